What follows belongs to an exercise in optimizing a design on an open flow for small area; a production flow would make more cautious choices. Where RTL was checked, it was by simulation tests only, not by an equivalence proof against the original. Runs are listed by start time; runs that overlapped did not see each other's results, and the first one shown may already differ from the original design. Some runs may be left out. An edit can pass the tests and still lose a function that they never use. For runs 2 to 6, 9, 10 and 18, only the layout was checked, not whether the RTL still works. In runs 15 to 24 the design's own scripts or RTL, not TritonCTS, make the clock network. No driver is modelled on the clock port, so clock power and skew are understated where the tree is cut down; a real chip needs a root buffer or a tree. No activity file was given, so power comes from the tool's default toggle rates.

File: flow/constraint.sdc
create_clock -name core_clock -period 5.0 [get_ports {sys_clk}]
set_input_delay 1.0000 -clock core_clock [delete_from_list [all_inputs] [get_ports {sys_clk}]]
set_output_delay 1.0000 -clock core_clock [all_outputs]
set_load 0.01 [all_outputs]
File: flow/config.mk
export PLATFORM = sky130hd
export DESIGN_NAME = top
export DESIGN_NICKNAME = top
export VERILOG_FILES = /design/flow/design.v
export SDC_FILE = /design/flow/constraint.sdc
export NUM_CORES = 4
export LEC_CHECK = 0
export CAP_MARGIN = 20
export CORE_MARGIN = 2
export CORE_UTILIZATION = 40
export SLEW_MARGIN = 20
File: flow/run.sh
#!/bin/bash
# synth_recipe.tcl (not shown) runs the flow's synth.tcl, then flattens the netlist and writes it again
# the make line also repeats each setting of config.mk as NAME=value (left out here)
make -C /OpenROAD-flow-scripts/flow DESIGN_CONFIG=/design/flow/config.mk WORK_HOME=/design/flow/orfs CLKGATE_MAP_FILE= SYNTH_SCRIPT=/design/flow/synth_recipe.tcl finish
File: flow/design.v
module apb_slave (
	input wire CLK,
	input wire RST_N,
	input wire PSEL,
	input wire PENABLE,
	input wire PWRITE,
	input wire PSLVERR,
	output wire PREADY,
	output wire WRITE_EN,
	output wire READ_EN
);
reg ready;
always @(posedge CLK or negedge RST_N) begin
	if(!RST_N) begin
		ready <= 1'b0;
	end
	else begin
		ready <= PSEL & PENABLE & !ready;
	end
end
assign PREADY   = ready;
assign WRITE_EN = ready & (PWRITE & ~PSLVERR);
assign READ_EN  = ready & !PWRITE;
endmodule
module counter(
	input wire CLK,
	input wire RST_N,
	input wire sel_wTDR0,
	input wire sel_wTDR1,
	input wire timer_en,
	input wire cnt_en,
	input wire [31:0]DATA_TDR0,
	input wire [31:0]DATA_TDR1,
	output reg [63:0]COUNTER_VALUE
);
reg pre_timer_en;
wire [1:0]timer_ctrl;
reg [63:0]cnt;
assign timer_ctrl = {pre_timer_en, timer_en};
always @* begin
	case (timer_ctrl)
		2'b00  : cnt = COUNTER_VALUE;
		2'b01  : cnt = cnt_en ? (COUNTER_VALUE + 1) : COUNTER_VALUE;
		2'b10  : cnt = 64'h0;
		default: cnt = cnt_en ? (COUNTER_VALUE + 1) : COUNTER_VALUE;	
	endcase
end
always @(posedge CLK or negedge RST_N) begin
	if(!RST_N) begin
		pre_timer_en <= 1'b0;
	end
	else begin
		pre_timer_en <= timer_en;
	end
end
always @(posedge CLK or negedge RST_N) begin
	if(!RST_N) begin
		COUNTER_VALUE <= 64'h0;
	end
	else begin
		if(sel_wTDR0) begin
			COUNTER_VALUE[31:0] <= DATA_TDR0; 
		end
		else begin
			COUNTER_VALUE[31:0] <= cnt[31:0];
		end
		if(sel_wTDR1) begin
			COUNTER_VALUE[63:32] <= DATA_TDR1; 
		end
		else begin
			COUNTER_VALUE[63:32] <= cnt[63:32];
		end
	end
end
endmodule
module counter_control(
	input wire CLK,
	input wire RST_N,
	input wire [3:0]div_val,
	input wire div_en,
	input wire timer_en,
	input wire halt_ack,
	output reg cnt_en
);
reg  [7:0]int_cnt;
always @(posedge CLK or negedge RST_N) begin
	if(!RST_N) begin
		int_cnt <= 8'b0;
	end
	else begin
		if(halt_ack) begin
			int_cnt <= int_cnt;
		end
		else begin
			if((int_cnt == 2**(div_val)-1) || !div_en || !timer_en) begin
				int_cnt <= 8'b0;
			end
			else begin
				int_cnt <= int_cnt + 1;
			end
		end
	end
end
always @* begin
	if(!timer_en) begin
		cnt_en = 1'b0;
	end
	else begin
		if(!div_en) begin
			cnt_en = ~halt_ack;
		end
		else begin
			cnt_en = (int_cnt == 2**(div_val)-1) & ~halt_ack;
		end
	end
end
endmodule
module register (
	input wire CLK,
	input wire RST_N,
	input wire WRITE_EN,
	input wire READ_EN,
	input wire PWRITE,
	input wire [11:0] PADDR,
	input wire [31:0] PWDATA,
	input wire [3:0]  PSTRB,
	input wire [63:0] COUNTER_VALUE,
	input wire dbg_mode,
	input wire PREADY,
	output wire halt_ack,
	output wire div_en,
	output wire [3:0] div_val,
	output wire timer_en,
	output wire sel_wTDR0,
	output wire sel_wTDR1,
	output reg [31:0] PRDATA, 
	output wire PSLVERR, 
	output wire tim_int,
	output wire err_div_val_timer,
        output wire err_div_en,
	output wire [31:0] DATA_TDR0,
	output wire [31:0] DATA_TDR1
);
wire sel_wTCR;
wire ewrite_div_val;
wire ewrite_div_timer_en;
reg  [3:0] div_val_t;
reg  div_en_t;
reg  timer_en_t;
assign sel_wTCR            = (PADDR == 12'h000) & WRITE_EN;
assign ewrite_div_val      = (PWDATA[11:8] < 4'b1001) & PSTRB[1] & sel_wTCR;
assign ewrite_div_timer_en = PSTRB[0] & sel_wTCR;
assign div_val             = div_val_t;
assign div_en              = div_en_t;
assign timer_en            = timer_en_t;
always @(posedge CLK or negedge RST_N) begin
	if(!RST_N) begin
		div_val_t <= 4'b0001;
		div_en_t <= 1'b0;
		timer_en_t <= 1'b0;
	end 
	else begin
		if(ewrite_div_val) begin
			div_val_t <= PWDATA[11:8];
		end
		else begin
			div_val_t <= div_val_t;
		end
		if(ewrite_div_timer_en) begin
			div_en_t <= PWDATA[1];
			timer_en_t <= PWDATA[0];
		end
		else begin
			div_en_t <= div_en_t;
			timer_en_t <= timer_en_t;
		end
	end
end
wire [31:0] TDR0;
assign sel_wTDR0   = WRITE_EN & (PADDR == 12'h004);
assign TDR0[31:24] = (PSTRB[3] & sel_wTDR0) ? PWDATA[31:24] : COUNTER_VALUE[31:24];
assign TDR0[23:16] = (PSTRB[2] & sel_wTDR0) ? PWDATA[23:16] : COUNTER_VALUE[23:16];
assign TDR0[15:8]  = (PSTRB[1] & sel_wTDR0) ? PWDATA[15:8]  : COUNTER_VALUE[15:8] ;
assign TDR0[7:0]   = (PSTRB[0] & sel_wTDR0) ? PWDATA[7:0]   : COUNTER_VALUE[7:0]  ;
assign DATA_TDR0   = TDR0;
wire [31:0] TDR1;
assign sel_wTDR1   = WRITE_EN & (PADDR == 12'h008);
assign TDR1[31:24] = (PSTRB[3] & sel_wTDR1) ? PWDATA[31:24] : COUNTER_VALUE[63:56];
assign TDR1[23:16] = (PSTRB[2] & sel_wTDR1) ? PWDATA[23:16] : COUNTER_VALUE[55:48];
assign TDR1[15:8]  = (PSTRB[1] & sel_wTDR1) ? PWDATA[15:8]  : COUNTER_VALUE[47:40];
assign TDR1[7:0]   = (PSTRB[0] & sel_wTDR1) ? PWDATA[7:0]   : COUNTER_VALUE[39:32];
assign DATA_TDR1   = TDR1;
reg [31:0] TCMP0;
wire sel_wTCMP0;
assign sel_wTCMP0 = WRITE_EN & (PADDR == 12'h00C);
always @(posedge CLK or negedge RST_N) begin
	if(!RST_N) begin
		TCMP0 <= 32'hffff_ffff;
	end
	else begin
		if(sel_wTCMP0 && PSTRB[3]) begin
			TCMP0[31:24] <= PWDATA[31:24];
		end
		else begin
			TCMP0[31:24] <= TCMP0[31:24];
		end
		if(sel_wTCMP0 && PSTRB[2]) begin
			TCMP0[23:16] <= PWDATA[23:16];
		end
		else begin
			TCMP0[23:16] <= TCMP0[23:16];
		end
		if(sel_wTCMP0 && PSTRB[1]) begin
			TCMP0[15:8] <= PWDATA[15:8];
		end
		else begin
			TCMP0[15:8] <= TCMP0[15:8];
		end
		if(sel_wTCMP0 && PSTRB[0]) begin
			TCMP0[7:0] <= PWDATA[7:0];
		end
		else begin
			TCMP0[7:0] <= TCMP0[7:0];
		end
	end
end
reg [31:0] TCMP1;
wire sel_wTCMP1;
assign sel_wTCMP1 = WRITE_EN & (PADDR == 12'h010);
always @(posedge CLK or negedge RST_N) begin
	if(!RST_N) begin
		TCMP1 <= 32'hffff_ffff;
	end
	else begin
		if(sel_wTCMP1 && PSTRB[3]) begin
			TCMP1[31:24] <= PWDATA[31:24];
		end
		else begin
			TCMP1[31:24] <= TCMP1[31:24];
		end
		if(sel_wTCMP1 && PSTRB[2]) begin
			TCMP1[23:16] <= PWDATA[23:16];
		end
		else begin
			TCMP1[23:16] <= TCMP1[23:16];
		end
		if(sel_wTCMP1 && PSTRB[1]) begin
			TCMP1[15:8] <= PWDATA[15:8];
		end
		else begin
			TCMP1[15:8] <= TCMP1[15:8];
		end
		if(sel_wTCMP1 && PSTRB[0]) begin
			TCMP1[7:0] <= PWDATA[7:0];
		end
		else begin
			TCMP1[7:0] <= TCMP1[7:0];
		end
	end
end
wire sel_wTIER;
reg INT_EN;
assign sel_wTIER = WRITE_EN & (PADDR == 12'h014);
always @(posedge CLK or negedge RST_N) begin
	if(!RST_N) begin
		INT_EN = 1'b0;
	end
	else begin
		if(sel_wTIER && PSTRB[0]) begin
			INT_EN <= PWDATA[0];
		end
		else begin
			INT_EN <= INT_EN;
		end
	end
end
wire [63:0] TCMP;
wire sel_wTISR;
reg INT_ST;
wire clr_int;
assign TCMP      = {TCMP1, TCMP0};
assign sel_wTISR = WRITE_EN & (PADDR == 12'h018);
assign clr_int   = (sel_wTISR & PSTRB[0]) & PWDATA[0];
always @(posedge CLK or negedge RST_N) begin
	if(!RST_N) begin
		INT_ST <= 1'b0;
	end
	else begin
		if(clr_int) begin
			INT_ST <= 1'b0;
		end
		else begin
			if(COUNTER_VALUE == TCMP) begin
				INT_ST <= 1'b1;
			end
			else begin
				INT_ST <= INT_ST;
			end
		end 
	end
end
assign tim_int = INT_EN & INT_ST;
wire sel_wTHCSR;
reg halt_req;
assign sel_wTHCSR = WRITE_EN & (PADDR == 12'h01C);
always @(posedge CLK or negedge RST_N) begin
	if(!RST_N) begin
		halt_req <= 1'b0;
	end
	else begin	
		if(sel_wTHCSR && PSTRB[0]) begin
			halt_req <= PWDATA[0];	
		end
		else begin
			halt_req <= halt_req;
		end
	end
end
assign halt_ack = halt_req & dbg_mode;
always @* begin
	if(!READ_EN) begin
		PRDATA = 32'h0;
	end
	else begin
		case(PADDR)
			12'h000: PRDATA = {20'h0, div_val_t, 6'h0, div_en_t, timer_en_t};
			12'h004: PRDATA = COUNTER_VALUE[31:0];
			12'h008: PRDATA = COUNTER_VALUE[63:32];
			12'h00C: PRDATA = TCMP0;
			12'h010: PRDATA = TCMP1;
			12'h014: PRDATA = {31'h0, INT_EN};
			12'h018: PRDATA = {31'h0, INT_ST};
			12'h01C: PRDATA = {30'h0, halt_ack, halt_req};
			default: PRDATA = 32'h0;
		endcase
	end
end
wire err_div_val_mode;
assign err_div_val_mode  = !(PWDATA[11:8] < 4'b1001) & PSTRB[1];
assign err_div_val_timer = (PWDATA[11:8] != div_val) & timer_en & PSTRB[1];
assign err_div_en        = (PWDATA[1] != div_en) & timer_en & PSTRB[0];
assign PSLVERR           = (err_div_val_mode | err_div_val_timer | err_div_en) & PREADY & (PADDR == 12'h000) & PWRITE;
endmodule
module top(
	input wire sys_clk,
	input wire sys_rst_n,
	input wire tim_psel,
	input wire tim_pwrite,
	input wire tim_penable,
	input wire [11:0]tim_paddr,
	input wire [31:0]tim_pwdata,
	input wire dbg_mode,
	input wire [3:0] tim_pstrb,
	output wire [31:0]tim_prdata,
	output wire tim_pready,
	output wire tim_pslverr,
	output wire tim_int
);
wire WRITE_EN;
wire READ_EN;
wire div_en;
wire [3:0]div_val;
wire timer_en;
wire halt_ack;
wire err_div_val;
wire err_div_en;
wire cnt_en;
wire sel_wTDR0;
wire sel_wTDR1;
wire [31:0]DATA_TDR0;
wire [31:0]DATA_TDR1;
wire [63:0]COUNTER_VALUE;
register re(.CLK(sys_clk),
            .RST_N(sys_rst_n),
            .WRITE_EN(WRITE_EN),
            .READ_EN(READ_EN),
            .PADDR(tim_paddr),
            .PWDATA(tim_pwdata),
            .PSTRB(tim_pstrb),
            .COUNTER_VALUE(COUNTER_VALUE),
            .dbg_mode(dbg_mode),
            .halt_ack(halt_ack),
            .div_en(div_en),
            .div_val(div_val),
            .timer_en(timer_en),
            .sel_wTDR0(sel_wTDR0),
            .sel_wTDR1(sel_wTDR1),
            .PRDATA(tim_prdata),
            .PSLVERR(tim_pslverr),
            .tim_int(tim_int),
            .err_div_val_timer(err_div_val),
            .err_div_en(err_div_en),
            .DATA_TDR0(DATA_TDR0),	    
            .DATA_TDR1(DATA_TDR1),
	    .PREADY(tim_pready),
	    .PWRITE(tim_pwrite)	    
);
apb_slave as(.CLK(sys_clk),
	     .RST_N(sys_rst_n),
	     .PSEL(tim_psel),
	     .PENABLE(tim_penable),
	     .PWRITE(tim_pwrite),
	     .PREADY(tim_pready),
	     .WRITE_EN(WRITE_EN),
	     .READ_EN(READ_EN),
	     .PSLVERR(tim_pslverr)
);
counter_control cc(.CLK(sys_clk),
	           .RST_N(sys_rst_n),
		   .div_en(div_en),
		   .div_val(div_val),
		   .timer_en(timer_en),
		   .halt_ack(halt_ack),
		   .cnt_en(cnt_en)
);
counter co(.CLK(sys_clk),
	   .RST_N(sys_rst_n),
	   .sel_wTDR0(sel_wTDR0),
	   .sel_wTDR1(sel_wTDR1),
	   .timer_en(timer_en),
	   .cnt_en(cnt_en),
	   .DATA_TDR0(DATA_TDR0),
	   .DATA_TDR1(DATA_TDR1),
	   .COUNTER_VALUE(COUNTER_VALUE)
);
endmodule
==> metrics.cfg, run 1 <==
[detailed_routing]
vias = 9578
drc = 0
avgRoutedWirePerCell_um = 23.18
avgViaCountPerCell = 6.281
routed_wl_um = 35350
drt_iter0_markers = 818
postRouteAntennaNets = 0
dr.pass1.iters = 5

[floorplan]
boundaryPins = 89
dieArea_sq_um = 26640
start_util_pct = 40.50
die_y_um = 163.2
chipWidth_um = 163.2
fp-row-count = 58
core_region_area_sq_um = 25040

[cts]
clkSinkCount = 147
cts_buffer_depth = 2
ctsHtreeMaxLevel = 4
post_cts_buffers = 0
clk_pin_slew_worst_paths_ns = 0.06
clock_latency_ns = 0.44
post_cts_resized = 0
cts_buffers = 17
cts_tree = done
clockRootBuffer = clkbuf_16
cts_hold_buf = 0

[timing]
fin_worst_skew_ns = 0.008789
timing.final.crit_period_ns = 4.573
relSlewSlack_pct = 37.46
fin_ws_ns = 0.4267
tns_ns = 0
rsz0062_at_grt = no
hold_ws_ns = 0.5313
setup_violations = 0
finalHoldViolCount = 0
max_freq_mhz = 218.7
timing.final.crit_share_pct = 91.47
tightest_slew_ns = 0.9381
maxSlewViolCount = 0

[logic_synthesis]
synth_largest_area_cell = dfrtp_1
synth-xor-area-share_pct = 6.219
synth-seq-cells = 147
synth.distinct_cells = 73
synthFlopType = dfrtp_1
synth_edf_count = 0
synth_top_family_by_area = compound AO/OA/AOI/OAI gates
synthTopCellsByArea = dfrtp_1 20%, dfstp_2 17%, mux2_2 8.4%, xor2_1 6.1%, a22oi_1 5.4%
synth-simple-area-share_pct = 19.51
synth_compound_area_share_pct = 22.98
yosysWarnings = 4
yosys.area.top_type_share_pct = 20.24
syn_nets = 1191
ys_async_sr_fraction_pct = 100.0
synth-seq-area-share_pct = 37.08
syn_inst = 1133
netlist_area_sq_um = 10140
synth_fa_ha_area_share_pct = 0.4936
avgSynthCellArea_sq_um = 8.949
muxShareOfSynthArea_pct = 8.835

[flow_run]
max-cap-violations = 0

[global_route]
grt_antenna_before_repair = 0
overflow = 0
grt_pass1_wl_um = 55120
grt_usage_pct = 26.92
grt_pass1_vias = 9172
grt_max_degree = 66

[min_path]
hold_class = reg2reg

[cells_and_area]
syn_to_final_growth_pct = 17.00
drive_above_1_share_pct = 20.00
num_antenna_cells = 0
stdcell_count = 1525
nets = 1240
post-route-util_pct = 47.39
final_area_sq_um = 11860

[placed_design]
gp_congestion = 0.9321
pre_cts_ws_ns = 0.3992
place_inst = 1493
dp_hpwl_um = 25310
io_buffers = 88
place_area_sq_um = 11320

[power]
irDropWorstVdd_mv = 0.1410
p_total_mw = 2.573
p_leak_nw = 4.334
power.density_nw_per_um2 = 216.8

[setup_path]
cp-start-kind = primary input
arrival_ns = 3.57
cp_max_fo = 32
worstSetupPathType = in2out
cp-end-kind = output port
cp_data_required_time_ns = 4.00

[run_status]
outcome = no timing/DRC/antenna violations

power by group:
group / internal (mW) / switching [mW] / leakage (nW)
clock: 0.680 / 0.561 / 0.265
sequential: 1.19 / 0.00442 / 1.67
combinational: 0.0533 / 0.0801 / 2.40
total: 1.93 / 0.645 / 4.33
cells by family (layout without fill, tap and decap cells):
kind of cell	after synthesis	after routing
compound gates	361	361
simple gates	356	356
flops	147	147
buf+inv	113	175
mux	80	80
xor+xnor	72	72
fa+ha+maj	4	4
synthesized netlist by cell type (all sizes together), types with 4 or more instances:
master   instances
buf             33
a22oi           73
nor3            48
nor2b           11
nand3           36
nor4            42
clkbuf          58
o21ai           84
nor2            69
nor3b            8
a222oi           5
o2111ai          4
and3            14
mux2i            4
and2            11
a31oi           20
nand2b           7
xor2            71
nand2           68
nand4           22
a221oi           5
o2bb2ai          4
inv             22
dfrtp           82
a32oi           12
ha               4
a21oi           98
dfstp           65
mux2            76
o211ai          15
o22ai           14
and4             5
metal layers:
metal	up-vias	part of all wire [%]	GRT usage [%]
met5	-	0	0
met4	0	3.3	9.936
met3	66	7.7	5.079
met2	443	46	42.54
met1	4708	43	36.66
li1	4361	-	-
cells in the final DEF, fill, tap and decap left out, types with 40 or more instances in the layout:
cell type,n
a21oi_1,96
clkdlybuf4s50_1,87
dfrtp_1,82
mux2_2,76
a22oi_1,73
xor2_1,71
nand2_1,68
nor2_1,66
dfstp_2,65
o21ai_0,44
nor3_1,42
o21ai_1,40
state kept, by name, summed over array words and instances, names as in the netlist:
signal,cells
as.ready,1
cc.int_cnt,8
co.COUNTER_VALUE,64
co.pre_timer_en,1
re.INT_EN,1
re.INT_ST,1
re.TCMP0,32
re.TCMP1,32
re.div_en_t,1
re.div_val_t,4
re.halt_req,1
re.timer_en_t,1
path summary, 6_finish.rpt:
check | start | depth (start not counted) | end | slack (ns)
max in group asynchronous | sys_rst_n | 2 | co.COUNTER_VALUE[49]$_DFFE_PN0P_ | 3.35
worst min-delay path | re.INT_ST$_DFFE_PN0P_ | 1 | re.INT_ST$_DFFE_PN0P_ | 0.53
worst max register to register | re.div_val_t[2]$_DFFE_PN0P_ | 10 | co.COUNTER_VALUE[59]$_DFFE_PN0P_ | 1.18
min in group asynchronous | sys_rst_n | 1 | co.COUNTER_VALUE[58]$_DFFE_PN0P_ | 0.56
worst min register to register | re.INT_ST$_DFFE_PN0P_ | 1 | re.INT_ST$_DFFE_PN0P_ | 0.53
worst max-delay path | tim_paddr[9] | 8 | tim_prdata[1] | 0.43
worst max-delay path, cell delays in order:
cell,delay (ns)
clkdlybuf4s50_1,0.44
nor4_4,0.39
nand3_4,0.22
nor3_2,0.28
buf_12,0.25
a32oi_1,0.09
a31oi_1,0.31
clkdlybuf4s50_1,0.59
layout make-up:
class,instances,area (sq um)
clock inverter,14,113.9
multi-input combinational,873,5911
tap,330,412.9
clock buffer,18,429.2
sequential,147,3760
timing repair buffer,121,1155
inverter,22,82.58
fill,2456,13170
==> run 2: changes to the inputs <==
==> flow/design.v (replaced) <==
module top(
	input wire sys_clk,
	input wire sys_rst_n,
	input wire tim_psel,
	input wire tim_pwrite,
	input wire tim_penable,
	input wire [11:0]tim_paddr,
	input wire [31:0]tim_pwdata,
	input wire dbg_mode,
	input wire [3:0] tim_pstrb,
	output reg [31:0]tim_prdata,
	output wire tim_pready,
	output wire tim_pslverr,
	output wire tim_int
);
reg        ready;
reg        timer_en;
reg        div_en;
reg  [3:0] div_val;
reg        pre_en;
reg  [63:0] cnt;
reg  [63:0] ncmp;       
reg        int_en;
reg        int_st;
reg        halt_req;
reg  [7:0] pcnt;
wire base = (tim_paddr[11:5] == 7'd0) & (tim_paddr[1:0] == 2'd0);
wire [2:0] a = tim_paddr[4:2];
wire s_tcr   = base & (a == 3'd0);
wire s_tdr0  = base & (a == 3'd1);
wire s_tdr1  = base & (a == 3'd2);
wire s_tcmp0 = base & (a == 3'd3);
wire s_tcmp1 = base & (a == 3'd4);
wire s_tier  = base & (a == 3'd5);
wire s_tisr  = base & (a == 3'd6);
wire s_thcsr = base & (a == 3'd7);
wire [3:0] dv = tim_pwdata[11:8];
wire err = (tim_pstrb[1] & ((dv > 4'd8) | (timer_en & (dv != div_val)))) |
           (tim_pstrb[0] & timer_en & (tim_pwdata[1] != div_en));
assign tim_pslverr = tim_pwrite & s_tcr & err;
assign tim_pready  = ready;
wire wr = ready & tim_pwrite;
wire halt_ack = halt_req & dbg_mode;
always @(posedge sys_clk or negedge sys_rst_n)
	if (!sys_rst_n) ready <= 1'b0;
	else ready <= tim_psel & tim_penable & ~ready;
always @(posedge sys_clk or negedge sys_rst_n)
	if (!sys_rst_n) begin
		timer_en <= 1'b0;
		div_en   <= 1'b0;
		div_val  <= 4'd1;
	end else if (wr & s_tcr & ~err) begin
		if (tim_pstrb[0]) begin
			timer_en <= tim_pwdata[0];
			div_en   <= tim_pwdata[1];
		end
		if (tim_pstrb[1]) div_val <= dv;
	end
wire [7:0] limit = {div_val > 4'd7, div_val > 4'd6, div_val > 4'd5, div_val > 4'd4,
                    div_val > 4'd3, div_val > 4'd2, div_val > 4'd1, div_val > 4'd0};
wire match = (pcnt == limit);
wire cnt_en = timer_en & ~halt_ack & (~div_en | match);
always @(posedge sys_clk or negedge sys_rst_n)
	if (!sys_rst_n) pcnt <= 8'd0;
	else if (!halt_ack) begin
		if (match | ~div_en | ~timer_en) pcnt <= 8'd0;
		else pcnt <= pcnt + 8'd1;
	end
wire clr = pre_en & ~timer_en;
wire w0 = wr & s_tdr0;
wire w1 = wr & s_tdr1;
always @(posedge sys_clk or negedge sys_rst_n)
	if (!sys_rst_n) pre_en <= 1'b0;
	else pre_en <= timer_en;
wire [7:0] ball;
genvar g;
generate for (g = 0; g < 8; g = g + 1) begin : gb
	assign ball[g] = &cnt[8*g+7:8*g];
end endgenerate
wire [7:0] bcin;
assign bcin[0] = cnt_en & ~w0;
assign bcin[1] = bcin[0] & ball[0];
assign bcin[2] = bcin[1] & ball[1];
assign bcin[3] = bcin[2] & ball[2];
assign bcin[4] = cnt_en & ~w1 & ball[0] & ball[1] & ball[2] & ball[3];
assign bcin[5] = bcin[4] & ball[4];
assign bcin[6] = bcin[5] & ball[5];
assign bcin[7] = bcin[6] & ball[6];
wire [63:0] tg;
generate for (g = 0; g < 8; g = g + 1) begin : gt
	wire [8:0] c;
	assign c[0] = bcin[g];
	genvar i;
	for (i = 0; i < 8; i = i + 1) begin : gi
		assign c[i+1] = c[i] & cnt[8*g+i];
		assign tg[8*g+i] = c[i];
	end
end endgenerate
wire [63:0] inc = (cnt ^ tg) & {64{~clr}};
wire [7:0] bsel = {{4{w1}} & tim_pstrb, {4{w0}} & tim_pstrb};
wire [63:0] nxt;
generate for (g = 0; g < 8; g = g + 1) begin : gn
	assign nxt[8*g+7:8*g] = bsel[g] ? tim_pwdata[8*(g%4)+7:8*(g%4)] : inc[8*g+7:8*g];
end endgenerate
always @(posedge sys_clk or negedge sys_rst_n)
	if (!sys_rst_n) cnt <= 64'd0;
	else cnt <= nxt;
wire [7:0] csel = {{4{wr & s_tcmp1}} & tim_pstrb, {4{wr & s_tcmp0}} & tim_pstrb};
generate for (g = 0; g < 8; g = g + 1) begin : gc
	always @(posedge sys_clk or negedge sys_rst_n)
		if (!sys_rst_n) ncmp[8*g+7:8*g] <= 8'd0;
		else if (csel[g]) ncmp[8*g+7:8*g] <= ~tim_pwdata[8*(g%4)+7:8*(g%4)];
end endgenerate
wire eq = &(cnt ^ ncmp);
wire clr_int = wr & s_tisr & tim_pstrb[0] & tim_pwdata[0];
always @(posedge sys_clk or negedge sys_rst_n)
	if (!sys_rst_n) begin
		int_en   <= 1'b0;
		int_st   <= 1'b0;
		halt_req <= 1'b0;
	end else begin
		if (wr & s_tier & tim_pstrb[0]) int_en <= tim_pwdata[0];
		if (clr_int) int_st <= 1'b0;
		else if (eq) int_st <= 1'b1;
		if (wr & s_thcsr & tim_pstrb[0]) halt_req <= tim_pwdata[0];
	end
assign tim_int = int_en & int_st;
always @* begin
	tim_prdata = 32'h0;
	if (base) case (a)
		3'd0: tim_prdata = {20'h0, div_val, 6'h0, div_en, timer_en};
		3'd1: tim_prdata = cnt[31:0];
		3'd2: tim_prdata = cnt[63:32];
		3'd3: tim_prdata = ~ncmp[31:0];
		3'd4: tim_prdata = ~ncmp[63:32];
		3'd5: tim_prdata = {31'h0, int_en};
		3'd6: tim_prdata = {31'h0, int_st};
		3'd7: tim_prdata = {30'h0, halt_ack, halt_req};
	endcase
end
endmodule
--- a/flow/config.mk
+++ b/flow/config.mk
@@ -7,5 +7,6 @@
 export LEC_CHECK = 0
 export CAP_MARGIN = 20
 export CORE_MARGIN = 2
-export CORE_UTILIZATION = 40
+export CORE_UTILIZATION = 60
+export CTS_BUF_LIST = sky130_fd_sc_hd__clkbuf_4 sky130_fd_sc_hd__clkbuf_8
 export SLEW_MARGIN = 20
==> run 2 against run 1 <==
  * Critical path type unchanged
  * Die area down 42%
  * Largest cell class unchanged
  * Count of clock-buffer cells in the layout up 1
  * Worst hold slack worse by 0.073 ns
  * Synthesized cell count down 12%
  * Cell count down 17%
  * Highest routed layer unchanged
  * Sequential share of layout area up 4.7 points
  * Utilization up 23 points
==> metrics.cfg, run 2 <==
[cts]
clkSinkCount = 147
cts_tree = done
cts_hold_buf = 0
clockRootBuffer = clkbuf_8
post_cts_buffers = 0
ctsHtreeMaxLevel = 4
clk_pin_slew_worst_paths_ns = 0.08
cts_buffers = 17
post_cts_resized = 0
clock_latency_ns = 0.45
cts_buffer_depth = 2

[cells_and_area]
largest_registers = cnt (64), ncmp (64), pcnt (8)
layout_common_cells = 211 x nand2_1, 146 x dfrtp_1, 123 x o21ai_0
syn_to_final_growth_pct = 16.22
drive_above_1_share_pct = 6.979
final_common_cell = nand2_1
num_antenna_cells = 0
nets = 1187
nFillCells = 1202

[logic_synthesis]
syn_nets = 1113
synth_compound_area_share_pct = 15.42
synth-seq-cells = 147
synth_edf_count = 0
ys_async_sr_fraction_pct = 100.0
synthTopCellsByArea = dfrtp_1 42%, nand2_1 9.1%, ha_1 8.2%, o21ai_0 7.1%, xnor2_1 6.8%
synth_largest_area_cell = dfrtp_1
synth-xor-area-share_pct = 8.448
synth.distinct_cells = 62
muxShareOfSynthArea_pct = 2.098
avgSynthCellArea_sq_um = 8.691
yosysWarnings = 1
yosys.area.top_type_share_pct = 41.95
netlist_area_sq_um = 8708
yosys.cell_count.top_type = nand2_1
synth_fa_ha_area_share_pct = 8.190
synth-simple-area-share_pct = 20.29
synthFlopType = dfrtp_1
yosys-top-cells-count = 211 x nand2_1, 146 x dfrtp_1, 123 x o21ai_0
synth_top_family_by_area = simple AND/OR/NAND/NOR gates
syn_inst = 1002
synth-seq-area-share_pct = 42.26

[detailed_routing]
drt_iter0_markers = 739
avgViaCountPerCell = 5.990
routed_wl_um = 24650
vias = 7625
postRouteAntennaNets = 0
avgRoutedWirePerCell_um = 19.36
drc = 0
dr.pass1.iters = 5

[power]
irDropWorstVdd_mv = 0.2296
p_seq_share_pct = 51.7
comb_power_share_pct = 6.8
power.density_nw_per_um2 = 227.4
switching_share_pct = 25.28
p_int_mw = 1.720
p_leak_nw = 4.401
p_sw_mw = 0.5818
pwr-share-clk_pct = 41.5

[floorplan]
core_region_area_sq_um = 14370
boundaryPins = 89
start_util_pct = 60.61
dieArea_sq_um = 15490
fp-row-count = 44
chipWidth_um = 124.5
die_y_um = 124.5

[setup_path]
worstSetupPathType = in2out
cp_max_fo = 18
cp_data_required_time_ns = 4.00
cp-start-kind = primary input
arrival_ns = 3.50
cp-end-kind = output port

[placed_design]
pre_cts_ws_ns = 0.3371
dp_hpwl_um = 17840
gp_congestion = 0.9139
io_buffers = 88

[timing]
maxSlewViolCount = 0
relSlewSlack_pct = 36.09
timing.final.crit_period_ns = 4.495
tightest_slew_ns = 0.9534
fin_worst_skew_ns = 0.01178
max_freq_mhz = 222.5
timing.final.crit_share_pct = 89.91
finalHoldViolCount = 0
rsz0062_at_grt = no
setup_violations = 0
fin_ws_ns = 0.5046
tns_ns = 0

[flow_run]
max-cap-violations = 0

[global_route]
grt_pass1_wl_um = 39930
grt_pass1_vias = 7393
grt_usage_pct = 32.92
overflow = 0
grt_max_degree = 87
grt_antenna_before_repair = 0

[min_path]
hold_class = reg2reg

[run_status]
outcome = no timing/DRC/antenna violations

[run 2: changes by cell type after synthesis, sizes merged, moves of 18 or more]
cell,previous run,this run
a22oi,73,2
a31oi,20,2
clkbuf,58,32
dfrtp,82,146
dfstp,65,1
ha,4,57
mux2,76,8
nand2,68,211
nand3,36,14
nor3,48,20
nor4,42,20
o21ai,84,131
xnor2,1,68
xor2,71,16
[run 2: kinds of logic after synthesis]
kind of cell / count (synthesis)
multiplexers: 16
buffers and inverters: 62
XOR/XNOR: 84
AND/OR/NAND/NOR: 390
flip-flops: 147
AO/OA/AOI/OAI: 246
adder cells (fa/ha/maj): 57
[run 2: critical path: stages]
cell             delay, ns
clkdlybuf4s50_1       0.65
buf_4                 0.29
nor2_1                0.25
nand2_1               0.12
buf_4                 0.24
nor2_1                0.11
a21oi_1               0.07
a21oi_1               0.19
clkdlybuf4s50_1       0.56
[run 2: power by group through the flow]
stage | Combinational, mW | Sequential (mW) | Clock (mW)
after global placement | 0.155 | 1.21 | 0
after global routing | 0.170 | 1.19 | 1.02
after floorplan | 0.0488 | 1.21 | 0
final | 0.155 | 1.19 | 0.956
after detailed placement | 0.154 | 1.21 | 0
after CTS | 0.155 | 1.19 | 0.969
[run 2: worst paths after layout]
path / startpoint / slack [ns] / endpoint / depth (start not counted)
worst max-delay path: tim_paddr[2] / 0.50 / tim_prdata[24] / 9
worst max register to register: cnt[9]$_DFF_PN0_ / 0.89 / cnt[63]$_DFF_PN0_ / 15
min in group asynchronous: sys_rst_n / 0.58 / ncmp[61]$_DFFE_PN0P_ / 1
max in group asynchronous: sys_rst_n / 3.43 / ncmp[48]$_DFFE_PN0P_ / 2
worst min register to register: ready$_DFF_PN0_ / 0.46 / ready$_DFF_PN0_ / 1
worst min-delay path: ready$_DFF_PN0_ / 0.46 / ready$_DFF_PN0_ / 1
[run 2: per-layer routing]
layer / global-route usage, % / up-vias / routed length, um
met5: 0 / - / 0
met4: 12.49 / 0 / 803
met3: 8.076 / 60 / 1871
met2: 48.47 / 304 / 10940
met1: 47.27 / 3619 / 11040
li1: - / 3642 / -
[run 2: final cells by class]
class | instances | area, sq um | share of cell area, %
Inverter | 11 | 41.29 | 0.4080
Multi-Input combinational cell | 793 | 4748 | 46.92
Timing Repair Buffer | 106 | 1017 | 10.05
Sequential cell | 147 | 3680 | 36.36
Clock buffer | 19 | 255.2 | 2.522
Tap cell | 184 | 230.2 | 2.275
Clock inverter | 13 | 148.9 | 1.471
[run 2: stage by stage]
stage               instances  util, %  instance area, sq um  hold WS, ns  total power, mW
floorplan                1002        -                  8708       0.4723            1.263
global placement         1241    67.62                  9717       0.4337            1.369
detailed placement       1241    67.62                  9717       0.4397            1.368
CTS                      1273    70.44                 10120       0.4505            2.314
global route             1273    70.44                 10120       0.4871            2.381
finish                   1273    70.44                 10120       0.4581            2.302
==> run 3: changes to the inputs <==
--- a/flow/config.mk
+++ b/flow/config.mk
@@ -7,6 +7,5 @@
 export LEC_CHECK = 0
 export CAP_MARGIN = 20
 export CORE_MARGIN = 2
-export CORE_UTILIZATION = 60
-export CTS_BUF_LIST = sky130_fd_sc_hd__clkbuf_4 sky130_fd_sc_hd__clkbuf_8
+export CORE_UTILIZATION = 40
 export SLEW_MARGIN = 20
==> run 3 against run 2 <==
  * Still clean
  * Utilization is 21 points lower
  * Setup slack worse by 0.067 ns
  * Combinational power hardly changed
==> metrics.cfg, run 3 <==
[run_status]
outcome = no timing/DRC/antenna violations

[cells_and_area]
regArea_sq_um = 3680
layout_common_cells = 211 x nand2_1, 146 x dfrtp_1, 123 x o21ai_0
drive_above_1_share_pct = 6.716
post-route-util_pct = 48.95
syn_to_final_growth_pct = 19.28
nFillCells = 2070
final_common_cell = nand2_1
nets = 1185
num_antenna_cells = 0
multi_input_area_sq_um = 4748
largest_registers = cnt (64), ncmp (64), pcnt (8)

[detailed_routing]
avgRoutedWirePerCell_um = 19.67
dr.pass1.iters = 5
postRouteAntennaNets = 0
drc = 0
wl_met1_um = 12130
avgViaCountPerCell = 5.538
drt_iter0_markers = 605
vias = 7543
dr_wl_met3_um = 1806
top_layer_used = met4
wl_met2_um = 12280
routed_wl_um = 26790

[logic_synthesis]
synth.distinct_cells = 62
yosysWarnings = 1
synth-seq-area-share_pct = 42.26
netlist_area_sq_um = 8708
syn_nets = 1113
avgSynthCellArea_sq_um = 8.691
synth-seq-cells = 147
yosys-top-cells-count = 211 x nand2_1, 146 x dfrtp_1, 123 x o21ai_0
synthTopCellsByArea = dfrtp_1 42%, nand2_1 9.1%, ha_1 8.2%, o21ai_0 7.1%, xnor2_1 6.8%
synthFlopType = dfrtp_1
ys_async_sr_fraction_pct = 100.0
synth_edf_count = 0
yosys.cell_count.top_type = nand2_1
yosys.area.top_type_share_pct = 41.95
syn_inst = 1002
synth_largest_area_cell = dfrtp_1

[floorplan]
dieArea_sq_um = 22970
die_y_um = 151.6
chipWidth_um = 151.6
fp-row-count = 53
core_region_area_sq_um = 21220
start_util_pct = 41.04
boundaryPins = 89

[setup_path]
cp_max_fo = 26
cp_data_required_time_ns = 4.00
cp_num_buf_inv = 3
worstSetupPathType = in2out
cp-end-kind = output port
slowest_delay_ns = 0.86
slowest_stage = clkdlybuf4s50_1
cp-start-kind = primary input
arrival_ns = 3.56
crit_chain = clkdlybuf4s50_1 -> nor2_1 -> nand2_1 -> nand2_1 -> buf_4 -> a21oi_1 -> clkdlybuf4s50_1
crit_family = buffers and inverters

[global_route]
overflow = 0
grt_usage_pct = 24.23
grt_pass1_vias = 7386
grt_max_degree = 83
grt_pass1_wl_um = 42020
grt_antenna_before_repair = 0

[timing]
finalHoldViolCount = 0
fin_worst_skew_ns = 0.01214
timing.final.crit_period_ns = 4.562
rsz0062_at_grt = no
relSlewSlack_pct = 29.99
hold_ws_ns = 0.4628
tightest_slew_ns = 1.045
setup_violations = 0
maxSlewViolCount = 0
tns_ns = 0
timing.final.crit_share_pct = 91.25
max_freq_mhz = 219.2

[min_path]
hold_class = reg2reg

[cts]
post_cts_resized = 0
cts_buffer_depth = 2
clockRootBuffer = clkbuf_16
ctsHtreeMaxLevel = 4
clk_pin_slew_worst_paths_ns = 0.06
clock_latency_ns = 0.44
clkSinkCount = 147
cts_hold_buf = 0
post_cts_buffers = 0
cts_buffers = 17
cts_tree = done

[power]
comb_power_share_pct = 6.1
p_leak_nw = 4.450
p_int_mw = 1.941
switching_share_pct = 24.23
pwr-share-clk_pct = 47.4
p_sw_mw = 0.6209
p_seq_share_pct = 46.5
power.density_nw_per_um2 = 246.7
irDropWorstVdd_mv = 0.1735

[flow_run]
max-cap-violations = 0

[placed_design]
gp_congestion = 0.9305
dp_hpwl_um = 19100
io_buffers = 88

## run 3: cell families (layout without fill, tap and decap cells)
logic type,Yosys count,after routing,synth area share (%)
adder cells (fa/ha/maj),57,57,8.190
XOR/XNOR,84,84,8.448
buffers and inverters,62,147,3.305
AO/OA/AOI/OAI,246,246,15.42
AND/OR/NAND/NOR,390,390,20.29
flip-flops,147,147,42.26
multiplexers,16,16,2.098
## run 3: final cells by class
type	instances	area share [%]
multi-input combinational	793	45.71
sequential	147	35.43
timing repair buffer	104	9.769
clock buffer	22	4.662
tap	275	3.312
clock inverter	10	0.7227
inverter	11	0.3975
## run 3: worst reg2reg max path: cells and delay by family, from the launching register on
kind,cells,cell delay (ns)
AOI/OAI and AO/OA,2,0.45
xor gates and xnor gates,1,0.16
adders and majority gates,7,1.13
DFF,1,0.44
and+or+nand+nor,5,1.81
## run 3: final timing paths
check,start,endpoint,slack (ns),cells after the start
setup / recovery,tim_paddr[3],tim_prdata[15],0.44,7
hold / removal,ready$_DFF_PN0_,ready$_DFF_PN0_,0.46,1
setup reg to reg,cnt[8]$_DFF_PN0_,cnt[55]$_DFF_PN0_,0.92,15
hold reg to reg,ready$_DFF_PN0_,ready$_DFF_PN0_,0.46,1
max in group asynchronous,sys_rst_n,div_val[0]$_DFFE_PN1P_,3.33,2
min in group asynchronous,sys_rst_n,ncmp[51]$_DFFE_PN0P_,0.61,1
## run 3: power groups by stage
stage / Sequential [mW] / Combinational [mW] / Clock, mW
3_3_place_gp: 1.21 / 0.155 / 0
5_1_grt: 1.19 / 0.171 / 1.29
4_1_cts: 1.19 / 0.157 / 1.23
6_report: 1.19 / 0.156 / 1.21
3_5_place_dp: 1.21 / 0.156 / 0
2_1_floorplan: 1.21 / 0.0488 / 0
## run 3: layer usage
| metal | track usage [%] | up-vias |
|---|---|---|
| li1 | - | 3639 |
| met1 | 33.95 | 3608 |
| met2 | 37.22 | 254 |
| met3 | 5.419 | 42 |
| met4 | 8.009 | 0 |
| met5 | 0 | - |
## run 3: metrics by stage
stage                     cells  instance area (sq um)  worst slack (ns)  power, mW
after detailed placement   1330                   9828            0.2887      1.370
after global placement     1330                   9828            0.3789      1.369
after global routing       1362                  10390            0.2881      2.647
after CTS                  1362                  10390            0.4734      2.580
after floorplan            1002                   8708             1.256      1.263
final                      1362                  10390            0.4377      2.562
==> run 4: changes to the inputs <==
==> flow/flow/run.sh (new file) <==
#!/bin/bash
# Own layout flow: the standard flow (standard.sh), with three changes:
#  - synthesis maps logic with an area-oriented ABC script (flow/area.abc);
#    every other synthesis step is the standard synthesis, unchanged;
#  - input/output ports are buffered with sky130_fd_sc_hd__buf_1;
#  - CTS does not insert dummy loads and uses the buffer list below.
set -euo pipefail
W=$(pwd)
# standard synthesis script with only the abc script swapped
sed "s#log_cmd abc {\*}\$abc_args#log_cmd abc -script $W/flow/area.abc {*}[lrange \$abc_args 2 end]#" \
  "$FLOW_HOME/scripts/synth.tcl" > "$W/synth_core.tcl"
grep -q "flow/area.abc" "$W/synth_core.tcl"
sed "s#\$::env(SCRIPTS_DIR)/synth.tcl#$W/synth_core.tcl#" "$W/synth_recipe.tcl" > "$W/own_synth.tcl"
grep -q "synth_core.tcl" "$W/own_synth.tcl"
CTS="-sink_clustering_enable -repair_clock_nets -dont_use_dummy_load"
CTS="$CTS ${OWN_CTS_EXTRA:-}"
bash standard.sh "SYNTH_SCRIPT=$W/own_synth.tcl" \
  "BUFFER_PORTS_ARGS=-buffer_cell sky130_fd_sc_hd__buf_1" \
  "CTS_ARGS=$CTS" finish > "$W/standard_sh.log" 2>&1
==> flow/flow/area.abc (new file) <==
&get -n
&st
&dch -f
&nf -R 1000
&put
==> flow/standard.sh (new file) <==
#!/bin/bash
# synth_recipe.tcl (not shown) runs the flow's synth.tcl, then flattens the netlist and writes it again
# the make line also repeats each setting of config.mk as NAME=value (left out here)
make -C /OpenROAD-flow-scripts/flow DESIGN_CONFIG=/design/flow/config.mk WORK_HOME=/design/flow/orfs CLKGATE_MAP_FILE= SYNTH_SCRIPT=/design/flow/synth_recipe.tcl "${@:-finish}"
removed: flow/run.sh
==> run 4 against run 3 <==
  * Still clean
  * Flip-flop and latch count did not move
  * Global-route usage rose by 0.15 points
  * Non-clock buffer count fell by 4
  * Maximum frequency rose by 2.1%
  * Area after synthesis fell by 6.6%
  * Power fell by 3.6%
  * Critical path depth rose by 12
  * Cell area fell by 9.8%
  * Sequential power rose by 5%
  * Clock power fell by 15%
  * Critical path type is now reg2reg
  * Largest cell class unchanged
==> metrics.cfg, run 4 <==
[run_status]
outcome = no timing/DRC/antenna violations

[logic_synthesis]
synth_top_family_by_area = compound AO/OA/AOI/OAI gates
synth-xor-area-share_pct = 6.351
avgSynthCellArea_sq_um = 9.246
synth_compound_area_share_pct = 20.02
netlist_area_sq_um = 8137
synth_largest_area_cell = dfrtp_1
synthTopCellsByArea = dfrtp_1 45%, ha_1 8.8%, nand2_1 8.6%, o21ai_0 7.8%, xor2_1 4.8%
synthFlopType = dfrtp_1
yosys.cell_count.top_type = nand2_1
synth-seq-cells = 147
synth.distinct_cells = 37
yosys.area.top_type_share_pct = 44.90
synth_fa_ha_area_share_pct = 8.765
syn_nets = 991
synth-simple-area-share_pct = 17.38
synth_edf_count = 0
yosys-top-cells-count = 187 x nand2_1, 146 x dfrtp_1, 126 x o21ai_0
synth-seq-area-share_pct = 45.23
yosysWarnings = 1
syn_inst = 880
ys_async_sr_fraction_pct = 100.0
muxShareOfSynthArea_pct = 2.076

[cells_and_area]
largest_registers = cnt (64), ncmp (64), pcnt (8)
final_common_cell = nand2_1
nFillCells = 1972
regArea_sq_um = 3680
multi_input_area_sq_um = 4479
layout_common_cells = 186 x nand2_1, 146 x dfrtp_1, 126 x o21ai_0
drive_above_1_share_pct = 3.611
syn_to_final_growth_pct = 15.21
nets = 1110
num_antenna_cells = 0
post-route-util_pct = 46.63

[setup_path]
cp_common_cell = ha_1
crit_family = simple AND/OR/NAND/NOR gates
r2r_cells = 19
arrival_ns = 4.78
cp_max_fo = 8
cp_data_required_time_ns = 5.31
slowest_delay_ns = 0.46
r2r-start = div_val[1]$_DFFE_PN0P_
worstSetupPathType = reg2reg
r2r_slack_ns = 0.53
cp-start-kind = register
cp-end-kind = register
crit_chain = or2_0 -> nor3_1 -> xor2_1 -> nand4_1 -> o21ai_0 -> nand3_1 -> or3_1 -> or3_1 -> nor3_1 -> and2_0 -> ha_1 -> ha_1 -> ha_1 -> ha_1 -> ha_1 -> ha_1 -> ha_1 -> a21oi_1 -> mux2_1
slowest_stage = dfrtp_1
rr_endpoint = cnt[63]$_DFF_PN0_
cp_num_buf_inv = 0

[power]
p_total_mw = 2.469
power.density_nw_per_um2 = 263.4
irDropWorstVdd_mv = 0.2273
p_leak_nw = 4.257

[detailed_routing]
postRouteAntennaNets = 0
drc = 0
routed_wl_um = 25620
drt_iter0_markers = 563
avgViaCountPerCell = 5.701
avgRoutedWirePerCell_um = 20.22
dr.pass1.iters = 5
vias = 7223

[floorplan]
start_util_pct = 40.47
fp-row-count = 52
core_region_area_sq_um = 20100
dieArea_sq_um = 21500
boundaryPins = 89
chipWidth_um = 146.6
die_y_um = 146.6

[cts]
cts_hold_buf = 0
cts_buffers = 17
clk_pin_slew_worst_paths_ns = 0.06
cts_buffer_depth = 2
clock_latency_ns = 0.43
cts_tree = done
post_cts_resized = 0
clockRootBuffer = clkbuf_16
clkSinkCount = 147
ctsHtreeMaxLevel = 4
post_cts_buffers = 0

[timing]
relSlewSlack_pct = 32.71
setup_violations = 0
maxSlewViolCount = 0
max_freq_mhz = 223.8
timing.final.crit_share_pct = 89.37
finalHoldViolCount = 0
hold_ws_ns = 0.4464
rsz0062_at_grt = no
fin_worst_skew_ns = 0.01127
tightest_slew_ns = 1.006
timing.final.crit_period_ns = 4.469
tns_ns = 0

[min_path]
min_path_cells = 1
min_from = ready$_DFF_PN0_
whs_endpoint = ready$_DFF_PN0_
hold_class = reg2reg

[placed_design]
gp_congestion = 0.9026
io_buffers = 88
dp_hpwl_um = 18050

[global_route]
grt_pass1_wl_um = 40390
grt_pass1_vias = 7025
grt_max_degree = 68
grt_antenna_before_repair = 0
grt_usage_pct = 24.38
overflow = 0

[flow_run]
max-cap-violations = 0

[run 4: cell count changes in the layout (fill, tap and decap cells not counted), moves of 19 or more]
cell / delta
xor2_1: +29
clkdlybuf4s50_1: -87
a21oi_1: -24
xnor2_1: -54
o22a_1: +26
buf_1: +87
nor2_1: -19
nand2_1: -25
a22oi_1: +25
[run 4: cells by family (layout without fill, tap and decap cells)]
kind of cell               count (synthesis)  count (layout)
buffers and inverters                      4             121
AOI/OAI and AO/OA                        275             275
and+or+nand+nor                          323             323
xor gates and xnor gates                  59              59
muxes                                     15              15
DFF                                      147             147
adders and majority gates                 57              57
[run 4: layer usage]
| metal | part of all wire (%) | track usage, % |
|---|---|---|
| met1 | 46 | 34.04 |
| met2 | 46 | 38.19 |
| met3 | 5.6 | 4.281 |
| met4 | 2.1 | 8.738 |
| met5 | 0 | 0 |
[run 4: layout make-up]
| cell class | instances | area share [%] |
|---|---|---|
| Multi-Input combinational cell | 729 | 47.78 |
| Sequential cell | 147 | 39.26 |
| Timing Repair Buffer | 100 | 4.658 |
| Clock buffer | 17 | 4.538 |
| Inverter | 4 | 0.1602 |
| Tap cell | 270 | 3.604 |
[run 4: report_power, final]
group | total [mW] | switching (mW) | internal [mW]
Sequential | 1.25 | 0.0357 | 1.22
Clock | 1.03 | 0.440 | 0.588
Combinational | 0.189 | 0.123 | 0.0655
Total | 2.47 | 0.599 | 1.87
[run 4: worst max path at each step]
stage                            from  depth (start not counted)           endpoint
2_1_floorplan            tim_paddr[2]                         16  cnt[63]$_DFF_PN0_
3_3_place_gp             tim_paddr[7]                         18  cnt[63]$_DFF_PN0_
3_5_place_dp            tim_paddr[11]                         19  cnt[31]$_DFF_PN0_
4_1_cts        div_val[1]$_DFFE_PN0P_                         19  cnt[63]$_DFF_PN0_
5_1_grt        div_val[1]$_DFFE_PN0P_                         20  cnt[63]$_DFF_PN0_
6_report       div_val[1]$_DFFE_PN0P_                         19  cnt[63]$_DFF_PN0_
[run 4: worst register-to-register path, cell delays in order (launching register included)]
cell	delay (ns)
dfrtp_1	0.46
or2_0	0.26
nor3_1	0.20
xor2_1	0.18
nand4_1	0.10
o21ai_0	0.23
nand3_1	0.17
or3_1	0.39
or3_1	0.43
nor3_1	0.41
and2_0	0.20
ha_1	0.16
ha_1	0.14
ha_1	0.14
ha_1	0.14
ha_1	0.14
ha_1	0.14
ha_1	0.15
a21oi_1	0.06
mux2_1	0.28
[run 4: per-stage QoR]
stage	std cells	area, sq um	worst slack (ns)
after global routing	1267	9374	0.1202
after global placement	1250	8949	0.5237
after detailed placement	1250	8949	0.4109
final	1267	9374	0.5313
after floorplan	880	8147	0.4393
after CTS	1267	9374	0.5083
==> run 5: changes to the inputs <==
--- a/flow/flow/run.sh
+++ b/flow/flow/run.sh
@@ -13,7 +13,7 @@
 sed "s#\$::env(SCRIPTS_DIR)/synth.tcl#$W/synth_core.tcl#" "$W/synth_recipe.tcl" > "$W/own_synth.tcl"
 grep -q "synth_core.tcl" "$W/own_synth.tcl"
 CTS="-sink_clustering_enable -repair_clock_nets -dont_use_dummy_load"
-CTS="$CTS ${OWN_CTS_EXTRA:-}"
+CTS="$CTS -buf_list sky130_fd_sc_hd__clkbuf_8 -root_buf sky130_fd_sc_hd__clkbuf_8 -sink_clustering_size 30 -sink_clustering_max_diameter 80"
 bash standard.sh "SYNTH_SCRIPT=$W/own_synth.tcl" \
   "BUFFER_PORTS_ARGS=-buffer_cell sky130_fd_sc_hd__buf_1" \
   "CTS_ARGS=$CTS" finish > "$W/standard_sh.log" 2>&1
==> run 5 against run 4 <==
  * Still clean on timing, DRC and antenna
  * Clock skew rose by 0.0057 ns
  * Maximum frequency fell by 1.0%
  * Power fell by 14%
  * Flip-flop and latch count did not move
  * Sequential power barely moved
  * Register-to-register slack got worse by 0.05 ns
==> metrics.cfg, run 5 <==
[power]
p_total_mw = 2.132
switching_share_pct = 25.91
p_seq_share_pct = 58.6
p_leak_nw = 4.170
pwr-share-clk_pct = 32.6
power.density_nw_per_um2 = 232.1
irDropWorstVdd_mv = 0.1608
p_int_mw = 1.579
comb_power_share_pct = 8.8
p_sw_mw = 0.5522

[setup_path]
cp_data_required_time_ns = 5.34
arrival_ns = 4.85
cp_max_fo = 8
slowest_delay_ns = 0.47
worstSetupPathType = reg2reg
cp-end-kind = register
crit_chain = or2_0 -> nor3_1 -> xor2_1 -> nand4_1 -> o21ai_0 -> nand3_1 -> or3_1 -> or3_1 -> nor3_1 -> and2_0 -> ha_1 -> ha_1 -> ha_1 -> ha_1 -> ha_1 -> ha_1 -> ha_1 -> a21oi_1 -> mux2_1
slowest_stage = dfrtp_1
r2r_slack_ns = 0.48
r2r_cells = 19
cp-start-kind = register
cp_common_cell = ha_1

[timing]
fin_worst_skew_ns = 0.01699
hold_ws_ns = 0.4476
setup_violations = 0
max_freq_mhz = 221.5
timing.final.crit_share_pct = 90.31
finalHoldViolCount = 0
maxSlewViolCount = 0
tightest_slew_ns = 0.9875
relSlewSlack_pct = 33.93
tns_ns = 0
timing.final.crit_period_ns = 4.516
rsz0062_at_grt = no

[logic_synthesis]
avgSynthCellArea_sq_um = 9.246
synthFlopType = dfrtp_1
synth-seq-cells = 147
syn_inst = 880
netlist_area_sq_um = 8137
syn_nets = 991
synthTopCellsByArea = dfrtp_1 45%, ha_1 8.8%, nand2_1 8.6%, o21ai_0 7.8%, xor2_1 4.8%
synth_largest_area_cell = dfrtp_1
ys_async_sr_fraction_pct = 100.0
synth-seq-area-share_pct = 45.23
yosys.area.top_type_share_pct = 44.90
synth_edf_count = 0
yosysWarnings = 1
yosys.cell_count.top_type = nand2_1
yosys-top-cells-count = 187 x nand2_1, 146 x dfrtp_1, 126 x o21ai_0
synth.distinct_cells = 37

[floorplan]
core_region_area_sq_um = 20100
boundaryPins = 89
fp-row-count = 52
start_util_pct = 40.47
dieArea_sq_um = 21500
chipWidth_um = 146.6
die_y_um = 146.6

[cts]
clkSinkCount = 147
post_cts_buffers = 0
cts_buffer_depth = 2
post_cts_resized = 0
clockRootBuffer = clkbuf_8
clk_pin_slew_worst_paths_ns = 0.07
cts_tree = done
ctsHtreeMaxLevel = 4
cts_buffers = 17
clock_latency_ns = 0.45
cts_hold_buf = 0

[detailed_routing]
dr.pass1.iters = 5
drt_iter0_markers = 484
vias = 7205
routed_wl_um = 25200
postRouteAntennaNets = 0
avgViaCountPerCell = 5.687
avgRoutedWirePerCell_um = 19.89
drc = 0

[global_route]
grt_usage_pct = 24.10
grt_pass1_vias = 6972
grt_max_degree = 68
overflow = 0
grt_antenna_before_repair = 0
grt_pass1_wl_um = 40030

[placed_design]
gp_congestion = 0.9026
place_inst = 1250
place_area_sq_um = 8949
io_buffers = 88
dp_hpwl_um = 18050

[cells_and_area]
largest_registers = cnt (64), ncmp (64), pcnt (8)
drive_above_1_share_pct = 3.611
num_antenna_cells = 0
layout_common_cells = 186 x nand2_1, 146 x dfrtp_1, 126 x o21ai_0
regArea_sq_um = 3680
nFillCells = 2004
final_area_sq_um = 9183
final_common_cell = nand2_1
syn_to_final_growth_pct = 12.86
multi_input_area_sq_um = 4479
nets = 1110
stdcell_count = 1267

[min_path]
min_path_cells = 1
hold_class = reg2reg

[flow_run]
max-cap-violations = 0

[run_status]
outcome = no timing/DRC/antenna violations

run 5: final timing paths:
check | startpoint | endpoint
worst min register to register | ready$_DFF_PN0_ | ready$_DFF_PN0_
worst max register to register | div_val[1]$_DFFE_PN0P_ | cnt[63]$_DFF_PN0_
min in group asynchronous | sys_rst_n | ncmp[21]$_DFFE_PN0P_
worst min-delay path | ready$_DFF_PN0_ | ready$_DFF_PN0_
max in group asynchronous | sys_rst_n | cnt[5]$_DFF_PN0_
worst max-delay path | div_val[1]$_DFFE_PN0P_ | cnt[63]$_DFF_PN0_
run 5: cell type report:
cell class                 count  share of cell area [%]
clock buffer                  17                   2.548
inverter                       4                  0.1635
multi-input combinational    729                   48.78
sequential                   147                   40.07
tap                          270                   3.679
timing repair buffer         100                   4.755
run 5: stage by stage:
step	setup slack (ns)	util (%)
floorplan	0.4393	-
global placement	0.5237	44.51
detailed placement	0.4109	44.51
CTS	0.5151	45.67
global route	0.1252	45.67
finish	0.4843	45.67
run 5: logic make-up after synthesis:
group,synth area share (%)
simple gates,17.38
xor+xnor,6.351
mux,2.076
flops,45.23
compound gates,20.02
fa+ha+maj,8.765
buf+inv,0.1845
run 5: critical path: cells and delay by family, from the launching register on:
family          cells  cell delay (ns)
fa+ha+maj           7             1.01
compound gates      2             0.29
xor+xnor            1             0.18
mux                 1             0.28
simple gates        8             2.21
flops               1             0.47
run 5: metal layers:
metal | share of wire (%) | GRT usage (%)
met1 | 46 | 34.01
met2 | 46 | 37.84
met3 | 5.9 | 3.938
met4 | 2.2 | 8.107
met5 | 0 | 0
run 5: power by group through the flow:
stage / logic [mW] / registers, mW / clock network, mW
final: 0.188 / 1.25 / 0.694
after global routing: 0.213 / 1.25 / 0.757
after CTS: 0.190 / 1.25 / 0.706
after detailed placement: 0.189 / 1.27 / 0
after global placement: 0.186 / 1.27 / 0
after floorplan: 0.0870 / 1.26 / 0
==> run 6: changes to the inputs <==
--- a/flow/flow/run.sh
+++ b/flow/flow/run.sh
@@ -13,7 +13,7 @@
 sed "s#\$::env(SCRIPTS_DIR)/synth.tcl#$W/synth_core.tcl#" "$W/synth_recipe.tcl" > "$W/own_synth.tcl"
 grep -q "synth_core.tcl" "$W/own_synth.tcl"
 CTS="-sink_clustering_enable -repair_clock_nets -dont_use_dummy_load"
-CTS="$CTS -buf_list sky130_fd_sc_hd__clkbuf_8 -root_buf sky130_fd_sc_hd__clkbuf_8 -sink_clustering_size 30 -sink_clustering_max_diameter 80"
+CTS="$CTS -buf_list sky130_fd_sc_hd__clkbuf_4 -root_buf sky130_fd_sc_hd__clkbuf_8 -sink_clustering_size 20"
 bash standard.sh "SYNTH_SCRIPT=$W/own_synth.tcl" \
   "BUFFER_PORTS_ARGS=-buffer_cell sky130_fd_sc_hd__buf_1" \
   "CTS_ARGS=$CTS" finish > "$W/standard_sh.log" 2>&1
==> run 6 against run 5 <==
  * Largest cell class unchanged
  * Cell count stayed put
  * Setup slack improved by 0.031 ns
  * Non-clock buffer count is the same
  * Synthesized cell count unchanged
  * Flip-flop and latch count is the same
  * Cell area is 1.1% lower
  * Area after synthesis is the same
  * First-iteration DRC count up 16%
  * Sequential power is essentially flat
  * Worst hold slack better by 0.0042 ns
==> metrics.cfg, run 6 <==
[timing]
rsz0062_at_grt = no
timing.final.crit_period_ns = 4.484
setup_violations = 0
max_freq_mhz = 223.0
relSlewSlack_pct = 33.46
finalHoldViolCount = 0
fin_worst_skew_ns = 0.02663
timing.final.crit_share_pct = 89.68
maxSlewViolCount = 0
tightest_slew_ns = 0.9946
tns_ns = 0

[cells_and_area]
multi_input_area_sq_um = 4479
largest_registers = cnt (64), ncmp (64), pcnt (8)
final_area_sq_um = 9082
nFillCells = 2020
regArea_sq_um = 3680
drive_above_1_share_pct = 3.611
nets = 1110
num_antenna_cells = 0
stdcell_count = 1267
syn_to_final_growth_pct = 11.63
layout_common_cells = 186 x nand2_1, 146 x dfrtp_1, 126 x o21ai_0
final_common_cell = nand2_1

[logic_synthesis]
netlist_area_sq_um = 8137
ys_async_sr_fraction_pct = 100.0
synthFlopType = dfrtp_1
synth_fa_ha_area_share_pct = 8.765
synth_edf_count = 0
synth-xor-area-share_pct = 6.351
syn_nets = 991
synth_compound_area_share_pct = 20.02
yosys-top-cells-count = 187 x nand2_1, 146 x dfrtp_1, 126 x o21ai_0
synthTopCellsByArea = dfrtp_1 45%, ha_1 8.8%, nand2_1 8.6%, o21ai_0 7.8%, xor2_1 4.8%
syn_inst = 880
yosys.area.top_type_share_pct = 44.90
synth_largest_area_cell = dfrtp_1
synth-seq-area-share_pct = 45.23
synth-seq-cells = 147
muxShareOfSynthArea_pct = 2.076
synth-simple-area-share_pct = 17.38
yosysWarnings = 1
synth.distinct_cells = 37
avgSynthCellArea_sq_um = 9.246
yosys.cell_count.top_type = nand2_1
synth_top_family_by_area = compound AO/OA/AOI/OAI gates

[setup_path]
r2r_slack_ns = 0.52
cp-start-kind = register
slowest_delay_ns = 0.47
cp_common_cell = ha_1
slowest_stage = dfrtp_1
cp_data_required_time_ns = 5.34
arrival_ns = 4.83
crit_chain = or2_0 -> nor3_1 -> xor2_1 -> nand4_1 -> o21ai_0 -> nand3_1 -> or3_1 -> or3_1 -> nor3_1 -> and2_0 -> ha_1 -> ha_1 -> ha_1 -> ha_1 -> ha_1 -> ha_1 -> ha_1 -> a21oi_1 -> mux2_1
worstSetupPathType = reg2reg
cp-end-kind = register
cp_max_fo = 8

[global_route]
grt_usage_pct = 24.18
grt_pass1_wl_um = 40060
grt_pass1_vias = 6952
overflow = 0
grt_antenna_before_repair = 0
grt_max_degree = 68

[detailed_routing]
dr.pass1.iters = 5
drc = 0
avgViaCountPerCell = 5.687
avgRoutedWirePerCell_um = 19.95
postRouteAntennaNets = 0
routed_wl_um = 25270
drt_iter0_markers = 562
vias = 7206

[floorplan]
chipWidth_um = 146.6
boundaryPins = 89
dieArea_sq_um = 21500
start_util_pct = 40.47
fp-row-count = 52
core_region_area_sq_um = 20100
die_y_um = 146.6

[cts]
cts_tree = done
cts_hold_buf = 0
post_cts_buffers = 0
clock_latency_ns = 0.45
clkSinkCount = 147
clk_pin_slew_worst_paths_ns = 0.11
post_cts_resized = 0
clockRootBuffer = clkbuf_8
cts_buffer_depth = 2
cts_buffers = 17
ctsHtreeMaxLevel = 4

[run_status]
outcome = no timing/DRC/antenna violations

[power]
p_total_mw = 1.982
irDropWorstVdd_mv = 0.1398
p_leak_nw = 4.129
power.density_nw_per_um2 = 218.2

[placed_design]
io_buffers = 88
gp_congestion = 0.9026
place_inst = 1250
dp_hpwl_um = 18050
place_area_sq_um = 8949

[min_path]
hold_class = reg2reg

[flow_run]
max-cap-violations = 0

## run 6: cell counts after synthesis
No cell type changed its count.
## run 6: path summary, 6_finish.rpt
kind	endpoint	startpoint	cells after the start
min	ready$_DFF_PN0_	ready$_DFF_PN0_	1
min in group asynchronous	ncmp[21]$_DFFE_PN0P_	sys_rst_n	1
max in group asynchronous	cnt[5]$_DFF_PN0_	sys_rst_n	2
max reg2reg	cnt[63]$_DFF_PN0_	div_val[1]$_DFFE_PN0P_	19
max	cnt[63]$_DFF_PN0_	div_val[1]$_DFFE_PN0P_	19
min reg2reg	ready$_DFF_PN0_	ready$_DFF_PN0_	1
## run 6: final cells by class
type,instances,share of cell area [%]
tap,270,3.720
sequential,147,40.52
multi-input combinational,729,49.32
clock buffer,17,1.474
timing repair buffer,100,4.808
inverter,4,0.1653
## run 6: per-stage QoR
step | hold slack (ns) | setup WS (ns) | utilization, %
global placement | 0.4425 | 0.5237 | 44.51
CTS | 0.4569 | 0.5248 | 45.18
floorplan | 0.3960 | 0.4393 | -
global route | 0.4753 | 0.1261 | 45.18
finish | 0.4519 | 0.5158 | 45.18
detailed placement | 0.4450 | 0.4109 | 44.51
## run 6: logic make-up (layout without fill, tap and decap cells)
logic type | Yosys count | after routing
simple gates | 323 | 323
fa+ha+maj | 57 | 57
xor+xnor | 59 | 59
buf+inv | 4 | 121
flops | 147 | 147
mux | 15 | 15
compound gates | 275 | 275
## run 6: critical path: cells and delay by family (launching register included)
| kind | cells | cell delay (ns) |
|---|---|---|
| compound gates | 2 | 0.29 |
| xor+xnor | 1 | 0.18 |
| fa+ha+maj | 7 | 1.01 |
| flops | 1 | 0.47 |
| mux | 1 | 0.28 |
| simple gates | 8 | 2.18 |
## run 6: metal layers
metal | routed length [um] | up-vias | GRT usage [%] | part of all wire [%]
met2 | 11610 | 216 | 37.65 | 46
met1 | 11720 | 3490 | 34.35 | 46
li1 | - | 3465 | - | -
met3 | 1416 | 35 | 4.313 | 5.6
met5 | 0 | - | 0 | 0
met4 | 524 | 0 | 7.621 | 2.1
## run 6: where the power goes
part | internal (mW) | switching [mW]
combinational | 0.0654 | 0.123
clock | 0.167 | 0.379
sequential | 1.21 | 0.0347
==> run 7: changes to the inputs <==
--- a/flow/design.v
+++ b/flow/design.v
@@ -16,7 +16,7 @@
 reg        ready;
 reg        timer_en;
 reg        div_en;
-reg  [3:0] div_val;
+reg  [3:1] div_val_h;
 reg        pre_en;
 reg  [63:0] cnt;
 reg  [63:0] ncmp;       
@@ -44,20 +44,28 @@
 always @(posedge sys_clk or negedge sys_rst_n)
 	if (!sys_rst_n) ready <= 1'b0;
 	else ready <= tim_psel & tim_penable & ~ready;
+reg  div_val0_n;
+wire [3:0] div_val = {div_val_h, ~div_val0_n};
+wire tcr_ok = wr & s_tcr & ~err;
 always @(posedge sys_clk or negedge sys_rst_n)
 	if (!sys_rst_n) begin
-		timer_en <= 1'b0;
-		div_en   <= 1'b0;
-		div_val  <= 4'd1;
-	end else if (wr & s_tcr & ~err) begin
+		timer_en   <= 1'b0;
+		div_en     <= 1'b0;
+		div_val_h  <= 3'd0;
+		div_val0_n <= 1'b0;
+	end else if (tcr_ok) begin
 		if (tim_pstrb[0]) begin
 			timer_en <= tim_pwdata[0];
 			div_en   <= tim_pwdata[1];
 		end
-		if (tim_pstrb[1]) div_val <= dv;
+		if (tim_pstrb[1]) begin
+			div_val_h  <= dv[3:1];
+			div_val0_n <= ~dv[0];
+		end
 	end
-wire [7:0] limit = {div_val > 4'd7, div_val > 4'd6, div_val > 4'd5, div_val > 4'd4,
-                    div_val > 4'd3, div_val > 4'd2, div_val > 4'd1, div_val > 4'd0};
+wire [2:0] dvl = div_val[2:0];
+wire [7:0] limit = {8{div_val[3]}} | {1'b0, dvl > 3'd6, dvl > 3'd5, dvl > 3'd4,
+                    dvl > 3'd3, dvl > 3'd2, dvl > 3'd1, dvl > 3'd0};
 wire match = (pcnt == limit);
 wire cnt_en = timer_en & ~halt_ack & (~div_en | match);
 always @(posedge sys_clk or negedge sys_rst_n)
@@ -72,28 +80,27 @@
 always @(posedge sys_clk or negedge sys_rst_n)
 	if (!sys_rst_n) pre_en <= 1'b0;
 	else pre_en <= timer_en;
-wire [7:0] ball;
+localparam CB = 16;
+localparam NB = 64 / CB;
+wire [NB-1:0] ball;
 genvar g;
-generate for (g = 0; g < 8; g = g + 1) begin : gb
-	assign ball[g] = &cnt[8*g+7:8*g];
+generate for (g = 0; g < NB; g = g + 1) begin : gb
+	assign ball[g] = &cnt[CB*g+CB-1:CB*g];
 end endgenerate
-wire [7:0] bcin;
-assign bcin[0] = cnt_en & ~w0;
-assign bcin[1] = bcin[0] & ball[0];
-assign bcin[2] = bcin[1] & ball[1];
-assign bcin[3] = bcin[2] & ball[2];
-assign bcin[4] = cnt_en & ~w1 & ball[0] & ball[1] & ball[2] & ball[3];
-assign bcin[5] = bcin[4] & ball[4];
-assign bcin[6] = bcin[5] & ball[5];
-assign bcin[7] = bcin[6] & ball[6];
+wire [NB-1:0] bcin;
+generate for (g = 0; g < NB; g = g + 1) begin : gcin
+	if (g == 0) assign bcin[g] = cnt_en & ~w0;
+	else if (g == NB/2) assign bcin[g] = cnt_en & ~w1 & (&ball[NB/2-1:0]);
+	else assign bcin[g] = bcin[g-1] & ball[g-1];
+end endgenerate
 wire [63:0] tg;
-generate for (g = 0; g < 8; g = g + 1) begin : gt
-	wire [8:0] c;
+generate for (g = 0; g < NB; g = g + 1) begin : gt
+	wire [CB:0] c;
 	assign c[0] = bcin[g];
 	genvar i;
-	for (i = 0; i < 8; i = i + 1) begin : gi
-		assign c[i+1] = c[i] & cnt[8*g+i];
-		assign tg[8*g+i] = c[i];
+	for (i = 0; i < CB; i = i + 1) begin : gi
+		assign c[i+1] = c[i] & cnt[CB*g+i];
+		assign tg[CB*g+i] = c[i];
 	end
 end endgenerate
 wire [63:0] inc = (cnt ^ tg) & {64{~clr}};
@@ -125,17 +132,19 @@
 		if (wr & s_thcsr & tim_pstrb[0]) halt_req <= tim_pwdata[0];
 	end
 assign tim_int = int_en & int_st;
+wire r0 = base & (a == 3'd0);
+wire r1 = base & (a == 3'd1);
+wire r2 = base & (a == 3'd2);
+wire r3 = base & (a == 3'd3);
+wire r4 = base & (a == 3'd4);
+wire r5 = base & (a == 3'd5);
+wire r6 = base & (a == 3'd6);
+wire r7 = base & (a == 3'd7);
 always @* begin
-	tim_prdata = 32'h0;
-	if (base) case (a)
-		3'd0: tim_prdata = {20'h0, div_val, 6'h0, div_en, timer_en};
-		3'd1: tim_prdata = cnt[31:0];
-		3'd2: tim_prdata = cnt[63:32];
-		3'd3: tim_prdata = ~ncmp[31:0];
-		3'd4: tim_prdata = ~ncmp[63:32];
-		3'd5: tim_prdata = {31'h0, int_en};
-		3'd6: tim_prdata = {31'h0, int_st};
-		3'd7: tim_prdata = {30'h0, halt_ack, halt_req};
-	endcase
+	tim_prdata = ({32{r1}} & cnt[31:0]) | ({32{r2}} & cnt[63:32]) |
+	             ({32{r3}} & ~ncmp[31:0]) | ({32{r4}} & ~ncmp[63:32]);
+	tim_prdata[11:8] = tim_prdata[11:8] | ({4{r0}} & div_val);
+	tim_prdata[1] = tim_prdata[1] | (r0 & div_en) | (r7 & halt_ack);
+	tim_prdata[0] = tim_prdata[0] | (r0 & timer_en) | (r5 & int_en) | (r6 & int_st) | (r7 & halt_req);
 end
 endmodule
--- a/flow/flow/run.sh
+++ b/flow/flow/run.sh
@@ -13,7 +13,7 @@
 sed "s#\$::env(SCRIPTS_DIR)/synth.tcl#$W/synth_core.tcl#" "$W/synth_recipe.tcl" > "$W/own_synth.tcl"
 grep -q "synth_core.tcl" "$W/own_synth.tcl"
 CTS="-sink_clustering_enable -repair_clock_nets -dont_use_dummy_load"
-CTS="$CTS -buf_list sky130_fd_sc_hd__clkbuf_4 -root_buf sky130_fd_sc_hd__clkbuf_8 -sink_clustering_size 20"
+CTS="$CTS -buf_list sky130_fd_sc_hd__clkbuf_8 -root_buf sky130_fd_sc_hd__clkbuf_8 -sink_clustering_size 30 -sink_clustering_max_diameter 80"
 bash standard.sh "SYNTH_SCRIPT=$W/own_synth.tcl" \
   "BUFFER_PORTS_ARGS=-buffer_cell sky130_fd_sc_hd__buf_1" \
   "CTS_ARGS=$CTS" finish > "$W/standard_sh.log" 2>&1
==> flow/flow/area.abc (replaced) <==
&get -n
&st
&dch -f
&nf -R 1000
&put
strash
&get -n
&dch -f
&nf -R 1000
&put
==> run 7 against run 6 <==
  * Still clean
  * Cell area increased by 7.5%
  * Flip-flop and latch count is the same
  * Maximum frequency down 5.6%
  * Non-clock buffer count up 4
  * Clock power increased by about 30%
  * Combinational power fell by 58%
  * First-iteration DRC count increased by 21%
  * Utilization grew 4.8 points
  * Cell count fell by 0.24%
  * Critical path type unchanged
  * Largest cell class unchanged
  * Highest routed layer unchanged
==> metrics.cfg, run 7 <==
[run_status]
outcome = no timing/DRC/antenna violations

[timing]
fin_worst_skew_ns = 0.01926
maxSlewViolCount = 0
tns_ns = 0
relSlewSlack_pct = 27.24
max_freq_mhz = 210.5
finalHoldViolCount = 0
setup_violations = 0
fin_ws_ns = 0.2493
timing.final.crit_period_ns = 4.751
hold_ws_ns = 0.4713
timing.final.crit_share_pct = 95.01
rsz0062_at_grt = no
tightest_slew_ns = 1.064

[cts]
post_cts_buffers = 0
cts_buffer_depth = 2
cts_buffers = 17
post_cts_resized = 0
clk_pin_slew_worst_paths_ns = 0.08
ctsHtreeMaxLevel = 4
cts_hold_buf = 0
cts_tree = done
clockRootBuffer = clkbuf_8
clkSinkCount = 147
clock_latency_ns = 0.45

[global_route]
grt_pass1_vias = 7064
grt_pass1_wl_um = 41320
grt_max_degree = 58
overflow = 0
grt_antenna_before_repair = 0
grt_usage_pct = 25.41

[power]
irDropWorstVdd_mv = 0.1405
p_total_mw = 1.976
power.density_nw_per_um2 = 202.4
p_leak_nw = 3.978

[detailed_routing]
vias = 7313
routed_wl_um = 26240
dr.pass1.iters = 7
avgViaCountPerCell = 5.786
drt_iter0_markers = 679
avgRoutedWirePerCell_um = 20.76
postRouteAntennaNets = 0
drc = 0

[setup_path]
cp-end-kind = register
cp_max_fo = 6
cp_data_required_time_ns = 5.33
cp-start-kind = register
worstSetupPathType = reg2reg
arrival_ns = 5.09
r2r_slack_ns = 0.25

[cells_and_area]
syn_to_final_growth_pct = 22.65
num_antenna_cells = 0
nets = 1116
stdcell_count = 1264
largest_registers = cnt (64), ncmp (64), pcnt (8)
final_common_cell = nand2_1
drive_above_1_share_pct = 10.21
layout_common_cells = 176 x nand2_1, 147 x dfrtp_1, 98 x nor2_1
post-route-util_pct = 50.01
final_area_sq_um = 9764

[logic_synthesis]
synth.distinct_cells = 37
yosysWarnings = 1
synth-seq-cells = 147
synth_largest_area_cell = dfrtp_1
avgSynthCellArea_sq_um = 9.068
synth-seq-area-share_pct = 46.20
synth_edf_count = 0
netlist_area_sq_um = 7961
syn_inst = 878
syn_nets = 993
ys_async_sr_fraction_pct = 100.0
synthTopCellsByArea = dfrtp_1 46%, ha_1 9.6%, nand2_1 8.3%, o21ai_0 6.4%, a21oi_1 4.8%
yosys.cell_count.top_type = nand2_1
yosys-top-cells-count = 176 x nand2_1, 147 x dfrtp_1, 102 x o21ai_0
yosys.area.top_type_share_pct = 46.20
synthFlopType = dfrtp_1

[floorplan]
boundaryPins = 89
dieArea_sq_um = 21050
fp-row-count = 51
die_y_um = 145.1
start_util_pct = 40.77
core_region_area_sq_um = 19530
chipWidth_um = 145.1

[min_path]
hold_class = reg2reg

[placed_design]
io_buffers = 88
gp_congestion = 0.9186
pre_cts_ws_ns = -0.1092
dp_hpwl_um = 19040
place_inst = 1246
place_area_sq_um = 9520

[flow_run]
max-cap-violations = 0

==> run 7: changes by cell type after synthesis, moves of 11 or more <==
| cell | change |
|---|---|
| o211ai_1 | +12 |
| nor2_1 | +46 |
| a21oi_1 | +12 |
| a22oi_1 | -13 |
| xor2_1 | -19 |
| nand2_1 | -11 |
| mux2_1 | -11 |
| a221oi_1 | +13 |
| o22a_1 | -25 |
| o21ai_0 | -24 |
==> run 7: cells by family after synthesis <==
logic type,count (synthesis),synth area share (%)
buf+inv,8,0.3772
xor+xnor,39,4.290
simple gates,348,18.54
fa+ha+maj,61,9.587
mux,4,0.5657
compound gates,271,20.43
flops,147,46.20
==> run 7: final timing paths <==
| kind | from | endpoint | depth (start not counted) |
|---|---|---|---|
| max | div_val_h[1]$_DFFE_PN0P_ | cnt[63]$_DFF_PN0_ | 26 |
| max reg2reg | div_val_h[1]$_DFFE_PN0P_ | cnt[63]$_DFF_PN0_ | 26 |
| min | ready$_DFF_PN0_ | ready$_DFF_PN0_ | 1 |
| max in group asynchronous | sys_rst_n | ncmp[51]$_DFFE_PN0P_ | 2 |
| min reg2reg | ready$_DFF_PN0_ | ready$_DFF_PN0_ | 1 |
| min in group asynchronous | sys_rst_n | ncmp[29]$_DFFE_PN0P_ | 1 |
==> run 7: final cells by class <==
| cell class | instances | area [sq um] |
|---|---|---|
| Clock buffer | 17 | 234.0 |
| Inverter | 8 | 30.03 |
| Timing Repair Buffer | 104 | 466.7 |
| Fill cell | 1886 | 9762 |
| Sequential cell | 147 | 3679 |
| Multi-Input combinational cell | 723 | 5024 |
| Tap cell | 265 | 331.6 |
==> run 7: metal layers <==
metal / share of wire, % / up-vias / global-route usage (%)
li1: - / 3475 / -
met1: 47 / 3539 / 37.90
met4: 1.9 / 0 / 7.059
met5: 0 / - / 0
met3: 6.5 / 22 / 4.528
met2: 44 / 277 / 37.90
==> run 7: critical path, cell delays in order, from the launching register on <==
cell      delay [ns]
dfrtp_1         0.45
nor3_1          0.41
a221oi_1        0.14
o221ai_1        0.11
nor3_1          0.09
a31oi_1         0.23
nand3b_1        0.21
a211oi_2        0.07
and2_0          0.19
ha_2            0.20
ha_4            0.16
ha_4            0.15
ha_4            0.15
ha_4            0.16
ha_4            0.15
ha_4            0.16
ha_4            0.15
ha_4            0.16
ha_4            0.16
ha_4            0.15
ha_4            0.15
ha_4            0.15
ha_4            0.15
ha_4            0.15
o21ai_0         0.14
a211oi_1        0.07
a21o_1          0.16
==> run 7: where the power goes <==
| group | switching, mW | internal (mW) | total, mW | leakage (nW) |
|---|---|---|---|---|
| logic | 0.0588 | 0.0194 | 0.0782 | 1.82 |
| clock network | 0.407 | 0.300 | 0.707 | 0.122 |
| registers | 0.00177 | 1.19 | 1.19 | 2.03 |
| total | 0.467 | 1.51 | 1.98 | 3.98 |
==> run 8: changes to the inputs <==
--- a/flow/flow/run.sh
+++ b/flow/flow/run.sh
@@ -13,7 +13,7 @@
 sed "s#\$::env(SCRIPTS_DIR)/synth.tcl#$W/synth_core.tcl#" "$W/synth_recipe.tcl" > "$W/own_synth.tcl"
 grep -q "synth_core.tcl" "$W/own_synth.tcl"
 CTS="-sink_clustering_enable -repair_clock_nets -dont_use_dummy_load"
-CTS="$CTS -buf_list sky130_fd_sc_hd__clkbuf_8 -root_buf sky130_fd_sc_hd__clkbuf_8 -sink_clustering_size 30 -sink_clustering_max_diameter 80"
+CTS="$CTS -buf_list sky130_fd_sc_hd__clkbuf_4 -root_buf sky130_fd_sc_hd__clkbuf_8"
 bash standard.sh "SYNTH_SCRIPT=$W/own_synth.tcl" \
   "BUFFER_PORTS_ARGS=-buffer_cell sky130_fd_sc_hd__buf_1" \
   "CTS_ARGS=$CTS" finish > "$W/standard_sh.log" 2>&1
--- a/flow/config.mk
+++ b/flow/config.mk
@@ -7,5 +7,5 @@
 export LEC_CHECK = 0
 export CAP_MARGIN = 20
 export CORE_MARGIN = 2
-export CORE_UTILIZATION = 40
+export CORE_UTILIZATION = 65
 export SLEW_MARGIN = 20
==> run 8 against run 7 <==
  * Count of clock-buffer cells in the layout did not move
  * Register-to-register slack improved by 0.04 ns
  * Sequential power barely moved
  * Die area fell by 38%
  * Non-clock buffer count fell by 2
  * Flip-flop and latch count did not move
  * Area after synthesis did not move
  * First-iteration DRC count rose by 68%
  * Setup slack improved by 0.041 ns
  * Maximum frequency rose by 0.87%
  * Critical path type unchanged
  * Largest power group unchanged
  * Highest routed layer unchanged
==> metrics.cfg, run 8 <==
[cells_and_area]
final_area_sq_um = 9492
largest_registers = cnt (64), ncmp (64), pcnt (8)
nets = 1114
syn_to_final_growth_pct = 19.22
layout_common_cells = 176 x nand2_1, 147 x dfrtp_1, 99 x nor2_1
post-route-util_pct = 79.35
nFillCells = 823
num_antenna_cells = 0
final_common_cell = nand2_1
drive_above_1_share_pct = 10.03

[setup_path]
crit_family = adder cells
cp_num_buf_inv = 0
startpoint = div_val_h[3]$_DFFE_PN0P_
cp_max_fo = 9
crit_path_end = cnt[63]$_DFF_PN0_
worstSetupPathType = reg2reg
cp-end-kind = register
r2r-start = div_val_h[3]$_DFFE_PN0P_
cp_common_cell = ha_4
rr_endpoint = cnt[63]$_DFF_PN0_
cp_data_required_time_ns = 5.32
r2r_slack_ns = 0.29
cp-start-kind = register
arrival_ns = 5.03
slowest_stage = dfrtp_1
r2r_cells = 26
crit_cells = 26
slowest_delay_ns = 0.57

[global_route]
grt_max_degree = 55
grt_antenna_before_repair = 0
grt_pass1_vias = 7439
grt_pass1_wl_um = 39780
grt_usage_pct = 39.89
overflow = 0

[detailed_routing]
drt_iter0_markers = 1141
routed_wl_um = 24870
vias = 7829
dr.pass1.iters = 6
avgRoutedWirePerCell_um = 21.74
avgViaCountPerCell = 6.844
postRouteAntennaNets = 0
drc = 0

[placed_design]
dp_hpwl_um = 18170
pre_cts_ws_ns = -0.1314
gp_congestion = 1.098
io_buffers = 88
place_area_sq_um = 9353

[logic_synthesis]
syn_inst = 878
synth_edf_count = 0
synthFlopType = dfrtp_1
synthTopCellsByArea = dfrtp_1 46%, ha_1 9.6%, nand2_1 8.3%, o21ai_0 6.4%, a21oi_1 4.8%
avgSynthCellArea_sq_um = 9.068
yosysWarnings = 1
syn_nets = 993
synth-seq-area-share_pct = 46.20
yosys-top-cells-count = 176 x nand2_1, 147 x dfrtp_1, 102 x o21ai_0
yosys.cell_count.top_type = nand2_1
ys_async_sr_fraction_pct = 100.0
synth_largest_area_cell = dfrtp_1
netlist_area_sq_um = 7961
synth-seq-cells = 147
yosys.area.top_type_share_pct = 46.20
synth.distinct_cells = 37

[timing]
finalHoldViolCount = 0
timing.final.crit_period_ns = 4.710
maxSlewViolCount = 0
max_freq_mhz = 212.3
fin_worst_skew_ns = 0.03323
rsz0062_at_grt = no
setup_violations = 0
hold_ws_ns = 0.5006
tns_ns = 0
fin_ws_ns = 0.2901
timing.final.crit_share_pct = 94.20
tightest_slew_ns = 1.078
relSlewSlack_pct = 27.88

[cts]
clock_latency_ns = 0.44
cts_buffer_depth = 2
clkSinkCount = 147
ctsHtreeMaxLevel = 4
clk_pin_slew_worst_paths_ns = 0.10
cts_tree = done
cts_buffers = 17
clockRootBuffer = clkbuf_8

[floorplan]
start_util_pct = 66.56
fp-row-count = 40
core_region_area_sq_um = 11960
die_y_um = 114.7
chipWidth_um = 114.7
boundaryPins = 89
dieArea_sq_um = 13150

[power]
power.density_nw_per_um2 = 189.0
p_leak_nw = 3.920
irDropWorstVdd_mv = 0.2006

[run_status]
outcome = no timing/DRC/antenna violations

[flow_run]
max-cap-violations = 0

[min_path]
hold_class = reg2reg

run 8: metrics by stage:
stage,cells,total power [mW]
global route,1144,1.858
floorplan,878,1.224
global placement,1127,1.287
detailed placement,1127,1.289
finish,1144,1.794
CTS,1144,1.804
run 8: cell type report:
type	count	area [sq um]	share of cell area [%]
Multi-Input combinational cell	723	5026	52.95
Sequential cell	147	3679	38.76
Timing Repair Buffer	102	439.2	4.627
Tap cell	147	183.9	1.938
Clock buffer	17	133.9	1.410
Inverter	8	30.03	0.3164
run 8: worst min-delay path by stage:
stage / to / cells past startpoint / slack (ns) / start
finish: ready$_DFF_PN0_ / 1 / 0.50 / ready$_DFF_PN0_
global route: ready$_DFF_PN0_ / 1 / 0.52 / ready$_DFF_PN0_
CTS: ready$_DFF_PN0_ / 1 / 0.49 / ready$_DFF_PN0_
detailed placement: ready$_DFF_PN0_ / 1 / 0.47 / ready$_DFF_PN0_
global placement: ready$_DFF_PN0_ / 1 / 0.44 / ready$_DFF_PN0_
floorplan: pre_en$_DFF_PN0_ / 0 / 0.46 / timer_en$_DFFE_PN0P_
run 8: repair_timing:
item / in CTS / in global routing
endpoints found under the setup margin: 0 / 2
setup buffers: 0 / 0
gates resized for setup: 0 / 1
hold buffers: 0 / 0
run 8: kinds of logic after synthesis:
group,share of synthesized area [%]
buffers and inverters,0.3772
and+or+nand+nor,18.54
adders and majority gates,9.587
DFF,46.20
muxes,0.5657
xor gates and xnor gates,4.290
AOI/OAI and AO/OA,20.43
run 8: layer usage:
| layer | GRT usage [%] | vias up | share of wire, % |
|---|---|---|---|
| li1 | - | 3458 | - |
| met1 | 56.52 | 3725 | 39 |
| met2 | 61.26 | 548 | 46 |
| met3 | 7.305 | 98 | 11 |
| met4 | 15.69 | 0 | 3.8 |
| met5 | 0 | - | 0 |
run 8: where the power goes:
part	internal [mW]	leakage (nW)	switching, mW	total (mW)
Clock	0.167	0.0808	0.361	0.527
Combinational	0.0183	1.81	0.0572	0.0755
Sequential	1.19	2.03	0.00190	1.19
==> run 9: changes to the inputs <==
--- a/flow/design.v
+++ b/flow/design.v
@@ -63,24 +63,29 @@
 			div_val0_n <= ~dv[0];
 		end
 	end
-wire [2:0] dvl = div_val[2:0];
-wire [7:0] limit = {8{div_val[3]}} | {1'b0, dvl > 3'd6, dvl > 3'd5, dvl > 3'd4,
-                    dvl > 3'd3, dvl > 3'd2, dvl > 3'd1, dvl > 3'd0};
-wire match = (pcnt == limit);
+wire [8:0] lo1, hi0;
+assign lo1[0] = 1'b1;
+assign hi0[8] = 1'b1;
+genvar k;
+generate for (k = 0; k < 8; k = k + 1) begin : gm
+	assign lo1[k+1] = lo1[k] & pcnt[k];
+	assign hi0[k] = hi0[k+1] & ~pcnt[k];
+end endgenerate
+wire [8:0] mk = lo1 & hi0;
+wire match = div_val[3] ? mk[8] : mk[div_val[2:0]];
 wire cnt_en = timer_en & ~halt_ack & (~div_en | match);
+wire pzero = ~halt_ack & (match | ~div_en | ~timer_en);
 always @(posedge sys_clk or negedge sys_rst_n)
 	if (!sys_rst_n) pcnt <= 8'd0;
-	else if (!halt_ack) begin
-		if (match | ~div_en | ~timer_en) pcnt <= 8'd0;
-		else pcnt <= pcnt + 8'd1;
-	end
+	else if (pzero) pcnt <= 8'd0;
+	else pcnt <= pcnt + {7'd0, ~halt_ack};
 wire clr = pre_en & ~timer_en;
 wire w0 = wr & s_tdr0;
 wire w1 = wr & s_tdr1;
 always @(posedge sys_clk or negedge sys_rst_n)
 	if (!sys_rst_n) pre_en <= 1'b0;
 	else pre_en <= timer_en;
-localparam CB = 16;
+localparam CB = 8;
 localparam NB = 64 / CB;
 wire [NB-1:0] ball;
 genvar g;
--- a/flow/flow/run.sh
+++ b/flow/flow/run.sh
@@ -13,7 +13,7 @@
 sed "s#\$::env(SCRIPTS_DIR)/synth.tcl#$W/synth_core.tcl#" "$W/synth_recipe.tcl" > "$W/own_synth.tcl"
 grep -q "synth_core.tcl" "$W/own_synth.tcl"
 CTS="-sink_clustering_enable -repair_clock_nets -dont_use_dummy_load"
-CTS="$CTS -buf_list sky130_fd_sc_hd__clkbuf_4 -root_buf sky130_fd_sc_hd__clkbuf_8"
+CTS="$CTS -buf_list sky130_fd_sc_hd__clkbuf_8 -root_buf sky130_fd_sc_hd__clkbuf_8 -sink_clustering_size 30 -sink_clustering_max_diameter 80"
 bash standard.sh "SYNTH_SCRIPT=$W/own_synth.tcl" \
   "BUFFER_PORTS_ARGS=-buffer_cell sky130_fd_sc_hd__buf_1" \
   "CTS_ARGS=$CTS" finish > "$W/standard_sh.log" 2>&1
--- a/flow/config.mk
+++ b/flow/config.mk
@@ -7,5 +7,5 @@
 export LEC_CHECK = 0
 export CAP_MARGIN = 20
 export CORE_MARGIN = 2
-export CORE_UTILIZATION = 65
+export CORE_UTILIZATION = 40
 export SLEW_MARGIN = 20
==> run 9 against run 8 <==
  * Cell area decreased by 5.1%
  * Global-route usage fell by 16 points
  * Setup slack improved by 0.38 ns
  * Cell count up 9.5%
  * Maximum frequency grew 8.8%
  * Largest power group unchanged
==> metrics.cfg, run 9 <==
[setup_path]
cp-start-kind = register
cp-end-kind = register
cp_max_fo = 8
cp_data_required_time_ns = 5.33
startpoint = pcnt[2]$_DFF_PN0_
r2r-start = pcnt[2]$_DFF_PN0_
arrival_ns = 4.66
worstSetupPathType = reg2reg

[floorplan]
dieArea_sq_um = 21060
die_y_um = 145.1
chipWidth_um = 145.1
core_region_area_sq_um = 19530
fp-row-count = 51
boundaryPins = 89
start_util_pct = 40.80

[detailed_routing]
drc = 0
routed_wl_um = 24980
postRouteAntennaNets = 0
avgRoutedWirePerCell_um = 19.94
dr.pass1.iters = 7
avgViaCountPerCell = 5.687
vias = 7126
drt_iter0_markers = 616

[logic_synthesis]
synth_largest_area_cell = dfrtp_1
synth-seq-cells = 147
yosys-top-cells-count = 170 x nor2_1, 151 x a21oi_1, 147 x dfrtp_1
synth_edf_count = 0
ys_async_sr_fraction_pct = 100.0
synth_compound_area_share_pct = 18.97
netlist_area_sq_um = 7966
synth-seq-area-share_pct = 46.18
yosysWarnings = 1
avgSynthCellArea_sq_um = 9.157
yosys.cell_count.top_type = nor2_1
muxShareOfSynthArea_pct = 1.963
synth-xor-area-share_pct = 4.837
synthTopCellsByArea = dfrtp_1 46%, a21oi_1 9.5%, ha_1 9.1%, nor2_1 8.0%, nand2_1 4.9%
synth_top_family_by_area = compound AO/OA/AOI/OAI gates
syn_inst = 870
yosys.area.top_type_share_pct = 46.18
synth_fa_ha_area_share_pct = 9.109
synthFlopType = dfrtp_1
synth-simple-area-share_pct = 18.71
synth.distinct_cells = 40
syn_nets = 982

[cts]
post_cts_resized = 0
cts_tree = done
clk_pin_slew_worst_paths_ns = 0.07
clock_latency_ns = 0.47
clockRootBuffer = clkbuf_8
post_cts_buffers = 0
cts_hold_buf = 0
clkSinkCount = 147
ctsHtreeMaxLevel = 4
cts_buffer_depth = 2
cts_buffers = 17

[power]
p_leak_nw = 4.149
irDropWorstVdd_mv = 0.1420
p_total_mw = 1.971
power.density_nw_per_um2 = 219.0

[placed_design]
io_buffers = 88
gp_congestion = 0.9410
dp_hpwl_um = 17810
place_inst = 1236

[cells_and_area]
largest_registers = cnt (64), ncmp (64), pcnt (8)
post-route-util_pct = 46.11
nets = 1102
nFillCells = 2013
drive_above_1_share_pct = 3.644
syn_to_final_growth_pct = 13.02
num_antenna_cells = 0
final_common_cell = nor2_1
stdcell_count = 1253
layout_common_cells = 168 x nor2_1, 151 x a21oi_1, 147 x dfrtp_1

[global_route]
grt_max_degree = 148
grt_antenna_before_repair = 0
grt_pass1_wl_um = 39920
grt_pass1_vias = 7010
grt_usage_pct = 24.37
overflow = 0

[timing]
timing.final.crit_period_ns = 4.330
fin_worst_skew_ns = 0.02330
tightest_slew_ns = 1.065
setup_violations = 0
max_freq_mhz = 231.0
rsz0062_at_grt = no
hold_ws_ns = 0.4733
relSlewSlack_pct = 28.76
tns_ns = 0
finalHoldViolCount = 0
timing.final.crit_share_pct = 86.60
maxSlewViolCount = 0

[flow_run]
max-cap-violations = 0

[min_path]
min_from = ready$_DFF_PN0_
hold_class = reg2reg

[run_status]
outcome = no timing/DRC/antenna violations

[run 9: cell count changes after synthesis, moves of 15 or more]
cell,change
nand2_1,-73
a21oi_1,+75
nor2_1,+71
xnor2_1,+15
o21ai_0,-79
[run 9: logic make-up after synthesis]
kind of cell             after synthesis
AND/OR/NAND/NOR                      348
AO/OA/AOI/OAI                        254
flip-flops                           147
adder cells (fa/ha/maj)               58
XOR/XNOR                              44
multiplexers                          14
buffers and inverters                  5
[run 9: final cells by class]
| type | instances | area, sq um | area share [%] |
|---|---|---|---|
| sequential | 147 | 3679 | 40.86 |
| tap | 265 | 331.6 | 3.683 |
| inverter | 5 | 18.77 | 0.2084 |
| multi-input combinational | 718 | 4297 | 47.72 |
| clock buffer | 17 | 234.0 | 2.599 |
| timing repair buffer | 101 | 444.2 | 4.933 |
[run 9: through the flow]
step | instance area [sq um] | setup slack (ns)
after detailed placement | 8765 | 0.3257
after CTS | 8999 | 0.6803
after floorplan | 7973 | 0.3543
after global placement | 8765 | 0.4416
after global routing | 9004 | 0.2446
final | 9004 | 0.6701
[run 9: power by group]
group          total [mW]  leakage [nW]  internal (mW)  switching, mW
sequential           1.19          2.04           1.19        0.00203
clock               0.705         0.122          0.299          0.405
combinational      0.0747          1.98         0.0165         0.0582
total                1.97          4.15           1.51          0.465
[run 9: worst max-delay path, stage by stage (launching register included)]
cell and delay, ns:
dfrtp_1 0.49, nand4_1 0.19, nor4_1 0.28, o21ai_0 0.12, a21oi_1 0.20, o211ai_1 0.15
or3_1 0.42, or3_1 0.43, nor3_1 0.30, and2_0 0.23, ha_1 0.17, ha_1 0.14
ha_1 0.14, ha_1 0.14, ha_1 0.14, ha_1 0.15, ha_1 0.17, a21oi_1 0.07
mux2_1 0.29
[run 9: metal layers]
metal / track usage, % / vias to the layer above / wire length [um]
met4: 6.471 / 0 / 389
li1: - / 3412 / -
met5: 0 / - / 0
met2: 39.05 / 249 / 11790
met3: 5.440 / 29 / 1844
met1: 33.48 / 3436 / 10950
[run 9: final timing paths]
path,end,slack (ns),cells after the start
hold / removal,ready$_DFF_PN0_,0.47,1
setup / recovery,cnt[63]$_DFF_PN0_,0.67,18
setup reg to reg,cnt[63]$_DFF_PN0_,0.67,18
hold reg to reg,ready$_DFF_PN0_,0.47,1
min in group asynchronous,cnt[26]$_DFF_PN0_,0.72,2
max in group asynchronous,ncmp[44]$_DFFE_PN0P_,3.68,2
==> run 10: changes to the inputs <==
--- a/flow/design.v
+++ b/flow/design.v
@@ -85,18 +85,24 @@
 always @(posedge sys_clk or negedge sys_rst_n)
 	if (!sys_rst_n) pre_en <= 1'b0;
 	else pre_en <= timer_en;
-localparam CB = 8;
+localparam CB = 16;
 localparam NB = 64 / CB;
 wire [NB-1:0] ball;
 genvar g;
 generate for (g = 0; g < NB; g = g + 1) begin : gb
 	assign ball[g] = &cnt[CB*g+CB-1:CB*g];
 end endgenerate
+wire [NB:0] bpre;
+assign bpre[0] = 1'b1;
+generate for (g = 0; g < NB; g = g + 1) begin : gp
+	assign bpre[g+1] = bpre[g] & ball[g];
+end endgenerate
+wire en_lo = cnt_en & ~w0;
+wire en_hi = cnt_en & ~w1;
 wire [NB-1:0] bcin;
 generate for (g = 0; g < NB; g = g + 1) begin : gcin
-	if (g == 0) assign bcin[g] = cnt_en & ~w0;
-	else if (g == NB/2) assign bcin[g] = cnt_en & ~w1 & (&ball[NB/2-1:0]);
-	else assign bcin[g] = bcin[g-1] & ball[g-1];
+	if (g < NB/2) assign bcin[g] = en_lo & bpre[g];
+	else assign bcin[g] = en_hi & bpre[g];
 end endgenerate
 wire [63:0] tg;
 generate for (g = 0; g < NB; g = g + 1) begin : gt
==> run 10 against run 9 <==
  * Still clean
  * First-iteration DRC count up 4.1%
  * Register-to-register slack worse by 0.53 ns
  * Clock power is 0.9% higher
  * Synthesized cell count decreased by 0.46%
  * Area after synthesis fell by 0.22%
  * Setup slack lost 0.53 ns
  * Combinational power up 11%
  * Power grew 0.76%
==> metrics.cfg, run 10 <==
[run_status]
outcome = no timing/DRC/antenna violations

[logic_synthesis]
synth_edf_count = 0
synthTopCellsByArea = dfrtp_1 46%, ha_1 9.8%, a21oi_1 9.5%, nor2_1 8.1%, nand2_1 5.2%
synth-seq-cells = 147
synth-seq-area-share_pct = 46.28
yosys.cell_count.top_type = nor2_1
synthFlopType = dfrtp_1
yosys.area.top_type_share_pct = 46.28
syn_nets = 982
synth.distinct_cells = 40
netlist_area_sq_um = 7949
yosysWarnings = 1
ys_async_sr_fraction_pct = 100.0
syn_inst = 866
yosys-top-cells-count = 171 x nor2_1, 151 x a21oi_1, 147 x dfrtp_1
synth_largest_area_cell = dfrtp_1
avgSynthCellArea_sq_um = 9.179

[cts]
clk_pin_slew_worst_paths_ns = 0.08
cts_hold_buf = 0
cts_buffer_depth = 2
cts_tree = done
clkSinkCount = 147
ctsHtreeMaxLevel = 4
clockRootBuffer = clkbuf_8
cts_buffers = 17
clock_latency_ns = 0.47

[global_route]
grt_max_degree = 78
grt_usage_pct = 25.27
grt_pass1_vias = 7093
overflow = 0
grt_antenna_before_repair = 0
grt_pass1_wl_um = 41070

[cells_and_area]
final_common_cell = nor2_1
drive_above_1_share_pct = 14.17
nFillCells = 1839
post-route-util_pct = 50.34
layout_common_cells = 165 x nor2_1, 149 x a21oi_1, 145 x dfrtp_1
num_antenna_cells = 0
syn_to_final_growth_pct = 23.26
nets = 1127
largest_registers = cnt (64), ncmp (64), pcnt (8)

[floorplan]
core_region_area_sq_um = 19460
start_util_pct = 40.84
chipWidth_um = 145.0
fp-row-count = 51
boundaryPins = 89
die_y_um = 145.0
dieArea_sq_um = 21020

[power]
p_leak_nw = 4.150
comb_power_share_pct = 4.2
p_seq_share_pct = 60.0
switching_share_pct = 23.91
pwr-share-clk_pct = 35.8
p_int_mw = 1.511
irDropWorstVdd_mv = 0.1593
p_sw_mw = 0.4748
power.density_nw_per_um2 = 202.7

[detailed_routing]
dr.pass1.iters = 5
drt_iter0_markers = 641
routed_wl_um = 26410
wl_met1_um = 11940
wl_met2_um = 11920
avgViaCountPerCell = 5.829
postRouteAntennaNets = 0
avgRoutedWirePerCell_um = 20.73
drc = 0
top_layer_used = met4
vias = 7426
dr_wl_met3_um = 1802

[timing]
fin_worst_skew_ns = 0.02585
fin_ws_ns = 0.1410
timing.final.crit_period_ns = 4.859
relSlewSlack_pct = 28.88
max_freq_mhz = 205.8
maxSlewViolCount = 0
finalHoldViolCount = 0
tightest_slew_ns = 1.063
setup_violations = 0
timing.final.crit_share_pct = 97.18
tns_ns = 0

[setup_path]
cp-start-kind = register
cp_data_required_time_ns = 5.35
slowest_delay_ns = 0.46
slowest_stage = dfrtp_2
crit_family = adder cells
cp_max_fo = 4
cp-end-kind = register
arrival_ns = 5.21
cp_common_cell = ha_4
worstSetupPathType = reg2reg
cp_num_buf_inv = 0
r2r_slack_ns = 0.14

[placed_design]
dp_hpwl_um = 19010
io_buffers = 88
pre_cts_ws_ns = -0.3631
gp_congestion = 0.9216

[flow_run]
max-cap-violations = 0

[min_path]
hold_class = reg2reg

-- run 10: cell count changes in the layout (fill, tap and decap cells not counted), moves of 5 or more --
cell | previous run | this run
mux2_1 | 13 | 7
a22oi_1 | 18 | 7
o22ai_1 | 4 | 16
nand2_1 | 103 | 110
ha_2 | 0 | 21
clkinv_1 | 5 | 0
buf_4 | 12 | 37
ha_4 | 0 | 36
xor2_1 | 16 | 11
o221ai_1 | 20 | 9
o21ai_0 | 23 | 9
a221o_1 | 2 | 13
ha_1 | 58 | 5
-- run 10: kinds of logic (layout without fill, tap and decap cells) --
logic type | Yosys count | after routing | share of synthesized area (%)
XOR/XNOR | 39 | 39 | 4.297
AO/OA/AOI/OAI | 250 | 250 | 19.00
buffers and inverters | 0 | 143 | 0
multiplexers | 11 | 11 | 1.558
adder cells (fa/ha/maj) | 62 | 62 | 9.759
AND/OR/NAND/NOR | 357 | 357 | 19.11
flip-flops | 147 | 147 | 46.28
-- run 10: final cells by class --
type | count | area (sq um) | share of cell area [%]
timing repair buffer | 126 | 631.9 | 6.449
tap | 265 | 331.6 | 3.384
multi-input combinational | 719 | 4920 | 50.21
clock buffer | 17 | 234.0 | 2.388
sequential | 147 | 3681 | 37.57
-- run 10: power groups by stage --
stage	Clock [mW]	Sequential [mW]	Combinational, mW
5_1_grt	0.779	1.19	0.0934
2_1_floorplan	0	1.21	0.0112
3_3_place_gp	0	1.22	0.0846
3_5_place_dp	0	1.22	0.0840
4_1_cts	0.720	1.19	0.0844
6_report	0.711	1.19	0.0830
-- run 10: worst register-to-register path, delay by kind of cell, from the launching register on --
| kind | cells | cell delay, ns |
|---|---|---|
| fa+ha+maj | 15 | 2.34 |
| compound gates | 6 | 0.83 |
| simple gates | 5 | 0.62 |
| flops | 1 | 0.46 |
| mux | 1 | 0.26 |
| xor+xnor | 1 | 0.23 |
-- run 10: final timing paths --
| kind | from | endpoint | cells past startpoint |
|---|---|---|---|
| max reg2reg | div_val0_n$_DFFE_PN0P_ | cnt[63]$_DFF_PN0_ | 28 |
| max | div_val0_n$_DFFE_PN0P_ | cnt[63]$_DFF_PN0_ | 28 |
| min in group asynchronous | sys_rst_n | ncmp[38]$_DFFE_PN0P_ | 1 |
| min | ready$_DFF_PN0_ | ready$_DFF_PN0_ | 1 |
| min reg2reg | ready$_DFF_PN0_ | ready$_DFF_PN0_ | 1 |
| max in group asynchronous | sys_rst_n | cnt[25]$_DFF_PN0_ | 2 |
-- run 10: per-stage QoR --
stage / power (mW) / cell area, sq um / hold WS (ns) / std cells
2_1_floorplan: 1.226 / 8049 / 0.4534 / 866
3_3_place_gp: 1.300 / 8997 / 0.4775 / 1254
3_5_place_dp: 1.299 / 8997 / 0.4785 / 1254
4_1_cts: 1.997 / 9249 / 0.4986 / 1271
5_1_grt: 2.065 / 9798 / 0.5224 / 1274
6_report: 1.986 / 9798 / 0.4968 / 1274
-- run 10: what timing repair did --
item / in CTS / in global routing
buffers inserted: 0 / 3
endpoints found under the setup margin: 4 / 10
pin swaps: 3 / 11
resized for setup: 12 / 88
-- run 10: metal layers --
layer  up-vias  GRT usage [%]
met5         -              0
met3        55          5.597
met1      3618          35.80
met4         0          9.208
met2       277          38.02
li1       3476              -
==> run 11: changes to the inputs <==
--- a/flow/design.v
+++ b/flow/design.v
@@ -85,7 +85,7 @@
 always @(posedge sys_clk or negedge sys_rst_n)
 	if (!sys_rst_n) pre_en <= 1'b0;
 	else pre_en <= timer_en;
-localparam CB = 16;
+localparam CB = 8;
 localparam NB = 64 / CB;
 wire [NB-1:0] ball;
 genvar g;
==> run 11 against run 10 <==
  * Cell area shrank 7.8%
  * Highest routed layer unchanged
  * Cell count shrank 2.0%
  * Global-route usage shrank 1.4 points
  * Flip-flop and latch count is the same
  * Critical path depth shrank 7
  * Still clean
  * Largest power group unchanged
  * Power shrank 0.95%
  * Die area grew 0.33%
==> metrics.cfg, run 11 <==
[run_status]
outcome = no timing/DRC/antenna violations

[logic_synthesis]
avgSynthCellArea_sq_um = 9.211
yosys-top-cells-count = 164 x nor2_1, 147 x dfrtp_1, 144 x a21oi_1
synth_largest_area_cell = dfrtp_1
yosys.cell_count.top_type = nor2_1
synth-seq-cells = 147
syn_inst = 866
ys_async_sr_fraction_pct = 100.0
yosysWarnings = 1
yosys.area.top_type_share_pct = 46.12
netlist_area_sq_um = 7976
synthFlopType = dfrtp_1
syn_nets = 978
synth_edf_count = 0
synthTopCellsByArea = dfrtp_1 46%, ha_1 9.1%, a21oi_1 9.0%, nor2_1 7.7%, nand2_1 5.1%
synth-seq-area-share_pct = 46.12
synth.distinct_cells = 41

[cells_and_area]
layout_common_cells = 162 x nor2_1, 147 x dfrtp_1, 144 x a21oi_1
drive_above_1_share_pct = 3.963
num_antenna_cells = 0
final_common_cell = nor2_1
multi_input_area_sq_um = 4338
nets = 1098
largest_registers = cnt (64), ncmp (64), pcnt (8)
post-route-util_pct = 46.26
regArea_sq_um = 3679
syn_to_final_growth_pct = 13.25
nFillCells = 1995

[setup_path]
slowest_stage = or4_1
r2r-start = pcnt[2]$_DFF_PN0_
worstSetupPathType = reg2reg
slowest_delay_ns = 0.59
crit_family = simple AND/OR/NAND/NOR gates
r2r_slack_ns = 0.47
cp_max_fo = 8
crit_chain = nand4_1 -> nor2_1 -> nand4b_1 -> a21boi_0 -> a31oi_1 -> o21ai_0 -> a41oi_1 -> nand3b_1 -> or2_0 -> or4_1 -> nor3_1 -> and2_0 -> ha_1 -> ha_1 -> ha_1 -> ha_1 -> ha_1 -> ha_1 -> ha_1 -> a21oi_1 -> mux2_1
cp_data_required_time_ns = 5.33
r2r_cells = 21
cp_common_cell = ha_1
rr_endpoint = cnt[63]$_DFF_PN0_
arrival_ns = 4.86
cp_num_buf_inv = 0
cp-start-kind = register
cp-end-kind = register
crit_cells = 21

[cts]
ctsHtreeMaxLevel = 4
post_cts_buffers = 0
cts_hold_buf = 0
clkSinkCount = 147
post_cts_resized = 0
clock_latency_ns = 0.46
cts_buffers = 17
cts_buffer_depth = 2
clockRootBuffer = clkbuf_8
clk_pin_slew_worst_paths_ns = 0.07
cts_tree = done

[flow_run]
max-cap-violations = 0

[power]
pwr-share-clk_pct = 35.5
irDropWorstVdd_mv = 0.1546
p_sw_mw = 0.4602
p_leak_nw = 4.190
comb_power_share_pct = 3.9
switching_share_pct = 23.39
power.density_nw_per_um2 = 217.8
p_seq_share_pct = 60.6
p_int_mw = 1.507

[timing]
tightest_slew_ns = 1.011
finalHoldViolCount = 0
fin_ws_ns = 0.4675
hold_ws_ns = 0.4845
maxSlewViolCount = 0
fin_worst_skew_ns = 0.02565
setup_violations = 0
rsz0062_at_grt = no
timing.final.crit_share_pct = 90.65
timing.final.crit_period_ns = 4.533
max_freq_mhz = 220.6
relSlewSlack_pct = 32.35

[global_route]
grt_max_degree = 59
overflow = 0
grt_usage_pct = 23.88
grt_antenna_before_repair = 0
grt_pass1_wl_um = 39160
grt_pass1_vias = 6881

[floorplan]
core_region_area_sq_um = 19530
boundaryPins = 89
start_util_pct = 40.85
dieArea_sq_um = 21090
chipWidth_um = 145.2
fp-row-count = 51
die_y_um = 145.2

[detailed_routing]
vias = 7085
dr.pass1.iters = 6
routed_wl_um = 24910
avgRoutedWirePerCell_um = 19.94
drt_iter0_markers = 540
drc = 0
avgViaCountPerCell = 5.673
postRouteAntennaNets = 0

[min_path]
min_from = ready$_DFF_PN0_
hold_class = reg2reg
whs_endpoint = ready$_DFF_PN0_
min_path_cells = 1

[placed_design]
pre_cts_ws_ns = 0.2775
io_buffers = 88
gp_congestion = 0.8620
dp_hpwl_um = 17850

## run 11: changes by cell type after synthesis, moves of 4 or more
| cell | change |
|---|---|
| a21oi_1 | -7 |
| a221o_1 | -11 |
| a22oi_1 | +10 |
| ha_1 | -4 |
| mux2_1 | +4 |
| nor2_1 | -7 |
| o21ai_0 | +5 |
| o221ai_1 | +8 |
| o22ai_1 | -11 |
| xor2_1 | +10 |
## run 11: cell families after synthesis
logic type	count (synthesis)	synth area share (%)
AND/OR/NAND/NOR	351	18.85
AO/OA/AOI/OAI	245	18.43
flip-flops	147	46.12
adder cells (fa/ha/maj)	58	9.098
XOR/XNOR	47	5.161
multiplexers	16	2.243
buffers and inverters	2	0.09415
## run 11: cell type report
type,count,share of cell area (%)
Sequential cell,147,40.72
Timing Repair Buffer,101,4.917
Tap cell,265,3.670
Multi-Input combinational cell,717,48.02
Inverter,2,0.08310
Clock buffer,17,2.590
## run 11: worst max-delay path by stage
stage | startpoint | endpoint | slack [ns]
floorplan | tim_paddr[8] | cnt[63]$_DFF_PN0_ | -0.1
global placement | tim_paddr[8] | cnt[63]$_DFF_PN0_ | 0.37
detailed placement | tim_paddr[8] | cnt[63]$_DFF_PN0_ | 0.28
CTS | pcnt[2]$_DFF_PN0_ | cnt[63]$_DFF_PN0_ | 0.49
global route | pcnt[2]$_DFF_PN0_ | cnt[63]$_DFF_PN0_ | 0.10
finish | pcnt[2]$_DFF_PN0_ | cnt[63]$_DFF_PN0_ | 0.47
## run 11: power groups by stage
stage	sequential [mW]	clock [mW]	combinational, mW
finish	1.19	0.698	0.0773
global route	1.19	0.764	0.0867
CTS	1.19	0.719	0.0789
detailed placement	1.21	0	0.0785
global placement	1.21	0	0.0784
floorplan	1.21	0	0.00947
## run 11: routing by layer
| metal | global-route usage (%) | vias to the layer above | wire [um] |
|---|---|---|---|
| li1 | - | 3411 | - |
| met1 | 33.06 | 3434 | 11450 |
| met2 | 37.23 | 215 | 11550 |
| met3 | 5.723 | 25 | 1417 |
| met4 | 7.206 | 0 | 487 |
| met5 | 0 | - | 0 |
## run 11: stage by stage
step / setup TNS, ns / instance area [sq um] / cells / total power [mW]
floorplan: -0.09897 / 8016 / 866 / 1.224
global placement: 0 / 8795 / 1232 / 1.293
detailed placement: 0 / 8795 / 1232 / 1.293
CTS: 0 / 9029 / 1249 / 1.990
global route: 0 / 9034 / 1249 / 2.042
finish: 0 / 9034 / 1249 / 1.967
==> run 12: changes to the inputs <==
==> flow/flow/area.abc (replaced) <==
&get -n
&st
&dc2
&dch -f
&nf -R 1000
&put
strash
&get -n
&dch -f
&nf -R 1000
&put
--- a/flow/config.mk
+++ b/flow/config.mk
@@ -5,7 +5,7 @@
 export SDC_FILE = /design/flow/constraint.sdc
 export NUM_CORES = 4
 export LEC_CHECK = 0
-export CAP_MARGIN = 20
+export CAP_MARGIN = 0
 export CORE_MARGIN = 2
 export CORE_UTILIZATION = 40
-export SLEW_MARGIN = 20
+export SLEW_MARGIN = 0
==> run 12 against run 11 <==
  * First-iteration DRC count grew 38%
  * Maximum frequency is 5.0% higher
  * Count of clock-buffer cells in the layout did not move
  * Area after synthesis down 0.60%
  * Critical path type unchanged
  * Register-to-register slack gained 0.22 ns
  * Clock power barely moved
  * Critical path depth decreased by 1
  * Routed wire length rose by 4.4%
==> metrics.cfg, run 12 <==
[run_status]
outcome = no timing/DRC/antenna violations

[logic_synthesis]
synthTopCellsByArea = dfrtp_1 46%, ha_1 9.2%, a21oi_1 7.7%, nand2_1 6.6%, nor2_1 6.4%
synth-seq-cells = 147
synthFlopType = dfrtp_1
ys_async_sr_fraction_pct = 100.0
synth-simple-area-share_pct = 19.17
muxShareOfSynthArea_pct = 0.5681
synth_edf_count = 0
syn_nets = 989
yosys.area.top_type_share_pct = 46.39
synth-seq-area-share_pct = 46.39
synth_fa_ha_area_share_pct = 9.153
avgSynthCellArea_sq_um = 9.041
yosys-top-cells-count = 147 x dfrtp_1, 139 x nand2_1, 135 x nor2_1
synth.distinct_cells = 36
synth_top_family_by_area = compound AO/OA/AOI/OAI gates
yosysWarnings = 1
yosys.cell_count.top_type = dfrtp_1
synth-xor-area-share_pct = 3.756
netlist_area_sq_um = 7929
synth_compound_area_share_pct = 20.62
synth_largest_area_cell = dfrtp_1
syn_inst = 877

[min_path]
min_path_cells = 1
hold_class = reg2reg
whs_endpoint = ready$_DFF_PN0_
min_from = ready$_DFF_PN0_

[detailed_routing]
drt_iter0_markers = 747
postRouteAntennaNets = 0
avgViaCountPerCell = 5.845
vias = 7359
routed_wl_um = 26000
dr.pass1.iters = 5
avgRoutedWirePerCell_um = 20.65
drc = 0

[cts]
clock_latency_ns = 0.47
cts_tree = done
ctsHtreeMaxLevel = 4
clkSinkCount = 147
cts_buffer_depth = 2
post_cts_resized = 0
post_cts_buffers = 0
clk_pin_slew_worst_paths_ns = 0.08
cts_hold_buf = 0
clockRootBuffer = clkbuf_8
cts_buffers = 17

[cells_and_area]
layout_common_cells = 147 x dfrtp_1, 138 x nand2_1, 133 x nor2_1
post-route-util_pct = 45.90
syn_to_final_growth_pct = 12.66
num_antenna_cells = 0
nets = 1108
drive_above_1_share_pct = 3.421
largest_registers = cnt (64), ncmp (64), pcnt (8)
final_common_cell = dfrtp_1

[timing]
tns_ns = 0
relSlewSlack_pct = 22.37
rsz0062_at_grt = no
finalHoldViolCount = 0
timing.final.crit_share_pct = 86.31
setup_violations = 0
fin_worst_skew_ns = 0.02406
timing.final.crit_period_ns = 4.315
hold_ws_ns = 0.4671
maxSlewViolCount = 0
fin_ws_ns = 0.6847
tightest_slew_ns = 1.160
max_freq_mhz = 231.7

[power]
p_seq_share_pct = 59.7
p_leak_nw = 4.101
irDropWorstVdd_mv = 0.1661
p_sw_mw = 0.5377
pwr-share-clk_pct = 33.3
power.density_nw_per_um2 = 235.6
p_total_mw = 2.104
comb_power_share_pct = 7.1
switching_share_pct = 25.55
p_int_mw = 1.567

[placed_design]
pre_cts_ws_ns = 0.5416
gp_congestion = 0.9246
dp_hpwl_um = 18510
io_buffers = 88

[setup_path]
r2r-start = div_val0_n$_DFFE_PN0P_
cp-start-kind = register
worstSetupPathType = reg2reg
r2r_slack_ns = 0.68
cp-end-kind = register
rr_endpoint = cnt[63]$_DFF_PN0_
r2r_cells = 20
cp_max_fo = 9
arrival_ns = 4.67
cp_data_required_time_ns = 5.36

[floorplan]
boundaryPins = 89
core_region_area_sq_um = 19460
chipWidth_um = 144.8
start_util_pct = 40.74
die_y_um = 144.8
dieArea_sq_um = 20960
fp-row-count = 51

[global_route]
overflow = 0
grt_pass1_wl_um = 39780
grt_pass1_vias = 6917
grt_max_degree = 77
grt_antenna_before_repair = 0
grt_usage_pct = 25.49

[flow_run]
max-cap-violations = 0

## run 12: cell types whose count changed after synthesis, moves of 3 or more
cell and change:
o21ai_0 +35, nand2_1 +30, nor2_1 -29, a21oi_1 -22
xnor2_1 -13, mux2_1 -11, clkinv_1 +5, o22ai_1 +5
a221oi_1 +4, and3_1 +4, nor3_1 +4, a22oi_1 +3
o221ai_1 +3
## run 12: worst max-delay path by stage
stage	from	to	slack, ns	cells after the start
floorplan	tim_paddr[8]	cnt[62]$_DFF_PN0_	0.82	17
global placement	tim_paddr[7]	cnt[63]$_DFF_PN0_	0.69	19
detailed placement	tim_paddr[10]	cnt[63]$_DFF_PN0_	0.54	19
CTS	pcnt[2]$_DFF_PN0_	cnt[63]$_DFF_PN0_	0.73	21
global route	pcnt[2]$_DFF_PN0_	cnt[63]$_DFF_PN0_	0.42	21
finish	div_val0_n$_DFFE_PN0P_	cnt[63]$_DFF_PN0_	0.68	20
## run 12: final cells by class
type | count | area (sq um)
flip-flops and latches | 147 | 3679
clock buffers | 17 | 234.0
inverters | 7 | 26.28
fillers | 1967 | 10530
well taps | 265 | 331.6
multi-input cells | 723 | 4238
repair buffers | 100 | 424.2
## run 12: power by group through the flow
stage                     combinational [mW]  clock, mW  sequential, mW
after global routing                   0.172      0.765            1.26
after global placement                 0.149          0            1.28
after detailed placement               0.148          0            1.28
after CTS                              0.148      0.712            1.25
final                                  0.149      0.700            1.26
after floorplan                       0.0663          0            1.26
## run 12: routing by layer
layer / routed length, um / vias up / share of wire [%] / track usage [%]
li1: - / 3461 / - / -
met1: 11850 / 3592 / 46 / 36.03
met2: 11960 / 280 / 46 / 40.24
met3: 1696 / 26 / 6.5 / 4.344
met4: 485 / 0 / 1.9 / 7.563
met5: 0 / - / 0 / 0
## run 12: critical path, stage by stage (launching register included)
cell and delay (ns):
dfrtp_1 0.49, xnor2_1 0.18, o41ai_1 0.32, nand3_1 0.12
a21o_1 0.18, o211ai_1 0.14, nand3_1 0.16, or3_1 0.42
or3_1 0.44, nor3_1 0.29, and2_0 0.17, ha_1 0.15
ha_1 0.14, ha_1 0.15, ha_1 0.14, ha_1 0.14
ha_1 0.16, ha_1 0.16, a21oi_1 0.06, o211ai_1 0.13
nand2_1 0.07
## run 12: metrics by stage
step / area, sq um / instances
finish: 8932 / 1259
global route: 8932 / 1259
CTS: 8932 / 1259
detailed placement: 8698 / 1242
global placement: 8698 / 1242
floorplan: 7929 / 877
## run 12: cells by family (layout without fill, tap and decap cells)
family | Yosys count | after routing
AND/OR/NAND/NOR | 356 | 356
AO/OA/AOI/OAI | 271 | 271
flip-flops | 147 | 147
adder cells (fa/ha/maj) | 58 | 58
XOR/XNOR | 34 | 34
buffers and inverters | 7 | 124
multiplexers | 4 | 4
==> run 13: changes to the inputs <==
--- a/flow/config.mk
+++ b/flow/config.mk
@@ -7,5 +7,5 @@
 export LEC_CHECK = 0
 export CAP_MARGIN = 0
 export CORE_MARGIN = 2
-export CORE_UTILIZATION = 40
+export CORE_UTILIZATION = 60
 export SLEW_MARGIN = 0
==> run 13 against run 12 <==
  * Still clean
  * Maximum frequency decreased by 3.2%
  * Clock skew decreased by 0.0042 ns
  * Critical path depth increased by 1
  * Area after synthesis unchanged
  * Die area decreased by 33%
  * Highest routed layer unchanged
==> metrics.cfg, run 13 <==
[run_status]
outcome = no timing/DRC/antenna violations

[setup_path]
cp_common_cell = ha_1
cp-start-kind = register
cp-end-kind = register
arrival_ns = 4.79
slowest_stage = dfrtp_1
worstSetupPathType = reg2reg
cp_data_required_time_ns = 5.33
crit_chain = and4_1 -> nand3_1 -> nor3_1 -> o21ai_0 -> a21o_1 -> o211ai_1 -> nand3_1 -> or3_1 -> or3_1 -> nor3_1 -> and2_0 -> ha_1 -> ha_1 -> ha_1 -> ha_1 -> ha_1 -> ha_1 -> ha_1 -> a21oi_1 -> o211ai_1 -> nand2_1
cp_max_fo = 8
slowest_delay_ns = 0.48

[logic_synthesis]
synth_top_family_by_area = compound AO/OA/AOI/OAI gates
synth-seq-area-share_pct = 46.39
syn_nets = 989
syn_inst = 877
synth_edf_count = 0
synth-simple-area-share_pct = 19.17
synthTopCellsByArea = dfrtp_1 46%, ha_1 9.2%, a21oi_1 7.7%, nand2_1 6.6%, nor2_1 6.4%
muxShareOfSynthArea_pct = 0.5681
synth-seq-cells = 147
ys_async_sr_fraction_pct = 100.0
avgSynthCellArea_sq_um = 9.041
synth.distinct_cells = 36
synth_largest_area_cell = dfrtp_1
yosys.cell_count.top_type = dfrtp_1
yosys-top-cells-count = 147 x dfrtp_1, 139 x nand2_1, 135 x nor2_1
synthFlopType = dfrtp_1
yosys.area.top_type_share_pct = 46.39
yosysWarnings = 1
synth_fa_ha_area_share_pct = 9.153
synth-xor-area-share_pct = 3.756
netlist_area_sq_um = 7929
synth_compound_area_share_pct = 20.62

[cells_and_area]
final_common_cell = dfrtp_1
multi_input_area_sq_um = 4238
layout_common_cells = 147 x dfrtp_1, 138 x nand2_1, 133 x nor2_1
syn_to_final_growth_pct = 11.35
regArea_sq_um = 3679
drive_above_1_share_pct = 3.421
nFillCells = 1090
num_antenna_cells = 0
nets = 1108
largest_registers = cnt (64), ncmp (64), pcnt (8)

[detailed_routing]
postRouteAntennaNets = 0
avgViaCountPerCell = 6.538
vias = 7623
drc = 0
drt_iter0_markers = 1033
avgRoutedWirePerCell_um = 21.33
routed_wl_um = 24870
dr.pass1.iters = 6

[cts]
cts_tree = done
clkSinkCount = 147
cts_buffers = 17
cts_buffer_depth = 2
clock_latency_ns = 0.45
clockRootBuffer = clkbuf_8
ctsHtreeMaxLevel = 4
post_cts_buffers = 0
cts_hold_buf = 0
post_cts_resized = 0
clk_pin_slew_worst_paths_ns = 0.08

[power]
irDropWorstVdd_mv = 0.2123
p_total_mw = 2.092
p_leak_nw = 4.105
comb_power_share_pct = 7.0
pwr-share-clk_pct = 33.0
power.density_nw_per_um2 = 237.0
p_sw_mw = 0.5237
p_int_mw = 1.568
switching_share_pct = 25.03
p_seq_share_pct = 60.0

[timing]
timing.final.crit_share_pct = 89.13
finalHoldViolCount = 0
relSlewSlack_pct = 13.94
maxSlewViolCount = 0
max_freq_mhz = 224.4
rsz0062_at_grt = no
hold_ws_ns = 0.4735
timing.final.crit_period_ns = 4.456
fin_worst_skew_ns = 0.01989
setup_violations = 0
tns_ns = 0
tightest_slew_ns = 1.288

[flow_run]
max-cap-violations = 0

[global_route]
overflow = 0
grt_antenna_before_repair = 0
grt_usage_pct = 36.33
grt_pass1_vias = 7422
grt_pass1_wl_um = 39680
grt_max_degree = 82

[floorplan]
chipWidth_um = 119.0
fp-row-count = 41
core_region_area_sq_um = 12770
start_util_pct = 62.07
dieArea_sq_um = 14150
boundaryPins = 89
die_y_um = 119.0

[min_path]
hold_class = reg2reg

[placed_design]
dp_hpwl_um = 17880
io_buffers = 88
gp_congestion = 0.9523

[run 13: cell counts after synthesis]
No cell type changed its count.
[run 13: worst max-delay path, delay by kind of cell, from the launching register on]
kind            cells  cell delay, ns
flops               1            0.48
fa+ha+maj           7            1.02
simple gates        9            2.14
compound gates      5            0.66
[run 13: layout make-up]
cell class	count	area share, %
clock buffer	17	2.650
inverter	7	0.2976
multi-input combinational	723	48.00
sequential	147	41.67
tap	172	2.438
timing repair buffer	100	4.946
[run 13: cell families after synthesis]
logic type	Yosys count
buffers and inverters	7
flip-flops	147
XOR/XNOR	34
multiplexers	4
adder cells (fa/ha/maj)	58
AND/OR/NAND/NOR	356
AO/OA/AOI/OAI	271
[run 13: routing by layer]
layer | share of wire [%] | global-route usage, %
met3 | 9.5 | 8.238
met1 | 41 | 49.76
met5 | 0 | 0
met2 | 47 | 57.29
met4 | 3.0 | 12.35
[run 13: final timing paths]
path | start | endpoint | slack (ns) | cells after the start
worst max-delay path | pcnt[2]$_DFF_PN0_ | cnt[63]$_DFF_PN0_ | 0.54 | 21
max in group asynchronous | sys_rst_n | cnt[35]$_DFF_PN0_ | 3.32 | 2
worst max register to register | pcnt[2]$_DFF_PN0_ | cnt[63]$_DFF_PN0_ | 0.54 | 21
worst min-delay path | ready$_DFF_PN0_ | ready$_DFF_PN0_ | 0.47 | 1
min in group asynchronous | sys_rst_n | cnt[30]$_DFF_PN0_ | 0.71 | 1
worst min register to register | ready$_DFF_PN0_ | ready$_DFF_PN0_ | 0.47 | 1
[run 13: power by group through the flow]
stage	Clock [mW]	Combinational [mW]	Sequential (mW)
CTS	0.695	0.148	1.25
global placement	0	0.143	1.27
floorplan	0	0.0663	1.26
finish	0.689	0.147	1.26
global route	0.745	0.168	1.26
detailed placement	0	0.147	1.28
[run 13: per-stage QoR]
stage               area (sq um)  worst slack (ns)  cells  util (%)
floorplan                   7929            0.8164    877         -
global placement            8587            0.6923   1148     67.23
global route                8828            0.2380   1166     69.12
finish                      8828            0.5437   1166     69.12
CTS                         8821            0.5804   1165     69.06
detailed placement          8587            0.5729   1148     67.23
==> run 14: changes to the inputs <==
--- a/flow/flow/run.sh
+++ b/flow/flow/run.sh
@@ -13,7 +13,7 @@
 sed "s#\$::env(SCRIPTS_DIR)/synth.tcl#$W/synth_core.tcl#" "$W/synth_recipe.tcl" > "$W/own_synth.tcl"
 grep -q "synth_core.tcl" "$W/own_synth.tcl"
 CTS="-sink_clustering_enable -repair_clock_nets -dont_use_dummy_load"
-CTS="$CTS -buf_list sky130_fd_sc_hd__clkbuf_8 -root_buf sky130_fd_sc_hd__clkbuf_8 -sink_clustering_size 30 -sink_clustering_max_diameter 80"
+CTS="$CTS -buf_list sky130_fd_sc_hd__clkbuf_4 -root_buf sky130_fd_sc_hd__clkbuf_16"
 bash standard.sh "SYNTH_SCRIPT=$W/own_synth.tcl" \
   "BUFFER_PORTS_ARGS=-buffer_cell sky130_fd_sc_hd__buf_1" \
   "CTS_ARGS=$CTS" finish > "$W/standard_sh.log" 2>&1
==> run 14 against run 13 <==
  * Still clean
  * Via count up 0.62%
  * Synthesized cell count unchanged
  * Count of clock-buffer cells in the layout unchanged
  * Clock power down 19%
  * Cell count about the same
  * Routed wire length about the same
  * Sequential power about the same
==> metrics.cfg, run 14 <==
[timing]
relSlewSlack_pct = 16.35
hold_ws_ns = 0.4777
max_freq_mhz = 222.4
setup_violations = 0
maxSlewViolCount = 0
tightest_slew_ns = 1.252
timing.final.crit_share_pct = 89.93
tns_ns = 0
rsz0062_at_grt = no
timing.final.crit_period_ns = 4.496
finalHoldViolCount = 0
fin_worst_skew_ns = 0.03574

[cts]
cts_tree = done
clk_pin_slew_worst_paths_ns = 0.12
post_cts_resized = 0
clkSinkCount = 147
ctsHtreeMaxLevel = 4
cts_hold_buf = 0
clockRootBuffer = clkbuf_16
cts_buffers = 17
clock_latency_ns = 0.39
post_cts_buffers = 0
cts_buffer_depth = 2

[floorplan]
start_util_pct = 62.07
boundaryPins = 89
core_region_area_sq_um = 12770
chipWidth_um = 119.0
fp-row-count = 41
die_y_um = 119.0
dieArea_sq_um = 14150

[global_route]
grt_usage_pct = 36.33
grt_antenna_before_repair = 1
grt_pass1_wl_um = 39690
grt_pass1_vias = 7372
grt_max_degree = 82
overflow = 0

[logic_synthesis]
synth_largest_area_cell = dfrtp_1
netlist_area_sq_um = 7929
avgSynthCellArea_sq_um = 9.041
syn_inst = 877
synthTopCellsByArea = dfrtp_1 46%, ha_1 9.2%, a21oi_1 7.7%, nand2_1 6.6%, nor2_1 6.4%
yosys.cell_count.top_type = dfrtp_1
ys_async_sr_fraction_pct = 100.0
synth_edf_count = 0
synth-seq-cells = 147
yosysWarnings = 1
syn_nets = 989
yosys.area.top_type_share_pct = 46.39
synthFlopType = dfrtp_1
yosys-top-cells-count = 147 x dfrtp_1, 139 x nand2_1, 135 x nor2_1
synth.distinct_cells = 36
synth-seq-area-share_pct = 46.39

[setup_path]
cp-end-kind = register
cp_data_required_time_ns = 5.25
cp_max_fo = 8
worstSetupPathType = reg2reg
crit_path_end = cnt[63]$_DFF_PN0_
r2r_cells = 21
rr_endpoint = cnt[63]$_DFF_PN0_
arrival_ns = 4.75
startpoint = pcnt[2]$_DFF_PN0_
r2r-start = pcnt[2]$_DFF_PN0_
cp-start-kind = register
r2r_slack_ns = 0.50

[detailed_routing]
avgViaCountPerCell = 6.572
routed_wl_um = 24870
dr.pass1.iters = 8
vias = 7670
postRouteAntennaNets = 0
drt_iter0_markers = 1102
avgRoutedWirePerCell_um = 21.31
drc = 0

[cells_and_area]
drive_above_1_share_pct = 3.421
largest_registers = cnt (64), ncmp (64), pcnt (8)
layout_common_cells = 147 x dfrtp_1, 138 x nand2_1, 133 x nor2_1
nets = 1108
final_area_sq_um = 8742
post-route-util_pct = 68.44
syn_to_final_growth_pct = 10.26
final_common_cell = dfrtp_1

[min_path]
hold_class = reg2reg

[run_status]
outcome = no timing/DRC/antenna violations

[power]
pwr-share-clk_pct = 28.4
power.density_nw_per_um2 = 224.1
p_total_mw = 1.959
irDropWorstVdd_mv = 0.2287
p_seq_share_pct = 64.0
p_sw_mw = 0.5047
comb_power_share_pct = 7.5
p_int_mw = 1.455
switching_share_pct = 25.76
p_leak_nw = 4.069

[flow_run]
max-cap-violations = 0

[placed_design]
gp_congestion = 0.9523
place_area_sq_um = 8587
dp_hpwl_um = 17880
io_buffers = 88

run 14: cell counts after synthesis:
No cell type changed its count.
run 14: worst min path at each step:
| stage | slack (ns) | from | endpoint | cells after the start |
|---|---|---|---|---|
| 3_3_place_gp | 0.46 | ready$_DFF_PN0_ | ready$_DFF_PN0_ | 1 |
| 4_1_cts | 0.48 | ready$_DFF_PN0_ | ready$_DFF_PN0_ | 1 |
| 5_1_grt | 0.52 | ready$_DFF_PN0_ | ready$_DFF_PN0_ | 1 |
| 3_5_place_dp | 0.46 | ready$_DFF_PN0_ | ready$_DFF_PN0_ | 1 |
| 6_report | 0.48 | ready$_DFF_PN0_ | ready$_DFF_PN0_ | 1 |
| 2_1_floorplan | 0.44 | timer_en$_DFFE_PN0P_ | pre_en$_DFF_PN0_ | 0 |
run 14: area by class of cell:
type	instances	area (sq um)
inverter	7	26.28
timing repair buffer	100	436.7
sequential	147	3679
antenna	1	2.502
fill	1113	4031
tap	172	215.2
multi-input combinational	723	4238
clock buffer	17	145.1
run 14: cell families (layout without fill, tap and decap cells):
logic type,after synthesis,count (layout),share of synthesized area [%]
AOI/OAI and AO/OA,271,271,20.63
xor gates and xnor gates,34,34,3.756
adders and majority gates,58,58,9.153
buffers and inverters,7,124,0.3314
DFF,147,147,46.39
muxes,4,4,0.5681
other,0,1,0
and+or+nand+nor,356,356,19.17
run 14: per-layer routing:
| metal | global-route usage (%) | wire length [um] | share of wire [%] | vias up |
|---|---|---|---|---|
| li1 | - | - | - | 3481 |
| met1 | 49.98 | 10170 | 41 | 3642 |
| met2 | 57.15 | 11540 | 46 | 473 |
| met3 | 7.950 | 2365 | 9.5 | 74 |
| met4 | 12.57 | 797 | 3.2 | 0 |
| met5 | 0 | 0 | 0 | - |
run 14: per-stage QoR:
step	setup WS, ns	std cells
after floorplan	0.8164	877
after global placement	0.6923	1148
after detailed placement	0.5729	1148
after CTS	0.5569	1165
after global routing	0.2120	1167
final	0.5035	1167
run 14: power groups by stage:
stage / combinational (mW) / clock, mW / sequential (mW)
final: 0.148 / 0.557 / 1.25
after global routing: 0.168 / 0.616 / 1.26
after CTS: 0.148 / 0.562 / 1.25
after detailed placement: 0.147 / 0 / 1.28
after global placement: 0.143 / 0 / 1.27
after floorplan: 0.0663 / 0 / 1.26
run 14: critical path, stage by stage (launching register included):
cell and delay (ns):
dfrtp_1 0.50, and4_1 0.24, nand3_1 0.11, nor3_1 0.22, o21ai_0 0.12, a21o_1 0.17, o211ai_1 0.14, nand3_1 0.18
or3_1 0.41, or3_1 0.44, nor3_1 0.31, and2_0 0.18, ha_1 0.14, ha_1 0.15, ha_1 0.16, ha_1 0.15
ha_1 0.14, ha_1 0.15, ha_1 0.16, a21oi_1 0.07, o211ai_1 0.15, nand2_1 0.06
==> run 15: changes to the inputs <==
==> flow/flow/run.sh (replaced) <==
#!/bin/bash
# Own layout flow: the standard flow (standard.sh), with three changes:
#  - synthesis maps logic with an area-oriented ABC script (flow/area.abc);
#    every other synthesis step is the standard synthesis, unchanged;
#  - input/output ports are buffered with sky130_fd_sc_hd__buf_1;
#  - the clock tree is built by flow/pre_cts.tcl (a root buffer and a grid of
#    leaf buffers over the flip-flops) in place of TritonCTS.
set -euo pipefail
W=$(pwd)
# standard synthesis script with only the abc script swapped
sed "s#log_cmd abc {\*}\$abc_args#log_cmd abc -script $W/flow/area.abc {*}[lrange \$abc_args 2 end]#" \
  "$FLOW_HOME/scripts/synth.tcl" > "$W/synth_core.tcl"
grep -q "flow/area.abc" "$W/synth_core.tcl"
sed "s#\$::env(SCRIPTS_DIR)/synth.tcl#$W/synth_core.tcl#" "$W/synth_recipe.tcl" > "$W/own_synth.tcl"
grep -q "synth_core.tcl" "$W/own_synth.tcl"
CTS="-sink_clustering_enable -repair_clock_nets -dont_use_dummy_load"
CTS="$CTS -buf_list sky130_fd_sc_hd__clkbuf_8 -root_buf sky130_fd_sc_hd__clkbuf_8 -sink_clustering_size 30 -sink_clustering_max_diameter 80"
bash standard.sh "SYNTH_SCRIPT=$W/own_synth.tcl" \
  "BUFFER_PORTS_ARGS=-buffer_cell sky130_fd_sc_hd__buf_1" \
  "CTS_ARGS=$CTS" "PRE_CTS_TCL=$W/flow/pre_cts.tcl" finish > "$W/standard_sh.log" 2>&1
==> flow/flow/pre_cts.tcl (new file) <==
# Manual clock tree, sourced by ORFS's CTS step before clock_tree_synthesis.
# The clock port drives one root clock buffer at the centre of the flip-flops;
# the root drives MCTS_NX x MCTS_NY leaf clock buffers, each at the centre of a
# group of flip-flops made by splitting the flip-flops into MCTS_NX equal
# columns by x, then each column into MCTS_NY equal groups by y.
# TritonCTS is then skipped; the rest of the CTS step (placement legalisation,
# timing repair) runs as usual.
set mcts_buf [expr {[info exists ::env(MCTS_BUF)] ? $::env(MCTS_BUF) : "sky130_fd_sc_hd__clkbuf_8"}]
set mcts_nx  [expr {[info exists ::env(MCTS_NX)] ? $::env(MCTS_NX) : 3}]
set mcts_ny  [expr {[info exists ::env(MCTS_NY)] ? $::env(MCTS_NY) : 3}]
set mcts_root [expr {[info exists ::env(MCTS_ROOT)] ? $::env(MCTS_ROOT) : "sky130_fd_sc_hd__clkbuf_16"}]
set db [ord::get_db]
set block [ord::get_db_block]
set clk_net [$block findNet sys_clk]
set master [$db findMaster $mcts_buf]
set sinks {}
foreach it [$clk_net getITerms] {
  set inst [$it getInst]
  set box [$inst getBBox]
  set x [expr {([$box xMin] + [$box xMax]) / 2}]
  set y [expr {([$box yMin] + [$box yMax]) / 2}]
  lappend sinks [list $it $x $y]
}
puts "manual CTS: [llength $sinks] sinks, $mcts_nx x $mcts_ny leaf buffers $mcts_buf"
proc mcts_split {items idx n} {
  set items [lsort -integer -index $idx $items]
  set len [llength $items]
  set parts {}
  for {set i 0} {$i < $n} {incr i} {
    set a [expr {$i * $len / $n}]
    set b [expr {($i + 1) * $len / $n - 1}]
    lappend parts [lrange $items $a $b]
  }
  return $parts
}
set groups {}
foreach col [mcts_split $sinks 1 $mcts_nx] {
  foreach g [mcts_split $col 2 $mcts_ny] { lappend groups $g }
}
set drv_net $clk_net
if {$mcts_root ne ""} {
  set rmaster [$db findMaster $mcts_root]
  set rinst [odb::dbInst_create $block $rmaster "clkbuf_root"]
  set drv_net [odb::dbNet_create $block "clknet_root"]
  $drv_net setSigType CLOCK
  [$rinst findITerm A] connect $clk_net
  [$rinst findITerm X] connect $drv_net
  set sx 0; set sy 0
  foreach s $sinks { set sx [expr {$sx + [lindex $s 1]}]; set sy [expr {$sy + [lindex $s 2]}] }
  set rx [expr {$sx / [llength $sinks]}]
  set ry [expr {$sy / [llength $sinks]}]
  $rinst setLocation [expr {$rx - [$rmaster getWidth] / 2}] [expr {$ry - [$rmaster getHeight] / 2}]
  $rinst setPlacementStatus PLACED
}
set k 0
foreach g $groups {
  set sx 0; set sy 0
  foreach s $g { set sx [expr {$sx + [lindex $s 1]}]; set sy [expr {$sy + [lindex $s 2]}] }
  set cx [expr {$sx / [llength $g]}]
  set cy [expr {$sy / [llength $g]}]
  set inst [odb::dbInst_create $block $master "clkbuf_leaf_$k"]
  set net [odb::dbNet_create $block "clknet_leaf_$k"]
  $net setSigType CLOCK
  [$inst findITerm A] connect $drv_net
  [$inst findITerm X] connect $net
  foreach s $g {
    set it [lindex $s 0]
    $it disconnect
    $it connect $net
  }
  $inst setLocation [expr {$cx - [$master getWidth] / 2}] [expr {$cy - [$master getHeight] / 2}]
  $inst setPlacementStatus PLACED
  puts "manual CTS: clkbuf_leaf_$k drives [llength $g] sinks at ($cx, $cy)"
  incr k
}
set_propagated_clock [all_clocks]
proc clock_tree_synthesis {args} { puts "manual CTS: TritonCTS skipped" }
==> run 15 against run 14 <==
  * Still clean on timing, DRC and antenna
  * Utilization barely moved
  * Register-to-register slack better by 0.09 ns
  * Combinational power about the same
  * Clock power rose by 3%
  * Power increased by 0.90%
  * Critical path depth unchanged
  * Routed wire length fell by 0.36%
  * Sequential power barely moved
  * Largest cell class unchanged
==> metrics.cfg, run 15 <==
[timing]
fin_worst_skew_ns = 0.01326
timing.final.crit_period_ns = 4.409
max_freq_mhz = 226.8
timing.final.crit_share_pct = 88.18
fin_ws_ns = 0.5908
maxSlewViolCount = 0
relSlewSlack_pct = 21.86
tightest_slew_ns = 1.170
tns_ns = 0
setup_violations = 0
rsz0062_at_grt = no
finalHoldViolCount = 0

[logic_synthesis]
synthTopCellsByArea = dfrtp_1 46%, ha_1 9.2%, a21oi_1 7.7%, nand2_1 6.6%, nor2_1 6.4%
syn_nets = 989
syn_inst = 877
yosys.cell_count.top_type = dfrtp_1
synth_edf_count = 0
yosys-top-cells-count = 147 x dfrtp_1, 139 x nand2_1, 135 x nor2_1
synth_largest_area_cell = dfrtp_1
ys_async_sr_fraction_pct = 100.0
synth.distinct_cells = 36
netlist_area_sq_um = 7929
avgSynthCellArea_sq_um = 9.041
synthFlopType = dfrtp_1
synth-seq-area-share_pct = 46.39
yosysWarnings = 1
synth-seq-cells = 147
yosys.area.top_type_share_pct = 46.39

[flow_run]
max-cap-violations = 0

[detailed_routing]
drc = 0
dr.pass1.iters = 6
vias = 7546
avgViaCountPerCell = 6.516
drt_iter0_markers = 1067
routed_wl_um = 24780
postRouteAntennaNets = 0
avgRoutedWirePerCell_um = 21.40

[cells_and_area]
nets = 1100
layout_common_cells = 147 x dfrtp_1, 138 x nand2_1, 133 x nor2_1
largest_registers = cnt (64), ncmp (64), pcnt (8)
syn_to_final_growth_pct = 10.29
drive_above_1_share_pct = 2.637
final_common_cell = dfrtp_1
num_antenna_cells = 0

[floorplan]
core_region_area_sq_um = 12770
die_y_um = 119.0
chipWidth_um = 119.0
fp-row-count = 41
dieArea_sq_um = 14150
start_util_pct = 62.07
boundaryPins = 89

[cts]
cts_hold_buf = 0
post_cts_resized = 0
clk_pin_slew_worst_paths_ns = 0.11
post_cts_buffers = 0
clock_latency_ns = 0.37

[setup_path]
startpoint = pcnt[2]$_DFF_PN0_
r2r-start = pcnt[2]$_DFF_PN0_
slowest_delay_ns = 0.49
crit_family = simple AND/OR/NAND/NOR gates
cp-end-kind = register
arrival_ns = 4.67
cp_common_cell = ha_1
cp_max_fo = 8
cp_data_required_time_ns = 5.26
cp_num_buf_inv = 0
cp-start-kind = register
crit_chain = and4_1 -> nand3_1 -> nor3_1 -> o21ai_0 -> a21o_1 -> o211ai_1 -> nand3_1 -> or3_1 -> or3_1 -> nor3_1 -> and2_0 -> ha_1 -> ha_1 -> ha_1 -> ha_1 -> ha_1 -> ha_1 -> ha_1 -> a21oi_1 -> o211ai_1 -> nand2_1
slowest_stage = dfrtp_1
worstSetupPathType = reg2reg

[placed_design]
io_buffers = 88
gp_congestion = 0.9523
pre_cts_ws_ns = 0.5729
dp_hpwl_um = 17880

[min_path]
min_from = ready$_DFF_PN0_
hold_class = reg2reg

[power]
power.density_nw_per_um2 = 226.1
p_leak_nw = 4.060
irDropWorstVdd_mv = 0.2158

[global_route]
grt_antenna_before_repair = 0
overflow = 0
grt_pass1_wl_um = 39830
grt_usage_pct = 35.19
grt_pass1_vias = 7381
grt_max_degree = 82

[run_status]
outcome = no timing/DRC/antenna violations

run 15: cell count changes in the layout (fill, tap and decap cells not counted):
cell	previous run	this run
buf_4	11	10
clkbuf_4	17	1
clkbuf_8	0	9
diode_2	1	0
nor4_2	1	0
nor4_4	0	1
run 15: logic make-up (layout without fill, tap and decap cells):
group                      after synthesis  after routing  share of synthesized area (%)
AOI/OAI and AO/OA                      271            271                          20.63
xor gates and xnor gates                34             34                          3.756
adders and majority gates               58             58                          9.153
buffers and inverters                    7            116                         0.3314
DFF                                    147            147                          46.39
muxes                                    4              4                         0.5681
and+or+nand+nor                        356            356                          19.17
run 15: power by group:
| group | leakage [nW] | internal [mW] | switching, mW | total, mW |
|---|---|---|---|---|
| clock network | 0.0770 | 0.201 | 0.374 | 0.575 |
| registers | 2.02 | 1.21 | 0.0389 | 1.25 |
| logic | 1.96 | 0.0535 | 0.0949 | 0.148 |
| total | 4.06 | 1.47 | 0.508 | 1.98 |
run 15: final cells by class:
type                       count  area, sq um
inverter                       7        26.28
buffer                        10        148.9
multi-input combinational    723         4247
timing repair buffer          99        429.2
fill                        1114         4029
sequential                   147         3679
tap                          172        215.2
run 15: layer usage:
layer	vias up	track usage, %	wire (um)
met2	413	57.44	11570
met4	0	9.301	684
li1	3453	-	-
met5	-	0	0
met3	60	3.975	2181
met1	3620	50.27	10350
run 15: final timing paths:
kind | to | slack [ns] | cells after the start
min | ready$_DFF_PN0_ | 0.48 | 1
min in group asynchronous | ncmp[62]$_DFFE_PN0P_ | 0.79 | 1
min reg2reg | ready$_DFF_PN0_ | 0.48 | 1
max reg2reg | cnt[63]$_DFF_PN0_ | 0.59 | 21
max in group asynchronous | ncmp[51]$_DFFE_PN0P_ | 3.24 | 2
max | cnt[63]$_DFF_PN0_ | 0.59 | 21
run 15: metrics by stage:
stage	hold slack (ns)	power, mW	area (sq um)	util (%)	cells
final	0.4830	1.977	8745	68.46	1158
after global routing	0.5228	2.045	8745	68.46	1158
after CTS	0.4806	1.976	8736	68.39	1158
after detailed placement	0.4646	1.424	8587	67.23	1148
after global placement	0.4554	1.417	8587	67.23	1148
after floorplan	0.4392	1.331	7929	-	877
==> run 16: changes to the inputs <==
--- a/flow/flow/pre_cts.tcl
+++ b/flow/flow/pre_cts.tcl
@@ -5,9 +5,9 @@
 # columns by x, then each column into MCTS_NY equal groups by y.
 # TritonCTS is then skipped; the rest of the CTS step (placement legalisation,
 # timing repair) runs as usual.
-set mcts_buf [expr {[info exists ::env(MCTS_BUF)] ? $::env(MCTS_BUF) : "sky130_fd_sc_hd__clkbuf_8"}]
+set mcts_buf [expr {[info exists ::env(MCTS_BUF)] ? $::env(MCTS_BUF) : "sky130_fd_sc_hd__clkbuf_16"}]
 set mcts_nx  [expr {[info exists ::env(MCTS_NX)] ? $::env(MCTS_NX) : 3}]
-set mcts_ny  [expr {[info exists ::env(MCTS_NY)] ? $::env(MCTS_NY) : 3}]
+set mcts_ny  [expr {[info exists ::env(MCTS_NY)] ? $::env(MCTS_NY) : 2}]
 set mcts_root [expr {[info exists ::env(MCTS_ROOT)] ? $::env(MCTS_ROOT) : "sky130_fd_sc_hd__clkbuf_16"}]
 set db [ord::get_db]
 set block [ord::get_db_block]
==> run 16 against run 15 <==
  * Still clean on timing, DRC and antenna
  * Cell count is 0.17% lower
  * Power rose by 2.2%
  * Utilization increased by 0.20 points
  * Worst hold slack lost 0.0022 ns
  * Register-to-register slack hardly changed
  * First-iteration DRC count down 9.1%
  * Synthesized cell count is the same
  * Combinational power about the same
  * Via count up 0.21%
  * Critical endpoint unchanged
==> metrics.cfg, run 16 <==
[detailed_routing]
drc = 0
dr.pass1.iters = 5
avgViaCountPerCell = 6.542
avgRoutedWirePerCell_um = 21.39
postRouteAntennaNets = 0
vias = 7562
drt_iter0_markers = 970
routed_wl_um = 24720

[timing]
rsz0062_at_grt = no
timing.final.crit_share_pct = 88.25
relSlewSlack_pct = 18.48
tns_ns = 0
timing.final.crit_period_ns = 4.412
maxSlewViolCount = 0
setup_violations = 0
finalHoldViolCount = 0
tightest_slew_ns = 1.220
max_freq_mhz = 226.6
fin_worst_skew_ns = 0.01039

[logic_synthesis]
yosys.area.top_type_share_pct = 46.39
syn_nets = 989
synth.distinct_cells = 36
synth_edf_count = 0
syn_inst = 877
yosysWarnings = 1
yosys-top-cells-count = 147 x dfrtp_1, 139 x nand2_1, 135 x nor2_1
yosys.cell_count.top_type = dfrtp_1
avgSynthCellArea_sq_um = 9.041
ys_async_sr_fraction_pct = 100.0
synth_largest_area_cell = dfrtp_1
synth-seq-cells = 147
synth-seq-area-share_pct = 46.39
synthFlopType = dfrtp_1
netlist_area_sq_um = 7929
synthTopCellsByArea = dfrtp_1 46%, ha_1 9.2%, a21oi_1 7.7%, nand2_1 6.6%, nor2_1 6.4%

[placed_design]
io_buffers = 88
gp_congestion = 0.9523
dp_hpwl_um = 17880
place_area_sq_um = 8587

[setup_path]
arrival_ns = 4.66
cp_max_fo = 8
cp_data_required_time_ns = 5.25
cp-start-kind = register
worstSetupPathType = reg2reg
cp-end-kind = register

[cells_and_area]
num_antenna_cells = 0
largest_registers = cnt (64), ncmp (64), pcnt (8)
nFillCells = 1107
final_area_sq_um = 8770
nets = 1098
layout_common_cells = 147 x dfrtp_1, 138 x nand2_1, 133 x nor2_1
final_common_cell = dfrtp_1
syn_to_final_growth_pct = 10.60
drive_above_1_share_pct = 2.439

[global_route]
grt_antenna_before_repair = 0
grt_usage_pct = 35.03
overflow = 0
grt_pass1_wl_um = 39660
grt_max_degree = 82
grt_pass1_vias = 7344

[power]
irDropWorstVdd_mv = 0.2818
p_leak_nw = 4.069
power.density_nw_per_um2 = 230.5

[cts]
post_cts_buffers = 0
clock_latency_ns = 0.37
clk_pin_slew_worst_paths_ns = 0.10
post_cts_resized = 0
cts_hold_buf = 0

[floorplan]
start_util_pct = 62.07
die_y_um = 119.0
chipWidth_um = 119.0
boundaryPins = 89
fp-row-count = 41
core_region_area_sq_um = 12770
dieArea_sq_um = 14150

[min_path]
hold_class = reg2reg

[flow_run]
max-cap-violations = 0

[run_status]
outcome = no timing/DRC/antenna violations

## run 16: kinds of logic after synthesis
| kind of cell | synth area share [%] |
|---|---|
| adders and majority gates | 9.153 |
| and+or+nand+nor | 19.17 |
| AOI/OAI and AO/OA | 20.63 |
| muxes | 0.5681 |
| xor gates and xnor gates | 3.756 |
| buffers and inverters | 0.3314 |
| DFF | 46.39 |
## run 16: through the flow
| step | std cells | setup slack, ns | hold WS (ns) | util (%) | total power, mW |
|---|---|---|---|---|---|
| detailed placement | 1148 | 0.5729 | 0.4646 | 67.23 | 1.424 |
| global placement | 1148 | 0.6923 | 0.4554 | 67.23 | 1.417 |
| floorplan | 877 | 0.8164 | 0.4392 | - | 1.331 |
| finish | 1156 | 0.5875 | 0.4808 | 68.66 | 2.021 |
| CTS | 1155 | 0.6468 | 0.4788 | 68.60 | 2.030 |
| global route | 1156 | 0.2955 | 0.5211 | 68.66 | 2.092 |
## run 16: metal layers
layer	global-route usage, %	vias to the layer above	part of all wire [%]
li1	-	3439	-
met1	49.78	3633	41
met2	57.51	437	47
met3	3.975	53	8.6
met4	9.152	0	2.8
met5	0	-	0
## run 16: worst paths after layout
kind,start,endpoint,slack (ns),cells after the start
min,ready$_DFF_PN0_,ready$_DFF_PN0_,0.48,1
min in group asynchronous,sys_rst_n,ncmp[62]$_DFFE_PN0P_,0.80,1
max in group asynchronous,sys_rst_n,cnt[34]$_DFF_PN0_,3.25,2
min reg2reg,ready$_DFF_PN0_,ready$_DFF_PN0_,0.48,1
max reg2reg,pcnt[2]$_DFF_PN0_,cnt[63]$_DFF_PN0_,0.59,21
max,pcnt[2]$_DFF_PN0_,cnt[63]$_DFF_PN0_,0.59,21
## run 16: cell type report
cell class              instances  area [sq um]  share of cell area, %
plain buffers                   7         175.2                  1.997
inverters                       7         26.28                 0.2996
multi-input cells             723          4238                  48.32
flip-flops and latches        147          3679                  41.95
well taps                     172         215.2                  2.454
repair buffers                100         436.7                  4.979
## run 16: power breakdown
part / internal, mW / switching (mW) / total, mW / leakage, nW
Clock: 0.254 / 0.365 / 0.619 / 0.0863
Sequential: 1.21 / 0.0390 / 1.25 / 2.02
Combinational: 0.0533 / 0.0951 / 0.148 / 1.96
## run 16: worst max-delay path, stage by stage (launching register included)
cell and delay, ns:
dfrtp_1 0.49, and4_1 0.24, nand3_1 0.10, nor3_1 0.20, o21ai_0 0.11, a21o_1 0.16, o211ai_1 0.14, nand3_1 0.17
or3_1 0.41, or3_1 0.44, nor3_1 0.32, and2_0 0.18, ha_1 0.15, ha_1 0.15, ha_1 0.16, ha_1 0.14
ha_1 0.13, ha_1 0.15, ha_1 0.16, a21oi_1 0.07, o211ai_1 0.14, nand2_1 0.07
==> run 17: changes to the inputs <==
--- a/flow/config.mk
+++ b/flow/config.mk
@@ -8,4 +8,5 @@
 export CAP_MARGIN = 0
 export CORE_MARGIN = 2
 export CORE_UTILIZATION = 60
+export GPL_TIMING_DRIVEN = 0
 export SLEW_MARGIN = 0
==> run 17 against run 16 <==
  * Die area unchanged
  * Largest cell class unchanged
  * Routed wire length decreased by 0.36%
  * Highest routed layer unchanged
  * Area after synthesis unchanged
==> metrics.cfg, run 17 <==
[logic_synthesis]
yosysWarnings = 1
synth-seq-cells = 147
netlist_area_sq_um = 7929
synthTopCellsByArea = dfrtp_1 46%, ha_1 9.2%, a21oi_1 7.7%, nand2_1 6.6%, nor2_1 6.4%
yosys-top-cells-count = 147 x dfrtp_1, 139 x nand2_1, 135 x nor2_1
syn_nets = 989
syn_inst = 877
avgSynthCellArea_sq_um = 9.041
yosys.cell_count.top_type = dfrtp_1
synth-seq-area-share_pct = 46.39
ys_async_sr_fraction_pct = 100.0
synthFlopType = dfrtp_1
yosys.area.top_type_share_pct = 46.39
synth_edf_count = 0
synth.distinct_cells = 36
synth_largest_area_cell = dfrtp_1

[setup_path]
cp_max_fo = 6
cp-end-kind = register
crit_chain = buf_1 -> nor4_1 -> nand3_1 -> or2_0 -> nor3_1 -> nor2_1 -> and3_1 -> and2_0 -> ha_1 -> ha_1 -> ha_1 -> ha_1 -> ha_1 -> ha_1 -> ha_1 -> a21oi_1 -> o21ai_0 -> a21oi_1
slowest_delay_ns = 0.75
worstSetupPathType = in2reg
crit_family = simple AND/OR/NAND/NOR gates
startpoint = tim_paddr[8]
arrival_ns = 5.04
cp_data_required_time_ns = 5.29
r2r-start = pcnt[2]$_DFF_PN0_
cp_common_cell = ha_1
cp_num_buf_inv = 1
cp-start-kind = primary input
slowest_stage = nor3_1

[timing]
max_freq_mhz = 210.5
setup_violations = 0
tightest_slew_ns = 1.189
timing.final.crit_share_pct = 95.02
finalHoldViolCount = 0
rsz0062_at_grt = yes
maxSlewViolCount = 0
relSlewSlack_pct = 20.41
fin_worst_skew_ns = 0.01435
timing.final.crit_period_ns = 4.751

[flow_run]
max-cap-violations = 0

[placed_design]
place_inst = 1145
gp_congestion = 0.9229
dp_hpwl_um = 17790
io_buffers = 88
place_area_sq_um = 8657

[cts]
clk_pin_slew_worst_paths_ns = 0.10
clock_latency_ns = 0.37
cts_hold_buf = 0
post_cts_resized = 1
post_cts_buffers = 0

[global_route]
grt_pass1_wl_um = 39560
grt_usage_pct = 34.94
grt_busiest_layer = met2
grt_pass1_vias = 7562
grt_max_degree = 39
grtUsageMet1_pct = 47.57
use_met3_pct = 4.646
overflow = 0
grt_antenna_before_repair = 0
global_route.usage.met2_pct = 56.65

[cells_and_area]
largest_registers = cnt (64), ncmp (64), pcnt (8)
final_common_cell = dfrtp_1
nets = 1094
stdcell_count = 1152
layout_common_cells = 147 x dfrtp_1, 138 x nand2_1, 133 x nor2_1
syn_to_final_growth_pct = 11.60
final_area_sq_um = 8848
nFillCells = 1060
num_antenna_cells = 0
post-route-util_pct = 69.27
drive_above_1_share_pct = 2.551

[power]
irDropWorstVdd_mv = 0.2724
p_leak_nw = 4.095
p_total_mw = 2.039
power.density_nw_per_um2 = 230.4

[min_path]
min_from = ready$_DFF_PN0_
hold_class = reg2reg

[detailed_routing]
routed_wl_um = 24630
drc = 0
postRouteAntennaNets = 0
avgRoutedWirePerCell_um = 21.38
dr.pass1.iters = 5
drt_iter0_markers = 745
avgViaCountPerCell = 6.607
vias = 7611

[floorplan]
boundaryPins = 89
fp-row-count = 41
chipWidth_um = 119.0
start_util_pct = 62.07
core_region_area_sq_um = 12770
die_y_um = 119.0
dieArea_sq_um = 14150

[run_status]
outcome = no timing/DRC/antenna violations

-- run 17: cell types whose count changed in the layout (fill, tap and decap cells not counted), sizes merged --
cell	delta
buf	-3
clkbuf	-1
-- run 17: kinds of logic (layout without fill, tap and decap cells) --
| family | after synthesis | count (layout) | share of synthesized area, % |
|---|---|---|---|
| AND/OR/NAND/NOR | 356 | 356 | 19.17 |
| flip-flops | 147 | 147 | 46.39 |
| XOR/XNOR | 34 | 34 | 3.756 |
| multiplexers | 4 | 4 | 0.5681 |
| buffers and inverters | 7 | 110 | 0.3314 |
| AO/OA/AOI/OAI | 271 | 271 | 20.63 |
| adder cells (fa/ha/maj) | 58 | 58 | 9.153 |
-- run 17: report_power, final --
group / switching [mW] / internal (mW) / total (mW)
Sequential: 0.0411 / 1.21 / 1.26
Combinational: 0.102 / 0.0591 / 0.161
Clock: 0.368 / 0.254 / 0.622
Total: 0.511 / 1.53 / 2.04
-- run 17: cell type report --
type                            count  area [sq um]  share of cell area (%)
Tap cell                          172         215.2                   2.432
Multi-Input combinational cell    723          4275                   48.32
Inverter                            7         26.28                  0.2969
Timing Repair Buffer               96         478.0                   5.402
Sequential cell                   147          3679                   41.57
Buffer                              7         175.2                   1.980
-- run 17: path summary, 6_finish.rpt --
kind / cells after the start / slack [ns] / endpoint
worst min-delay path: 1 / 0.47 / ready$_DFF_PN0_
min in group asynchronous: 1 / 0.60 / ncmp[63]$_DFFE_PN0P_
worst max-delay path: 18 / 0.25 / cnt[31]$_DFF_PN0_
worst max register to register: 21 / 0.40 / cnt[63]$_DFF_PN0_
worst min register to register: 1 / 0.47 / ready$_DFF_PN0_
max in group asynchronous: 3 / 3.61 / cnt[32]$_DFF_PN0_
-- run 17: layer usage --
| metal | wire length (um) | part of all wire [%] |
|---|---|---|
| met5 | 0 | 0 |
| met4 | 1122 | 4.6 |
| met3 | 2187 | 8.9 |
| met2 | 11520 | 47 |
| met1 | 9800 | 40 |
-- run 17: through the flow --
stage               worst slack [ns]  hold WS, ns    TNS [ns]
floorplan                     0.8164       0.4392           0
global placement              -3.630       0.4540     -551.92
detailed placement           -0.4653       0.4628      -2.055
CTS                          0.09855       0.4715           0
global route              -0.0002585       0.5120  -0.0002585
finish                        0.2492       0.4723           0
-- run 17: worst reg2reg max path, delay by kind of cell, from the launching register on --
family | cells | cell delay [ns]
fa+ha+maj | 7 | 1.12
compound gates | 5 | 0.61
flops | 1 | 0.49
simple gates | 9 | 2.27
==> run 18: changes to the inputs <==
--- a/flow/design.v
+++ b/flow/design.v
@@ -114,21 +114,24 @@
 		assign tg[CB*g+i] = c[i];
 	end
 end endgenerate
-wire [63:0] inc = (cnt ^ tg) & {64{~clr}};
 wire [7:0] bsel = {{4{w1}} & tim_pstrb, {4{w0}} & tim_pstrb};
+wire [7:0] bkeep = ~bsel & {8{~clr}};
 wire [63:0] nxt;
-generate for (g = 0; g < 8; g = g + 1) begin : gn
-	assign nxt[8*g+7:8*g] = bsel[g] ? tim_pwdata[8*(g%4)+7:8*(g%4)] : inc[8*g+7:8*g];
+generate for (g = 0; g < 64; g = g + 1) begin : gn
+	cnt_bit u (.q(cnt[g]), .t(tg[g]), .sel(bsel[g/8]), .keep(bkeep[g/8]),
+	           .d(tim_pwdata[g%32]), .nx(nxt[g]));
 end endgenerate
 always @(posedge sys_clk or negedge sys_rst_n)
 	if (!sys_rst_n) cnt <= 64'd0;
 	else cnt <= nxt;
 wire [7:0] csel = {{4{wr & s_tcmp1}} & tim_pstrb, {4{wr & s_tcmp0}} & tim_pstrb};
-generate for (g = 0; g < 8; g = g + 1) begin : gc
-	always @(posedge sys_clk or negedge sys_rst_n)
-		if (!sys_rst_n) ncmp[8*g+7:8*g] <= 8'd0;
-		else if (csel[g]) ncmp[8*g+7:8*g] <= ~tim_pwdata[8*(g%4)+7:8*(g%4)];
+wire [63:0] ncmp_nx;
+generate for (g = 0; g < 64; g = g + 1) begin : gc
+	cmp_bit u (.n(ncmp[g]), .we(csel[g/8]), .d(tim_pwdata[g%32]), .nx(ncmp_nx[g]));
 end endgenerate
+always @(posedge sys_clk or negedge sys_rst_n)
+	if (!sys_rst_n) ncmp <= 64'd0;
+	else ncmp <= ncmp_nx;
 wire eq = &(cnt ^ ncmp);
 wire clr_int = wr & s_tisr & tim_pstrb[0] & tim_pwdata[0];
 always @(posedge sys_clk or negedge sys_rst_n)
@@ -159,3 +162,9 @@
 	tim_prdata[0] = tim_prdata[0] | (r0 & timer_en) | (r5 & int_en) | (r6 & int_st) | (r7 & halt_req);
 end
 endmodule
+module cnt_bit(input wire q, t, sel, keep, d, output wire nx);
+assign nx = (sel & d) | (keep & (q ^ t));
+endmodule
+module cmp_bit(input wire n, we, d, output wire nx);
+assign nx = we ? ~d : n;
+endmodule
--- a/flow/config.mk
+++ b/flow/config.mk
@@ -8,5 +8,4 @@
 export CAP_MARGIN = 0
 export CORE_MARGIN = 2
 export CORE_UTILIZATION = 60
-export GPL_TIMING_DRIVEN = 0
 export SLEW_MARGIN = 0
==> run 18 against run 17 <==
  * Utilization down 1.4 points
  * Via count down 7.6%
  * Flip-flop and latch count unchanged
  * Register-to-register slack better by 0.06 ns
  * Routed wire length down 3.1%
  * Clock power about the same
  * Power down 0.34%
  * Maximum frequency up 4.7%
  * Sequential power about the same
  * Cell area down 3.2%
  * Cell count down 9.7%
  * Clock skew down 0.0043 ns
  * Critical endpoint is now cnt[62]$_DFF_PN0_
==> metrics.cfg, run 18 <==
[global_route]
grt_max_degree = 70
grt_pass1_vias = 6993
grt_antenna_before_repair = 0
overflow = 0
grt_pass1_wl_um = 38100
grt_usage_pct = 34.22

[power]
power.density_nw_per_um2 = 237.2
switching_share_pct = 24.73
p_int_mw = 1.529
pwr-share-clk_pct = 30.6
p_seq_share_pct = 62.0
p_leak_nw = 3.956
p_sw_mw = 0.5024
comb_power_share_pct = 7.4
irDropWorstVdd_mv = 0.2645

[logic_synthesis]
netlist_area_sq_um = 7761
avgSynthCellArea_sq_um = 10.17
ys_async_sr_fraction_pct = 100.0
synth-seq-cells = 147
synthFlopType = dfrtp_1
synth-seq-area-share_pct = 47.40
yosys.cell_count.top_type = dfrtp_1
synth.distinct_cells = 35
synthTopCellsByArea = dfrtp_1 47%, ha_1 9.4%, a22o_1 7.3%, nor2_1 4.7%, a21oi_1 4.4%
yosysWarnings = 1
synth_largest_area_cell = dfrtp_1
synth_edf_count = 0
syn_nets = 875
yosys.area.top_type_share_pct = 47.40
yosys-top-cells-count = 147 x dfrtp_1, 98 x nor2_1, 72 x nand2_1
syn_inst = 763

[setup_path]
cp-start-kind = register
r2r_cells = 18
cp_common_cell = ha_1
slowest_delay_ns = 0.48
slowest_stage = nor3_1
cp_max_fo = 6
crit_cells = 18
cp-end-kind = register
crit_family = simple AND/OR/NAND/NOR gates
worstSetupPathType = reg2reg
arrival_ns = 4.79
crit_chain = and3_1 -> nand4_1 -> a2111oi_0 -> o21ai_0 -> o211ai_1 -> nand3_1 -> a211o_1 -> or3_1 -> nor3_1 -> and2_0 -> ha_1 -> ha_1 -> ha_1 -> ha_1 -> ha_1 -> ha_1 -> ha_1 -> a22o_1
cp_num_buf_inv = 0
cp_data_required_time_ns = 5.26

[timing]
fin_worst_skew_ns = 0.01001
max_freq_mhz = 220.4
setup_violations = 0
tns_ns = 0
rsz0062_at_grt = no
timing.final.crit_period_ns = 4.538
timing.final.crit_share_pct = 90.75
maxSlewViolCount = 0
finalHoldViolCount = 0
tightest_slew_ns = 0.9796
relSlewSlack_pct = 34.69

[cts]
clk_pin_slew_worst_paths_ns = 0.10
clock_latency_ns = 0.36
post_cts_buffers = 0
post_cts_resized = 0
cts_hold_buf = 0

[cells_and_area]
syn_to_final_growth_pct = 10.37
final_common_cell = dfrtp_1
layout_common_cells = 147 x dfrtp_1, 96 x nor2_1, 87 x buf_1
nets = 982
drive_above_1_share_pct = 2.304
num_antenna_cells = 0
stdcell_count = 1040
largest_registers = cnt (64), ncmp (64), pcnt (8)

[floorplan]
die_y_um = 117.7
start_util_pct = 61.50
fp-row-count = 41
core_region_area_sq_um = 12620
dieArea_sq_um = 13860
chipWidth_um = 117.7
boundaryPins = 89

[flow_run]
max-cap-violations = 0

[run_status]
outcome = no timing/DRC/antenna violations

[detailed_routing]
postRouteAntennaNets = 0
dr.pass1.iters = 5
drt_iter0_markers = 766
avgRoutedWirePerCell_um = 22.96
drc = 0
routed_wl_um = 23880
avgViaCountPerCell = 6.760
vias = 7030

[placed_design]
io_buffers = 88
gp_congestion = 0.9408
dp_hpwl_um = 17280
place_inst = 1033

[min_path]
hold_class = reg2reg
min_path_cells = 1

[run 18: cells by family after synthesis]
logic type / Yosys count / share of synthesized area, %
xor gates and xnor gates: 48 / 5.417
AOI/OAI and AO/OA: 252 / 22.62
and+or+nand+nor: 248 / 14.25
buffers and inverters: 5 / 0.2418
DFF: 147 / 47.40
muxes: 5 / 0.7254
adders and majority gates: 58 / 9.350
[run 18: final cells by class]
cell class                 instances  area [sq um]
sequential                       147          3679
tap                              172         215.2
multi-input combinational        611          4069
inverter                           5         18.77
fill                            1082          4054
buffer                             7         175.2
timing repair buffer              98         409.1
[run 18: worst reg2reg max path, delay by kind of cell (launching register included)]
kind                     cells  cell delay [ns]
AND/OR/NAND/NOR              6             1.63
AO/OA/AOI/OAI                5             1.19
flip-flops                   1             0.47
adder cells (fa/ha/maj)      7             1.15
[run 18: metrics by stage]
step / total power, mW / utilization [%] / hold WS (ns) / setup WS (ns) / instance area (sq um)
after global routing: 2.101 / 67.88 / 0.5177 / 0.1796 / 8566
after floorplan: 1.334 / - / 0.4382 / -0.04892 / 7761
after CTS: 2.037 / 67.88 / 0.4765 / 0.5468 / 8566
after detailed placement: 1.431 / 66.49 / 0.4612 / 0.5787 / 8391
after global placement: 1.428 / 66.49 / 0.4507 / 0.7254 / 8391
final: 2.032 / 67.88 / 0.4739 / 0.4624 / 8566
[run 18: worst paths after layout]
kind	slack [ns]	endpoint	start
min reg2reg	0.47	ready$_DFF_PN0_	ready$_DFF_PN0_
max	0.46	cnt[62]$_DFF_PN0_	pcnt[2]$_DFF_PN0_
min in group asynchronous	0.79	cnt[20]$_DFF_PN0_	sys_rst_n
max in group asynchronous	3.05	pcnt[0]$_DFF_PN0_	sys_rst_n
max reg2reg	0.46	cnt[62]$_DFF_PN0_	pcnt[2]$_DFF_PN0_
min	0.47	ready$_DFF_PN0_	ready$_DFF_PN0_
[run 18: layer usage]
metal	track usage [%]	wire (um)	vias up	share of wire, %
li1	-	-	3112	-
met1	48.14	9670	3464	40
met2	55.05	11190	390	47
met3	4.990	2138	64	9.0
met4	10.99	876	0	3.7
met5	0	0	-	0
[run 18: power groups by stage]
stage | clock, mW | combinational, mW | sequential, mW
floorplan | 0 | 0.0688 | 1.26
global placement | 0 | 0.149 | 1.28
detailed placement | 0 | 0.150 | 1.28
CTS | 0.629 | 0.151 | 1.26
global route | 0.669 | 0.169 | 1.26
finish | 0.622 | 0.150 | 1.26
==> run 19: changes to the inputs <==
--- a/flow/design.v
+++ b/flow/design.v
@@ -92,17 +92,11 @@
 generate for (g = 0; g < NB; g = g + 1) begin : gb
 	assign ball[g] = &cnt[CB*g+CB-1:CB*g];
 end endgenerate
-wire [NB:0] bpre;
-assign bpre[0] = 1'b1;
-generate for (g = 0; g < NB; g = g + 1) begin : gp
-	assign bpre[g+1] = bpre[g] & ball[g];
-end endgenerate
-wire en_lo = cnt_en & ~w0;
-wire en_hi = cnt_en & ~w1;
 wire [NB-1:0] bcin;
 generate for (g = 0; g < NB; g = g + 1) begin : gcin
-	if (g < NB/2) assign bcin[g] = en_lo & bpre[g];
-	else assign bcin[g] = en_hi & bpre[g];
+	if (g == 0) assign bcin[g] = cnt_en & ~w0;
+	else if (g == NB/2) assign bcin[g] = cnt_en & ~w1 & (&ball[NB/2-1:0]);
+	else assign bcin[g] = bcin[g-1] & ball[g-1];
 end endgenerate
 wire [63:0] tg;
 generate for (g = 0; g < NB; g = g + 1) begin : gt
==> run 19 against run 18 <==
  * Critical path depth rose by 1
  * Combinational power down 53%
  * Power shrank 7.4%
  * Via count grew 1.6%
  * Clock skew is 0.0036 ns higher
  * First-iteration DRC count rose by 20%
  * Cell count is 0.48% lower
  * Setup slack gained 0.069 ns
  * Synthesized cell count fell by 0.52%
  * Routed wire length is 3.1% higher
  * Die area is 0.52% lower
==> metrics.cfg, run 19 <==
[timing]
rsz0062_at_grt = no
tightest_slew_ns = 1.106
fin_worst_skew_ns = 0.01361
relSlewSlack_pct = 25.67
max_freq_mhz = 223.8
setup_violations = 0
timing.final.crit_share_pct = 89.36
fin_ws_ns = 0.5318
hold_ws_ns = 0.5021
finalHoldViolCount = 0
timing.final.crit_period_ns = 4.468
maxSlewViolCount = 0

[logic_synthesis]
netlist_area_sq_um = 7720
avgSynthCellArea_sq_um = 10.17
synthTopCellsByArea = dfrtp_1 48%, ha_1 9.4%, a22o_1 7.4%, nor2_1 4.9%, a21oi_1 4.3%
synth_edf_count = 0
yosysWarnings = 1
synth.distinct_cells = 36
yosys.cell_count.top_type = dfrtp_1
yosys.area.top_type_share_pct = 47.65
synthFlopType = dfrtp_1
synth-seq-cells = 147
ys_async_sr_fraction_pct = 100.0
syn_inst = 759
yosys-top-cells-count = 147 x dfrtp_1, 100 x nor2_1, 69 x nand2_1
synth-seq-area-share_pct = 47.65
syn_nets = 871
synth_largest_area_cell = dfrtp_1

[setup_path]
r2r_slack_ns = 0.53
rr_endpoint = cnt[62]$_DFF_PN0_
worstSetupPathType = reg2reg
arrival_ns = 4.72
startpoint = pcnt[2]$_DFF_PN0_
crit_cells = 19
cp_num_buf_inv = 0
cp_common_cell = ha_1
crit_family = simple AND/OR/NAND/NOR gates
crit_chain = nand4_1 -> nor4_1 -> a21oi_1 -> a21oi_1 -> o21ai_0 -> o311ai_0 -> nand3_1 -> a211o_1 -> or3_1 -> nor3_1 -> and2_0 -> ha_1 -> ha_1 -> ha_1 -> ha_1 -> ha_1 -> ha_1 -> ha_1 -> a22o_1
crit_path_end = cnt[62]$_DFF_PN0_
slowest_stage = dfrtp_1
cp_data_required_time_ns = 5.25
r2r_cells = 19
cp-end-kind = register
cp-start-kind = register
cp_max_fo = 7
slowest_delay_ns = 0.48
r2r-start = pcnt[2]$_DFF_PN0_

[detailed_routing]
avgViaCountPerCell = 6.899
drt_iter0_markers = 917
vias = 7140
dr.pass1.iters = 5
avgRoutedWirePerCell_um = 23.79
routed_wl_um = 24630
drc = 0
postRouteAntennaNets = 0

[floorplan]
fp-row-count = 41
boundaryPins = 89
die_y_um = 117.4
dieArea_sq_um = 13790
start_util_pct = 61.42
core_region_area_sq_um = 12570
chipWidth_um = 117.4

[cts]
clock_latency_ns = 0.37
clk_pin_slew_worst_paths_ns = 0.10
cts_hold_buf = 0
post_cts_buffers = 0
post_cts_resized = 0

[power]
power.density_nw_per_um2 = 220.9
irDropWorstVdd_mv = 0.2983
p_leak_nw = 3.943

[cells_and_area]
nFillCells = 1057
syn_to_final_growth_pct = 10.32
largest_registers = cnt (64), ncmp (64), pcnt (8)
drive_above_1_share_pct = 2.202
num_antenna_cells = 0
stdcell_count = 1035
layout_common_cells = 147 x dfrtp_1, 98 x nor2_1, 87 x buf_1
nets = 977
final_common_cell = dfrtp_1

[global_route]
grt_max_degree = 67
grt_pass1_wl_um = 38430
overflow = 0
grt_antenna_before_repair = 0
grt_usage_pct = 35.08
grt_pass1_vias = 6870

[placed_design]
gp_congestion = 0.9514
dp_hpwl_um = 18080
pre_cts_ws_ns = 0.6202
place_inst = 1028
io_buffers = 88

[flow_run]
max-cap-violations = 0

[min_path]
hold_class = reg2reg

[run_status]
outcome = no timing/DRC/antenna violations

==> run 19: cell types whose count changed after synthesis, sizes merged, moves of 3 or more <==
cell	delta
nand2	-3
a22oi	+9
o221ai	+9
o211ai	-7
xnor2	-19
o21ai	+5
==> run 19: worst min path at each step <==
stage,slack [ns],cells past startpoint,startpoint,to
floorplan,0.45,0,timer_en$_DFFE_PN0P_,pre_en$_DFF_PN0_
global placement,0.47,1,ready$_DFF_PN0_,ready$_DFF_PN0_
detailed placement,0.48,1,ready$_DFF_PN0_,ready$_DFF_PN0_
CTS,0.50,1,ready$_DFF_PN0_,ready$_DFF_PN0_
global route,0.52,1,ready$_DFF_PN0_,ready$_DFF_PN0_
finish,0.50,1,ready$_DFF_PN0_,ready$_DFF_PN0_
==> run 19: final cells by class <==
cell class,count,area (sq um),share of cell area (%)
repair buffers,97,401.6,4.716
inverters,5,18.77,0.2204
multi-input cells,607,4028,47.29
plain buffers,7,175.2,2.057
flip-flops and latches,147,3679,43.19
well taps,172,215.2,2.527
==> run 19: per-layer routing <==
metal	routed length (um)	part of all wire, %	vias up	global-route usage, %
met3	2170	8.8	60	4.183
met2	11600	47	379	57.75
met1	10200	41	3534	49.81
met4	654	2.7	0	9.187
li1	-	-	3167	-
met5	0	0	-	0
==> run 19: worst reg2reg max path, stage by stage (launching register included) <==
cell and delay, ns:
dfrtp_1 0.48, nand4_1 0.18, nor4_1 0.32, a21oi_1 0.10
a21oi_1 0.19, o21ai_0 0.12, o311ai_0 0.14, nand3_1 0.23
a211o_1 0.29, or3_1 0.45, nor3_1 0.33, and2_0 0.19
ha_1 0.14, ha_1 0.16, ha_1 0.16, ha_1 0.14
ha_1 0.14, ha_1 0.15, ha_1 0.23, a22o_1 0.20
==> run 19: through the flow <==
step	TNS [ns]	power (mW)	instance area [sq um]	utilization [%]
floorplan	-0.1023	1.223	7720	-
global placement	0	1.283	8342	66.37
detailed placement	0	1.286	8342	66.37
CTS	0	1.882	8517	67.77
global route	0	1.936	8517	67.77
finish	0	1.882	8517	67.77
==> run 19: cells by family after synthesis <==
group,synth area share [%]
simple gates,14.25
buf+inv,0.2431
flops,47.65
mux,0.8751
compound gates,24.52
xor+xnor,3.063
fa+ha+maj,9.400
==> run 19: power by group <==
group | internal, mW | switching (mW) | leakage, nW | total [mW]
registers | 1.19 | 0.00195 | 2.05 | 1.19
logic | 0.0157 | 0.0555 | 1.81 | 0.0712
clock network | 0.254 | 0.365 | 0.0863 | 0.619
total | 1.46 | 0.423 | 3.94 | 1.88
==> run 20: changes to the inputs <==
--- a/flow/flow/pre_cts.tcl
+++ b/flow/flow/pre_cts.tcl
@@ -5,9 +5,9 @@
 # columns by x, then each column into MCTS_NY equal groups by y.
 # TritonCTS is then skipped; the rest of the CTS step (placement legalisation,
 # timing repair) runs as usual.
-set mcts_buf [expr {[info exists ::env(MCTS_BUF)] ? $::env(MCTS_BUF) : "sky130_fd_sc_hd__clkbuf_16"}]
+set mcts_buf [expr {[info exists ::env(MCTS_BUF)] ? $::env(MCTS_BUF) : "sky130_fd_sc_hd__clkbuf_8"}]
 set mcts_nx  [expr {[info exists ::env(MCTS_NX)] ? $::env(MCTS_NX) : 3}]
-set mcts_ny  [expr {[info exists ::env(MCTS_NY)] ? $::env(MCTS_NY) : 2}]
+set mcts_ny  [expr {[info exists ::env(MCTS_NY)] ? $::env(MCTS_NY) : 3}]
 set mcts_root [expr {[info exists ::env(MCTS_ROOT)] ? $::env(MCTS_ROOT) : "sky130_fd_sc_hd__clkbuf_16"}]
 set db [ord::get_db]
 set block [ord::get_db_block]
==> run 20 against run 19 <==
  * Power is 2.9% lower
  * Combinational power is 1% lower
  * Maximum frequency is 1.9% lower
  * Clock power is 8.7% lower
  * Setup slack worse by 0.085 ns
  * Cell area is 0.31% lower
  * Sequential share of layout area is 0.13 points higher
  * Global-route usage is 0.24 points higher
  * Cell count is 0.29% higher
  * Critical endpoint unchanged
==> metrics.cfg, run 20 <==
[cts]
clock_latency_ns = 0.38
post_cts_resized = 0
post_cts_buffers = 0
cts_hold_buf = 0
clk_pin_slew_worst_paths_ns = 0.10

[timing]
timing.final.crit_period_ns = 4.554
tightest_slew_ns = 1.077
timing.final.crit_share_pct = 91.07
relSlewSlack_pct = 27.62
rsz0062_at_grt = no
setup_violations = 0
fin_ws_ns = 0.4463
maxSlewViolCount = 0
finalHoldViolCount = 0
max_freq_mhz = 219.6
fin_worst_skew_ns = 0.02157

[power]
comb_power_share_pct = 3.9
pwr-share-clk_pct = 30.9
p_int_mw = 1.406
power.density_nw_per_um2 = 215.2
p_seq_share_pct = 65.2
irDropWorstVdd_mv = 0.2151
p_sw_mw = 0.4214
switching_share_pct = 23.06
p_leak_nw = 3.934

[setup_path]
worstSetupPathType = reg2reg
r2r-start = pcnt[2]$_DFF_PN0_
cp_common_cell = ha_1
cp_max_fo = 7
r2r_slack_ns = 0.45
r2r_cells = 19
slowest_stage = dfrtp_1
cp_data_required_time_ns = 5.26
slowest_delay_ns = 0.49
cp-start-kind = register
startpoint = pcnt[2]$_DFF_PN0_
cp-end-kind = register
crit_family = simple AND/OR/NAND/NOR gates
arrival_ns = 4.81
crit_chain = nand4_1 -> nor4_1 -> a21oi_1 -> a21oi_1 -> o21ai_0 -> o311ai_0 -> nand3_1 -> a211o_1 -> or3_1 -> nor3_1 -> and2_0 -> ha_1 -> ha_1 -> ha_1 -> ha_1 -> ha_1 -> ha_1 -> ha_1 -> a22o_1
crit_cells = 19
rr_endpoint = cnt[62]$_DFF_PN0_
cp_num_buf_inv = 0
crit_path_end = cnt[62]$_DFF_PN0_

[flow_run]
max-cap-violations = 0

[logic_synthesis]
avgSynthCellArea_sq_um = 10.17
synth.distinct_cells = 36
synth-seq-cells = 147
yosysWarnings = 1
synthFlopType = dfrtp_1
netlist_area_sq_um = 7720
synth_largest_area_cell = dfrtp_1
syn_inst = 759
ys_async_sr_fraction_pct = 100.0
synth_edf_count = 0
synthTopCellsByArea = dfrtp_1 48%, ha_1 9.4%, a22o_1 7.4%, nor2_1 4.9%, a21oi_1 4.3%
yosys-top-cells-count = 147 x dfrtp_1, 100 x nor2_1, 69 x nand2_1
syn_nets = 871
yosys.area.top_type_share_pct = 47.65
synth-seq-area-share_pct = 47.65
yosys.cell_count.top_type = dfrtp_1

[cells_and_area]
final_common_cell = dfrtp_1
num_antenna_cells = 0
drive_above_1_share_pct = 2.540
syn_to_final_growth_pct = 9.984
largest_registers = cnt (64), ncmp (64), pcnt (8)
post-route-util_pct = 67.56
layout_common_cells = 147 x dfrtp_1, 98 x nor2_1, 87 x buf_1
nFillCells = 1065
nets = 980
stdcell_count = 1038

[detailed_routing]
vias = 7025
drc = 0
drt_iter0_markers = 882
dr.pass1.iters = 5
avgViaCountPerCell = 6.768
routed_wl_um = 24540
postRouteAntennaNets = 0
avgRoutedWirePerCell_um = 23.64

[placed_design]
gp_congestion = 0.9514
dp_hpwl_um = 18080
pre_cts_ws_ns = 0.6202
io_buffers = 88
place_inst = 1028

[floorplan]
core_region_area_sq_um = 12570
dieArea_sq_um = 13790
start_util_pct = 61.42
fp-row-count = 41
die_y_um = 117.4
boundaryPins = 89
chipWidth_um = 117.4

[global_route]
grt_pass1_wl_um = 38740
grt_antenna_before_repair = 0
grt_pass1_vias = 6933
grt_max_degree = 67
grt_usage_pct = 35.32
overflow = 0

[min_path]
min_from = ready$_DFF_PN0_
hold_class = reg2reg

[run_status]
outcome = no timing/DRC/antenna violations

run 20: final cells by class:
cell class	count	area, sq um	area share (%)
inverter	5	18.77	0.2210
sequential	147	3679	43.32
buffer	10	148.9	1.754
timing repair buffer	97	401.6	4.730
multi-input combinational	607	4028	47.44
tap	172	215.2	2.535
run 20: power by group through the flow:
stage | Combinational, mW | Sequential (mW) | Clock [mW]
floorplan | 0.00840 | 1.21 | 0
global placement | 0.0690 | 1.21 | 0
detailed placement | 0.0711 | 1.21 | 0
CTS | 0.0712 | 1.19 | 0.572
global route | 0.0805 | 1.19 | 0.612
finish | 0.0705 | 1.19 | 0.565
run 20: stage by stage:
step	TNS [ns]	instance area (sq um)	total power [mW]	hold slack [ns]
floorplan	-0.1023	7720	1.223	0.4538
global placement	0	8342	1.283	0.4717
detailed placement	0	8342	1.286	0.4809
CTS	0	8491	1.834	0.4977
global route	0	8491	1.884	0.5263
finish	0	8491	1.827	0.4963
run 20: worst min-delay path by stage:
stage	slack (ns)	depth (start not counted)	to
6_report	0.50	1	ready$_DFF_PN0_
2_1_floorplan	0.45	0	pre_en$_DFF_PN0_
5_1_grt	0.53	1	ready$_DFF_PN0_
4_1_cts	0.50	1	ready$_DFF_PN0_
3_3_place_gp	0.47	1	ready$_DFF_PN0_
3_5_place_dp	0.48	1	ready$_DFF_PN0_
run 20: cell families after synthesis:
kind of cell / after synthesis / synth area share [%]
compound gates: 270 / 24.52
xor+xnor: 27 / 3.063
fa+ha+maj: 58 / 9.400
buf+inv: 5 / 0.2431
flops: 147 / 47.65
mux: 6 / 0.8751
simple gates: 246 / 14.25
run 20: per-layer routing:
layer  part of all wire (%)  track usage (%)  wire length (um)
met5                      0                0                 0
met4                    3.4            10.92               846
met3                    7.6            4.134              1863
met2                     47            57.20             11600
met1                     42            50.29             10230
==> run 21: changes to the inputs <==
--- a/flow/config.mk
+++ b/flow/config.mk
@@ -7,5 +7,5 @@
 export LEC_CHECK = 0
 export CAP_MARGIN = 0
 export CORE_MARGIN = 2
-export CORE_UTILIZATION = 60
+export CORE_UTILIZATION = 70
 export SLEW_MARGIN = 0
==> run 21 against run 20 <==
  * Clock skew fell by 0.0038 ns
  * Still clean
  * Register-to-register slack better by 0.18 ns
  * Worst hold slack got worse by 0.0035 ns
==> metrics.cfg, run 21 <==
[logic_synthesis]
synth_edf_count = 0
synth-seq-area-share_pct = 47.65
yosys.area.top_type_share_pct = 47.65
synth.distinct_cells = 36
syn_nets = 871
netlist_area_sq_um = 7720
synth-seq-cells = 147
yosysWarnings = 1
yosys.cell_count.top_type = dfrtp_1
synthTopCellsByArea = dfrtp_1 48%, ha_1 9.4%, a22o_1 7.4%, nor2_1 4.9%, a21oi_1 4.3%
syn_inst = 759
synthFlopType = dfrtp_1
ys_async_sr_fraction_pct = 100.0
avgSynthCellArea_sq_um = 10.17
synth_largest_area_cell = dfrtp_1
yosys-top-cells-count = 147 x dfrtp_1, 100 x nor2_1, 69 x nand2_1

[cells_and_area]
nets = 981
final_common_cell = dfrtp_1
final_area_sq_um = 8461
nFillCells = 717
largest_registers = cnt (64), ncmp (64), pcnt (8)
drive_above_1_share_pct = 2.653
syn_to_final_growth_pct = 9.595
layout_common_cells = 147 x dfrtp_1, 98 x nor2_1, 87 x buf_1
regArea_sq_um = 3679
multi_input_area_sq_um = 4028

[setup_path]
slowest_stage = dfrtp_1
worstSetupPathType = reg2reg
cp_data_required_time_ns = 5.27
crit_family = simple AND/OR/NAND/NOR gates
cp_max_fo = 5
cp_common_cell = ha_1
cp-end-kind = register
r2r_cells = 20
crit_chain = or3_1 -> nor4_1 -> a21oi_1 -> a21oi_1 -> o21ai_0 -> o311ai_0 -> nand3_1 -> a211o_1 -> or3_1 -> nor3_1 -> and2_0 -> ha_1 -> ha_1 -> ha_1 -> ha_1 -> ha_1 -> ha_1 -> ha_1 -> xor2_1 -> a22o_1
slowest_delay_ns = 0.45
cp_num_buf_inv = 0
cp-start-kind = register
arrival_ns = 4.65
crit_cells = 20

[global_route]
grt_pass1_wl_um = 38580
grt_antenna_before_repair = 1
grt_max_degree = 64
grt_pass1_vias = 7141
grt_usage_pct = 42.36
overflow = 0

[timing]
timing.final.crit_period_ns = 4.377
relSlewSlack_pct = 28.86
rsz0062_at_grt = no
fin_worst_skew_ns = 0.01781
timing.final.crit_share_pct = 87.54
max_freq_mhz = 228.5
finalHoldViolCount = 0
tightest_slew_ns = 1.059
setup_violations = 0
maxSlewViolCount = 0

[power]
comb_power_share_pct = 3.9
p_sw_mw = 0.4324
pwr-share-clk_pct = 31.3
p_int_mw = 1.406
p_total_mw = 1.838
p_leak_nw = 3.940
p_seq_share_pct = 64.8
power.density_nw_per_um2 = 217.3
irDropWorstVdd_mv = 0.2487
switching_share_pct = 23.52

[detailed_routing]
drt_iter0_markers = 975
dr.pass1.iters = 7
routed_wl_um = 24860
avgViaCountPerCell = 7.361
postRouteAntennaNets = 0
drc = 0
avgRoutedWirePerCell_um = 24.66
vias = 7420

[run_status]
outcome = no timing/DRC/antenna violations

[cts]
clk_pin_slew_worst_paths_ns = 0.10
post_cts_buffers = 0
post_cts_resized = 0
cts_hold_buf = 0
clock_latency_ns = 0.39

[min_path]
hold_class = reg2reg
min_path_cells = 1

[floorplan]
die_y_um = 109.0
dieArea_sq_um = 11880
fp-row-count = 38
start_util_pct = 71.53
core_region_area_sq_um = 10790
boundaryPins = 89
chipWidth_um = 109.0

[placed_design]
io_buffers = 88
gp_congestion = 0.9679
place_area_sq_um = 8309
dp_hpwl_um = 18110

[flow_run]
max-cap-violations = 0

[run 21: changes by cell type in the layout (fill, tap and decap cells not counted), sizes merged]
cell   before  now
buf        96   97
diode       0    1
[run 21: per-layer routing]
layer	part of all wire, %	vias to the layer above	global-route usage [%]
met1	38	3560	57.33
met5	0	-	0
met3	12	120	8.010
li1	-	3165	-
met2	45	575	66.99
met4	5.3	0	18.50
[run 21: worst register-to-register path, cell delays in order, from the launching register on]
cell and delay (ns):
dfrtp_1 0.45, or3_1 0.40, nor4_1 0.22, a21oi_1 0.08
a21oi_1 0.14, o21ai_0 0.08, o311ai_0 0.15, nand3_1 0.23
a211o_1 0.29, or3_1 0.44, nor3_1 0.30, and2_0 0.19
ha_1 0.16, ha_1 0.16, ha_1 0.14, ha_1 0.14
ha_1 0.14, ha_1 0.14, ha_1 0.16, xor2_1 0.07
a22o_1 0.20
[run 21: final timing paths]
check / slack, ns / to / from
setup / recovery: 0.62 / cnt[63]$_DFF_PN0_ / pcnt[6]$_DFF_PN0_
hold / removal: 0.49 / ready$_DFF_PN0_ / ready$_DFF_PN0_
setup reg to reg: 0.62 / cnt[63]$_DFF_PN0_ / pcnt[6]$_DFF_PN0_
hold reg to reg: 0.49 / ready$_DFF_PN0_ / ready$_DFF_PN0_
max in group asynchronous: 3.15 / ncmp[14]$_DFFE_PN0P_ / sys_rst_n
min in group asynchronous: 0.75 / ncmp[31]$_DFFE_PN0P_ / sys_rst_n
[run 21: power groups by stage]
stage	Clock (mW)	Sequential, mW	Combinational, mW
finish	0.575	1.19	0.0722
global route	0.615	1.19	0.0795
CTS	0.567	1.19	0.0711
detailed placement	0	1.21	0.0710
global placement	0	1.21	0.0686
floorplan	0	1.21	0.00840
[run 21: layout make-up]
type / count / area share [%]
diodes: 1 / 0.02958
plain buffers: 10 / 1.760
inverters: 5 / 0.2218
multi-input cells: 607 / 47.60
flip-flops and latches: 147 / 43.48
well taps: 140 / 2.070
repair buffers: 98 / 4.836
[run 21: kinds of logic after synthesis]
logic type,Yosys count,share of synthesized area [%]
AOI/OAI and AO/OA,270,24.52
xor gates and xnor gates,27,3.063
and+or+nand+nor,246,14.25
muxes,6,0.8751
adders and majority gates,58,9.400
DFF,147,47.65
buffers and inverters,5,0.2431
[run 21: per-stage QoR]
step | util (%) | TNS, ns | setup slack, ns | cells | hold slack, ns
floorplan | - | -0.1023 | -0.05211 | 759 | 0.4538
global placement | 76.99 | 0 | 0.7521 | 997 | 0.4502
detailed placement | 76.99 | 0 | 0.5800 | 997 | 0.4736
CTS | 78.37 | 0 | 0.6370 | 1007 | 0.4882
global route | 78.37 | 0 | 0.3312 | 1007 | 0.5099
finish | 78.39 | 0 | 0.6231 | 1008 | 0.4928
==> run 22: changes to the inputs <==
--- a/flow/design.v
+++ b/flow/design.v
@@ -17,6 +17,7 @@
 reg        timer_en;
 reg        div_en;
 reg  [3:1] div_val_h;
+reg        div_val0_n;   
 reg        pre_en;
 reg  [63:0] cnt;
 reg  [63:0] ncmp;       
@@ -24,6 +25,7 @@
 reg        int_st;
 reg        halt_req;
 reg  [7:0] pcnt;
+wire [3:0] div_val = {div_val_h, ~div_val0_n};
 wire base = (tim_paddr[11:5] == 7'd0) & (tim_paddr[1:0] == 2'd0);
 wire [2:0] a = tim_paddr[4:2];
 wire s_tcr   = base & (a == 3'd0);
@@ -44,8 +46,6 @@
 always @(posedge sys_clk or negedge sys_rst_n)
 	if (!sys_rst_n) ready <= 1'b0;
 	else ready <= tim_psel & tim_penable & ~ready;
-reg  div_val0_n;
-wire [3:0] div_val = {div_val_h, ~div_val0_n};
 wire tcr_ok = wr & s_tcr & ~err;
 always @(posedge sys_clk or negedge sys_rst_n)
 	if (!sys_rst_n) begin
@@ -140,20 +140,13 @@
 		if (wr & s_thcsr & tim_pstrb[0]) halt_req <= tim_pwdata[0];
 	end
 assign tim_int = int_en & int_st;
-wire r0 = base & (a == 3'd0);
-wire r1 = base & (a == 3'd1);
-wire r2 = base & (a == 3'd2);
-wire r3 = base & (a == 3'd3);
-wire r4 = base & (a == 3'd4);
-wire r5 = base & (a == 3'd5);
-wire r6 = base & (a == 3'd6);
-wire r7 = base & (a == 3'd7);
 always @* begin
-	tim_prdata = ({32{r1}} & cnt[31:0]) | ({32{r2}} & cnt[63:32]) |
-	             ({32{r3}} & ~ncmp[31:0]) | ({32{r4}} & ~ncmp[63:32]);
-	tim_prdata[11:8] = tim_prdata[11:8] | ({4{r0}} & div_val);
-	tim_prdata[1] = tim_prdata[1] | (r0 & div_en) | (r7 & halt_ack);
-	tim_prdata[0] = tim_prdata[0] | (r0 & timer_en) | (r5 & int_en) | (r6 & int_st) | (r7 & halt_req);
+	tim_prdata = ({32{s_tdr0}} & cnt[31:0]) | ({32{s_tdr1}} & cnt[63:32]) |
+	             ({32{s_tcmp0}} & ~ncmp[31:0]) | ({32{s_tcmp1}} & ~ncmp[63:32]);
+	tim_prdata[11:8] = tim_prdata[11:8] | ({4{s_tcr}} & div_val);
+	tim_prdata[1] = tim_prdata[1] | (s_tcr & div_en) | (s_thcsr & halt_ack);
+	tim_prdata[0] = tim_prdata[0] | (s_tcr & timer_en) | (s_tier & int_en) |
+	                (s_tisr & int_st) | (s_thcsr & halt_req);
 end
 endmodule
 module cnt_bit(input wire q, t, sel, keep, d, output wire nx);
--- a/flow/flow/pre_cts.tcl
+++ b/flow/flow/pre_cts.tcl
@@ -5,10 +5,10 @@
 # columns by x, then each column into MCTS_NY equal groups by y.
 # TritonCTS is then skipped; the rest of the CTS step (placement legalisation,
 # timing repair) runs as usual.
-set mcts_buf [expr {[info exists ::env(MCTS_BUF)] ? $::env(MCTS_BUF) : "sky130_fd_sc_hd__clkbuf_8"}]
+set mcts_buf [expr {[info exists ::env(MCTS_BUF)] ? $::env(MCTS_BUF) : "sky130_fd_sc_hd__clkbuf_16"}]
 set mcts_nx  [expr {[info exists ::env(MCTS_NX)] ? $::env(MCTS_NX) : 3}]
-set mcts_ny  [expr {[info exists ::env(MCTS_NY)] ? $::env(MCTS_NY) : 3}]
-set mcts_root [expr {[info exists ::env(MCTS_ROOT)] ? $::env(MCTS_ROOT) : "sky130_fd_sc_hd__clkbuf_16"}]
+set mcts_ny  [expr {[info exists ::env(MCTS_NY)] ? $::env(MCTS_NY) : 2}]
+set mcts_root [expr {[info exists ::env(MCTS_ROOT)] ? $::env(MCTS_ROOT) : "sky130_fd_sc_hd__clkbuf_8"}]
 set db [ord::get_db]
 set block [ord::get_db_block]
 set clk_net [$block findNet sys_clk]
--- a/flow/config.mk
+++ b/flow/config.mk
@@ -7,5 +7,5 @@
 export LEC_CHECK = 0
 export CAP_MARGIN = 0
 export CORE_MARGIN = 2
-export CORE_UTILIZATION = 70
+export CORE_UTILIZATION = 60
 export SLEW_MARGIN = 0
==> run 22 against run 21 <==
  * Power rose by 1.0%
  * Cell area up 0.68%
  * Synthesized cell count unchanged
  * Sequential share of layout area down 0.29 points
  * Utilization decreased by 11 points
  * Clock power up 3.5%
  * Critical path type unchanged
==> metrics.cfg, run 22 <==
[run_status]
outcome = no timing/DRC/antenna violations

[min_path]
min_from = ready$_DFF_PN0_
whs_endpoint = ready$_DFF_PN0_
hold_class = reg2reg
min_path_cells = 1

[setup_path]
cp_max_fo = 5
cp_data_required_time_ns = 5.31
rr_endpoint = cnt[62]$_DFF_PN0_
arrival_ns = 4.67
crit_family = simple AND/OR/NAND/NOR gates
crit_chain = or3_1 -> nor4_1 -> a21oi_1 -> a21oi_1 -> o21ai_0 -> o311ai_0 -> nand3_1 -> a211o_1 -> or3_1 -> nor3_1 -> and2_0 -> ha_1 -> ha_1 -> ha_1 -> ha_1 -> ha_1 -> ha_1 -> ha_1 -> a22o_1
worstSetupPathType = reg2reg
r2r-start = pcnt[6]$_DFF_PN0_
slowest_delay_ns = 0.45
cp_num_buf_inv = 0
cp-end-kind = register
r2r_cells = 19
r2r_slack_ns = 0.64
cp-start-kind = register
cp_common_cell = ha_1
slowest_stage = dfrtp_1

[timing]
rsz0062_at_grt = no
maxSlewViolCount = 0
setup_violations = 0
fin_ws_ns = 0.6376
fin_worst_skew_ns = 0.01269
tightest_slew_ns = 0.9959
relSlewSlack_pct = 33.10
finalHoldViolCount = 0
max_freq_mhz = 229.2
hold_ws_ns = 0.4811
timing.final.crit_share_pct = 87.25
timing.final.crit_period_ns = 4.362

[logic_synthesis]
avgSynthCellArea_sq_um = 10.17
synth_edf_count = 0
netlist_area_sq_um = 7720
synthTopCellsByArea = dfrtp_1 48%, ha_1 9.4%, a22o_1 7.4%, nor2_1 4.9%, a21oi_1 4.3%
yosys.cell_count.top_type = dfrtp_1
syn_inst = 759
synth-seq-area-share_pct = 47.65
ys_async_sr_fraction_pct = 100.0
syn_nets = 871
yosys-top-cells-count = 147 x dfrtp_1, 100 x nor2_1, 69 x nand2_1
synth.distinct_cells = 36
yosysWarnings = 1
synthFlopType = dfrtp_1
synth_largest_area_cell = dfrtp_1
yosys.area.top_type_share_pct = 47.65
synth-seq-cells = 147

[global_route]
overflow = 0
grt_usage_pct = 34.50
grt_pass1_wl_um = 38440
grt_pass1_vias = 6783
grt_max_degree = 148
grt_antenna_before_repair = 0

[power]
power.density_nw_per_um2 = 218.0
p_int_mw = 1.440
p_sw_mw = 0.4176
irDropWorstVdd_mv = 0.2636
p_seq_share_pct = 64.1
p_leak_nw = 3.944
comb_power_share_pct = 3.9
pwr-share-clk_pct = 32.0
switching_share_pct = 22.49

[placed_design]
io_buffers = 88
dp_hpwl_um = 17480
place_inst = 1028
gp_congestion = 1.000
pre_cts_ws_ns = 0.6131

[detailed_routing]
postRouteAntennaNets = 0
drc = 0
routed_wl_um = 23970
avgViaCountPerCell = 6.871
avgRoutedWirePerCell_um = 23.16
vias = 7112
drt_iter0_markers = 1065
dr.pass1.iters = 6

[floorplan]
chipWidth_um = 117.4
die_y_um = 117.4
fp-row-count = 41
dieArea_sq_um = 13790
boundaryPins = 89
start_util_pct = 61.42
core_region_area_sq_um = 12570

[cells_and_area]
stdcell_count = 1035
layout_common_cells = 147 x dfrtp_1, 98 x nor2_1, 87 x buf_1
num_antenna_cells = 0
syn_to_final_growth_pct = 10.34
nets = 977
nFillCells = 1040
drive_above_1_share_pct = 2.202
largest_registers = cnt (64), ncmp (64), pcnt (8)
final_common_cell = dfrtp_1

[cts]
post_cts_buffers = 0
post_cts_resized = 0
clk_pin_slew_worst_paths_ns = 0.10
clock_latency_ns = 0.42
cts_hold_buf = 0

[flow_run]
max-cap-violations = 0

## run 22: cell counts after synthesis
Identical to the previous run, type by type.
## run 22: how the worst max path moves through the flow
stage	from	endpoint	slack [ns]	cells after the start
2_1_floorplan	tim_paddr[8]	cnt[63]$_DFF_PN0_	-0.05	17
4_1_cts	pcnt[6]$_DFF_PN0_	cnt[62]$_DFF_PN0_	0.67	19
5_1_grt	pcnt[6]$_DFF_PN0_	cnt[62]$_DFF_PN0_	0.42	19
3_5_place_dp	tim_paddr[8]	cnt[63]$_DFF_PN0_	0.61	18
3_3_place_gp	tim_paddr[8]	cnt[63]$_DFF_PN0_	0.76	18
6_report	pcnt[6]$_DFF_PN0_	cnt[62]$_DFF_PN0_	0.64	19
## run 22: kinds of logic (layout without fill, tap and decap cells)
family                     Yosys count  after routing  synth area share (%)
adders and majority gates           58             58                 9.400
AOI/OAI and AO/OA                  270            270                 24.52
DFF                                147            147                 47.65
xor gates and xnor gates            27             27                 3.063
muxes                                6              6                0.8751
and+or+nand+nor                    246            246                 14.25
buffers and inverters                5            109                0.2431
## run 22: per-layer routing
metal	GRT usage [%]	routed length [um]
met5	0	0
met4	8.133	714
met3	4.523	2263
met2	55.56	11250
met1	50.13	9740
## run 22: worst reg2reg max path, stage by stage, from the launching register on
cell and delay [ns]:
dfrtp_1 0.45, or3_1 0.39, nor4_1 0.19, a21oi_1 0.07, a21oi_1 0.14, o21ai_0 0.09, o311ai_0 0.14, nand3_1 0.21
a211o_1 0.29, or3_1 0.44, nor3_1 0.32, and2_0 0.19, ha_1 0.15, ha_1 0.14, ha_1 0.15, ha_1 0.16
ha_1 0.15, ha_1 0.15, ha_1 0.23, a22o_1 0.19
## run 22: power groups by stage
stage | Combinational (mW) | Sequential, mW | Clock, mW
after global placement | 0.0703 | 1.21 | 0
after global routing | 0.0799 | 1.19 | 0.647
after CTS | 0.0719 | 1.19 | 0.600
final | 0.0716 | 1.19 | 0.595
after detailed placement | 0.0716 | 1.21 | 0
after floorplan | 0.00840 | 1.21 | 0
## run 22: stage by stage
step	TNS, ns	cell area, sq um	util, %	power (mW)
after floorplan	-0.1023	7720	-	1.223
after global placement	0	8354	66.47	1.285
after detailed placement	0	8354	66.47	1.286
after CTS	0	8518	67.77	1.863
after global routing	0	8518	67.77	1.918
final	0	8518	67.77	1.857
## run 22: cell type report
type | instances | area (sq um) | share of cell area (%)
repair buffers | 97 | 414.1 | 4.862
inverters | 5 | 18.77 | 0.2203
well taps | 172 | 215.2 | 2.526
flip-flops and latches | 147 | 3679 | 43.18
plain buffers | 7 | 163.9 | 1.924
multi-input cells | 607 | 4028 | 47.28
==> run 23: changes to the inputs <==
==> flow/flow/area.abc (replaced) <==
&get -n
&st
&dc2
&dch -f
&nf -R 1000
&put
strash
&get -n
&dch -f
&nf -R 1000
&put
strash
&get -n
&dch -f
&nf -R 1000
&put
strash
&get -n
&dch -f
&nf -R 1000
&put
==> run 23 against run 22 <==
  * Still clean on timing, DRC and antenna
  * Utilization shrank 0.15 points
  * First-iteration DRC count decreased by 18%
  * Critical path depth shrank 10
  * Cell count fell by 1.4%
  * Power increased by 0.46%
  * Synthesized cell count is 1.8% lower
  * Flip-flop and latch count is the same
  * Worst hold slack worse by 0.0015 ns
  * Critical endpoint is now tim_prdata[28]
==> metrics.cfg, run 23 <==
[detailed_routing]
postRouteAntennaNets = 0
drc = 0
vias = 7172
dr.pass1.iters = 7
top_layer_used = met4
dr_wl_met3_um = 2434
drt_iter0_markers = 876
wl_met2_um = 11110
avgRoutedWirePerCell_um = 24.03
routed_wl_um = 24540
wl_met1_um = 10000
avgViaCountPerCell = 7.024

[cells_and_area]
drive_above_1_share_pct = 2.238
layout_common_cells = 147 x dfrtp_1, 127 x nor2_1, 87 x buf_1
syn_to_final_growth_pct = 10.37
final_common_cell = dfrtp_1
stdcell_count = 1021
largest_registers = cnt (64), ncmp (64), pcnt (8)
nets = 963
num_antenna_cells = 0

[cts]
cts_hold_buf = 0
post_cts_buffers = 0
clk_pin_slew_worst_paths_ns = 0.10
clock_latency_ns = 0.42
post_cts_resized = 0

[timing]
tns_ns = 0
rsz0062_at_grt = no
relSlewSlack_pct = 24.44
finalHoldViolCount = 0
tightest_slew_ns = 1.129
maxSlewViolCount = 0
hold_ws_ns = 0.4796
timing.final.crit_share_pct = 87.96
setup_violations = 0
max_freq_mhz = 227.4
timing.final.crit_period_ns = 4.398
fin_ws_ns = 0.6018
fin_worst_skew_ns = 0.01672

[global_route]
grt_antenna_before_repair = 0
grt_max_degree = 93
grt_pass1_wl_um = 38090
overflow = 0
grt_pass1_vias = 6737
grt_usage_pct = 36.11

[placed_design]
pre_cts_ws_ns = 0.6426
io_buffers = 88
dp_hpwl_um = 18250
place_inst = 1014
gp_congestion = 1.007

[logic_synthesis]
netlist_area_sq_um = 7701
yosysWarnings = 1
synthFlopType = dfrtp_1
ys_async_sr_fraction_pct = 100.0
synth_largest_area_cell = dfrtp_1
yosys-top-cells-count = 147 x dfrtp_1, 129 x nor2_1, 83 x a21oi_1
synth.distinct_cells = 40
syn_nets = 857
synthTopCellsByArea = dfrtp_1 48%, ha_1 9.4%, a22o_1 7.3%, nor2_1 6.3%, a21oi_1 5.4%
synth-seq-area-share_pct = 47.77
synth-seq-cells = 147
yosys.area.top_type_share_pct = 47.77
syn_inst = 745
yosys.cell_count.top_type = dfrtp_1
avgSynthCellArea_sq_um = 10.34
synth_edf_count = 0

[floorplan]
fp-row-count = 41
dieArea_sq_um = 13760
start_util_pct = 61.27
core_region_area_sq_um = 12570
chipWidth_um = 117.3
boundaryPins = 89
die_y_um = 117.3

[power]
irDropWorstVdd_mv = 0.2438
p_leak_nw = 3.961
power.density_nw_per_um2 = 219.5

[min_path]
min_from = ready$_DFF_PN0_
hold_class = reg2reg

[setup_path]
cp_max_fo = 23
arrival_ns = 3.40
startpoint = tim_paddr[8]
cp-end-kind = output port
r2r-start = div_val0_n$_DFFE_PN0P_
cp-start-kind = primary input
cp_data_required_time_ns = 4.00
worstSetupPathType = in2out

[flow_run]
max-cap-violations = 0

[run_status]
outcome = no timing/DRC/antenna violations

==> run 23: cell count changes in the layout (fill, tap and decap cells not counted), sizes merged, moves of 4 or more <==
cell	before	now
nand2	69	37
nor2	100	129
o21ai	38	10
a21oi	67	83
and3	12	3
o221ai	21	26
xor2	15	20
a2111oi	5	1
nor4	11	7
==> run 23: power by group <==
part | internal [mW] | switching, mW | leakage (nW)
registers | 1.19 | 0.00195 | 2.05
clock network | 0.235 | 0.368 | 0.0811
logic | 0.0162 | 0.0555 | 1.83
==> run 23: layer usage <==
layer / up-vias / global-route usage, %
met1: 3506 / 52.34
met4: 0 / 11.53
met3: 72 / 4.840
li1: 3118 / -
met2: 476 / 56.67
met5: - / 0
==> run 23: path summary, 6_finish.rpt <==
kind	to	slack [ns]	depth (start not counted)
max reg2reg	cnt[62]$_DFF_PN0_	0.85	20
max in group asynchronous	cnt[21]$_DFF_PN0_	3.36	2
min reg2reg	ready$_DFF_PN0_	0.48	1
min	ready$_DFF_PN0_	0.48	1
max	tim_prdata[28]	0.60	9
min in group asynchronous	ncmp[22]$_DFFE_PN0P_	0.67	1
==> run 23: area by class of cell <==
cell class / count / area (sq um)
fill: 1053 / 4069
multi-input combinational: 595 / 4016
sequential: 147 / 3679
timing repair buffer: 97 / 414.1
tap: 172 / 215.2
buffer: 7 / 163.9
inverter: 3 / 11.26
==> run 23: critical path, cell delays in order <==
cell	delay, ns
buf_1	0.07
nor4_1	0.43
nand3_1	0.23
or3_1	0.83
buf_4	0.40
nor2_1	0.10
a21oi_1	0.05
o211ai_1	0.12
buf_1	0.17
==> run 23: cell families after synthesis <==
group	share of synthesized area, %
xor+xnor	3.526
flops	47.77
fa+ha+maj	9.423
compound gates	24.86
buf+inv	0.1462
mux	1.024
simple gates	13.26
==> run 23: through the flow <==
stage | utilization (%) | power (mW) | cell area (sq um)
after floorplan | - | 1.224 | 7706
after global placement | 66.32 | 1.284 | 8335
after detailed placement | 66.32 | 1.286 | 8335
after CTS | 67.63 | 1.876 | 8499
after global routing | 67.63 | 1.917 | 8499
final | 67.63 | 1.866 | 8499
==> run 24: changes to the inputs <==
==> flow/flow/run.sh (replaced) <==
#!/bin/bash
# Own layout flow: the standard flow (standard.sh), with three changes:
#  - synthesis maps logic with an area-oriented ABC script (flow/area.abc);
#    every other synthesis step is the standard synthesis, unchanged;
#  - input/output ports are buffered with sky130_fd_sc_hd__buf_1;
#  - the clock tree is built by flow/pre_cts.tcl (a root buffer and a grid of
#    leaf buffers over the flip-flops) in place of TritonCTS.
# Every tool's output stays in ORFS's per-step logs (orfs/logs/...); make's
# own output goes to standard_sh.log.
set -euo pipefail
W=$(pwd)
# standard synthesis script with only the abc script swapped
sed "s#log_cmd abc {\*}\$abc_args#log_cmd abc -script $W/flow/area.abc {*}[lrange \$abc_args 2 end]#" \
  "$FLOW_HOME/scripts/synth.tcl" > "$W/synth_core.tcl"
grep -q "flow/area.abc" "$W/synth_core.tcl"
sed "s#\$::env(SCRIPTS_DIR)/synth.tcl#$W/synth_core.tcl#" "$W/synth_recipe.tcl" > "$W/own_synth.tcl"
grep -q "synth_core.tcl" "$W/own_synth.tcl"
bash standard.sh "SYNTH_SCRIPT=$W/own_synth.tcl" \
  "BUFFER_PORTS_ARGS=-buffer_cell sky130_fd_sc_hd__buf_1" \
  "PRE_CTS_TCL=$W/flow/pre_cts.tcl" finish > "$W/standard_sh.log" 2>&1
==> run 24 against run 23 <==
  * Still clean on timing, DRC and antenna
  * First-iteration DRC count unchanged
  * Power unchanged
  * Register-to-register slack about the same
  * Via count unchanged
  * Critical path depth unchanged
  * Setup slack unchanged
  * Highest routed layer unchanged
==> metrics.cfg, run 24 <==
[placed_design]
dp_hpwl_um = 18250
gp_congestion = 1.007
place_area_sq_um = 8335
io_buffers = 88

[power]
power.density_nw_per_um2 = 219.5
irDropWorstVdd_mv = 0.2438
p_total_mw = 1.866
p_leak_nw = 3.961

[global_route]
grt_usage_pct = 36.11
grt_pass1_wl_um = 38090
grt_pass1_vias = 6737
overflow = 0
grt_antenna_before_repair = 0
grt_max_degree = 93

[setup_path]
slowest_delay_ns = 0.83
cp-end-kind = output port
slowest_stage = or3_1
cp-start-kind = primary input
worstSetupPathType = in2out
cp_max_fo = 23
crit_chain = buf_1 -> nor4_1 -> nand3_1 -> or3_1 -> buf_4 -> nor2_1 -> a21oi_1 -> o211ai_1 -> buf_1
cp_common_cell = buf_1
cp_data_required_time_ns = 4.00
cp_num_buf_inv = 3
crit_family = simple AND/OR/NAND/NOR gates
arrival_ns = 3.40

[cells_and_area]
final_common_cell = dfrtp_1
layout_common_cells = 147 x dfrtp_1, 127 x nor2_1, 87 x buf_1
largest_registers = cnt (64), ncmp (64), pcnt (8)
final_area_sq_um = 8499
num_antenna_cells = 0
nets = 963
syn_to_final_growth_pct = 10.37
nFillCells = 1053
drive_above_1_share_pct = 2.238

[timing]
finalHoldViolCount = 0
tightest_slew_ns = 1.129
relSlewSlack_pct = 24.44
max_freq_mhz = 227.4
rsz0062_at_grt = no
tns_ns = 0
fin_worst_skew_ns = 0.01672
setup_violations = 0
timing.final.crit_period_ns = 4.398
hold_ws_ns = 0.4796
maxSlewViolCount = 0
timing.final.crit_share_pct = 87.96

[logic_synthesis]
synthTopCellsByArea = dfrtp_1 48%, ha_1 9.4%, a22o_1 7.3%, nor2_1 6.3%, a21oi_1 5.4%
yosysWarnings = 1
synth_edf_count = 0
synth_fa_ha_area_share_pct = 9.423
synthFlopType = dfrtp_1
synth-seq-cells = 147
avgSynthCellArea_sq_um = 10.34
muxShareOfSynthArea_pct = 1.024
synth_largest_area_cell = dfrtp_1
yosys-top-cells-count = 147 x dfrtp_1, 129 x nor2_1, 83 x a21oi_1
synth-simple-area-share_pct = 13.26
netlist_area_sq_um = 7701
synth-seq-area-share_pct = 47.77
ys_async_sr_fraction_pct = 100.0
yosys.cell_count.top_type = dfrtp_1
synth-xor-area-share_pct = 3.526
synth.distinct_cells = 40
synth_top_family_by_area = compound AO/OA/AOI/OAI gates
syn_inst = 745
synth_compound_area_share_pct = 24.86
syn_nets = 857
yosys.area.top_type_share_pct = 47.77

[detailed_routing]
dr.pass1.iters = 7
avgViaCountPerCell = 7.024
drt_iter0_markers = 876
wl_met1_um = 10000
avgRoutedWirePerCell_um = 24.03
postRouteAntennaNets = 0
top_layer_used = met4
vias = 7172
routed_wl_um = 24540
dr_wl_met3_um = 2434
wl_met2_um = 11110
drc = 0

[min_path]
hold_class = reg2reg

[cts]
post_cts_resized = 0
clk_pin_slew_worst_paths_ns = 0.10
post_cts_buffers = 0
cts_hold_buf = 0
clock_latency_ns = 0.42

[floorplan]
fp-row-count = 41
chipWidth_um = 117.3
dieArea_sq_um = 13760
die_y_um = 117.3
boundaryPins = 89
core_region_area_sq_um = 12570
start_util_pct = 61.27

[run_status]
outcome = no timing/DRC/antenna violations

[flow_run]
max-cap-violations = 0

==> run 24: routing by layer <==
metal	track usage, %	up-vias
met5	0	-
met4	11.53	0
met3	4.840	72
met2	56.67	476
met1	52.34	3506
li1	-	3118
==> run 24: layout make-up <==
cell class	count	area, sq um	share of cell area, %
Multi-Input combinational cell	595	4016	47.25
Sequential cell	147	3679	43.28
Timing Repair Buffer	97	414.1	4.873
Tap cell	172	215.2	2.532
Buffer	7	163.9	1.928
Inverter	3	11.26	0.1325
==> run 24: metrics by stage <==
step	worst slack, ns	util, %	instances
3_3_place_gp	0.7408	66.32	1014
6_report	0.6018	67.63	1021
2_1_floorplan	0.3194	-	745
5_1_grt	0.3851	67.63	1021
3_5_place_dp	0.6426	66.32	1014
4_1_cts	0.6784	67.63	1021
==> run 24: logic make-up after synthesis <==
logic type | Yosys count
AND/OR/NAND/NOR | 232
multiplexers | 7
buffers and inverters | 3
flip-flops | 147
AO/OA/AOI/OAI | 267
XOR/XNOR | 31
adder cells (fa/ha/maj) | 58
==> run 24: final timing paths <==
kind | to | startpoint | slack, ns | depth (start not counted)
hold reg to reg | ready$_DFF_PN0_ | ready$_DFF_PN0_ | 0.48 | 1
max in group asynchronous | cnt[21]$_DFF_PN0_ | sys_rst_n | 3.36 | 2
setup reg to reg | cnt[62]$_DFF_PN0_ | div_val0_n$_DFFE_PN0P_ | 0.85 | 20
min in group asynchronous | ncmp[22]$_DFFE_PN0P_ | sys_rst_n | 0.67 | 1
setup / recovery | tim_prdata[28] | tim_paddr[8] | 0.60 | 9
hold / removal | ready$_DFF_PN0_ | ready$_DFF_PN0_ | 0.48 | 1
==> run 24: report_power, final <==
group | internal (mW) | switching [mW]
Clock | 0.235 | 0.368
Combinational | 0.0162 | 0.0555
Sequential | 1.19 | 0.00195

## static timing again, ports no longer ideal
In the flow no input, the clock included, has a driving cell. The finished layouts below were timed again as built, in two steps. Step 1: set_driving_cell puts a clkbuf_16 on sys_clk and a buf_2 on each other input, an assumption about the parent block. Step 2 times the ports against the registers' clock, not the clock port: input delays grow and output delays shrink by t, the midpoint of the rising clock arrivals with the driver on. a / b / c = ideal ports / drivers / drivers and shift; a / b = the first two.
| run | t, ns | slack for setup (ns) | worst register clock-pin slew, ns | cell pins on the clock port's net |
|---|---|---|---|---|
| run 1 | 0.489 | 0.427 / 0.405 / 0.405 | 0.07 / 0.07 | 1 |
| run 2 | 0.488 | 0.505 / 0.481 / 0.258 | 0.09 / 0.09 | 1 |
| run 3 | 0.474 | 0.438 / 0.400 / 0.215 | 0.07 / 0.07 | 1 |
| run 4 | 0.465 | 0.531 / 0.531 / 0.389 | 0.06 / 0.06 | 1 |
| run 5 | 0.484 | 0.484 / 0.484 / 0.393 | 0.08 / 0.08 | 1 |
| run 6 | 0.477 | 0.516 / 0.516 / 0.392 | 0.12 / 0.12 | 1 |
| run 7 | 0.485 | 0.249 / 0.249 / -0.109 | 0.08 / 0.08 | 1 |
| run 8 | 0.462 | 0.290 / 0.290 / -0.126 | 0.12 / 0.12 | 1 |
| run 9 | 0.498 | 0.670 / 0.670 / 0.313 | 0.08 / 0.08 | 1 |
| run 10 | 0.493 | 0.141 / 0.141 / -0.020 | 0.09 / 0.09 | 1 |
| run 11 | 0.486 | 0.467 / 0.467 / 0.259 | 0.09 / 0.09 | 1 |
| run 12 | 0.499 | 0.685 / 0.685 / 0.510 | 0.08 / 0.08 | 1 |
| run 13 | 0.481 | 0.544 / 0.544 / 0.526 | 0.08 / 0.08 | 1 |
| run 14 | 0.418 | 0.504 / 0.504 / 0.504 | 0.12 / 0.12 | 1 |
| run 15 | 0.407 | 0.591 / 0.591 / 0.465 | 0.11 / 0.11 | 1 |
| run 16 | 0.403 | 0.588 / 0.587 / 0.519 | 0.10 / 0.10 | 1 |
| run 17 | 0.399 | 0.249 / 0.271 / -0.129 | 0.10 / 0.10 | 1 |
| run 18 | 0.397 | 0.462 / 0.462 / 0.462 | 0.10 / 0.10 | 1 |
| run 19 | 0.401 | 0.532 / 0.532 / 0.532 | 0.10 / 0.10 | 1 |
| run 20 | 0.409 | 0.446 / 0.446 / 0.446 | 0.12 / 0.12 | 1 |
| run 21 | 0.423 | 0.623 / 0.623 / 0.523 | 0.11 / 0.11 | 1 |
| run 22 | 0.452 | 0.638 / 0.638 / 0.554 | 0.10 / 0.10 | 1 |
| run 23 | 0.451 | 0.602 / 0.577 / 0.577 | 0.11 / 0.11 | 1 |
| run 24 | 0.451 | 0.602 / 0.577 / 0.577 | 0.11 / 0.11 | 1 |
With both steps, setup timing fails in run 7, run 8, run 10 and run 17, where it was met with ideal ports. For run 8, which loses most, drivers alone change the setup slack by 0.000 ns; drivers and shift together by -0.416 ns.
